From an optimization exercise on the open Yosys and OpenROAD flow, aimed at small area; shortcuts taken in it are not production practice. RTL that was checked went through simulation tests only; none was proved equivalent to the original. The runs stand in the order in which they began. Some may have run side by side, so a run need not build on the results above it, and the first need not be the original design. Not every run is shown, and edits may drop behaviour that the tests do not exercise. No functional check of the RTL was part of runs 11 to 13.

==> flow/design.v <==
`timescale 1ns / 1ps
module elephent(
    input	clk,
	 input	rst,
	 input	onoff,
	 output o
	 );
	parameter clk_hz = 500000;
	parameter doo = (clk_hz/262/2);
	parameter re = (clk_hz/294/2);
	parameter mi = (clk_hz/330/2);
	parameter fa = (clk_hz/349/2);
	parameter sol = (clk_hz/392/2);
	parameter la = (clk_hz/440/2);
	parameter si = (clk_hz/494/2);
	parameter step = (clk_hz/5);
	reg s_do,s_re,s_mi,s_fa,s_sol,s_la,s_si;
	reg [31:0] cnt1,cnt2,cnt3,cnt4,cnt5,cnt6,cnt7;
	reg sp;
	assign	o = sp;
	always@(posedge clk)
	begin
		if(rst) cnt1 <= 0; else
		if(cnt1 == 0) cnt1 <= doo-1; else cnt1 <= cnt1-1;
	end
	always@(posedge clk) if(rst) s_do <= 0; else if(cnt1 == 0) s_do <= ~s_do;
	always@(posedge clk)
	begin
		if(rst) cnt2 <= 0; else
		if(cnt2 == 0) cnt2 <= re-1; else cnt2 <= cnt2-1;
	end
	always@(posedge clk) if(rst) s_re <= 0; else if(cnt2 == 0) s_re <= ~s_re;
	always@(posedge clk)
	begin
		if(rst) cnt3 <= 0; else
		if(cnt3 == 0) cnt3 <= mi-1; else cnt3 <= cnt3-1;
	end
	always@(posedge clk) if(rst) s_mi <= 0; else if(cnt3 == 0) s_mi <= ~s_mi;
	always@(posedge clk)
	begin
		if(rst) cnt4 <= 0; else
		if(cnt4 == 0) cnt4 <= fa-1; else cnt4 <= cnt4-1;
	end
	always@(posedge clk) if(rst) s_fa <= 0; else if(cnt4 == 0) s_fa <= ~s_fa;
	always@(posedge clk)
	begin
		if(rst) cnt5 <= 0; else
		if(cnt5 == 0) cnt5 <= sol-1; else cnt5 <= cnt5-1;
	end
	always@(posedge clk) if(rst) s_sol <= 0; else if(cnt5 == 0) s_sol <= ~s_sol;
	always@(posedge clk)
	begin
		if(rst) cnt6 <= 0; else
		if(cnt6 == 0) cnt6 <= la-1; else cnt6 <= cnt6-1;
	end
	always@(posedge clk) if(rst) s_la <= 0; else if(cnt6 == 0) s_la <= ~s_la;
	always@(posedge clk)
	begin
		if(rst) cnt7 <= 0; else
		if(cnt7 == 0) cnt7 <= si-1; else cnt7 <= cnt7-1;
	end
	always@(posedge clk) if(rst) s_si <= 0; else if(cnt7 == 0) s_si <= ~s_si;
	reg[6:0] state;
	always@(*)
		if(onoff == 0) sp=0;
		else
			begin
				case (state)
				8 : sp=s_sol; 
				16 : sp=s_sol; 
				24 : sp=s_sol; 
				34 : sp=s_sol;
				36 : sp=s_mi; 
				38 : sp=s_re; 
				40 : sp=s_mi; 
				42 : sp=s_sol;
				44 : sp=s_do; 
				50 : sp=s_sol; 
				52 : sp=s_mi; 
				54 : sp=s_re;
				56 : sp=s_mi; 
				58 : sp=s_do; 
				60 : sp=s_re; 
				62 : sp=s_do; 
				64 : sp=s_la; 
				66 : sp=s_do;
				68 : sp=s_do; 
				70 : sp=s_la; 
				72 : sp=s_sol; 
				75 : sp=s_do;
				78 : sp=s_do; 
				80 : sp=s_la; 
				82 : sp=s_do; 
				83 : sp=s_do;
				84 : sp=s_do; 
				86 : sp=s_la; 
				88 : sp=s_sol; 
				90 : sp=s_do;
				94 : sp=s_sol; 
				96 : sp=s_la; 
				98 : sp=s_sol; 
				100 : sp=s_mi;
				104 : sp=s_re; 
				108 : sp=s_do; 
				default : sp=0;
			endcase
		end
	reg [31:0] cnt;
	always@(posedge clk)
	if(rst) begin state <= 0; cnt <= 0; end else
	if(onoff ==0) state <=0; else
	begin
		if(cnt == step) begin state <= state+1; cnt <=0; end
		else cnt <= cnt+1;
	end
endmodule
==> flow/run.sh <==
#!/bin/bash
# synth_recipe.tcl (not shown) runs the flow's synth.tcl, then flattens the netlist and writes it again
# the make line also repeats each setting of config.mk as NAME=value (left out here)
make -C /OpenROAD-flow-scripts/flow DESIGN_CONFIG=/design/flow/config.mk WORK_HOME=/design/flow/orfs CLKGATE_MAP_FILE= SYNTH_SCRIPT=/design/flow/synth_recipe.tcl finish
==> flow/config.mk <==
export PLATFORM = sky130hd
export DESIGN_NAME = elephent
export DESIGN_NICKNAME = elephent
export VERILOG_FILES = /design/flow/design.v
export SDC_FILE = /design/flow/constraint.sdc
export NUM_CORES = 4
export LEC_CHECK = 0
export CAP_MARGIN = 20
export CORE_MARGIN = 2
export CORE_UTILIZATION = 40
export SLEW_MARGIN = 20
==> flow/constraint.sdc <==
create_clock -name core_clock -period 10.0 [get_ports {clk}]
set_input_delay 2.0000 -clock core_clock [delete_from_list [all_inputs] [get_ports {clk}]]
set_output_delay 2.0000 -clock core_clock [all_outputs]
set_load 0.01 [all_outputs]
==> impl_metrics.yaml, run 1 <==
run_status:
  status: "no timing/DRC/antenna violations"
sta:
  rsz0062_at_grt: "false"
  timing.slew.headroom_pct: 34.4
  finalHoldViolCount: 0
  fin_crit_ps: 5510
  finClkSkew_ps: 13.3
  post-route-period-util_pct: 55.1
  fmax_mhz: 181
  fin_setup_tns_ps: 0
  tightestPinTransition_ps: 982
  drv_slew: 0
  setup_viol: 0
  hold_slack_ps: 458
cts:
  cts_buffers: 24
  clk_latency_ps: 510
  cts_tree: "done"
  postCtsResizedCells: 0
  cts_buffer_depth: 3
  ctsHoldBuffers: 0
  cts_root_buf: "clkbuf_16"
  h-tree-depth: 1
  clk_pin_slew_ps: 50
  clock-sinks: 204
  postCtsSetupRepairBufs: 0
setup_path:
  r2r_slack_ps: 6640
  arrival_ps: 3510
  crit_type: "primary input to output pin"
  rr_worst_depth: 5
  end_kind: "output pin"
  cp_max_fo: 10
  critPathLaunch: "onoff"
  regToRegStartpoint: "cnt1[7]"
  cp.required_ps: 8000
  cp-start-kind: "primary input"
  r2r-end: "cnt1[12]"
finish:
  drive_above_1_share_pct: 4.97
  area_growth_pct: 10.1
  final_util_pct: 45.2
  fin_nets: 1087
  antenna_cells: 0
  fin_cells: 1399
worst_hold_path:
  min_from: "cnt3[0]"
  min_path_type: "flip-flop to flip-flop"
  holdPathStages: 1
  worst_hold_path.endpoint: "cnt3[0]"
drt:
  routed_wl_mm: 17.1
  dr_total_vias: 7138
  dr.pass1.iters: 4
  drc_errors: 0
  ant_nets: 0
  vias_per_cell: 5.10
  drtIter0Drc: 314
  wl_per_cell_um: 12.2
synth:
  synth.distinct_cells: 45
  yosysMostFrequentCell: "nor2_1"
  synth.largest_area_cell: "dfxtp_1"
  ys_seq_elements: 204
  syn-instance-count: 1085
  syn-cell-area_mm2: 0.00936
  synthesis.nets: 1103
  synth-edff-count: 0
  async_reset_ff_share_pct: 0
  synth_area_leaders: "dfxtp_1, xnor2_1, nor2_1, nor4_1, xor2_1"
  dominantRegCellSynth: "dfxtp_1"
  synth_commonest_cells: "nor2_1, dfxtp_1, xnor2_1"
  ys_warn_count: 1
  syn_area_per_cell_um2: 8.62
  post-synth-top-area-fraction_pct: 43.6
  ys_seq_area_share_pct: 43.6
placed_design:
  dp_cells: 1356
  gp_congestion: 0.788
  place_hpwl_mm: 10.9
  numPortBuffers: 3
global_routing:
  grt_pass1_wl_mm: 30.2
  grt_overflow: 0
  grt_max_degree: 50
  first_global_vias: 6723
  grtUsageTotal_pct: 14.2
  antenna_found_initial: 0
floorplan:
  die_width_um: 157
  fp.dieArea_mm2: 0.0246
  initial_core_util_pct: 41.1
  core_area_mm2: 0.0228
  die_y_um: 157
  rows: 55
  io_pins: 4
job:
  max-cap-violations: 0
area by class of cell:
type	instances	area (um^2)
repair buffers	5	40.0
well taps	313	392
inverters	22	82.6
clock buffers	31	668
multi-input cells	812	4940
flip-flops and latches	204	4080
fillers	2231	12500
clock inverters	12	100
routing by layer:
metal | GRT usage, % | routed length [um] | vias up | share of wire (%)
met5 | 0 | 0 | - | 0
met4 | 4.67 | 325 | 0 | 1.9
met3 | 2.37 | 486 | 26 | 2.8
met2 | 23.3 | 7560 | 62 | 44
met1 | 19.1 | 8730 | 3311 | 51
li1 | - | - | 3739 | -
worst max path at each step:
stage	to	cells past startpoint
2_1_floorplan	o	3
3_3_place_gp	o	4
3_5_place_dp	o	4
4_1_cts	o	4
5_1_grt	o	4
6_report	o	4
sequential cells by signal (all words and copies together), names as in the netlist:
register,count
cnt3,32
s_do,1
cnt6,32
cnt5,32
s_la,1
s_re,1
cnt2,32
cnt1,32
s_mi,1
cnt,32
s_sol,1
state,7
cell families after synthesis:
logic type | count (synthesis) | share of synthesized area (%)
mux | 3 | 0.321
xor+xnor | 170 | 15.9
simple gates | 538 | 29.2
compound gates | 86 | 5.27
fa+ha+maj | 15 | 2.01
buf+inv | 69 | 3.60
flops | 204 | 43.6
cells in the final DEF (no fill, tap or decap), types with 8 or more instances in the layout:
cell	synthesis	final
or4_1	21	21
nor3_1	53	53
dfxtp_1	204	204
nor2_1	206	206
nand3_1	31	31
xor2_1	46	46
inv_1	22	22
o21ai_0	16	16
or3_1	37	37
nor4_1	70	70
nand4_1	19	19
clkbuf_16	0	25
nand2b_1	11	11
ha_1	15	15
nand2_1	47	47
xnor2_1	124	124
nand3b_1	8	8
a21oi_1	45	45
worst max-delay path: stages:
cell	delay [ps]
clkdlybuf4s50_1	660
inv_1	130
a31oi_1	160
clkdlybuf4s50_1	560
per-stage QoR:
step	area, um^2	setup slack, ps
3_5_place_dp	9530	4520
2_1_floorplan	9360	5390
3_3_place_gp	9530	4450
6_report	10300	4490
5_1_grt	10300	4420
4_1_cts	10300	4500
Power of run 1 is not shown: the default activity estimate is doubtful for this run.
==> inputs of run 2 (changes only) <==
==> flow/design.v (replaced) <==
module elephent(
    input  clk,
    input  rst,
    input  onoff,
    output o
);
    reg [9:0] y_do; reg s_do;
    wire [9:0] x_do = y_do ^ 10'b1010101010;
    wire j_do = (x_do & 10'b0011111111) == 10'b0011111111;
    wire [9:0] n_do = {x_do[8:0], x_do[2] ^ x_do[9]};
    wire [9:0] m_do = {n_do[9], n_do[8], n_do[7], n_do[6], n_do[5], n_do[4], n_do[3], n_do[2], n_do[1], (j_do ? 1'b0 : n_do[0])};
    always @(posedge clk) begin
        if (rst) begin y_do <= 10'b1001010101; s_do <= 1'b0; end
        else begin y_do <= m_do ^ 10'b1010101010; s_do <= s_do ^ j_do; end
    end
    reg [9:0] y_re; reg s_re;
    wire [9:0] x_re = y_re ^ 10'b1010101010;
    wire j_re = (x_re & 10'b0111111111) == 10'b0110010001;
    wire [9:0] n_re = {x_re[8:0], x_re[0] ^ x_re[9]};
    wire [9:0] m_re = {n_re[9], n_re[8], n_re[7], n_re[6], n_re[5], n_re[4], n_re[3], n_re[2], n_re[1], (j_re ? 1'b1 : n_re[0])};
    always @(posedge clk) begin
        if (rst) begin y_re <= 10'b0100111011; s_re <= 1'b0; end
        else begin y_re <= m_re ^ 10'b1010101010; s_re <= s_re ^ j_re; end
    end
    reg [9:0] y_mi; reg s_mi;
    wire [9:0] x_mi = y_mi ^ 10'b1010101010;
    wire j_mi = (x_mi & 10'b1011011011) == 10'b0010010010;
    wire [9:0] n_mi = {x_mi[8:0], x_mi[0] ^ x_mi[9]};
    wire [9:0] m_mi = {n_mi[9], n_mi[8], n_mi[7], n_mi[6], n_mi[5], n_mi[4], (j_mi ? 1'b0 : n_mi[3]), n_mi[2], n_mi[1], n_mi[0]};
    always @(posedge clk) begin
        if (rst) begin y_mi <= 10'b1000011100; s_mi <= 1'b0; end
        else begin y_mi <= m_mi ^ 10'b1010101010; s_mi <= s_mi ^ j_mi; end
    end
    reg [9:0] y_sol; reg s_sol;
    wire [9:0] x_sol = y_sol ^ 10'b1010101010;
    wire j_sol = (x_sol & 10'b0111111011) == 10'b0010110010;
    wire [9:0] n_sol = {x_sol[8:0], x_sol[2] ^ x_sol[9]};
    wire [9:0] m_sol = {n_sol[9], n_sol[8], n_sol[7], n_sol[6], n_sol[5], n_sol[4], n_sol[3], n_sol[2], n_sol[1], (j_sol ? 1'b0 : n_sol[0])};
    always @(posedge clk) begin
        if (rst) begin y_sol <= 10'b0000011000; s_sol <= 1'b0; end
        else begin y_sol <= m_sol ^ 10'b1010101010; s_sol <= s_sol ^ j_sol; end
    end
    reg [9:0] y_la; reg s_la;
    wire [9:0] x_la = y_la ^ 10'b1010101010;
    wire j_la = (x_la & 10'b1101111001) == 10'b0000001000;
    wire [9:0] n_la = {x_la[8:0], x_la[0] ^ x_la[9]};
    wire [9:0] m_la = {n_la[9], n_la[8], n_la[7], n_la[6], n_la[5], n_la[4], n_la[3], n_la[2], n_la[1], (j_la ? 1'b1 : n_la[0])};
    always @(posedge clk) begin
        if (rst) begin y_la <= 10'b1010100100; s_la <= 1'b0; end
        else begin y_la <= m_la ^ 10'b1010101010; s_la <= s_la ^ j_la; end
    end
    reg [6:0] state;
    reg [16:0] cnt;
    always @(posedge clk)
        if (rst) begin state <= 0; cnt <= 0; end
        else if (!onoff) state <= 0;
        else if (cnt == 100000) begin state <= state + 1; cnt <= 0; end
        else cnt <= cnt + 1;
    reg sp;
    always @(*)
        if (!onoff) sp = 0;
        else case (state)
            8,16,24,34,42,50,72,88,94,98: sp = s_sol;
            36,40,52,56,100: sp = s_mi;
            38,54,60,104: sp = s_re;
            64,70,80,86,96: sp = s_la;
            44,58,62,66,68,75,78,82,83,84,90,108: sp = s_do;
            default: sp = 0;
        endcase
    assign o = sp;
endmodule
==> run 2 against run 1 <==
  * Largest cell class is now registers
  * Utilization increased by 0.16 points
  * Via count decreased by 72%
  * Flip-flop and latch count decreased by 125
  * Die area decreased by 67%
  * Area after synthesis decreased by 68%
  * Maximum frequency increased by 1.1%
  * Cell count decreased by 70%
  * Sequential share of layout area increased by 8.1 points
  * Register-to-register slack improved by 1600 ps
  * Clock skew decreased by 3.3 ps
  * Synthesized cell count decreased by 71%
  * Final area decreased by 68%
==> impl_metrics.yaml, run 2 <==
run_status:
  status: "no timing/DRC/antenna violations"
global_routing:
  grt_overflow: 0
  grt_pass1_wl_mm: 8.22
  grtUsageMet1_pct: 16.8
  top_usage_layer: "met2"
  grtUsageTotal_pct: 12.4
  first_global_vias: 1837
  antenna_found_initial: 0
  grtUsageMet3_pct: 3.01
  grt_max_degree: 59
  met2_usage_pct: 17.7
setup_path:
  crit_type: "primary input to output pin"
  cp_slowest_cell: "clkdlybuf4s50_1"
  rr_worst_depth: 6
  end_kind: "output pin"
  arrival_ps: 3450
  cp_slowest_stage_delay_ps: 690
  cp.required_ps: 8000
  cp-start-kind: "primary input"
  crit_top_cell: "clkdlybuf4s50_1"
  cp_max_fo: 9
  cp_cell_sequence: "clkdlybuf4s50_1, o41a_1, clkdlybuf4s50_1"
drt:
  drc_errors: 0
  drtIter0Drc: 84
  wl_per_cell_um: 11.1
  dr.pass1.iters: 4
  vias_per_cell: 4.73
  ant_nets: 0
  routed_wl_mm: 4.62
  dr_total_vias: 1979
sta:
  post-route-period-util_pct: 54.5
  drv_slew: 0
  fin_setup_tns_ps: 0
  fmax_mhz: 183
  finalHoldViolCount: 0
  timing.slew.headroom_pct: 65.6
  fin_crit_ps: 5450
  tightestPinTransition_ps: 515
  setup_viol: 0
  rsz0062_at_grt: "false"
  finClkSkew_ps: 9.98
synth:
  synth_commonest_cells: "dfxtp_1, nor2_1, nand2b_1"
  syn-cell-area_mm2: 0.00301
  synth_area_leaders: "dfxtp_1, nor2_1, xor2_1, nand2b_1, xnor2_1"
  ys_seq_elements: 79
  async_reset_ff_share_pct: 0
  post-synth-top-area-fraction_pct: 52.5
  ys_seq_area_share_pct: 52.5
  syn_area_per_cell_um2: 9.63
  synthesis.nets: 321
  synth.distinct_cells: 47
  ys_warn_count: 1
  syn-instance-count: 313
  dominantRegCellSynth: "dfxtp_1"
  synth-edff-count: 0
  synth.largest_area_cell: "dfxtp_1"
  yosysMostFrequentCell: "dfxtp_1"
cts:
  cts_root_buf: "clkbuf_8"
  clock-sinks: 79
  cts_buffer_depth: 2
  postCtsResizedCells: 0
  cts_tree: "done"
  postCtsSetupRepairBufs: 0
  cts_buffers: 9
  clk_pin_slew_ps: 80
  h-tree-depth: 3
  ctsHoldBuffers: 0
  clk_latency_ps: 350
job:
  max-cap-violations: 0
floorplan:
  die_y_um: 90.8
  core_area_mm2: 0.00729
  rows: 31
  die_width_um: 90.8
  initial_core_util_pct: 41.3
  fp.dieArea_mm2: 0.00824
  io_pins: 4
finish:
  final_common_cell: "dfxtp_1"
  area_growth_pct: 9.84
  drive_above_1_share_pct: 8.78
  largest_reg_flops: 17
  antenna_cells: 0
  largest_register: "cnt"
  fin_nets: 322
  final_cell_mix: "dfxtp_1, nor2_1, nand2b_1"
worst_hold_path:
  min_path_type: "flip-flop to flip-flop"
  holdPathStages: 1
placed_design:
  gp_congestion: 0.807
  place_hpwl_mm: 3.05
  numPortBuffers: 3
run 2: changes by cell type after synthesis, moves of 28 or more:
cell | previous run | this run
nor4_1 | 70 | 2
or3_1 | 37 | 5
nand2_1 | 47 | 14
xnor2_1 | 124 | 12
a21oi_1 | 45 | 7
xor2_1 | 46 | 18
nor2_1 | 206 | 59
dfxtp_1 | 204 | 79
nor3_1 | 53 | 1
run 2: cell type report:
type | instances | area (um^2)
clock buffer | 9 | 124
multi-input combinational | 209 | 1320
timing repair buffer | 4 | 37.5
fill | 737 | 3980
inverter | 11 | 41.3
tap | 99 | 124
sequential | 79 | 1580
clock inverter | 7 | 80.1
run 2: cell families (layout without fill, tap and decap cells):
logic type               Yosys count  in the layout  synth area share (%)
AO/OA/AOI/OAI                     26             26                  5.61
AND/OR/NAND/NOR                  148            148                  27.5
XOR/XNOR                          30             30                  8.72
flip-flops                        79             79                  52.5
adder cells (fa/ha/maj)            5              5                  2.08
buffers and inverters             25             31                  3.65
run 2: path summary, 6_finish.rpt:
path	slack, ps	end	from
hold reg to reg	380	y_la[2]	y_la[1]
hold / removal	380	y_la[2]	y_la[1]
setup / recovery	4550	o	onoff
setup reg to reg	8250	cnt[16]	cnt[0]
run 2: routing by layer:
layer / vias to the layer above / share of wire [%]
li1: 1049 / -
met2: 19 / 41
met3: 9 / 2.4
met1: 902 / 54
met4: 0 / 2.7
met5: - / 0
run 2: worst max-delay path, delay by kind of cell:
| kind | cells | cell delay, ps |
|---|---|---|
| AO/OA/AOI/OAI | 1 | 230 |
| buffers and inverters | 2 | 1220 |
run 2: stage by stage:
| step | cells | worst slack (ps) | instance area (um^2) | util (%) | hold slack [ps] |
|---|---|---|---|---|---|
| 6_report | 418 | 4550 | 3310 | 45.4 | 381 |
| 5_1_grt | 418 | 4490 | 3310 | 45.4 | 401 |
| 4_1_cts | 418 | 4540 | 3310 | 45.4 | 385 |
| 3_5_place_dp | 402 | 4550 | 3110 | 42.6 | 366 |
| 3_3_place_gp | 402 | 4540 | 3110 | 42.6 | 357 |
| 2_1_floorplan | 313 | 5690 | 3010 | - | 356 |
Power of run 2 is not shown: the default activity estimate is doubtful for this run.
==> inputs of run 3 (changes only) <==
--- a/flow/config.mk
+++ b/flow/config.mk
@@ -5,6 +5,7 @@
 export SDC_FILE = /design/flow/constraint.sdc
 export NUM_CORES = 4
 export LEC_CHECK = 0
+export ABC_AREA = 1
 export CAP_MARGIN = 20
 export CORE_MARGIN = 2
 export CORE_UTILIZATION = 40
==> run 3 against run 2 <==
  * Synthesized cell count up 28%
  * Non-clock buffer count unchanged
  * Worst setup slack better by 190 ps
  * Register-to-register slack better by 190 ps
  * Via count up 24%
  * Cell count up 23%
  * First-iteration DRC count up 15%
  * Critical path type unchanged
  * Critical endpoint unchanged
  * Largest cell class unchanged
  * Highest routed layer unchanged
==> impl_metrics.yaml, run 3 <==
cts:
  postCtsSetupRepairBufs: 0
  cts_buffers: 9
  clk_pin_slew_ps: 80
  ctsHoldBuffers: 0
  clock-sinks: 79
  cts_tree: "done"
  cts_root_buf: "clkbuf_8"
  h-tree-depth: 3
  cts_buffer_depth: 2
  postCtsResizedCells: 0
  clk_latency_ps: 350
setup_path:
  arrival_ps: 3260
  cp-start-kind: "primary input"
  end_kind: "output pin"
  cp.required_ps: 8000
  cp_max_fo: 5
  r2r_slack_ps: 8440
  rr_worst_depth: 9
  crit_type: "primary input to output pin"
sta:
  post-route-period-util_pct: 52.6
  fmax_mhz: 190
  finalHoldViolCount: 0
  fin_crit_ps: 5260
  setup_ws_ps: 4740
  tightestPinTransition_ps: 810
  setup_viol: 0
  drv_slew: 0
  finClkSkew_ps: 17.1
  timing.slew.headroom_pct: 45.9
  rsz0062_at_grt: "false"
  fin_setup_tns_ps: 0
synth:
  dominantRegCellSynth: "dfxtp_1"
  synth.distinct_cells: 31
  async_reset_ff_share_pct: 0
  synth-edff-count: 0
  ys_seq_elements: 79
  synth_top_family_by_area: "simple AND/OR/NAND/NOR gates"
  synth.largest_area_cell: "dfxtp_1"
  syn_area_per_cell_um2: 7.81
  ys_seq_area_share_pct: 50.4
  synthAdderAreaFrac_pct: 1.99
  synth-xor-area-share_pct: 3.90
  synthesis.nets: 410
  ys_warn_count: 1
  synth-compound-area-share_pct: 5.62
  synth-simple-area-share_pct: 31.8
  yosys-mux-area-fraction_pct: 0
  syn-instance-count: 402
  yosysMostFrequentCell: "nand2_1"
  post-synth-top-area-fraction_pct: 50.4
  synth_commonest_cells: "nand2_1, dfxtp_1, nor2_1"
  synth_area_leaders: "dfxtp_1, nand2_1, nor2_1, inv_1, nand3_1"
  syn-cell-area_mm2: 0.00314
worst_hold_path:
  holdPathStages: 1
  min_path_type: "flip-flop to flip-flop"
placed_design:
  gp_congestion: 0.853
  place_hpwl_mm: 3.87
  numPortBuffers: 3
  place_ws_ps: 4740
finish:
  multiInputGateArea_mm2: 0.00136
  fillers: 738
  final_util_pct: 45.5
  antenna_cells: 0
  drive_above_1_share_pct: 7.97
  seq_area_mm2: 0.00158
  largest_reg_flops: 17
  final_cell_mix: "nand2_1, dfxtp_1, nor2_1"
  final_common_cell: "nand2_1"
  largest_register: "cnt"
  fin_nets: 417
  area_growth_pct: 10.7
global_routing:
  met2_usage_pct: 22.8
  antenna_found_initial: 0
  grtUsageTotal_pct: 14.9
  grt_max_degree: 38
  grtUsageMet3_pct: 3.17
  first_global_vias: 2288
  grt_pass1_wl_mm: 10.1
  top_usage_layer: "met2"
  grt_overflow: 0
  grtUsageMet1_pct: 19.5
floorplan:
  core_area_mm2: 0.00765
  io_pins: 4
  rows: 32
  initial_core_util_pct: 41.1
  fp.dieArea_mm2: 0.00858
  die_y_um: 92.6
  die_width_um: 92.6
run_status:
  status: "no timing/DRC/antenna violations"
drt:
  dr.pass1.iters: 4
  routed_wl_mm: 5.59
  vias_per_cell: 4.76
  drtIter0Drc: 97
  wl_per_cell_um: 10.8
  drc_errors: 0
  dr_total_vias: 2454
  ant_nets: 0
job:
  max-cap-violations: 0
-- run 3: cell count changes in the layout (fill, tap and decap cells not counted), moves of 4 or more --
| cell | previous run | this run |
|---|---|---|
| xnor2_1 | 12 | 0 |
| nor2_4 | 0 | 4 |
| nor2_1 | 59 | 71 |
| nand2_1 | 14 | 80 |
| xor2_1 | 18 | 14 |
| nor3_1 | 1 | 11 |
| inv_1 | 11 | 42 |
| nand3_1 | 6 | 27 |
| or3_1 | 5 | 0 |
| nand4b_1 | 5 | 0 |
| a21oi_1 | 7 | 17 |
| nand2b_1 | 21 | 0 |
-- run 3: worst max-delay path: stages --
cell and delay, ps:
clkdlybuf4s50_1 570, nand2_1 90, inv_1 70, clkdlybuf4s50_1 530
-- run 3: cells by family (layout without fill, tap and decap cells) --
family,after synthesis,count (layout)
AND/OR/NAND/NOR,219,219
flip-flops,79,79
buffers and inverters,52,64
AO/OA/AOI/OAI,33,33
XOR/XNOR,14,14
adder cells (fa/ha/maj),5,5
-- run 3: path summary, 6_finish.rpt --
check	to	from
setup / recovery	o	onoff
setup reg to reg	cnt[10]	cnt[0]
hold reg to reg	y_la[2]	y_la[1]
hold / removal	y_la[2]	y_la[1]
-- run 3: final cells by class --
| cell class | instances | area share [%] |
|---|---|---|
| Multi-Input combinational cell | 271 | 39.1 |
| Sequential cell | 79 | 45.5 |
| Clock buffer | 9 | 3.56 |
| Tap cell | 102 | 3.67 |
| Clock inverter | 7 | 2.30 |
| Inverter | 44 | 4.79 |
| Timing Repair Buffer | 4 | 1.08 |
-- run 3: metal layers --
layer / routed length, um / part of all wire [%]
met5: 0 / 0
met4: 140 / 2.5
met3: 177 / 3.2
met2: 2420 / 43
met1: 2850 / 51
-- run 3: stage by stage --
step                instance area, um^2  instances  hold WS [ps]
finish                             3480        516           374
global route                       3480        516           379
CTS                                3480        516           376
detailed placement                 3270        500           358
global placement                   3270        500           354
floorplan                          3140        402           352
Power of run 3 is not shown: the default activity estimate is doubtful for this run.
==> inputs of run 4 (changes only) <==
--- a/flow/design.v
+++ b/flow/design.v
@@ -49,22 +49,27 @@
         if (rst) begin y_la <= 10'b1010100100; s_la <= 1'b0; end
         else begin y_la <= m_la ^ 10'b1010101010; s_la <= s_la ^ j_la; end
     end
-    reg [6:0] state;
-    reg [16:0] cnt;
+    reg [16:0] yc;
+    wire [16:0] xc = yc ^ 17'b11011000111111111;
+    wire last = (xc & 17'b11111101111111101) == 17'b01101101011111101;
+    wire [16:0] nc = {xc[15:0], xc[11] ^ xc[16]};
+    wire [16:0] mc = {nc[16], nc[15], nc[14], nc[13], nc[12], nc[11], (last ? 1'b0 : nc[10]), nc[9], nc[8], nc[7], nc[6], nc[5], nc[4], nc[3], nc[2], nc[1], nc[0]};
     always @(posedge clk)
-        if (rst) begin state <= 0; cnt <= 0; end
-        else if (!onoff) state <= 0;
-        else if (cnt == 100000) begin state <= state + 1; cnt <= 0; end
-        else cnt <= cnt + 1;
+        if (rst) yc <= 0;
+        else if (onoff) yc <= mc ^ 17'b11011000111111111;
+    reg [6:0] code;
+    always @(posedge clk)
+        if (rst || !onoff) code <= 7'd0;
+        else if (last) code <= code + 7'd1;
     reg sp;
     always @(*)
         if (!onoff) sp = 0;
-        else case (state)
-            8,16,24,34,42,50,72,88,94,98: sp = s_sol;
-            36,40,52,56,100: sp = s_mi;
-            38,54,60,104: sp = s_re;
-            64,70,80,86,96: sp = s_la;
-            44,58,62,66,68,75,78,82,83,84,90,108: sp = s_do;
+        else case (code)
+            8, 16, 24, 34, 42, 50, 72, 88, 94, 98: sp = s_sol;
+            36, 40, 52, 56, 100: sp = s_mi;
+            38, 54, 60, 104: sp = s_re;
+            64, 70, 80, 86, 96: sp = s_la;
+            44, 58, 62, 66, 68, 75, 78, 82, 83, 84, 90, 108: sp = s_do;
             default: sp = 0;
         endcase
     assign o = sp;
--- a/flow/config.mk
+++ b/flow/config.mk
@@ -5,7 +5,6 @@
 export SDC_FILE = /design/flow/constraint.sdc
 export NUM_CORES = 4
 export LEC_CHECK = 0
-export ABC_AREA = 1
 export CAP_MARGIN = 20
 export CORE_MARGIN = 2
 export CORE_UTILIZATION = 40
==> run 4 against run 3 <==
  * Maximum frequency is 14% lower
  * Flip-flop and latch count stayed put
  * Critical path type unchanged
  * Die area is 10% lower
  * Register-to-register slack worse by 380 ps
  * Synthesized cell count is 30% lower
  * Hold slack worse by 0.76 ps
  * Clock-buffer cell count is 1 higher
  * Area after synthesis is 11% lower
  * Still clean on timing, DRC and antenna
  * Worst setup slack worse by 880 ps
  * Final area is 11% lower
  * First-iteration DRC count is 31% lower
==> impl_metrics.yaml, run 4 <==
sta:
  tightestPinTransition_ps: 839
  rsz0062_at_grt: "false"
  drv_slew: 0
  fmax_mhz: 163
  finClkSkew_ps: 10.2
  hold_slack_ps: 373
  timing.slew.headroom_pct: 43.9
  finalHoldViolCount: 0
  fin_setup_tns_ps: 0
  fin_crit_ps: 6140
  post-route-period-util_pct: 61.4
  setup_viol: 0
setup_path:
  r2r-end: "code[5]"
  r2r_slack_ps: 8060
  arrival_ps: 4140
  rr_worst_depth: 5
  cp_max_fo: 18
  critPathLaunch: "onoff"
  end_kind: "output pin"
  cp.required_ps: 8000
  setup.worst_path.end: "o"
  cp-start-kind: "primary input"
  crit_type: "primary input to output pin"
  regToRegStartpoint: "yc[15]"
finish:
  final_cell_mix: "dfxtp_1, nor2_1, nand2b_1"
  fillers: 660
  largest_reg_flops: 17
  antenna_cells: 0
  drive_above_1_share_pct: 6.36
  final_common_cell: "dfxtp_1"
  largest_register: "yc"
  area_growth_pct: 10.4
  final_area_mm2: 0.00310
  fin_nets: 286
  fin_cells: 379
cts:
  cts_tree: "done"
  h-tree-depth: 3
  cts_root_buf: "clkbuf_8"
  cts_buffers: 9
  cts_buffer_depth: 2
  postCtsResizedCells: 0
  ctsHoldBuffers: 0
  postCtsSetupRepairBufs: 0
  clk_pin_slew_ps: 70
  clock-sinks: 79
  clk_latency_ps: 340
synth:
  yosysMostFrequentCell: "dfxtp_1"
  ys_seq_area_share_pct: 56.4
  ys_seq_elements: 79
  async_reset_ff_share_pct: 0
  synth.largest_area_cell: "dfxtp_1"
  synth_area_leaders: "dfxtp_1, nor2_1, nand2b_1, mux2i_1, xor2_1"
  synth.distinct_cells: 38
  ys_warn_count: 1
  dominantRegCellSynth: "dfxtp_1"
  synth-edff-count: 0
  synthesis.nets: 286
  synth_commonest_cells: "dfxtp_1, nor2_1, nand2b_1"
  syn-cell-area_mm2: 0.00280
  syn_area_per_cell_um2: 10.0
  post-synth-top-area-fraction_pct: 56.4
  syn-instance-count: 280
drt:
  vias_per_cell: 4.65
  ant_nets: 0
  drtIter0Drc: 67
  routed_wl_mm: 4.25
  wl_per_cell_um: 11.2
  drc_errors: 0
  dr.pass1.iters: 4
  dr_total_vias: 1761
placed_design:
  dp_cells: 365
  place_hpwl_mm: 2.63
  numPortBuffers: 3
  placed_area_mm2: 0.00290
  gp_congestion: 0.778
floorplan:
  core_area_mm2: 0.00679
  die_width_um: 87.7
  rows: 30
  die_y_um: 87.7
  fp.dieArea_mm2: 0.00770
  initial_core_util_pct: 41.3
  io_pins: 4
global_routing:
  antenna_found_initial: 0
  first_global_vias: 1609
  grt_overflow: 0
  grtUsageTotal_pct: 12.9
  grt_pass1_wl_mm: 7.57
  grt_max_degree: 74
job:
  max-cap-violations: 0
run_status:
  status: "no timing/DRC/antenna violations"
worst_hold_path:
  min_path_type: "flip-flop to flip-flop"
run 4: cell count changes after synthesis, sizes merged, moves of 6 or more:
cell,previous run,this run
nand2,85,7
inv,43,3
nand3,29,4
nand2b,0,22
nor2,75,62
mux2i,0,12
nor3,12,0
a21oi,17,6
o21ai,11,2
xnor2,0,6
run 4: worst min-delay path by stage:
stage / slack (ps) / cells past startpoint / from / end
global route: 380 / 1 / y_mi[8] / y_mi[9]
global placement: 360 / 1 / y_mi[8] / y_mi[9]
CTS: 370 / 1 / y_mi[8] / y_mi[9]
detailed placement: 360 / 1 / y_do[8] / y_do[9]
finish: 370 / 1 / y_mi[8] / y_mi[9]
floorplan: 360 / 1 / y_do[8] / y_do[9]
run 4: critical path: stages:
cell and delay (ps):
clkdlybuf4s50_1 1020, inv_1 310, a31oi_1 250, clkdlybuf4s50_1 560
run 4: kinds of logic after synthesis:
kind of cell | after synthesis | synth area share [%]
multiplexers | 12 | 4.28
buffers and inverters | 18 | 2.54
AO/OA/AOI/OAI | 21 | 5.09
adder cells (fa/ha/maj) | 4 | 1.70
flip-flops | 79 | 56.4
AND/OR/NAND/NOR | 128 | 24.4
XOR/XNOR | 18 | 5.62
run 4: layout make-up:
class / instances / area (um^2) / share of cell area, %
sequential: 79 / 1580 / 51.1
timing repair buffer: 4 / 32.5 / 1.05
inverter: 3 / 11.3 / 0.364
multi-input combinational: 183 / 1150 / 37.2
tap: 96 / 120 / 3.88
clock buffer: 10 / 128 / 4.12
clock inverter: 4 / 72.6 / 2.34
run 4: stage by stage:
| step | worst slack [ps] | util [%] |
|---|---|---|
| 4_1_cts | 3870 | 45.6 |
| 2_1_floorplan | 5220 | - |
| 5_1_grt | 3790 | 45.6 |
| 3_5_place_dp | 3870 | 42.6 |
| 3_3_place_gp | 3890 | 42.6 |
| 6_report | 3860 | 45.6 |
run 4: per-layer routing:
layer  part of all wire, %  vias up  global-route usage [%]
met2                    40       17                    16.7
met1                    55      803                    18.2
met5                     0        -                       0
met4                   1.8        0                    8.95
met3                   2.5        8                    3.77
li1                      -      933                       -
Power of run 4 is not shown: the default activity estimate is doubtful for this run.
==> inputs of run 5 (changes only) <==
==> flow/flow/run.sh (new file) <==
#!/bin/bash
# Own layout flow: the standard flow (standard.sh), with two changes:
#  - synthesis is the standard synthesis script with ABC's mapping script replaced by an
#    area-oriented one (flow/area.abc); registers are mapped before ABC, so their names and
#    cells are those of the standard synthesis;
#  - clock tree synthesis without dummy loads.
set -euo pipefail
W=$(pwd)
cat > "$W/own_synth.tcl" <<EOT
proc abc {args} {
  set i [lsearch -exact \$args -script]
  if {\$i >= 0} { set args [lreplace \$args \$i [expr {\$i + 1}] -script $W/flow/area.abc] }
  yosys abc {*}\$args
}
source $W/synth_recipe.tcl
EOT
bash "$W/standard.sh" "SYNTH_SCRIPT=$W/own_synth.tcl" \
  "CTS_ARGS=-sink_clustering_enable -repair_clock_nets -dont_use_dummy_load" \
  finish > "$W/flow_make.log" 2>&1
==> flow/flow/area.abc (new file) <==
strash
dch
amap
topo
==> flow/standard.sh (new file) <==
#!/bin/bash
# synth_recipe.tcl (not shown) runs the flow's synth.tcl, then flattens the netlist and writes it again
# the make line also repeats each setting of config.mk as NAME=value (left out here)
make -C /OpenROAD-flow-scripts/flow DESIGN_CONFIG=/design/flow/config.mk WORK_HOME=/design/flow/orfs CLKGATE_MAP_FILE= SYNTH_SCRIPT=/design/flow/synth_recipe.tcl "${@:-finish}"
removed: flow/run.sh
==> run 5 against run 4 <==
  * Still clean on timing, DRC and antenna
  * Sequential share of layout area up 3.7 points
  * Clock skew up 7.4 ps
  * Hold slack worse by 7.5 ps
  * Critical endpoint unchanged
==> impl_metrics.yaml, run 5 <==
synth:
  yosys-mux-area-fraction_pct: 0
  dominantRegCellSynth: "dfxtp_1"
  synth-xor-area-share_pct: 0
  synth_top_family_by_area: "simple AND/OR/NAND/NOR gates"
  ys_seq_elements: 79
  synth_area_leaders: "dfxtp_1, nor2_1, nand2_1, a22oi_1, clkinv_1"
  synthAdderAreaFrac_pct: 1.43
  syn_area_per_cell_um2: 9.27
  ys_warn_count: 1
  post-synth-top-area-fraction_pct: 60.1
  yosysMostFrequentCell: "dfxtp_1"
  synth-compound-area-share_pct: 14.8
  syn-cell-area_mm2: 0.00263
  async_reset_ff_share_pct: 0
  ys_seq_area_share_pct: 60.1
  synthesis.nets: 290
  synth.distinct_cells: 32
  synth-simple-area-share_pct: 20.7
  synth_commonest_cells: "dfxtp_1, nor2_1, nand2_1"
  synth-edff-count: 0
  synth.largest_area_cell: "dfxtp_1"
  syn-instance-count: 284
cts:
  ctsHoldBuffers: 0
  cts_root_buf: "clkbuf_8"
  postCtsSetupRepairBufs: 0
  clk_latency_ps: 340
  h-tree-depth: 3
  cts_buffers: 9
  clock-sinks: 79
  cts_buffer_depth: 2
  cts_tree: "done"
  clk_pin_slew_ps: 80
  postCtsResizedCells: 0
placed_design:
  gp_congestion: 0.799
  place_hpwl_mm: 3.01
  numPortBuffers: 3
finish:
  final_util_pct: 45.4
  largest_register: "yc"
  antenna_cells: 0
  final_common_cell: "dfxtp_1"
  final_cell_mix: "dfxtp_1, nor2_1, nand2_1"
  largest_reg_flops: 17
  area_growth_pct: 9.60
  fin_nets: 305
  drive_above_1_share_pct: 3.70
setup_path:
  cp-start-kind: "primary input"
  end_kind: "output pin"
  arrival_ps: 4260
  cp.required_ps: 8000
  crit_type: "primary input to output pin"
  cp_max_fo: 20
drt:
  wl_per_cell_um: 12.2
  drtIter0Drc: 68
  drc_errors: 0
  dr_total_vias: 1929
  routed_wl_mm: 4.56
  wl_met1_mm: 2.35
  wl_met3_um: 168
  dr.pass1.iters: 4
  vias_per_cell: 5.16
  route.top_layer_used: "met4"
  dr_wl_met2_mm: 1.96
  ant_nets: 0
global_routing:
  grt_overflow: 0
  grtUsageTotal_pct: 14.4
  first_global_vias: 1891
  grt_max_degree: 49
  antenna_found_initial: 0
  grt_pass1_wl_mm: 8.28
sta:
  post-route-period-util_pct: 62.6
  rsz0062_at_grt: "false"
  timing.slew.headroom_pct: 53.2
  finalHoldViolCount: 0
  fin_crit_ps: 6260
  fin_setup_tns_ps: 0
  tightestPinTransition_ps: 685
  setup_viol: 0
  drv_slew: 0
  fmax_mhz: 160
  finClkSkew_ps: 17.6
floorplan:
  io_pins: 4
  initial_core_util_pct: 41.5
  die_width_um: 85.1
  core_area_mm2: 0.00635
  rows: 29
  fp.dieArea_mm2: 0.00725
  die_y_um: 85.1
worst_hold_path:
  min_path_type: "flip-flop to flip-flop"
run_status:
  status: "no timing/DRC/antenna violations"
job:
  max-cap-violations: 0
run 5: cell count changes in the layout (fill, tap and decap cells not counted), sizes merged, moves of 10 or more:
cell	change
xor2	-12
mux2i	-12
a22oi	+11
nand2	+17
o21ai	+10
clkinv	+20
nand2b	-22
run 5: critical path, cell delays in order:
cell             delay [ps]
clkdlybuf4s50_1         890
clkinv_1                570
nor2_1                  250
clkdlybuf4s50_1         560
run 5: path summary, 6_finish.rpt:
path | start | endpoint | slack (ps) | depth (start not counted)
max | onoff | o | 3740 | 4
min | y_mi[2] | y_mi[3] | 370 | 1
max reg2reg | yc[16] | code[6] | 7770 | 10
min reg2reg | y_mi[2] | y_mi[3] | 370 | 1
run 5: cell type report:
type | instances | area (um^2)
repair buffers | 4 | 32.5
flip-flops and latches | 79 | 1580
fillers | 604 | 3460
clock buffers | 9 | 124
multi-input cells | 184 | 972
well taps | 77 | 96.3
inverters | 21 | 78.8
run 5: logic make-up after synthesis:
family                     after synthesis
and+or+nand+nor                        123
DFF                                     79
AOI/OAI and AO/OA                       58
buffers and inverters                   21
adders and majority gates                3
run 5: through the flow:
stage	setup WS [ps]	instances	cell area, um^2	hold slack [ps]
floorplan	5490	284	2630	343
detailed placement	3770	365	2760	360
finish	3740	374	2890	366
global route	3550	374	2890	377
global placement	3830	365	2760	354
CTS	3770	374	2890	372
run 5: layer usage:
layer	up-vias	global-route usage, %
met2	25	21.2
li1	1014	-
met5	-	0
met4	0	7.79
met1	883	18.8
met3	7	4.67
Power of run 5 is not shown: the default activity estimate is doubtful for this run.
==> inputs of run 6 (changes only) <==
--- a/flow/flow/run.sh
+++ b/flow/flow/run.sh
@@ -15,5 +15,5 @@
 source $W/synth_recipe.tcl
 EOT
 bash "$W/standard.sh" "SYNTH_SCRIPT=$W/own_synth.tcl" \
-  "CTS_ARGS=-sink_clustering_enable -repair_clock_nets -dont_use_dummy_load" \
+  "CTS_ARGS=-sink_clustering_enable -repair_clock_nets -dont_use_dummy_load -buf_list sky130_fd_sc_hd__clkbuf_2 -root_buf sky130_fd_sc_hd__clkbuf_4 -sink_clustering_size 12 -sink_clustering_max_diameter 60" \
   finish > "$W/flow_make.log" 2>&1
==> run 6 against run 5 <==
  * Still clean
  * Final area down 2.0%
  * Die area unchanged
  * Utilization down 0.89 points
  * Wire length up 0.86%
  * Synthesized cell count unchanged
  * Area after synthesis unchanged
  * Critical path depth unchanged
  * Via count up 0.73%
  * Non-clock buffer count unchanged
  * Critical path type unchanged
  * Largest cell class unchanged
  * Highest routed layer unchanged
==> impl_metrics.yaml, run 6 <==
global_routing:
  grtUsageTotal_pct: 14.3
  top_usage_layer: "met2"
  grtUsageMet3_pct: 4.67
  grt_pass1_wl_mm: 8.24
  antenna_found_initial: 0
  grt_overflow: 0
  first_global_vias: 1884
  grtUsageMet1_pct: 19.0
  met2_usage_pct: 21.0
  grt_max_degree: 49
drt:
  routed_wl_mm: 4.59
  drtIter0Drc: 79
  drc_errors: 0
  dr_total_vias: 1943
  wl_per_cell_um: 12.3
  ant_nets: 0
  vias_per_cell: 5.20
  dr.pass1.iters: 4
setup_path:
  cp_max_fo: 20
  crit_type: "primary input to output pin"
  rr_worst_depth: 10
  cp-start-kind: "primary input"
  end_kind: "output pin"
  cp.required_ps: 8000
  arrival_ps: 4250
finish:
  final_cell_mix: "dfxtp_1, nor2_1, nand2_1"
  fin_nets: 305
  drive_above_1_share_pct: 3.70
  final_common_cell: "dfxtp_1"
  largest_register: "yc"
  antenna_cells: 0
  area_growth_pct: 7.46
  largest_reg_flops: 17
  fillers: 620
synth:
  synth_area_leaders: "dfxtp_1, nor2_1, nand2_1, a22oi_1, clkinv_1"
  synth_commonest_cells: "dfxtp_1, nor2_1, nand2_1"
  synth.distinct_cells: 32
  post-synth-top-area-fraction_pct: 60.1
  async_reset_ff_share_pct: 0
  synthesis.nets: 290
  syn-instance-count: 284
  synth-edff-count: 0
  synth.largest_area_cell: "dfxtp_1"
  ys_seq_area_share_pct: 60.1
  syn_area_per_cell_um2: 9.27
  syn-cell-area_mm2: 0.00263
  dominantRegCellSynth: "dfxtp_1"
  yosysMostFrequentCell: "dfxtp_1"
  ys_warn_count: 1
  ys_seq_elements: 79
sta:
  timing.slew.headroom_pct: 51.6
  post-route-period-util_pct: 62.5
  finalHoldViolCount: 0
  tightestPinTransition_ps: 708
  fin_crit_ps: 6250
  finClkSkew_ps: 26.9
  setup_viol: 0
  fin_setup_tns_ps: 0
  fmax_mhz: 160
  rsz0062_at_grt: "false"
  drv_slew: 0
cts:
  cts_root_buf: "clkbuf_4"
  cts_tree: "done"
  cts_buffer_depth: 2
  cts_buffers: 9
  clk_latency_ps: 410
  clock-sinks: 79
  postCtsResizedCells: 0
  clk_pin_slew_ps: 120
  h-tree-depth: 3
  ctsHoldBuffers: 0
  postCtsSetupRepairBufs: 0
placed_design:
  gp_congestion: 0.799
  numPortBuffers: 3
  place_hpwl_mm: 3.01
worst_hold_path:
  holdPathStages: 1
  min_path_type: "flip-flop to flip-flop"
floorplan:
  die_y_um: 85.1
  core_area_mm2: 0.00635
  io_pins: 4
  die_width_um: 85.1
  fp.dieArea_mm2: 0.00725
  rows: 29
  initial_core_util_pct: 41.5
job:
  max-cap-violations: 0
run_status:
  status: "no timing/DRC/antenna violations"
## run 6: cells by family (layout without fill, tap and decap cells)
group | after synthesis | in the layout | synth area share, %
buffers and inverters | 21 | 34 | 2.99
AO/OA/AOI/OAI | 58 | 58 | 14.8
adder cells (fa/ha/maj) | 3 | 3 | 1.43
flip-flops | 79 | 79 | 60.1
AND/OR/NAND/NOR | 123 | 123 | 20.7
## run 6: layer usage
layer,routed length (um),share of wire [%]
met5,0,0
met4,72,1.6
met3,203,4.4
met2,1960,43
met1,2360,51
## run 6: area by class of cell
cell class / count / area [um^2] / share of cell area, %
clock buffer: 9 / 67.6 / 2.39
inverter: 21 / 78.8 / 2.79
multi-input combinational: 184 / 972 / 34.4
sequential: 79 / 1580 / 55.9
tap: 77 / 96.3 / 3.41
timing repair buffer: 4 / 32.5 / 1.15
## run 6: metrics by stage
| stage | hold slack (ps) | setup WS [ps] | instances | utilization, % | instance area, um^2 |
|---|---|---|---|---|---|
| final | 367 | 3750 | 374 | 44.6 | 2830 |
| after global routing | 381 | 3550 | 374 | 44.6 | 2830 |
| after CTS | 373 | 3770 | 374 | 44.6 | 2830 |
| after detailed placement | 360 | 3770 | 365 | 43.5 | 2760 |
| after global placement | 354 | 3830 | 365 | 43.5 | 2760 |
| after floorplan | 343 | 5490 | 284 | - | 2630 |
## run 6: path summary, 6_finish.rpt
path | end | from | slack [ps]
max | o | onoff | 3750
min | y_la[2] | y_la[1] | 370
max reg2reg | code[6] | yc[16] | 7770
min reg2reg | y_la[2] | y_la[1] | 370
## run 6: critical path, cell delays in order
cell,delay [ps]
clkdlybuf4s50_1,860
clkinv_1,570
nor2_1,250
clkdlybuf4s50_1,560
Power of run 6 is not shown: the default activity estimate is doubtful for this run.
==> inputs of run 7 (changes only) <==
--- a/flow/flow/run.sh
+++ b/flow/flow/run.sh
@@ -15,5 +15,5 @@
 source $W/synth_recipe.tcl
 EOT
 bash "$W/standard.sh" "SYNTH_SCRIPT=$W/own_synth.tcl" \
-  "CTS_ARGS=-sink_clustering_enable -repair_clock_nets -dont_use_dummy_load -buf_list sky130_fd_sc_hd__clkbuf_2 -root_buf sky130_fd_sc_hd__clkbuf_4 -sink_clustering_size 12 -sink_clustering_max_diameter 60" \
+  "CTS_ARGS=-sink_clustering_enable -repair_clock_nets -dont_use_dummy_load -buf_list sky130_fd_sc_hd__clkbuf_4 -root_buf sky130_fd_sc_hd__clkbuf_4 -sink_clustering_size 20 -sink_clustering_max_diameter 100" \
   finish > "$W/flow_make.log" 2>&1
==> run 7 against run 6 <==
  * Cell count did not move
  * Clock skew stayed put
  * Area after synthesis stayed put
  * Hold slack unchanged
  * Non-clock buffer count is the same
  * Critical path type unchanged
==> impl_metrics.yaml, run 7 <==
setup_path:
  r2r-end: "code[6]"
  crit_cells: 4
  path_buf_inv: 3
  cp.required_ps: 8000
  crit_top_cell: "clkdlybuf4s50_1"
  cp_cell_sequence: "clkdlybuf4s50_1, clkinv_1, nor2_1, clkdlybuf4s50_1"
  end_kind: "output pin"
  crit_family: "buffers and inverters"
  arrival_ps: 4250
  crit_type: "primary input to output pin"
  cp_slowest_stage_delay_ps: 860
  regToRegStartpoint: "yc[16]"
  rr_worst_depth: 10
  cp-start-kind: "primary input"
  cp_slowest_cell: "clkdlybuf4s50_1"
  cp_max_fo: 20
  r2r_slack_ps: 7770
drt:
  routed_wl_mm: 4.59
  wl_met3_um: 203
  ant_nets: 0
  vias_per_cell: 5.20
  wl_met1_mm: 2.36
  drc_errors: 0
  route.top_layer_used: "met4"
  wl_per_cell_um: 12.3
  dr.pass1.iters: 4
  drtIter0Drc: 79
  dr_wl_met2_mm: 1.96
  dr_total_vias: 1943
placed_design:
  place_hpwl_mm: 3.01
  dp_cells: 365
  place_ws_ps: 3770
  numPortBuffers: 3
  gp_congestion: 0.799
sta:
  finalHoldViolCount: 0
  setup_ws_ps: 3750
  finClkSkew_ps: 26.9
  setup_viol: 0
  fin_crit_ps: 6250
  fmax_mhz: 160
  tightestPinTransition_ps: 708
  drv_slew: 0
  post-route-period-util_pct: 62.5
  rsz0062_at_grt: "false"
  timing.slew.headroom_pct: 51.6
  fin_setup_tns_ps: 0
synth:
  dominantRegCellSynth: "dfxtp_1"
  synth.largest_area_cell: "dfxtp_1"
  synth.distinct_cells: 32
  ys_warn_count: 1
  yosysMostFrequentCell: "dfxtp_1"
  async_reset_ff_share_pct: 0
  syn-cell-area_mm2: 0.00263
  synth-edff-count: 0
  syn_area_per_cell_um2: 9.27
  post-synth-top-area-fraction_pct: 60.1
  synthesis.nets: 290
  ys_seq_elements: 79
  synth_area_leaders: "dfxtp_1, nor2_1, nand2_1, a22oi_1, clkinv_1"
  syn-instance-count: 284
  synth_commonest_cells: "dfxtp_1, nor2_1, nand2_1"
  ys_seq_area_share_pct: 60.1
global_routing:
  antenna_found_initial: 0
  grt_max_degree: 49
  grt_overflow: 0
  first_global_vias: 1884
  grt_pass1_wl_mm: 8.24
  grtUsageTotal_pct: 14.3
job:
  max-cap-violations: 0
floorplan:
  core_area_mm2: 0.00635
  fp.dieArea_mm2: 0.00725
  rows: 29
  io_pins: 4
  initial_core_util_pct: 41.5
  die_width_um: 85.1
  die_y_um: 85.1
finish:
  final_util_pct: 44.6
  fin_cells: 374
  largest_register: "yc"
  largest_reg_flops: 17
  antenna_cells: 0
  area_growth_pct: 7.46
  final_cell_mix: "dfxtp_1, nor2_1, nand2_1"
  final_common_cell: "dfxtp_1"
  fin_nets: 305
  drive_above_1_share_pct: 3.70
worst_hold_path:
  worst_hold_path.endpoint: "y_la[2]"
  holdPathStages: 1
  min_from: "y_la[1]"
  min_path_type: "flip-flop to flip-flop"
cts:
  postCtsSetupRepairBufs: 0
  cts_root_buf: "clkbuf_4"
  cts_buffers: 9
  clk_latency_ps: 410
  postCtsResizedCells: 0
  cts_buffer_depth: 2
  cts_tree: "done"
  ctsHoldBuffers: 0
  clock-sinks: 79
  h-tree-depth: 3
  clk_pin_slew_ps: 120
run_status:
  status: "no timing/DRC/antenna violations"
[run 7: how the worst max path moves through the flow]
| stage | startpoint | to | slack [ps] |
|---|---|---|---|
| 4_1_cts | onoff | o | 3770 |
| 6_report | onoff | o | 3750 |
| 3_5_place_dp | onoff | o | 3770 |
| 2_1_floorplan | onoff | o | 5490 |
| 3_3_place_gp | onoff | o | 3830 |
| 5_1_grt | onoff | o | 3550 |
[run 7: per-layer routing]
| layer | GRT usage [%] | vias up |
|---|---|---|
| met3 | 4.67 | 6 |
| met1 | 19.0 | 888 |
| met4 | 6.93 | 0 |
| li1 | - | 1017 |
| met5 | 0 | - |
| met2 | 21.0 | 32 |
[run 7: per-stage QoR]
step	hold WS [ps]	instance area (um^2)
finish	367	2830
global route	381	2830
CTS	373	2830
detailed placement	360	2760
global placement	354	2760
floorplan	343	2630
[run 7: cell families after synthesis]
family          share of synthesized area, %
simple gates                            20.7
flops                                   60.1
compound gates                          14.8
buf+inv                                 2.99
fa+ha+maj                               1.43
[run 7: layout make-up]
| type | count | area (um^2) |
|---|---|---|
| Tap cell | 77 | 96.3 |
| Clock buffer | 9 | 67.6 |
| Inverter | 21 | 78.8 |
| Sequential cell | 79 | 1580 |
| Timing Repair Buffer | 4 | 32.5 |
| Multi-Input combinational cell | 184 | 972 |
| Fill cell | 620 | 3520 |
Power of run 7 is not shown: the default activity estimate is doubtful for this run.
==> inputs of run 8 (changes only) <==
--- a/flow/flow/run.sh
+++ b/flow/flow/run.sh
@@ -15,5 +15,5 @@
 source $W/synth_recipe.tcl
 EOT
 bash "$W/standard.sh" "SYNTH_SCRIPT=$W/own_synth.tcl" \
-  "CTS_ARGS=-sink_clustering_enable -repair_clock_nets -dont_use_dummy_load -buf_list sky130_fd_sc_hd__clkbuf_4 -root_buf sky130_fd_sc_hd__clkbuf_4 -sink_clustering_size 20 -sink_clustering_max_diameter 100" \
+  "CTS_ARGS=-sink_clustering_enable -repair_clock_nets -dont_use_dummy_load -buf_list sky130_fd_sc_hd__clkbuf_4 -root_buf sky130_fd_sc_hd__clkbuf_8 -sink_clustering_size 8 -sink_clustering_max_diameter 40" \
   finish > "$W/flow_make.log" 2>&1
==> run 8 against run 7 <==
  * Maximum frequency shrank 0.25%
  * Flip-flop and latch count is the same
  * Worst setup slack lost 16 ps
  * Area after synthesis is the same
  * Register-to-register slack barely moved
  * Critical path depth unchanged
  * Sequential share of layout area decreased by 1.1 points
  * Cell count unchanged
  * First-iteration DRC count down 14%
  * Non-clock buffer count did not move
  * Via count is 0.72% lower
  * Highest routed layer unchanged
==> impl_metrics.yaml, run 8 <==
finish:
  largest_reg_flops: 17
  drive_above_1_share_pct: 3.70
  fin_cells: 374
  final_cell_mix: "dfxtp_1, nor2_1, nand2_1"
  final_util_pct: 45.4
  final_common_cell: "dfxtp_1"
  area_growth_pct: 9.60
  largest_register: "yc"
  fillers: 604
  fin_nets: 305
  final_area_mm2: 0.00289
  antenna_cells: 0
synth:
  ys_warn_count: 1
  async_reset_ff_share_pct: 0
  syn-cell-area_mm2: 0.00263
  syn-instance-count: 284
  dominantRegCellSynth: "dfxtp_1"
  synth.distinct_cells: 32
  synth-edff-count: 0
  ys_seq_area_share_pct: 60.1
  ys_seq_elements: 79
  post-synth-top-area-fraction_pct: 60.1
  syn_area_per_cell_um2: 9.27
  synth_commonest_cells: "dfxtp_1, nor2_1, nand2_1"
  synth.largest_area_cell: "dfxtp_1"
  synthesis.nets: 290
  yosysMostFrequentCell: "dfxtp_1"
  synth_area_leaders: "dfxtp_1, nor2_1, nand2_1, a22oi_1, clkinv_1"
drt:
  drc_errors: 0
  routed_wl_mm: 4.56
  vias_per_cell: 5.16
  drtIter0Drc: 68
  wl_per_cell_um: 12.2
  route.top_layer_used: "met4"
  dr_wl_met2_mm: 1.96
  dr.pass1.iters: 4
  dr_total_vias: 1929
  wl_met3_um: 168
  wl_met1_mm: 2.35
  ant_nets: 0
sta:
  finClkSkew_ps: 17.6
  post-route-period-util_pct: 62.6
  fin_crit_ps: 6260
  timing.slew.headroom_pct: 53.2
  fmax_mhz: 160
  fin_setup_tns_ps: 0
  finalHoldViolCount: 0
  rsz0062_at_grt: "false"
  tightestPinTransition_ps: 685
  setup_viol: 0
  drv_slew: 0
cts:
  clk_pin_slew_ps: 80
  cts_tree: "done"
  clk_latency_ps: 340
  cts_buffers: 9
  postCtsSetupRepairBufs: 0
  h-tree-depth: 3
  clock-sinks: 79
  ctsHoldBuffers: 0
  cts_root_buf: "clkbuf_8"
  postCtsResizedCells: 0
  cts_buffer_depth: 2
setup_path:
  crit_type: "primary input to output pin"
  r2r_slack_ps: 7770
  cp-start-kind: "primary input"
  arrival_ps: 4260
  cp.required_ps: 8000
  rr_worst_depth: 10
  r2r-end: "code[6]"
  end_kind: "output pin"
  cp_max_fo: 20
  regToRegStartpoint: "yc[16]"
floorplan:
  core_area_mm2: 0.00635
  die_width_um: 85.1
  die_y_um: 85.1
  fp.dieArea_mm2: 0.00725
  io_pins: 4
  rows: 29
  initial_core_util_pct: 41.5
placed_design:
  dp_cells: 365
  placed_area_mm2: 0.00276
  place_hpwl_mm: 3.01
  gp_congestion: 0.799
  numPortBuffers: 3
run_status:
  status: "no timing/DRC/antenna violations"
job:
  max-cap-violations: 0
worst_hold_path:
  min_from: "y_mi[2]"
  worst_hold_path.endpoint: "y_mi[3]"
  min_path_type: "flip-flop to flip-flop"
  holdPathStages: 1
global_routing:
  grt_pass1_wl_mm: 8.28
  antenna_found_initial: 0
  grtUsageTotal_pct: 14.4
  grt_overflow: 0
  first_global_vias: 1891
  grt_max_degree: 49
## run 8: cell counts after synthesis
Identical to the previous run, type by type.
## run 8: how the worst max path moves through the flow
| stage | depth (start not counted) | slack, ps | startpoint | end |
|---|---|---|---|---|
| 2_1_floorplan | 2 | 5490 | onoff | o |
| 3_3_place_gp | 4 | 3830 | onoff | o |
| 3_5_place_dp | 4 | 3770 | onoff | o |
| 4_1_cts | 4 | 3770 | onoff | o |
| 5_1_grt | 4 | 3550 | onoff | o |
| 6_report | 4 | 3740 | onoff | o |
## run 8: area by class of cell
cell class,instances,area [um^2],share of cell area [%]
timing repair buffer,4,32.5,1.13
clock buffer,9,124,4.29
multi-input combinational,184,972,33.7
tap,77,96.3,3.34
inverter,21,78.8,2.73
sequential,79,1580,54.8
## run 8: kinds of logic (layout without fill, tap and decap cells)
family                     Yosys count  in the layout  share of synthesized area, %
AOI/OAI and AO/OA                   58             58                          14.8
buffers and inverters               21             34                          2.99
DFF                                 79             79                          60.1
adders and majority gates            3              3                          1.43
and+or+nand+nor                    123            123                          20.7
## run 8: metal layers
metal | global-route usage [%] | vias to the layer above
met2 | 21.2 | 25
met5 | 0 | -
li1 | - | 1014
met1 | 18.8 | 883
met4 | 7.79 | 0
met3 | 4.67 | 7
## run 8: critical path, cell delays in order
cell and delay [ps]:
clkdlybuf4s50_1 890, clkinv_1 570, nor2_1 250, clkdlybuf4s50_1 560
## run 8: metrics by stage
stage	setup slack (ps)	hold slack, ps
6_report	3740	366
5_1_grt	3550	377
4_1_cts	3770	372
3_5_place_dp	3770	360
3_3_place_gp	3830	354
2_1_floorplan	5490	343
Power of run 8 is not shown: the default activity estimate is doubtful for this run.
==> inputs of run 9 (changes only) <==
--- a/flow/flow/run.sh
+++ b/flow/flow/run.sh
@@ -15,5 +15,5 @@
 source $W/synth_recipe.tcl
 EOT
 bash "$W/standard.sh" "SYNTH_SCRIPT=$W/own_synth.tcl" \
-  "CTS_ARGS=-sink_clustering_enable -repair_clock_nets -dont_use_dummy_load -buf_list sky130_fd_sc_hd__clkbuf_4 -root_buf sky130_fd_sc_hd__clkbuf_8 -sink_clustering_size 8 -sink_clustering_max_diameter 40" \
+  "CTS_ARGS=-sink_clustering_enable -repair_clock_nets -dont_use_dummy_load -buf_list {sky130_fd_sc_hd__clkbuf_4 sky130_fd_sc_hd__clkbuf_8} -root_buf sky130_fd_sc_hd__clkbuf_8" \
   finish > "$W/flow_make.log" 2>&1
==> run 9 against run 8 <==
  * Clock-buffer cell count unchanged
  * Synthesized cell count is the same
  * Register-to-register slack is essentially flat
  * Flip-flop and latch count unchanged
  * Cell count did not move
  * Final area stayed put
==> impl_metrics.yaml, run 9 <==
worst_hold_path:
  holdPathStages: 1
  min_path_type: "flip-flop to flip-flop"
finish:
  largest_reg_flops: 17
  fin_nets: 305
  drive_above_1_share_pct: 3.70
  area_growth_pct: 9.60
  antenna_cells: 0
  final_common_cell: "dfxtp_1"
  largest_register: "yc"
  final_cell_mix: "dfxtp_1, nor2_1, nand2_1"
setup_path:
  arrival_ps: 4260
  cp_slowest_stage_delay_ps: 890
  crit_top_cell: "clkdlybuf4s50_1"
  cp_slowest_cell: "clkdlybuf4s50_1"
  cp_max_fo: 20
  cp_cell_sequence: "clkdlybuf4s50_1, clkinv_1, nor2_1, clkdlybuf4s50_1"
  cp-start-kind: "primary input"
  cp.required_ps: 8000
  rr_worst_depth: 10
  end_kind: "output pin"
  crit_type: "primary input to output pin"
synth:
  yosys-mux-area-fraction_pct: 0
  post-synth-top-area-fraction_pct: 60.1
  synth_area_leaders: "dfxtp_1, nor2_1, nand2_1, a22oi_1, clkinv_1"
  synth.distinct_cells: 32
  yosysMostFrequentCell: "dfxtp_1"
  synth_top_family_by_area: "simple AND/OR/NAND/NOR gates"
  synthAdderAreaFrac_pct: 1.43
  synth.largest_area_cell: "dfxtp_1"
  dominantRegCellSynth: "dfxtp_1"
  synth-xor-area-share_pct: 0
  ys_seq_area_share_pct: 60.1
  synth-compound-area-share_pct: 14.8
  synth-edff-count: 0
  ys_warn_count: 1
  ys_seq_elements: 79
  synthesis.nets: 290
  syn-cell-area_mm2: 0.00263
  async_reset_ff_share_pct: 0
  syn_area_per_cell_um2: 9.27
  syn-instance-count: 284
  synth_commonest_cells: "dfxtp_1, nor2_1, nand2_1"
  synth-simple-area-share_pct: 20.7
floorplan:
  die_width_um: 85.1
  fp.dieArea_mm2: 0.00725
  core_area_mm2: 0.00635
  die_y_um: 85.1
  rows: 29
  initial_core_util_pct: 41.5
  io_pins: 4
sta:
  drv_slew: 0
  tightestPinTransition_ps: 685
  setup_viol: 0
  fin_setup_tns_ps: 0
  finalHoldViolCount: 0
  timing.slew.headroom_pct: 53.2
  rsz0062_at_grt: "false"
  fin_crit_ps: 6260
  fmax_mhz: 160
  post-route-period-util_pct: 62.6
  finClkSkew_ps: 17.6
drt:
  drtIter0Drc: 68
  vias_per_cell: 5.16
  dr.pass1.iters: 4
  wl_per_cell_um: 12.2
  ant_nets: 0
  drc_errors: 0
  routed_wl_mm: 4.56
  dr_total_vias: 1929
cts:
  ctsHoldBuffers: 0
  postCtsSetupRepairBufs: 0
  clock-sinks: 79
  postCtsResizedCells: 0
  cts_tree: "done"
  h-tree-depth: 3
  clk_pin_slew_ps: 80
  clk_latency_ps: 340
  cts_root_buf: "clkbuf_8"
  cts_buffer_depth: 2
  cts_buffers: 9
placed_design:
  numPortBuffers: 3
  gp_congestion: 0.799
  place_hpwl_mm: 3.01
global_routing:
  grtUsageTotal_pct: 14.4
  grt_max_degree: 49
  antenna_found_initial: 0
  first_global_vias: 1891
  grt_overflow: 0
  grt_pass1_wl_mm: 8.28
job:
  max-cap-violations: 0
run_status:
  status: "no timing/DRC/antenna violations"
[run 9: layout make-up]
class / count / area (um^2)
fillers: 604 / 3460
flip-flops and latches: 79 / 1580
multi-input cells: 184 / 972
clock buffers: 9 / 124
well taps: 77 / 96.3
inverters: 21 / 78.8
repair buffers: 4 / 32.5
[run 9: final timing paths]
kind	startpoint	endpoint	slack, ps
worst min-delay path	y_mi[2]	y_mi[3]	370
worst min register to register	y_mi[2]	y_mi[3]	370
worst max-delay path	onoff	o	3740
worst max register to register	yc[16]	code[6]	7770
[run 9: critical path, delay by kind of cell]
kind	cells	cell delay, ps
buffers and inverters	3	2020
AND/OR/NAND/NOR	1	250
[run 9: cells by family after synthesis]
family          Yosys count
compound gates           58
fa+ha+maj                 3
buf+inv                  21
flops                    79
simple gates            123
[run 9: through the flow]
stage | setup WS [ps] | area (um^2) | util (%) | instances | hold slack (ps)
final | 3740 | 2890 | 45.4 | 374 | 366
after global routing | 3550 | 2890 | 45.4 | 374 | 377
after CTS | 3770 | 2890 | 45.4 | 374 | 372
after detailed placement | 3770 | 2760 | 43.5 | 365 | 360
after global placement | 3830 | 2760 | 43.5 | 365 | 354
after floorplan | 5490 | 2630 | - | 284 | 343
[run 9: routing by layer]
metal	up-vias	global-route usage, %	part of all wire, %
li1	1014	-	-
met1	883	18.8	52
met2	25	21.2	43
met3	7	4.67	3.7
met4	0	7.79	1.7
met5	-	0	0
Power of run 9 is not shown: the default activity estimate is doubtful for this run.
==> inputs of run 10 (changes only) <==
--- a/flow/flow/run.sh
+++ b/flow/flow/run.sh
@@ -15,5 +15,5 @@
 source $W/synth_recipe.tcl
 EOT
 bash "$W/standard.sh" "SYNTH_SCRIPT=$W/own_synth.tcl" \
-  "CTS_ARGS=-sink_clustering_enable -repair_clock_nets -dont_use_dummy_load -buf_list {sky130_fd_sc_hd__clkbuf_4 sky130_fd_sc_hd__clkbuf_8} -root_buf sky130_fd_sc_hd__clkbuf_8" \
+  "CTS_ARGS=-sink_clustering_enable -repair_clock_nets -dont_use_dummy_load -buf_list sky130_fd_sc_hd__clkbuf_4 -root_buf sky130_fd_sc_hd__clkbuf_4 -sink_clustering_size 20 -sink_clustering_max_diameter 100" \
   finish > "$W/flow_make.log" 2>&1
==> flow/flow/area.abc (replaced) <==
strash
&get -n
&deepsyn -T 60
&put
dc2
dch
amap
topo
--- a/flow/config.mk
+++ b/flow/config.mk
@@ -7,5 +7,5 @@
 export LEC_CHECK = 0
 export CAP_MARGIN = 20
 export CORE_MARGIN = 2
-export CORE_UTILIZATION = 40
+export CORE_UTILIZATION = 75
 export SLEW_MARGIN = 20
==> run 10 against run 9 <==
  * Highest routed layer unchanged
  * Non-clock buffer count unchanged
  * Sequential share of layout area grew 3.0 points
  * Critical path type unchanged
  * Register-to-register slack worse by 90 ps
  * Worst setup slack better by 950 ps
  * Clock-buffer cell count is the same
  * Critical endpoint unchanged
  * Global-route usage is 14 points higher
  * First-iteration DRC count is 140% higher
  * Utilization is 37 points higher
  * Clock skew up 11 ps
==> impl_metrics.yaml, run 10 <==
floorplan:
  fp.dieArea_mm2: 0.00392
  die_y_um: 62.6
  die_width_um: 62.6
  core_area_mm2: 0.00331
  io_pins: 4
  initial_core_util_pct: 77.8
  rows: 21
finish:
  largest_reg_flops: 17
  drive_above_1_share_pct: 3.44
  fin_cells: 337
  final_cell_mix: "dfxtp_1, nor2_1, clkinv_1"
  antenna_cells: 0
  largest_register: "yc"
  fillers: 205
  area_growth_pct: 6.32
  fin_nets: 299
  final_common_cell: "dfxtp_1"
synth:
  ys_warn_count: 1
  synthesis.nets: 284
  dominantRegCellSynth: "dfxtp_1"
  synth.largest_area_cell: "dfxtp_1"
  async_reset_ff_share_pct: 0
  yosysMostFrequentCell: "dfxtp_1"
  synth_area_leaders: "dfxtp_1, nor2_1, clkinv_1, o22ai_1, nand2_1"
  syn-instance-count: 278
  synth_commonest_cells: "dfxtp_1, nor2_1, clkinv_1"
  syn_area_per_cell_um2: 9.26
  ys_seq_area_share_pct: 61.4
  post-synth-top-area-fraction_pct: 61.4
  synth.distinct_cells: 28
  syn-cell-area_mm2: 0.00257
  ys_seq_elements: 79
  synth-edff-count: 0
sta:
  fmax_mhz: 188
  post-route-period-util_pct: 53.1
  tightestPinTransition_ps: 755
  fin_setup_tns_ps: 0
  timing.slew.headroom_pct: 49.5
  setup_ws_ps: 4690
  finalHoldViolCount: 0
  fin_crit_ps: 5310
  finClkSkew_ps: 28.5
  setup_viol: 0
  drv_slew: 0
  rsz0062_at_grt: "false"
drt:
  drtIter0Drc: 166
  dr.pass1.iters: 4
  routed_wl_mm: 4.90
  dr_total_vias: 1955
  ant_nets: 0
  wl_per_cell_um: 14.5
  drc_errors: 0
  vias_per_cell: 5.80
setup_path:
  cp.required_ps: 8000
  cp-start-kind: "primary input"
  arrival_ps: 3310
  cp_slowest_stage_delay_ps: 550
  end_kind: "output pin"
  cp_slowest_cell: "clkdlybuf4s50_1"
  crit_top_cell: "clkdlybuf4s50_1"
  cp_max_fo: 3
  crit_type: "primary input to output pin"
  cp_cell_sequence: "clkdlybuf4s50_1, clkinv_1, a31oi_1, clkdlybuf4s50_1"
cts:
  clk_pin_slew_ps: 120
  h-tree-depth: 3
  ctsHoldBuffers: 0
  clock-sinks: 79
  cts_buffers: 9
  cts_buffer_depth: 2
  cts_root_buf: "clkbuf_4"
  postCtsSetupRepairBufs: 0
  postCtsResizedCells: 0
  clk_latency_ps: 420
  cts_tree: "done"
placed_design:
  dp_cells: 328
  place_ws_ps: 4680
  place_hpwl_mm: 3.06
  gp_congestion: 0.832
  numPortBuffers: 3
job:
  max-cap-violations: 0
global_routing:
  antenna_found_initial: 0
  first_global_vias: 1949
  grt_overflow: 0
  grt_pass1_wl_mm: 8.48
  grtUsageTotal_pct: 28.5
  grt_max_degree: 37
worst_hold_path:
  min_path_type: "flip-flop to flip-flop"
run_status:
  status: "no timing/DRC/antenna violations"
## run 10: cell types whose count changed after synthesis, sizes merged, moves of 3 or more
cell and delta:
o22ai +14, o21ai -10, clkinv +12, nand4 +5, nor3 +3, nor2 -7, a21oi -6, a22oi -10
## run 10: routing by layer
| metal | routed length, um | vias up | track usage, % |
|---|---|---|---|
| met5 | 0 | - | 0 |
| met4 | 76 | 0 | 11.4 |
| met3 | 246 | 7 | 9.73 |
| met2 | 2380 | 49 | 47.0 |
| met1 | 2190 | 915 | 34.3 |
| li1 | - | 984 | - |
## run 10: area by class of cell
| class | count | area (um^2) | share of cell area [%] |
|---|---|---|---|
| clock buffers | 9 | 67.6 | 2.47 |
| repair buffers | 4 | 37.5 | 1.37 |
| flip-flops and latches | 79 | 1580 | 57.8 |
| well taps | 46 | 57.6 | 2.10 |
| multi-input cells | 166 | 870 | 31.8 |
| inverters | 33 | 124 | 4.52 |
## run 10: critical path, delay by kind of cell
kind	cells	cell delay [ps]
compound gates	1	150
buf+inv	3	1150
## run 10: worst paths after layout
path / start / end / slack (ps) / cells past startpoint
setup / recovery: onoff / o / 4690 / 4
hold / removal: y_do[5] / y_do[6] / 380 / 1
setup reg to reg: yc[9] / code[5] / 7680 / 9
hold reg to reg: y_do[5] / y_do[6] / 380 / 1
## run 10: cells by family (layout without fill, tap and decap cells)
| logic type | count (synthesis) | after routing | share of synthesized area, % |
|---|---|---|---|
| buffers and inverters | 33 | 46 | 4.81 |
| DFF | 79 | 79 | 61.4 |
| xor gates and xnor gates | 1 | 1 | 0.340 |
| AOI/OAI and AO/OA | 45 | 45 | 12.1 |
| adders and majority gates | 3 | 3 | 1.46 |
| and+or+nand+nor | 117 | 117 | 19.9 |
## run 10: per-stage QoR
stage | utilization [%] | area, um^2 | hold WS [ps]
6_report | 82.7 | 2740 | 380
5_1_grt | 82.7 | 2740 | 386
4_1_cts | 82.7 | 2740 | 382
3_5_place_dp | 80.7 | 2670 | 353
3_3_place_gp | 80.7 | 2670 | 349
2_1_floorplan | - | 2570 | 343
Power of run 10 is not shown: the default activity estimate is doubtful for this run.
==> inputs of run 11 (changes only) <==
--- a/flow/design.v
+++ b/flow/design.v
@@ -54,22 +54,21 @@
     wire last = (xc & 17'b11111101111111101) == 17'b01101101011111101;
     wire [16:0] nc = {xc[15:0], xc[11] ^ xc[16]};
     wire [16:0] mc = {nc[16], nc[15], nc[14], nc[13], nc[12], nc[11], (last ? 1'b0 : nc[10]), nc[9], nc[8], nc[7], nc[6], nc[5], nc[4], nc[3], nc[2], nc[1], nc[0]};
-    always @(posedge clk)
-        if (rst) yc <= 0;
-        else if (onoff) yc <= mc ^ 17'b11011000111111111;
+    wire adv = onoff & ~rst, hold = ~onoff & ~rst;
+    always @(posedge clk) yc <= ({17{adv}} & (mc ^ 17'b11011000111111111)) | ({17{hold}} & yc);
     reg [6:0] code;
     always @(posedge clk)
-        if (rst || !onoff) code <= 7'd0;
+        if (rst || !onoff) code <= 7'd35;
         else if (last) code <= code + 7'd1;
     reg sp;
     always @(*)
         if (!onoff) sp = 0;
         else case (code)
-            8, 16, 24, 34, 42, 50, 72, 88, 94, 98: sp = s_sol;
-            36, 40, 52, 56, 100: sp = s_mi;
-            38, 54, 60, 104: sp = s_re;
-            64, 70, 80, 86, 96: sp = s_la;
-            44, 58, 62, 66, 68, 75, 78, 82, 83, 84, 90, 108: sp = s_do;
+            43, 51, 59, 69, 77, 85, 107, 123, 1, 5: sp = s_sol;
+            71, 75, 87, 91, 7: sp = s_mi;
+            73, 89, 95, 11: sp = s_re;
+            99, 105, 115, 121, 3: sp = s_la;
+            79, 93, 97, 101, 103, 110, 113, 117, 118, 119, 125, 15: sp = s_do;
             default: sp = 0;
         endcase
     assign o = sp;
--- a/flow/config.mk
+++ b/flow/config.mk
@@ -7,5 +7,5 @@
 export LEC_CHECK = 0
 export CAP_MARGIN = 20
 export CORE_MARGIN = 2
-export CORE_UTILIZATION = 75
+export CORE_UTILIZATION = 85
 export SLEW_MARGIN = 20
==> run 11 against run 10 <==
  * The flow now stops in global placement
  * Area after synthesis is 1.1% lower
  * Synthesized cell count down 3.2%
==> impl_metrics.yaml, run 11 <==
synth:
  ys_seq_area_share_pct: 62.1
  synth-edff-count: 0
  dominantRegCellSynth: "dfxtp_1"
  synth_area_leaders: "dfxtp_1, nor2_1, nand2_1, clkinv_1, a211oi_1"
  yosys-mux-area-fraction_pct: 0
  synth_top_family_by_area: "simple AND/OR/NAND/NOR gates"
  ys_warn_count: 1
  async_reset_ff_share_pct: 0
  synth-xor-area-share_pct: 0.344
  ys_seq_elements: 79
  synth_commonest_cells: "dfxtp_1, nor2_1, nand2_1"
  syn-instance-count: 269
  syn-cell-area_mm2: 0.00255
  synth.largest_area_cell: "dfxtp_1"
  synth-compound-area-share_pct: 13.0
  post-synth-top-area-fraction_pct: 62.1
  syn_area_per_cell_um2: 9.47
  synthAdderAreaFrac_pct: 1.47
  synth-simple-area-share_pct: 19.1
  yosysMostFrequentCell: "dfxtp_1"
  synth.distinct_cells: 29
  synthesis.nets: 275
floorplan:
  die_y_um: 58.7
  die_width_um: 58.7
  io_pins: 4
  initial_core_util_pct: 90.8
  rows: 19
run_status:
  error: "[ERROR GPL-0301] Utilization 100.406 % exceeds 100%."
  status: "did not finish"
  haltStage: "global placement"
placed_design:
  numPortBuffers: 3
==> run 11: cell types whose count changed after synthesis, moves of 2 or more <==
cell / change
nand4_1: -2
a32o_1: +4
a31oi_1: -2
nor2_1: -6
o21ai_0: +8
a211oi_1: -2
nand2_1: +2
o22ai_1: -8
o311ai_0: -2
nor4_1: +4
clkinv_1: -6
==> run 11: cells by family after synthesis <==
logic type | after synthesis
AND/OR/NAND/NOR | 112
adder cells (fa/ha/maj) | 3
AO/OA/AOI/OAI | 47
buffers and inverters | 27
flip-flops | 79
XOR/XNOR | 1
==> inputs of run 12 (changes only) <==
--- a/flow/flow/run.sh
+++ b/flow/flow/run.sh
@@ -15,5 +15,5 @@
 source $W/synth_recipe.tcl
 EOT
 bash "$W/standard.sh" "SYNTH_SCRIPT=$W/own_synth.tcl" \
-  "CTS_ARGS=-sink_clustering_enable -repair_clock_nets -dont_use_dummy_load -buf_list sky130_fd_sc_hd__clkbuf_4 -root_buf sky130_fd_sc_hd__clkbuf_4 -sink_clustering_size 20 -sink_clustering_max_diameter 100" \
+  "CTS_ARGS=-sink_clustering_enable -repair_clock_nets -dont_use_dummy_load" \
   finish > "$W/flow_make.log" 2>&1
--- a/flow/config.mk
+++ b/flow/config.mk
@@ -7,5 +7,5 @@
 export LEC_CHECK = 0
 export CAP_MARGIN = 20
 export CORE_MARGIN = 2
-export CORE_UTILIZATION = 85
+export CORE_UTILIZATION = 75
 export SLEW_MARGIN = 20
==> run 12 against run 11 <==
  * The run now finishes clean
  * Area after synthesis did not move
  * Synthesized cell count stayed put
==> impl_metrics.yaml, run 12 <==
sta:
  timing.slew.headroom_pct: 47.9
  finalHoldViolCount: 0
  tightestPinTransition_ps: 777
  fmax_mhz: 182
  fin_crit_ps: 5500
  drv_slew: 0
  rsz0062_at_grt: "false"
  fin_setup_tns_ps: 0
  post-route-period-util_pct: 55.0
  setup_viol: 0
  finClkSkew_ps: 19.4
drt:
  routed_wl_mm: 4.56
  vias_per_cell: 5.77
  drtIter0Drc: 150
  dr.pass1.iters: 4
  drc_errors: 0
  dr_total_vias: 1891
  ant_nets: 0
  wl_per_cell_um: 13.9
floorplan:
  initial_core_util_pct: 76.9
  io_pins: 4
  die_width_um: 62.3
  core_area_mm2: 0.00331
  fp.dieArea_mm2: 0.00388
  die_y_um: 62.3
  rows: 21
global_routing:
  grtUsageMet3_pct: 6.16
  grt_overflow: 0
  first_global_vias: 1833
  grtUsageMet1_pct: 36.4
  grt_pass1_wl_mm: 8.30
  grt_max_degree: 37
  met2_usage_pct: 42.8
  grtUsageTotal_pct: 27.2
  top_usage_layer: "met2"
  antenna_found_initial: 0
cts:
  cts_buffers: 9
  ctsHoldBuffers: 0
  postCtsSetupRepairBufs: 0
  postCtsResizedCells: 0
  cts_tree: "done"
  cts_root_buf: "clkbuf_4"
  cts_buffer_depth: 2
  h-tree-depth: 3
  clk_latency_ps: 400
  clock-sinks: 79
  clk_pin_slew_ps: 110
placed_design:
  placed_area_mm2: 0.00264
  place_hpwl_mm: 2.92
  dp_cells: 319
  gp_congestion: 0.868
  numPortBuffers: 3
job:
  max-cap-violations: 0
finish:
  fillers: 219
  antenna_cells: 0
  largest_register: "yc"
  fin_nets: 290
  area_growth_pct: 6.39
  final_area_mm2: 0.00271
  drive_above_1_share_pct: 3.55
  final_common_cell: "dfxtp_1"
  fin_cells: 328
  largest_reg_flops: 17
  final_cell_mix: "dfxtp_1, nor2_1, nand2_1"
setup_path:
  arrival_ps: 3500
  cp.required_ps: 8000
  cp_max_fo: 10
  end_kind: "output pin"
  cp-start-kind: "primary input"
  crit_type: "primary input to output pin"
  rr_worst_depth: 7
synth:
  yosysMostFrequentCell: "dfxtp_1"
  syn-cell-area_mm2: 0.00255
  ys_seq_area_share_pct: 62.1
  dominantRegCellSynth: "dfxtp_1"
  synth-edff-count: 0
  post-synth-top-area-fraction_pct: 62.1
  synth_area_leaders: "dfxtp_1, nor2_1, nand2_1, clkinv_1, a211oi_1"
  synth.distinct_cells: 29
  synth.largest_area_cell: "dfxtp_1"
  ys_warn_count: 1
  synth_commonest_cells: "dfxtp_1, nor2_1, nand2_1"
  syn-instance-count: 269
  synthesis.nets: 275
  async_reset_ff_share_pct: 0
  ys_seq_elements: 79
  syn_area_per_cell_um2: 9.47
worst_hold_path:
  holdPathStages: 1
  min_path_type: "flip-flop to flip-flop"
run_status:
  status: "no timing/DRC/antenna violations"
[run 12: cell counts after synthesis]
No cell type changed its count.
[run 12: final cells by class]
class | count | area (um^2) | area share, %
repair buffers | 4 | 37.5 | 1.39
well taps | 46 | 57.6 | 2.12
flip-flops and latches | 79 | 1580 | 58.4
multi-input cells | 163 | 865 | 31.9
inverters | 27 | 101 | 3.74
clock buffers | 9 | 67.6 | 2.49
[run 12: through the flow]
stage	setup slack, ps	hold WS, ps	utilization (%)
2_1_floorplan	5490	352	-
5_1_grt	4400	393	81.9
4_1_cts	4500	386	81.9
3_3_place_gp	4510	354	79.8
3_5_place_dp	4490	355	79.8
6_report	4500	385	81.9
[run 12: logic make-up after synthesis]
| logic type | Yosys count | share of synthesized area [%] |
|---|---|---|
| buffers and inverters | 27 | 3.98 |
| XOR/XNOR | 1 | 0.344 |
| AND/OR/NAND/NOR | 112 | 19.1 |
| AO/OA/AOI/OAI | 47 | 13.0 |
| flip-flops | 79 | 62.1 |
| adder cells (fa/ha/maj) | 3 | 1.47 |
[run 12: worst paths after layout]
path         slack [ps]  endpoint     from
max reg2reg        7330   code[5]    yc[5]
min reg2reg         380   y_la[3]  y_la[2]
min                 380   y_la[3]  y_la[2]
max                4500         o    onoff
[run 12: worst max-delay path, cell delays in order]
cell	delay (ps)
clkdlybuf4s50_1	460
clkinv_1	230
nor3_1	250
clkdlybuf4s50_1	570
[run 12: layer usage]
layer / up-vias / share of wire, %
met5: - / 0
met4: 0 / 2.0
met3: 12 / 4.1
met2: 40 / 45
met1: 875 / 49
li1: 964 / -
Power of run 12 is not shown: the default activity estimate is doubtful for this run.
==> inputs of run 13 (changes only) <==
--- a/flow/flow/run.sh
+++ b/flow/flow/run.sh
@@ -16,4 +16,5 @@
 EOT
 bash "$W/standard.sh" "SYNTH_SCRIPT=$W/own_synth.tcl" \
   "CTS_ARGS=-sink_clustering_enable -repair_clock_nets -dont_use_dummy_load" \
+  "BUFFER_PORTS_ARGS=-buffer_cell sky130_fd_sc_hd__buf_1" \
   finish > "$W/flow_make.log" 2>&1
==> run 13 against run 12 <==
  * Cell count unchanged
  * Die area stayed put
  * Clock-buffer cell count did not move
  * Highest routed layer unchanged
==> impl_metrics.yaml, run 13 <==
placed_design:
  numPortBuffers: 3
  place_hpwl_mm: 2.83
  dp_cells: 319
  gp_congestion: 0.846
run_status:
  status: "no timing/DRC/antenna violations"
setup_path:
  path_buf_inv: 3
  r2r_slack_ps: 7330
  cp_cell_sequence: "buf_1, clkinv_1, nor3_1, buf_1"
  r2r-end: "code[5]"
  crit_top_cell: "buf_1"
  regToRegStartpoint: "yc[5]"
  cp_slowest_cell: "nor3_1"
  crit_type: "primary input to output pin"
  crit_family: "buffers and inverters"
  arrival_ps: 2710
  cp_slowest_stage_delay_ps: 240
  cp.required_ps: 8000
  rr_worst_depth: 7
  end_kind: "output pin"
  cp_max_fo: 10
  cp-start-kind: "primary input"
sta:
  finClkSkew_ps: 23.2
  drv_slew: 0
  post-route-period-util_pct: 47.1
  fmax_mhz: 212
  finalHoldViolCount: 0
  tightestPinTransition_ps: 719
  timing.slew.headroom_pct: 51.8
  hold_slack_ps: 361
  setup_viol: 0
  fin_crit_ps: 4710
  fin_setup_tns_ps: 0
  rsz0062_at_grt: "false"
drt:
  wl_per_cell_um: 12.6
  drc_errors: 0
  ant_nets: 0
  routed_wl_mm: 4.12
  dr.pass1.iters: 4
  vias_per_cell: 5.48
  dr_total_vias: 1797
  drtIter0Drc: 145
finish:
  area_growth_pct: 5.65
  final_common_cell: "dfxtp_1"
  final_util_pct: 81.3
  drive_above_1_share_pct: 3.55
  final_cell_mix: "dfxtp_1, nor2_1, nand2_1"
  largest_reg_flops: 17
  antenna_cells: 0
  fin_nets: 290
  fin_cells: 328
  largest_register: "yc"
floorplan:
  die_y_um: 62.3
  die_width_um: 62.3
  io_pins: 4
  rows: 21
  core_area_mm2: 0.00331
  fp.dieArea_mm2: 0.00388
  initial_core_util_pct: 76.9
synth:
  post-synth-top-area-fraction_pct: 62.1
  ys_seq_area_share_pct: 62.1
  syn-cell-area_mm2: 0.00255
  syn_area_per_cell_um2: 9.47
  synthesis.nets: 275
  synth_commonest_cells: "dfxtp_1, nor2_1, nand2_1"
  synth.largest_area_cell: "dfxtp_1"
  synth_area_leaders: "dfxtp_1, nor2_1, nand2_1, clkinv_1, a211oi_1"
  synth-edff-count: 0
  async_reset_ff_share_pct: 0
  dominantRegCellSynth: "dfxtp_1"
  ys_warn_count: 1
  ys_seq_elements: 79
  synth.distinct_cells: 29
  yosysMostFrequentCell: "dfxtp_1"
  syn-instance-count: 269
global_routing:
  grt_overflow: 0
  grt_max_degree: 37
  grt_pass1_wl_mm: 7.56
  grtUsageTotal_pct: 25.4
  antenna_found_initial: 0
  first_global_vias: 1772
worst_hold_path:
  worst_hold_path.endpoint: "y_la[8]"
  holdPathStages: 1
  min_from: "y_la[7]"
  min_path_type: "flip-flop to flip-flop"
cts:
  postCtsResizedCells: 0
  ctsHoldBuffers: 0
  cts_root_buf: "clkbuf_4"
  clk_pin_slew_ps: 120
  clock-sinks: 79
  h-tree-depth: 3
  cts_buffer_depth: 2
  clk_latency_ps: 410
  cts_buffers: 9
  postCtsSetupRepairBufs: 0
  cts_tree: "done"
job:
  max-cap-violations: 0
run 13: cell counts after synthesis:
Identical to the previous run, type by type.
run 13: final cells by class:
| class | count | area (um^2) |
|---|---|---|
| flip-flops and latches | 79 | 1580 |
| multi-input cells | 163 | 865 |
| fillers | 240 | 619 |
| inverters | 27 | 101 |
| clock buffers | 9 | 67.6 |
| well taps | 46 | 57.6 |
| repair buffers | 4 | 18.8 |
run 13: per-stage QoR:
| stage | instance area [um^2] | worst slack [ps] |
|---|---|---|
| 6_report | 2690 | 5290 |
| 3_5_place_dp | 2620 | 5290 |
| 3_3_place_gp | 2620 | 5290 |
| 2_1_floorplan | 2550 | 5490 |
| 4_1_cts | 2690 | 5290 |
| 5_1_grt | 2690 | 5200 |
run 13: kinds of logic after synthesis:
logic type / synth area share [%]
AO/OA/AOI/OAI: 13.0
XOR/XNOR: 0.344
adder cells (fa/ha/maj): 1.47
buffers and inverters: 3.98
flip-flops: 62.1
AND/OR/NAND/NOR: 19.1
run 13: worst register-to-register path, stage by stage (launching register included):
cell and delay, ps:
dfxtp_1 340, nor4_1 280, nand4_1 130, nor3_1 490, clkinv_1 260, nor4_1 640
a21oi_1 140, a311o_1 280
run 13: worst max path at each step:
stage	slack, ps	start	to	cells past startpoint
floorplan	5490	onoff	o	2
global placement	5290	onoff	o	4
detailed placement	5290	onoff	o	4
CTS	5290	onoff	o	4
global route	5200	onoff	o	4
finish	5290	onoff	o	4
run 13: routing by layer:
| metal | part of all wire, % | vias up | global-route usage (%) | routed length (um) |
|---|---|---|---|---|
| met5 | 0 | - | 0 | 0 |
| li1 | - | 957 | - | - |
| met4 | 2.7 | 0 | 16.1 | 110 |
| met1 | 52 | 812 | 33.0 | 2150 |
| met3 | 2.4 | 10 | 6.88 | 100 |
| met2 | 43 | 18 | 37.8 | 1770 |
Power of run 13 is not shown: the default activity estimate is doubtful for this run.
==> inputs of run 14 (changes only) <==
==> flow/design.v (replaced) <==
module elephent(
    input  clk,
    input  rst,
    input  onoff,
    output o
);
    reg par;
    always @(posedge clk) par <= ~rst & ~par;
    reg [8:0] y_do; reg s_do;
    wire [8:0] x_do = y_do ^ 9'b010101010;
    wire j_do = (x_do & 9'b011111111) == 9'b011100001;
    wire [8:0] n_do = {x_do[7:0], x_do[3] ^ x_do[8]};
    wire [8:0] m_do = {n_do[8], (j_do ? 1'b0 : n_do[7]), n_do[6], n_do[5], n_do[4], n_do[3], n_do[2], n_do[1], n_do[0]};
    always @(posedge clk)
        if (rst) begin y_do <= 9'b101001011; s_do <= 1'b0; end
        else begin y_do <= m_do ^ 9'b010101010; s_do <= s_do ^ (j_do & ~par); end
    reg [8:0] y_re; reg s_re;
    wire [8:0] x_re = y_re ^ 9'b101010101;
    wire j_re = (x_re & 9'b101111110) == 9'b001110010;
    wire [8:0] n_re = {x_re[7:0], x_re[1] ^ x_re[8]};
    wire [8:0] m_re = {n_re[8], n_re[7], n_re[6], n_re[5], n_re[4], n_re[3], (j_re ? 1'b0 : n_re[2]), n_re[1], n_re[0]};
    always @(posedge clk)
        if (rst) begin y_re <= 9'b100100111; s_re <= 1'b0; end
        else begin y_re <= m_re ^ 9'b101010101; s_re <= s_re ^ (j_re & ~par); end
    reg [9:0] y_mi; reg s_mi;
    wire [9:0] x_mi = y_mi ^ 10'b1010101010;
    wire j_mi = (x_mi & 10'b1101101101) == 10'b1001001001;
    wire [9:0] n_mi = {x_mi[8:0], x_mi[0] ^ x_mi[9]};
    wire [9:0] m_mi = {n_mi[9], n_mi[8], n_mi[7], n_mi[6], n_mi[5], n_mi[4], n_mi[3], (j_mi ? 1'b0 : n_mi[2]), n_mi[1], n_mi[0]};
    always @(posedge clk)
        if (rst) begin y_mi <= 10'b0011110001; s_mi <= 1'b0; end
        else begin y_mi <= m_mi ^ 10'b1010101010; s_mi <= s_mi ^ j_mi; end
    reg [9:0] y_sol; reg s_sol;
    wire [9:0] x_sol = y_sol ^ 10'b0101010101;
    wire j_sol = (x_sol & 10'b0111111011) == 10'b0010110010;
    wire [9:0] n_sol = {x_sol[8:0], x_sol[2] ^ x_sol[9]};
    wire [9:0] m_sol = {n_sol[9], n_sol[8], n_sol[7], n_sol[6], n_sol[5], n_sol[4], n_sol[3], n_sol[2], n_sol[1], (j_sol ? 1'b0 : n_sol[0])};
    always @(posedge clk)
        if (rst) begin y_sol <= 10'b1111100111; s_sol <= 1'b0; end
        else begin y_sol <= m_sol ^ 10'b0101010101; s_sol <= s_sol ^ j_sol; end
    reg [9:0] y_la; reg s_la;
    wire [9:0] x_la = y_la ^ 10'b1010101010;
    wire j_la = (x_la & 10'b0101111011) == 10'b0000000001;
    wire [9:0] n_la = {x_la[8:0], x_la[0] ^ x_la[9]};
    wire [9:0] m_la = {n_la[9], n_la[8], (j_la ? 1'b1 : n_la[7]), n_la[6], n_la[5], n_la[4], n_la[3], n_la[2], n_la[1], n_la[0]};
    always @(posedge clk)
        if (rst) begin y_la <= 10'b1000101011; s_la <= 1'b0; end
        else begin y_la <= m_la ^ 10'b1010101010; s_la <= s_la ^ j_la; end
    reg [16:0] yc;
    wire [16:0] xc = yc ^ 17'b11011000111111111;
    wire last = (xc & 17'b11111101111111101) == 17'b01101101011111101;
    wire [16:0] nc = {xc[15:0], xc[11] ^ xc[16]};
    wire [16:0] mc = {nc[16], nc[15], nc[14], nc[13], nc[12], nc[11], (last ? 1'b0 : nc[10]), nc[9], nc[8], nc[7], nc[6], nc[5], nc[4], nc[3], nc[2], nc[1], nc[0]};
    wire adv = onoff & ~rst, hold = ~onoff & ~rst;
    always @(posedge clk) yc <= ({17{adv}} & (mc ^ 17'b11011000111111111)) | ({17{hold}} & yc);
    reg [6:0] code;
    always @(posedge clk)
        if (rst || !onoff) code <= 7'd35;
        else if (last) code <= code + 7'd1;
    reg sp;
    always @(*)
        if (!onoff) sp = 1'b0;
        else case (code)
            43, 51, 59, 69, 77, 85, 107, 123, 1, 5: sp = s_sol;
            71, 75, 87, 91, 7: sp = s_mi;
            73, 89, 95, 11: sp = s_re;
            99, 105, 115, 121, 3: sp = s_la;
            79, 93, 97, 101, 103, 110, 113, 117, 118, 119, 125, 15: sp = s_do;
            default: sp = 1'b0;
        endcase
    assign o = sp;
endmodule
==> run 14 against run 13 <==
  * Critical path depth is 4 higher
  * Non-clock buffer count stayed put
  * Worst setup slack better by 240 ps
  * Still clean on timing, DRC and antenna
  * Critical endpoint unchanged
  * Final area is 0.93% lower
  * Cell count stayed put
  * Global-route usage is 1.9 points higher
  * Synthesized cell count stayed put
  * Clock-buffer cell count stayed put
  * Die area is 0.91% lower
==> impl_metrics.yaml, run 14 <==
run_status:
  status: "no timing/DRC/antenna violations"
synth:
  synthesis.nets: 275
  synth_commonest_cells: "dfxtp_1, nor2_1, clkinv_1"
  synth.largest_area_cell: "dfxtp_1"
  synth-edff-count: 0
  post-synth-top-area-fraction_pct: 61.9
  syn-cell-area_mm2: 0.00252
  syn_area_per_cell_um2: 9.38
  synth.distinct_cells: 25
  ys_warn_count: 1
  syn-instance-count: 269
  ys_seq_elements: 78
  ys_seq_area_share_pct: 61.9
  dominantRegCellSynth: "dfxtp_1"
  async_reset_ff_share_pct: 0
  yosysMostFrequentCell: "dfxtp_1"
  synth_area_leaders: "dfxtp_1, nor2_1, clkinv_1, nand2_1, o22ai_1"
setup_path:
  arrival_ps: 2470
  cp.required_ps: 8000
  end_kind: "output pin"
  cp_max_fo: 6
  cp_slowest_cell: "dfxtp_1"
  cp_slowest_stage_delay_ps: 440
  cp-start-kind: "flip-flop"
  cp_cell_sequence: "clkinv_1, nor2b_1, o21ai_0, a21oi_1, nor3_1, a222oi_1, nor2_1, buf_1"
  crit_type: "flip-flop to output pin"
sta:
  rsz0062_at_grt: "false"
  drv_slew: 0
  finalHoldViolCount: 0
  fmax_mhz: 224
  post-route-period-util_pct: 44.7
  fin_setup_tns_ps: 0
  tightestPinTransition_ps: 753
  setup_viol: 0
  timing.slew.headroom_pct: 49.5
  setup_ws_ps: 5530
  fin_crit_ps: 4470
  finClkSkew_ps: 28.1
finish:
  multiInputGateArea_um2: 841
  largest_reg_flops: 17
  largest_register: "yc"
  area_growth_pct: 5.70
  drive_above_1_share_pct: 3.55
  fillers: 212
  final_common_cell: "dfxtp_1"
  seq_area_mm2: 0.00156
  final_cell_mix: "dfxtp_1, nor2_1, clkinv_1"
  antenna_cells: 0
  fin_nets: 290
drt:
  wl_per_cell_um: 14.0
  dr_total_vias: 1878
  drtIter0Drc: 174
  dr.pass1.iters: 5
  routed_wl_mm: 4.58
  drc_errors: 0
  ant_nets: 0
  vias_per_cell: 5.73
cts:
  postCtsSetupRepairBufs: 0
  clock-sinks: 78
  clk_latency_ps: 410
  clk_pin_slew_ps: 100
  h-tree-depth: 3
  postCtsResizedCells: 0
  ctsHoldBuffers: 0
  cts_buffer_depth: 2
  cts_tree: "done"
  cts_root_buf: "clkbuf_4"
  cts_buffers: 9
global_routing:
  grt_max_degree: 31
  first_global_vias: 1720
  grt_pass1_wl_mm: 7.35
  antenna_found_initial: 0
  grt_overflow: 0
  grtUsageTotal_pct: 27.2
job:
  max-cap-violations: 0
floorplan:
  io_pins: 4
  rows: 21
  initial_core_util_pct: 76.8
  die_width_um: 62.0
  core_area_mm2: 0.00328
  die_y_um: 62.0
  fp.dieArea_mm2: 0.00384
placed_design:
  place_hpwl_mm: 3.18
  numPortBuffers: 3
  place_ws_ps: 5540
  gp_congestion: 0.881
worst_hold_path:
  min_path_type: "flip-flop to flip-flop"
run 14: per-stage QoR:
| stage | cell area (um^2) | hold WS (ps) | utilization [%] | instances |
|---|---|---|---|---|
| 6_report | 2670 | 375 | 81.2 | 328 |
| 5_1_grt | 2670 | 397 | 81.2 | 328 |
| 4_1_cts | 2670 | 378 | 81.2 | 328 |
| 3_5_place_dp | 2600 | 361 | 79.1 | 319 |
| 3_3_place_gp | 2600 | 353 | 79.1 | 319 |
| 2_1_floorplan | 2520 | 352 | - | 269 |
run 14: path summary, 6_finish.rpt:
check | start | to | slack, ps | cells past startpoint
hold / removal | y_mi[4] | y_mi[5] | 370 | 1
hold reg to reg | y_mi[4] | y_mi[5] | 370 | 1
setup / recovery | code[3] | o | 5530 | 8
setup reg to reg | yc[16] | code[5] | 7440 | 9
run 14: kinds of logic after synthesis:
kind of cell	count (synthesis)	share of synthesized area [%]
AO/OA/AOI/OAI	50	12.8
buffers and inverters	32	4.76
adder cells (fa/ha/maj)	3	1.49
AND/OR/NAND/NOR	106	19.0
flip-flops	78	61.9
run 14: final cells by class:
type | instances | area share, %
Tap cell | 46 | 2.16
Sequential cell | 78 | 58.6
Inverter | 32 | 4.50
Multi-Input combinational cell | 159 | 31.5
Timing Repair Buffer | 4 | 0.704
Clock buffer | 9 | 2.53
run 14: worst max-delay path, delay by kind of cell (launching register included):
kind	cells	cell delay, ps
AO/OA/AOI/OAI	3	750
buffers and inverters	2	350
flip-flops	1	440
AND/OR/NAND/NOR	3	530
run 14: per-layer routing:
layer	wire length [um]	track usage, %	up-vias
met3	292	13.0	10
li1	-	-	961
met4	77	8.81	0
met5	0	0	-
met1	2000	32.0	862
met2	2210	44.0	45
Power of run 14 is not shown: the default activity estimate is doubtful for this run.
==> inputs of run 15 (changes only) <==
--- a/flow/flow/run.sh
+++ b/flow/flow/run.sh
@@ -15,6 +15,6 @@
 source $W/synth_recipe.tcl
 EOT
 bash "$W/standard.sh" "SYNTH_SCRIPT=$W/own_synth.tcl" \
-  "CTS_ARGS=-sink_clustering_enable -repair_clock_nets -dont_use_dummy_load" \
+  "CTS_ARGS=-sink_clustering_enable -repair_clock_nets -dont_use_dummy_load -root_buf sky130_fd_sc_hd__clkbuf_8 -buf_list sky130_fd_sc_hd__clkbuf_8" \
   "BUFFER_PORTS_ARGS=-buffer_cell sky130_fd_sc_hd__buf_1" \
   finish > "$W/flow_make.log" 2>&1
==> run 15 against run 14 <==
  * Hold slack got worse by 1.2 ps
  * Clock-buffer cell count stayed put
  * Clock skew down 9.0 ps
  * Utilization rose by 1.7 points
  * Critical endpoint unchanged
==> impl_metrics.yaml, run 15 <==
sta:
  finalHoldViolCount: 0
  fmax_mhz: 224
  drv_slew: 0
  rsz0062_at_grt: "false"
  timing.slew.headroom_pct: 51.0
  finClkSkew_ps: 19.1
  fin_setup_tns_ps: 0
  post-route-period-util_pct: 44.7
  setup_viol: 0
  tightestPinTransition_ps: 731
  fin_crit_ps: 4470
floorplan:
  rows: 21
  initial_core_util_pct: 76.8
  die_width_um: 62.0
  core_area_mm2: 0.00328
  fp.dieArea_mm2: 0.00384
  die_y_um: 62.0
  io_pins: 4
setup_path:
  cp-start-kind: "primary input"
  cp.required_ps: 8000
  regToRegStartpoint: "yc[16]"
  arrival_ps: 2470
  cp_max_fo: 5
  end_kind: "output pin"
  critPathLaunch: "onoff"
  crit_type: "primary input to output pin"
placed_design:
  numPortBuffers: 3
  place_hpwl_mm: 3.18
  gp_congestion: 0.881
global_routing:
  grt_max_degree: 31
  grtUsageTotal_pct: 27.2
  grt_pass1_wl_mm: 7.36
  antenna_found_initial: 0
  grt_overflow: 0
  first_global_vias: 1715
synth:
  synth-compound-area-share_pct: 12.8
  synth-simple-area-share_pct: 19.0
  synth.largest_area_cell: "dfxtp_1"
  ys_warn_count: 1
  async_reset_ff_share_pct: 0
  synthAdderAreaFrac_pct: 1.49
  synth_area_leaders: "dfxtp_1, nor2_1, clkinv_1, nand2_1, o22ai_1"
  synth_top_family_by_area: "simple AND/OR/NAND/NOR gates"
  ys_seq_elements: 78
  yosysMostFrequentCell: "dfxtp_1"
  syn-instance-count: 269
  synth-edff-count: 0
  synth-xor-area-share_pct: 0
  dominantRegCellSynth: "dfxtp_1"
  yosys-mux-area-fraction_pct: 0
  synth.distinct_cells: 25
  synth_commonest_cells: "dfxtp_1, nor2_1, clkinv_1"
  post-synth-top-area-fraction_pct: 61.9
  syn-cell-area_mm2: 0.00252
  synthesis.nets: 275
  ys_seq_area_share_pct: 61.9
  syn_area_per_cell_um2: 9.38
run_status:
  status: "no timing/DRC/antenna violations"
cts:
  postCtsResizedCells: 0
  cts_buffer_depth: 2
  cts_tree: "done"
  cts_root_buf: "clkbuf_8"
  clock-sinks: 78
  clk_latency_ps: 340
  postCtsSetupRepairBufs: 0
  cts_buffers: 9
  clk_pin_slew_ps: 60
  ctsHoldBuffers: 0
  h-tree-depth: 3
finish:
  area_growth_pct: 7.94
  final_common_cell: "dfxtp_1"
  largest_reg_flops: 17
  final_cell_mix: "dfxtp_1, nor2_1, clkinv_1"
  drive_above_1_share_pct: 3.55
  largest_register: "yc"
  fin_nets: 290
  antenna_cells: 0
worst_hold_path:
  min_path_type: "flip-flop to flip-flop"
  min_from: "y_mi[4]"
drt:
  ant_nets: 0
  dr.pass1.iters: 4
  drc_errors: 0
  dr_total_vias: 1873
  vias_per_cell: 5.71
  drtIter0Drc: 158
  routed_wl_mm: 4.66
  wl_per_cell_um: 14.2
job:
  max-cap-violations: 0
## run 15: cell counts after synthesis
No cell type changed its count.
## run 15: worst max-delay path, stage by stage
cell	delay, ps
buf_1	70
clkinv_1	120
nor2_1	120
buf_1	150
## run 15: cell families (layout without fill, tap and decap cells)
family | after synthesis | in the layout
DFF | 78 | 78
AOI/OAI and AO/OA | 50 | 50
buffers and inverters | 32 | 45
and+or+nand+nor | 106 | 106
adders and majority gates | 3 | 3
## run 15: cell type report
cell class                 count  area (um^2)
timing repair buffer           4         18.8
multi-input combinational    159          841
inverter                      32          120
fill                         195          562
clock buffer                   9          124
sequential                    78         1560
tap                           46         57.6
## run 15: through the flow
step	cells	setup slack, ps	hold WS (ps)	cell area, um^2	utilization, %
2_1_floorplan	269	5710	352	2520	-
3_3_place_gp	319	5550	353	2600	79.1
3_5_place_dp	319	5540	361	2600	79.1
4_1_cts	328	5540	372	2720	82.9
5_1_grt	328	5430	393	2720	82.9
6_report	328	5530	374	2720	82.9
## run 15: path summary, 6_finish.rpt
kind	slack (ps)	cells past startpoint	endpoint
setup / recovery	5530	4	o
hold / removal	370	1	y_mi[5]
setup reg to reg	7430	9	code[5]
hold reg to reg	370	1	y_mi[5]
## run 15: layer usage
metal / global-route usage [%] / part of all wire [%] / vias to the layer above
met5: 0 / 0 / -
li1: - / - / 958
met1: 31.7 / 45 / 870
met3: 11.8 / 4.8 / 9
met4: 8.21 / 1.2 / 0
met2: 45.4 / 49 / 36
Power of run 15 is not shown: the default activity estimate is doubtful for this run.
==> inputs of run 16 (changes only) <==
==> flow/flow/run.sh (replaced) <==
#!/bin/bash
# Own layout flow: the standard flow (standard.sh) with these changes:
#  - synthesis: the standard synthesis script (synth_recipe.tcl), but ABC's technology mapping
#    is run with each area-oriented script in flow/abc/ and the smallest result is kept
#    (flow/own_synth.tcl); no adder extraction (ADDER_MAP_FILE empty), so adders go through ABC.
#    Registers are mapped before ABC, so their names and cells are the standard synthesis's;
#  - clock tree synthesis without dummy loads;
#  - port buffers are sky130_fd_sc_hd__buf_1.
# make's output goes to flow_make.log; each ORFS step's log is under orfs/logs/.
set -euo pipefail
W=$(pwd)
export FLOW_ABC_DIR="$W/flow/abc"
export FLOW_SYNTH_TCL="$W/synth_recipe.tcl"
bash "$W/standard.sh" "SYNTH_SCRIPT=$W/flow/own_synth.tcl" "ADDER_MAP_FILE=" \
  "CTS_ARGS=-sink_clustering_enable -repair_clock_nets -dont_use_dummy_load" \
  "BUFFER_PORTS_ARGS=-buffer_cell sky130_fd_sc_hd__buf_1" \
  finish > "$W/flow_make.log" 2>&1
==> flow/flow/abc/b1.abc (new file) <==
strash
dch
amap
topo
==> flow/flow/abc/c1.abc (new file) <==
strash
&get -n
&deepsyn -T 20
&put
dch
amap
topo
==> flow/flow/abc/e4.abc (new file) <==
strash
&get -n
&deepsyn -T 30
&put
amap
topo
==> flow/flow/abc/s3.abc (new file) <==
strash
&get -n
&deepsyn -T 30 -S 3
&put
amap
topo
==> flow/flow/abc/s4.abc (new file) <==
strash
&get -n
&deepsyn -T 30 -S 4
&put
amap
topo
==> flow/flow/own_synth.tcl (new file) <==
# Standard synthesis (synth_recipe.tcl) with ABC's technology mapping run with several
# area-oriented scripts; the smallest mapped result is kept. Registers are mapped to cells
# before ABC runs, so their names and cells are those of the standard synthesis.
proc my_area {} {
  set s [tee -q -s result.string stat {*}$::lib_args]
  if {[regexp {Chip area for module '[^']*': ([0-9.]+)} $s -> a]} { return $a }
  return 1e18
}
proc abc {args} {
  set i [lsearch -exact $args -script]
  yosys design -save my_pre_abc
  set best 1e18
  set bestscript ""
  foreach script [lsort [glob $::env(FLOW_ABC_DIR)/*.abc]] {
    yosys design -load my_pre_abc
    set a2 [lreplace $args $i [expr {$i + 1}] -script $script]
    yosys abc {*}$a2
    set area [my_area]
    puts "FLOW_ABC $script area $area"
    if {$area < $best} {
      set best $area
      set bestscript $script
      yosys design -save my_best_abc
    }
  }
  yosys design -load my_best_abc
  puts "FLOW_ABC chosen $bestscript area $best"
}
source $::env(FLOW_SYNTH_TCL)
removed: flow/flow/area.abc
==> run 16 against run 15 <==
  * Utilization up 1.5 points
  * Still clean
  * Die area down 2.4%
  * First-iteration DRC count down 47%
  * Worst setup slack worse by 130 ps
  * Critical path depth unchanged
  * Final area down 4.5%
  * Flip-flop and latch count unchanged
==> impl_metrics.yaml, run 16 <==
cts:
  cts_buffer_depth: 2
  h-tree-depth: 3
  cts_tree: "done"
  clock-sinks: 78
  cts_root_buf: "clkbuf_4"
  cts_buffers: 9
  ctsHoldBuffers: 0
  postCtsSetupRepairBufs: 0
  clk_latency_ps: 410
  clk_pin_slew_ps: 100
  postCtsResizedCells: 0
setup_path:
  cp.required_ps: 8000
  cp_max_fo: 5
  end_kind: "output pin"
  arrival_ps: 2600
  crit_type: "primary input to output pin"
  cp-start-kind: "primary input"
drt:
  ant_nets: 0
  dr.pass1.iters: 4
  vias_per_cell: 5.77
  dr_total_vias: 1834
  drtIter0Drc: 83
  wl_per_cell_um: 14.6
  drc_errors: 0
  routed_wl_mm: 4.64
global_routing:
  first_global_vias: 1717
  grt_pass1_wl_mm: 7.55
  grtUsageTotal_pct: 28.6
  grt_max_degree: 31
  grt_overflow: 0
  antenna_found_initial: 0
finish:
  final_util_pct: 84.4
  drive_above_1_share_pct: 3.65
  final_common_cell: "dfxtp_1"
  area_growth_pct: 5.75
  fin_nets: 279
  largest_register: "yc"
  fillers: 174
  seq_area_mm2: 0.00156
  antenna_cells: 0
  fin_cells: 318
  final_cell_mix: "dfxtp_1, nor2_1, clkinv_1"
  largest_reg_flops: 17
  multiInputGateArea_um2: 779
  final_area_mm2: 0.00260
placed_design:
  dp_cells: 309
  place_hpwl_mm: 3.03
  gp_congestion: 0.895
  placed_area_mm2: 0.00253
  numPortBuffers: 3
job:
  max-cap-violations: 0
sta:
  timing.slew.headroom_pct: 48.8
  setup_viol: 0
  drv_slew: 0
  fmax_mhz: 217
  fin_crit_ps: 4600
  fin_setup_tns_ps: 0
  rsz0062_at_grt: "false"
  finClkSkew_ps: 16.4
  tightestPinTransition_ps: 764
  post-route-period-util_pct: 46.0
  finalHoldViolCount: 0
synth:
  synth.largest_area_cell: "dfxtp_1"
  syn-instance-count: 261
  synthesis.nets: 264
  ys_seq_elements: 78
  yosysMostFrequentCell: "dfxtp_1"
  async_reset_ff_share_pct: 0
  syn_area_per_cell_um2: 9.42
  post-synth-top-area-fraction_pct: 63.5
  synth.distinct_cells: 28
  dominantRegCellSynth: "dfxtp_1"
  synth-edff-count: 0
  ys_warn_count: 1
  synth_commonest_cells: "dfxtp_1, nor2_1, clkinv_1"
  ys_seq_area_share_pct: 63.5
  synth_area_leaders: "dfxtp_1, nor2_1, clkinv_1, nand2_1, o22ai_1"
  syn-cell-area_mm2: 0.00246
floorplan:
  die_width_um: 61.2
  rows: 20
  die_y_um: 61.2
  core_area_mm2: 0.00308
  fp.dieArea_mm2: 0.00375
  io_pins: 4
  initial_core_util_pct: 79.8
run_status:
  status: "no timing/DRC/antenna violations"
worst_hold_path:
  min_path_type: "flip-flop to flip-flop"
## run 16: kinds of logic (layout without fill, tap and decap cells)
family                 after synthesis  in the layout  share of synthesized area, %
flip-flops                          78             78                          63.5
buffers and inverters               31             44                          4.74
XOR/XNOR                             2              2                         0.713
AND/OR/NAND/NOR                     97             97                          17.8
AO/OA/AOI/OAI                       53             53                          13.2
## run 16: layer usage
layer	vias up	GRT usage, %	part of all wire, %
met1	855	34.0	44
met2	43	46.7	49
met4	0	12.7	2.0
met5	-	0	0
li1	925	-	-
met3	11	10.5	4.8
## run 16: cell type report
cell class	instances	area share, %
flip-flops and latches	78	60.1
multi-input cells	152	30.0
inverters	31	4.48
clock buffers	9	2.60
well taps	44	2.12
repair buffers	4	0.722
## run 16: worst paths after layout
check        startpoint       to  slack (ps)  cells after the start
max reg2reg       yc[8]  code[6]        7170                     13
min reg2reg     y_la[2]  y_la[3]         380                      1
min             y_la[2]  y_la[3]         380                      1
max               onoff        o        5400                      4
## run 16: stage by stage
| step | hold WS, ps | worst slack [ps] |
|---|---|---|
| global route | 388 | 5310 |
| finish | 379 | 5400 |
| global placement | 353 | 5460 |
| detailed placement | 359 | 5410 |
| floorplan | 352 | 5580 |
| CTS | 382 | 5410 |
## run 16: worst max-delay path, stage by stage
cell and delay (ps):
buf_1 70, clkinv_1 130, nor3_1 230, buf_1 170
Power of run 16 is not shown: the default activity estimate is doubtful for this run.
==> inputs of run 17 (changes only) <==
--- a/flow/design.v
+++ b/flow/design.v
@@ -47,12 +47,12 @@
         if (rst) begin y_la <= 10'b1000101011; s_la <= 1'b0; end
         else begin y_la <= m_la ^ 10'b1010101010; s_la <= s_la ^ j_la; end
     reg [16:0] yc;
-    wire [16:0] xc = yc ^ 17'b11011000111111111;
-    wire last = (xc & 17'b11111101111111101) == 17'b01101101011111101;
-    wire [16:0] nc = {xc[15:0], xc[11] ^ xc[16]};
-    wire [16:0] mc = {nc[16], nc[15], nc[14], nc[13], nc[12], nc[11], (last ? 1'b0 : nc[10]), nc[9], nc[8], nc[7], nc[6], nc[5], nc[4], nc[3], nc[2], nc[1], nc[0]};
+    wire [16:0] xc = yc ^ 17'b11111111010110110;
+    wire last = (xc & 17'b11111011110111111) == 17'b11111011100011011;
+    wire [16:0] nc = {xc[15:0], xc[4] ^ xc[16]};
+    wire [16:0] mc = {nc[16], nc[15], nc[14], nc[13], nc[12], nc[11], nc[10], nc[9], nc[8], (last ? 1'b1 : nc[7]), nc[6], nc[5], nc[4], nc[3], nc[2], nc[1], nc[0]};
     wire adv = onoff & ~rst, hold = ~onoff & ~rst;
-    always @(posedge clk) yc <= ({17{adv}} & (mc ^ 17'b11011000111111111)) | ({17{hold}} & yc);
+    always @(posedge clk) yc <= ({17{adv}} & (mc ^ 17'b11111111010110110)) | ({17{hold}} & yc);
     reg [6:0] code;
     always @(posedge clk)
         if (rst || !onoff) code <= 7'd35;
==> flow/flow/abc/s1.abc (new file) <==
strash
&get -n
&deepsyn -T 30 -S 1
&put
amap
topo
==> flow/flow/abc/s2.abc (new file) <==
strash
&get -n
&deepsyn -T 30 -S 2
&put
amap
topo
==> flow/flow/abc/s5.abc (new file) <==
strash
&get -n
&deepsyn -T 30 -S 5
&put
amap
topo
==> flow/flow/abc/s6.abc (new file) <==
strash
&get -n
&deepsyn -T 30 -S 6
&put
amap
topo
==> flow/flow/abc/s7.abc (new file) <==
strash
&get -n
&deepsyn -T 30 -S 7
&put
amap
topo
==> flow/flow/abc/s8.abc (new file) <==
strash
&get -n
&deepsyn -T 30 -S 8
&put
amap
topo
==> flow/flow/abc/sd1.abc (new file) <==
strash
&get -n
&deepsyn -T 30 -S 1
&put
dch
amap
topo
==> flow/flow/abc/sd5.abc (new file) <==
strash
&get -n
&deepsyn -T 30 -S 5
&put
dch
amap
topo
==> run 17 against run 16 <==
  * Global-route usage decreased by 2.3 points
  * Clock-buffer cell count unchanged
  * Critical path depth unchanged
  * Sequential share of layout area increased by 0.29 points
  * Via count decreased by 2.3%
  * Maximum frequency increased by 0.72%
  * Worst setup slack improved by 33 ps
  * Register-to-register slack improved by 460 ps
  * First-iteration DRC count increased to 2.6 times the previous value
  * Area after synthesis decreased by 0.51%
  * Die area decreased by 0.47%
  * Critical path type unchanged
  * Still clean
==> impl_metrics.yaml, run 17 <==
run_status:
  status: "no timing/DRC/antenna violations"
cts:
  cts_buffer_depth: 2
  h-tree-depth: 3
  clock-sinks: 78
  cts_buffers: 9
  clk_pin_slew_ps: 110
  cts_root_buf: "clkbuf_4"
  postCtsSetupRepairBufs: 0
  ctsHoldBuffers: 0
  clk_latency_ps: 400
  cts_tree: "done"
  postCtsResizedCells: 0
finish:
  largest_reg_flops: 17
  multiInputGateArea_um2: 774
  final_common_cell: "dfxtp_1"
  antenna_cells: 0
  final_cell_mix: "dfxtp_1, nor2_1, clkinv_1"
  area_growth_pct: 5.78
  seq_area_mm2: 0.00156
  fillers: 187
  fin_nets: 277
  drive_above_1_share_pct: 3.68
  final_util_pct: 84.0
  largest_register: "yc"
drt:
  routed_wl_mm: 4.20
  ant_nets: 0
  drtIter0Drc: 212
  dr_total_vias: 1792
  vias_per_cell: 5.67
  wl_per_cell_um: 13.3
  dr.pass1.iters: 4
  drc_errors: 0
global_routing:
  first_global_vias: 1634
  antenna_found_initial: 0
  grtUsageTotal_pct: 26.4
  grt_overflow: 0
  grt_max_degree: 31
  grt_pass1_wl_mm: 7.04
floorplan:
  rows: 20
  die_y_um: 61.1
  die_width_um: 61.1
  io_pins: 4
  initial_core_util_pct: 79.4
  core_area_mm2: 0.00308
  fp.dieArea_mm2: 0.00373
synth:
  synth-edff-count: 0
  ys_warn_count: 1
  dominantRegCellSynth: "dfxtp_1"
  synth_commonest_cells: "dfxtp_1, nor2_1, clkinv_1"
  synth.distinct_cells: 24
  syn-cell-area_mm2: 0.00244
  synthesis.nets: 262
  ys_seq_elements: 78
  synth_area_leaders: "dfxtp_1, nor2_1, clkinv_1, nand2_1, o22ai_1"
  post-synth-top-area-fraction_pct: 63.9
  yosysMostFrequentCell: "dfxtp_1"
  syn_area_per_cell_um2: 9.44
  async_reset_ff_share_pct: 0
  ys_seq_area_share_pct: 63.9
  syn-instance-count: 259
  synth.largest_area_cell: "dfxtp_1"
worst_hold_path:
  min_path_type: "flip-flop to flip-flop"
placed_design:
  gp_congestion: 0.892
  place_hpwl_mm: 2.87
  numPortBuffers: 3
  place_ws_ps: 5430
sta:
  drv_slew: 0
  setup_viol: 0
  fin_setup_tns_ps: 0
  post-route-period-util_pct: 45.6
  rsz0062_at_grt: "false"
  finalHoldViolCount: 0
  setup_ws_ps: 5440
  hold_slack_ps: 366
  fmax_mhz: 219
  finClkSkew_ps: 22.6
  tightestPinTransition_ps: 767
  timing.slew.headroom_pct: 48.6
  fin_crit_ps: 4560
setup_path:
  arrival_ps: 2560
  crit_type: "primary input to output pin"
  cp-start-kind: "primary input"
  end_kind: "output pin"
  cp.required_ps: 8000
  cp_max_fo: 5
job:
  max-cap-violations: 0
run 17: changes by cell type in the layout (fill, tap and decap cells not counted), moves of 2 or more:
cell,previous run,this run
xnor2_1,2,0
nor4_1,3,5
o211a_1,0,2
clkinv_1,31,29
o21ai_0,15,17
or2_0,4,2
run 17: area by class of cell:
type                            count  share of cell area [%]
Sequential cell                    78                    60.4
Tap cell                           44                    2.13
Inverter                           29                    4.21
Timing Repair Buffer                4                   0.726
Clock buffer                        9                    2.61
Multi-Input combinational cell    152                    29.9
run 17: cells by family (layout without fill, tap and decap cells):
kind of cell,Yosys count,in the layout,synth area share [%]
compound gates,57,57,14.3
simple gates,95,95,17.3
flops,78,78,63.9
buf+inv,29,42,4.45
run 17: path summary, 6_finish.rpt:
kind                 from      end  slack, ps  cells past startpoint
hold / removal    y_re[4]  y_re[5]        370                      1
setup / recovery    onoff        o       5440                      4
hold reg to reg   y_re[4]  y_re[5]        370                      1
setup reg to reg    yc[2]  code[6]       7630                      9
run 17: critical path, stage by stage:
cell      delay (ps)
buf_1             70
clkinv_1         120
nor3_1           210
buf_1            170
run 17: routing by layer:
layer  share of wire (%)  GRT usage (%)  wire, um
met2                  46           38.8      1940
met1                  48           34.6      2010
met3                 5.4           11.6       226
met4                0.57           10.2        24
met5                   0              0         0
run 17: metrics by stage:
stage,instance area (um^2),instances
floorplan,2440,259
global placement,2520,307
detailed placement,2520,307
CTS,2590,316
global route,2590,316
finish,2590,316
Power of run 17 is not shown: the default activity estimate is doubtful for this run.
==> inputs of run 18 (changes only) <==
--- a/flow/config.mk
+++ b/flow/config.mk
@@ -5,7 +5,8 @@
 export SDC_FILE = /design/flow/constraint.sdc
 export NUM_CORES = 4
 export LEC_CHECK = 0
-export CAP_MARGIN = 20
+export CAP_MARGIN = 0
 export CORE_MARGIN = 2
 export CORE_UTILIZATION = 75
-export SLEW_MARGIN = 20
+export GPL_TIMING_DRIVEN = 0
+export SLEW_MARGIN = 0
==> run 18 against run 17 <==
  * Via count fell by 0.17%
  * Area after synthesis did not move
  * Hold slack barely moved
  * Clock-buffer cell count did not move
  * Sequential share of layout area rose by 0.18 points
  * Utilization fell by 0.24 points
  * Maximum frequency fell by 0.78%
  * Global-route usage fell by 0.72 points
==> impl_metrics.yaml, run 18 <==
synth:
  dominantRegCellSynth: "dfxtp_1"
  syn-cell-area_mm2: 0.00244
  yosysMostFrequentCell: "dfxtp_1"
  synth.distinct_cells: 24
  ys_seq_elements: 78
  ys_seq_area_share_pct: 63.9
  syn-instance-count: 259
  post-synth-top-area-fraction_pct: 63.9
  ys_warn_count: 1
  synth_commonest_cells: "dfxtp_1, nor2_1, clkinv_1"
  syn_area_per_cell_um2: 9.44
  async_reset_ff_share_pct: 0
  synth.largest_area_cell: "dfxtp_1"
  synthesis.nets: 262
  synth_area_leaders: "dfxtp_1, nor2_1, clkinv_1, nand2_1, o22ai_1"
  synth-edff-count: 0
worst_hold_path:
  holdPathStages: 1
  min_path_type: "flip-flop to flip-flop"
  min_from: "y_la[2]"
  worst_hold_path.endpoint: "y_la[3]"
cts:
  cts_root_buf: "clkbuf_4"
  cts_buffers: 9
  clk_latency_ps: 400
  h-tree-depth: 3
  clk_pin_slew_ps: 100
  postCtsResizedCells: 0
  ctsHoldBuffers: 0
  cts_buffer_depth: 2
  postCtsSetupRepairBufs: 0
  cts_tree: "done"
  clock-sinks: 78
finish:
  largest_register: "yc"
  antenna_cells: 0
  final_common_cell: "dfxtp_1"
  fin_nets: 276
  fillers: 171
  drive_above_1_share_pct: 3.32
  fin_cells: 315
  final_cell_mix: "dfxtp_1, nor2_1, clkinv_1"
  area_growth_pct: 5.48
  largest_reg_flops: 17
placed_design:
  gp_congestion: 0.925
  place_hpwl_mm: 2.83
  dp_cells: 306
  numPortBuffers: 3
setup_path:
  end_kind: "output pin"
  crit_type: "primary input to output pin"
  cp_slowest_stage_delay_ps: 200
  crit_top_cell: "buf_1"
  r2r-end: "code[6]"
  critPathLaunch: "onoff"
  r2r_slack_ps: 7600
  regToRegStartpoint: "yc[2]"
  arrival_ps: 2600
  rr_worst_depth: 9
  cp_slowest_cell: "nor3_1"
  cp-start-kind: "primary input"
  cp_cell_sequence: "buf_1, clkinv_1, nor3_1, buf_1"
  cp_max_fo: 5
  cp.required_ps: 8000
sta:
  fmax_mhz: 217
  setup_viol: 0
  fin_crit_ps: 4600
  timing.slew.headroom_pct: 17.2
  drv_slew: 0
  tightestPinTransition_ps: 1240
  fin_setup_tns_ps: 0
  finalHoldViolCount: 0
  post-route-period-util_pct: 46.0
  rsz0062_at_grt: "false"
  finClkSkew_ps: 28.0
floorplan:
  fp.dieArea_mm2: 0.00373
  die_width_um: 61.1
  die_y_um: 61.1
  io_pins: 4
  rows: 20
  initial_core_util_pct: 79.4
  core_area_mm2: 0.00308
drt:
  wl_met3_um: 186
  wl_met1_mm: 2.00
  wl_per_cell_um: 13.2
  drtIter0Drc: 128
  ant_nets: 0
  vias_per_cell: 5.68
  dr_total_vias: 1789
  route.top_layer_used: "met4"
  drc_errors: 0
  routed_wl_mm: 4.17
  dr_wl_met2_mm: 1.95
  dr.pass1.iters: 4
global_routing:
  first_global_vias: 1635
  grt_pass1_wl_mm: 6.87
  grtUsageTotal_pct: 25.6
  grt_overflow: 0
  grt_max_degree: 31
  antenna_found_initial: 0
run_status:
  status: "no timing/DRC/antenna violations"
job:
  max-cap-violations: 0
run 18: cell types whose count changed in the layout (fill, tap and decap cells not counted):
cell	before	now
buf_4	1	0
run 18: metal layers:
layer,track usage [%],vias to the layer above
met5,0,-
met4,8.07,0
met3,12.2,2
met2,39.8,46
met1,31.9,821
li1,-,920
run 18: metrics by stage:
step | setup slack (ps) | area (um^2) | utilization, % | hold slack, ps
2_1_floorplan | 5580 | 2440 | - | 352
3_3_place_gp | 5010 | 2510 | 81.6 | 354
3_5_place_dp | 5000 | 2510 | 81.6 | 357
4_1_cts | 5400 | 2580 | 83.8 | 362
5_1_grt | 5120 | 2580 | 83.8 | 382
6_report | 5400 | 2580 | 83.8 | 365
run 18: how the worst max path moves through the flow:
| stage | to | slack [ps] | cells past startpoint |
|---|---|---|---|
| after floorplan | o | 5580 | 2 |
| after global placement | yc[0] | 5010 | 4 |
| after detailed placement | yc[14] | 5000 | 4 |
| after CTS | o | 5400 | 4 |
| after global routing | yc[0] | 5120 | 4 |
| final | o | 5400 | 4 |
run 18: final cells by class:
type	instances	area (um^2)	share of cell area, %
Clock buffer	9	67.6	2.62
Inverter	29	109	4.22
Multi-Input combinational cell	152	774	30.0
Sequential cell	78	1560	60.6
Tap cell	44	55.1	2.13
Timing Repair Buffer	3	11.3	0.437
run 18: worst max-delay path, delay by kind of cell:
kind,cells,cell delay (ps)
and+or+nand+nor,1,200
buffers and inverters,3,400
run 18: cells by family (layout without fill, tap and decap cells):
group | Yosys count | count (layout) | synth area share (%)
buffers and inverters | 29 | 41 | 4.45
DFF | 78 | 78 | 63.9
AOI/OAI and AO/OA | 57 | 57 | 14.3
and+or+nand+nor | 95 | 95 | 17.3
Power of run 18 is not shown: the default activity estimate is doubtful for this run.
==> inputs of run 19 (changes only) <==
==> flow/flow/abc/n2.abc (new file) <==
strash
&get -n
&deepsyn -T 20
&nf -p -a -R 1000
&put
topo
==> flow/flow/abc/s10.abc (new file) <==
strash
&get -n
&deepsyn -T 30 -S 10
&put
amap
topo
==> flow/flow/abc/s11.abc (new file) <==
strash
&get -n
&deepsyn -T 30 -S 11
&put
amap
topo
==> flow/flow/abc/s12.abc (new file) <==
strash
&get -n
&deepsyn -T 30 -S 12
&put
amap
topo
==> flow/flow/abc/s9.abc (new file) <==
strash
&get -n
&deepsyn -T 30 -S 9
&put
amap
topo
==> flow/flow/abc/t1.abc (new file) <==
strash
&get -n
&deepsyn -T 60 -S 1
&put
amap
topo
==> flow/flow/abc/t3.abc (new file) <==
strash
&get -n
&deepsyn -T 60 -S 3
&put
amap
topo
==> run 19 against run 18 <==
  * Utilization is 0.24 points lower
  * Register-to-register slack better by 360 ps
  * Flip-flop and latch count did not move
  * Maximum frequency grew 2.6%
  * First-iteration DRC count increased by 7.8%
  * Wire length fell by 7.0%
  * Final area is 0.29% lower
  * Cell count stayed put
  * Global-route usage fell by 0.68 points
==> impl_metrics.yaml, run 19 <==
sta:
  tightestPinTransition_ps: 1130
  rsz0062_at_grt: "false"
  fin_crit_ps: 4480
  drv_slew: 0
  finalHoldViolCount: 0
  fin_setup_tns_ps: 0
  finClkSkew_ps: 27.8
  timing.slew.headroom_pct: 24.3
  setup_viol: 0
  post-route-period-util_pct: 44.8
  fmax_mhz: 223
synth:
  ys_warn_count: 1
  post-synth-top-area-fraction_pct: 64.1
  synth_commonest_cells: "dfxtp_1, nor2_1, clkinv_1"
  async_reset_ff_share_pct: 0
  yosysMostFrequentCell: "dfxtp_1"
  synthesis.nets: 262
  syn-instance-count: 259
  ys_seq_elements: 78
  dominantRegCellSynth: "dfxtp_1"
  syn_area_per_cell_um2: 9.41
  synth-edff-count: 0
  syn-cell-area_mm2: 0.00244
  synth.distinct_cells: 24
  ys_seq_area_share_pct: 64.1
  synth_area_leaders: "dfxtp_1, nor2_1, clkinv_1, nand2_1, o22ai_1"
  synth.largest_area_cell: "dfxtp_1"
setup_path:
  cp-start-kind: "primary input"
  rr_worst_depth: 9
  cp_max_fo: 5
  cp_cell_sequence: "buf_1, clkinv_1, nor2_1, buf_1"
  regToRegStartpoint: "yc[2]"
  cp_slowest_cell: "buf_1"
  cp.required_ps: 8000
  r2r_slack_ps: 7960
  crit_top_cell: "buf_1"
  end_kind: "output pin"
  r2r-end: "code[4]"
  cp_slowest_stage_delay_ps: 150
  crit_type: "primary input to output pin"
  arrival_ps: 2480
global_routing:
  grt_max_degree: 31
  first_global_vias: 1535
  grt_pass1_wl_mm: 6.52
  antenna_found_initial: 0
  grt_overflow: 0
  grtUsageTotal_pct: 25.0
drt:
  drc_errors: 0
  dr_total_vias: 1754
  wl_per_cell_um: 12.3
  routed_wl_mm: 3.87
  dr.pass1.iters: 4
  drtIter0Drc: 138
  ant_nets: 0
  vias_per_cell: 5.57
finish:
  largest_reg_flops: 17
  fin_nets: 276
  final_common_cell: "dfxtp_1"
  drive_above_1_share_pct: 3.32
  area_growth_pct: 5.49
  antenna_cells: 0
  final_cell_mix: "dfxtp_1, nor2_1, clkinv_1"
  largest_register: "yc"
worst_hold_path:
  min_path_type: "flip-flop to flip-flop"
  worst_hold_path.endpoint: "y_la[5]"
  min_from: "y_la[4]"
  holdPathStages: 1
cts:
  clk_latency_ps: 400
  clk_pin_slew_ps: 110
  cts_root_buf: "clkbuf_4"
  cts_buffers: 9
  cts_tree: "done"
  h-tree-depth: 3
  ctsHoldBuffers: 0
  cts_buffer_depth: 2
  clock-sinks: 78
  postCtsResizedCells: 0
  postCtsSetupRepairBufs: 0
floorplan:
  io_pins: 4
  initial_core_util_pct: 79.2
  die_width_um: 61.0
  core_area_mm2: 0.00308
  fp.dieArea_mm2: 0.00372
  rows: 20
  die_y_um: 61.0
placed_design:
  numPortBuffers: 3
  place_hpwl_mm: 2.62
  gp_congestion: 0.921
run_status:
  status: "no timing/DRC/antenna violations"
job:
  max-cap-violations: 0
## run 19: cells by family (layout without fill, tap and decap cells)
family,Yosys count,count (layout),share of synthesized area (%)
AND/OR/NAND/NOR,98,98,17.7
AO/OA/AOI/OAI,54,54,13.8
buffers and inverters,29,41,4.47
flip-flops,78,78,64.1
## run 19: how the worst max path moves through the flow
stage	start	endpoint	depth (start not counted)
floorplan	onoff	o	2
global placement	rst	yc[7]	4
detailed placement	rst	yc[7]	4
CTS	onoff	o	4
global route	rst	yc[0]	4
finish	onoff	o	4
## run 19: area by class of cell
| type | count | area (um^2) |
|---|---|---|
| repair buffers | 3 | 11.3 |
| inverters | 29 | 109 |
| multi-input cells | 152 | 767 |
| flip-flops and latches | 78 | 1560 |
| clock buffers | 9 | 67.6 |
| fillers | 195 | 507 |
| well taps | 44 | 55.1 |
## run 19: routing by layer
metal | part of all wire, % | global-route usage (%)
met2 | 42 | 33.5
met1 | 51 | 33.7
met3 | 3.9 | 10.2
met5 | 0 | 0
met4 | 2.4 | 14.9
## run 19: worst max-delay path, delay by kind of cell
| family | cells | cell delay, ps |
|---|---|---|
| buffers and inverters | 3 | 350 |
| AND/OR/NAND/NOR | 1 | 130 |
## run 19: stage by stage
stage               cells  hold slack [ps]  util [%]  cell area (um^2)  worst slack (ps)
floorplan             259              352         -              2440              5710
global placement      306              354      81.3              2500              5070
detailed placement    306              361      81.3              2500              5110
CTS                   315              371      83.5              2570              5520
global route          315              386      83.5              2570              5210
finish                315              367      83.5              2570              5520
Power of run 19 is not shown: the default activity estimate is doubtful for this run.
==> inputs of run 20 (changes only) <==
==> flow/flow/abc/t0.abc (new file) <==
strash
&get -n
&deepsyn -T 60
&put
amap
topo
==> flow/flow/abc/t11.abc (new file) <==
strash
&get -n
&deepsyn -T 60 -S 11
&put
amap
topo
==> flow/flow/abc/t5.abc (new file) <==
strash
&get -n
&deepsyn -T 60 -S 5
&put
amap
topo
==> flow/flow/abc/t7.abc (new file) <==
strash
&get -n
&deepsyn -T 60 -S 7
&put
amap
topo
==> flow/flow/abc/t9.abc (new file) <==
strash
&get -n
&deepsyn -T 60 -S 9
&put
amap
topo
removed: flow/flow/abc/b1.abc
removed: flow/flow/abc/n2.abc
removed: flow/flow/abc/s12.abc
removed: flow/flow/abc/s2.abc
removed: flow/flow/abc/s4.abc
removed: flow/flow/abc/s5.abc
removed: flow/flow/abc/s9.abc
removed: flow/flow/abc/sd5.abc
==> run 20 against run 19 <==
  * Global-route usage is the same
  * Highest routed layer unchanged
  * Worst setup slack is the same
  * Wire length is the same
  * Cell count is the same
  * Final area is the same
  * Area after synthesis is the same
  * Critical path type unchanged
  * Largest cell class unchanged
  * Utilization is the same
  * Still clean on timing, DRC and antenna
  * Register-to-register slack is essentially flat
  * Clock skew is the same
  * Critical endpoint unchanged
==> impl_metrics.yaml, run 20 <==
floorplan:
  fp.dieArea_mm2: 0.00372
  die_width_um: 61.0
  io_pins: 4
  core_area_mm2: 0.00308
  initial_core_util_pct: 79.2
  die_y_um: 61.0
  rows: 20
global_routing:
  grt_pass1_wl_mm: 6.52
  grt_overflow: 0
  first_global_vias: 1535
  grt_max_degree: 31
  antenna_found_initial: 0
  grtUsageTotal_pct: 25.0
finish:
  final_common_cell: "dfxtp_1"
  fillers: 195
  drive_above_1_share_pct: 3.32
  largest_register: "yc"
  final_cell_mix: "dfxtp_1, nor2_1, clkinv_1"
  fin_nets: 276
  antenna_cells: 0
  final_area_mm2: 0.00257
  area_growth_pct: 5.49
  largest_reg_flops: 17
drt:
  drtIter0Drc: 138
  routed_wl_mm: 3.87
  drc_errors: 0
  wl_per_cell_um: 12.3
  dr_total_vias: 1754
  ant_nets: 0
  dr.pass1.iters: 4
  vias_per_cell: 5.57
cts:
  cts_tree: "done"
  h-tree-depth: 3
  postCtsResizedCells: 0
  cts_buffers: 9
  postCtsSetupRepairBufs: 0
  ctsHoldBuffers: 0
  clock-sinks: 78
  clk_pin_slew_ps: 110
  cts_buffer_depth: 2
  clk_latency_ps: 400
  cts_root_buf: "clkbuf_4"
synth:
  synthAdderAreaFrac_pct: 0
  synth_commonest_cells: "dfxtp_1, nor2_1, clkinv_1"
  ys_seq_elements: 78
  dominantRegCellSynth: "dfxtp_1"
  async_reset_ff_share_pct: 0
  synth-xor-area-share_pct: 0
  synth_area_leaders: "dfxtp_1, nor2_1, clkinv_1, nand2_1, o22ai_1"
  ys_warn_count: 1
  syn-instance-count: 259
  synthesis.nets: 262
  syn-cell-area_mm2: 0.00244
  yosys-mux-area-fraction_pct: 0
  synth-simple-area-share_pct: 17.7
  synth_top_family_by_area: "simple AND/OR/NAND/NOR gates"
  synth.distinct_cells: 24
  synth-edff-count: 0
  ys_seq_area_share_pct: 64.1
  yosysMostFrequentCell: "dfxtp_1"
  synth-compound-area-share_pct: 13.8
  synth.largest_area_cell: "dfxtp_1"
  post-synth-top-area-fraction_pct: 64.1
  syn_area_per_cell_um2: 9.41
run_status:
  status: "no timing/DRC/antenna violations"
job:
  max-cap-violations: 0
setup_path:
  cp-start-kind: "primary input"
  crit_type: "primary input to output pin"
  crit_top_cell: "buf_1"
  end_kind: "output pin"
  cp_slowest_stage_delay_ps: 150
  cp_cell_sequence: "buf_1, clkinv_1, nor2_1, buf_1"
  cp.required_ps: 8000
  cp_slowest_cell: "buf_1"
  arrival_ps: 2480
  cp_max_fo: 5
sta:
  tightestPinTransition_ps: 1130
  fmax_mhz: 223
  timing.slew.headroom_pct: 24.3
  setup_viol: 0
  rsz0062_at_grt: "false"
  fin_crit_ps: 4480
  finClkSkew_ps: 27.8
  fin_setup_tns_ps: 0
  post-route-period-util_pct: 44.8
  drv_slew: 0
  finalHoldViolCount: 0
worst_hold_path:
  min_path_type: "flip-flop to flip-flop"
placed_design:
  gp_congestion: 0.921
  place_hpwl_mm: 2.62
  numPortBuffers: 3
  placed_area_mm2: 0.00250
[run 20: cell counts after synthesis]
Identical to the previous run, type by type.
[run 20: per-layer routing]
| layer | up-vias | global-route usage (%) | wire [um] |
|---|---|---|---|
| met4 | 0 | 14.9 | 94 |
| met2 | 37 | 33.5 | 1630 |
| li1 | 911 | - | - |
| met3 | 8 | 10.2 | 152 |
| met5 | - | 0 | 0 |
| met1 | 798 | 33.7 | 1990 |
[run 20: stage by stage]
stage	hold WS, ps	util [%]	cells	setup slack (ps)
after floorplan	352	-	259	5710
after global placement	354	81.3	306	5070
after detailed placement	361	81.3	306	5110
after CTS	371	83.5	315	5520
after global routing	386	83.5	315	5210
final	367	83.5	315	5520
[run 20: area by class of cell]
type | instances | area, um^2 | share of cell area, %
inverter | 29 | 109 | 4.23
sequential | 78 | 1560 | 60.7
timing repair buffer | 3 | 11.3 | 0.438
tap | 44 | 55.1 | 2.14
multi-input combinational | 152 | 767 | 29.8
clock buffer | 9 | 67.6 | 2.63
[run 20: cells by family after synthesis]
logic type	Yosys count
buffers and inverters	29
flip-flops	78
AND/OR/NAND/NOR	98
AO/OA/AOI/OAI	54
[run 20: path summary, 6_finish.rpt]
check,from,end,slack [ps],cells after the start
worst min-delay path,y_la[4],y_la[5],370,1
worst max-delay path,onoff,o,5520,4
worst max register to register,yc[2],code[4],7960,9
worst min register to register,y_la[4],y_la[5],370,1
[run 20: critical path: cells and delay by family]
kind / cells / cell delay, ps
buffers and inverters: 3 / 350
AND/OR/NAND/NOR: 1 / 130
Power of run 20 is not shown: the default activity estimate is doubtful for this run.

[afterwards: timing with drivers on the ports]
The results above use ideal ports. As a check the final layouts listed here were re-extracted and re-timed, cells and wires unchanged.
Step 1, drivers: a clkbuf_16 drives clk and a buf_2 each remaining input, both assumed.
Step 2, shift: input delay + t, output delay - t, t = (earliest + latest rising clock arrival at the registers) / 2. This alone moves slack from input paths to output paths.
Slacks: no drivers / after step 1 / after step 2; pairs: no drivers / after step 1.
run | t (ns) | slack for setup (ns) | hold slack, ns | latest minus earliest clock arrival (ns) | cell pins on the clock port's net
run 1 | 0.550 | 4.487 / 4.465 / 4.465 | 0.458 / 0.458 / 0.458 | 0.013 / 0.013 | 1
run 2 | 0.372 | 4.547 / 4.511 / 4.511 | 0.381 / 0.381 / 0.381 | 0.010 / 0.010 | 1
run 3 | 0.375 | 4.742 / 4.701 / 4.701 | 0.374 / 0.374 / 0.374 | 0.017 / 0.018 | 1
run 4 | 0.362 | 3.858 / 3.833 / 3.833 | 0.373 / 0.373 / 0.373 | 0.013 / 0.013 | 1
run 5 | 0.359 | 3.735 / 3.713 / 3.713 | 0.366 / 0.366 / 0.366 | 0.019 / 0.019 | 1
run 6 | 0.418 | 3.751 / 3.729 / 3.729 | 0.367 / 0.367 / 0.367 | 0.034 / 0.034 | 1
run 7 | 0.418 | 3.751 / 3.729 / 3.729 | 0.367 / 0.367 / 0.367 | 0.034 / 0.034 | 1
run 8 | 0.359 | 3.735 / 3.713 / 3.713 | 0.366 / 0.366 / 0.366 | 0.019 / 0.019 | 1
run 9 | 0.359 | 3.735 / 3.713 / 3.713 | 0.366 / 0.366 / 0.366 | 0.019 / 0.019 | 1
run 10 | 0.433 | 4.686 / 4.661 / 4.661 | 0.380 / 0.380 / 0.380 | 0.030 / 0.029 | 1
run 12 | 0.409 | 4.496 / 4.474 / 4.474 | 0.385 / 0.385 / 0.385 | 0.023 / 0.023 | 1
run 13 | 0.425 | 5.291 / 5.269 / 5.269 | 0.361 / 0.361 / 0.361 | 0.024 / 0.024 | 1
run 14 | 0.421 | 5.530 / 5.506 / 5.518 | 0.375 / 0.375 / 0.375 | 0.028 / 0.028 | 1
run 15 | 0.357 | 5.532 / 5.510 / 5.510 | 0.374 / 0.374 / 0.374 | 0.019 / 0.019 | 1
run 16 | 0.422 | 5.402 / 5.369 / 5.369 | 0.379 / 0.379 / 0.379 | 0.016 / 0.017 | 1
run 17 | 0.411 | 5.435 / 5.413 / 5.413 | 0.366 / 0.366 / 0.366 | 0.029 / 0.029 | 1
run 18 | 0.405 | 5.399 / 5.370 / 5.018 | 0.365 / 0.365 / 0.365 | 0.028 / 0.028 | 1
run 19 | 0.410 | 5.517 / 5.493 / 5.146 | 0.367 / 0.367 / 0.367 | 0.028 / 0.028 | 1
run 20 | 0.410 | 5.517 / 5.493 / 5.146 | 0.367 / 0.367 / 0.367 | 0.028 / 0.028 | 1
After both steps every run listed still meets setup and hold. For run 18, which loses most, drivers alone change the setup slack by -0.029 ns; drivers and shift together by -0.381 ns.
